What follows belongs to an exercise in optimizing a design on an open flow for small area; a production flow would make more cautious choices. At most, simulation tests tie the RTL to the original design; equivalence was not proved. The runs stand in the order in which they began. Some may have run side by side, so a run need not build on the results above it, and the first need not be the original design. Not every run is shown, and edits may drop behaviour that the tests do not exercise. No functional check of the RTL was part of runs 4 to 10, 17 and 18. In runs 14 to 20 the design's own scripts or RTL, not TritonCTS, make the clock network. The clock port is modelled as an ideal driver, which makes a skipped or thinned clock tree look cheaper than it is; a real chip needs a root buffer or a tree. No activity file was given, so power comes from the tool's default toggle rates.

==> design.v <==
`timescale 10ns/1ns
module servo( input clk, input rst, output reg PWM, input [1:0]boton_cambiar_grados );
integer contador;
integer frecuencia;
integer auxContador;
reg C;
always@(posedge clk) begin
if (rst) begin
	PWM<=0;
	contador<=0;
end else begin
PWM<=~boton_cambiar_grados;
	auxContador=auxContador+1;
	if(boton_cambiar_grados==1)
		begin
				contador<= contador +1;                      
				if (contador< 75_000) 
				begin
					PWM <= 1;
				end
				else
				if (contador < 1_900_000)  
				begin
				PWM <= 0;
				end
	end			
	else if(boton_cambiar_grados==2)
		begin
				contador<= contador +1;                      
				if (contador<150_000)  
				begin
					PWM <= 1;
				end
				else
				if (contador < 1_850_000)  
				begin
				PWM <= 0;
				end
	end	
	else if(boton_cambiar_grados==3)
		begin
				contador<= contador +1;                      
				if (contador<240_000)	 
				begin
					PWM <= 1;
				end
				else
				if (contador < 1_800_000)  
				begin
				PWM <= 0;
				end
	end
	if(contador >=2_100_000)  
	begin
		contador <= 0;
	end			
end
end
 endmodule 
module ultrasonido1(input ultra, input clk, input rst, input echo, output reg done, output reg trigger, output reg [15:0] distance);
	parameter divH = 1000; 
	parameter divL = 2000;
	integer countF;
	integer countEcho;
	always @(posedge clk) begin 
		if (rst | ultra) 
		begin 
			countF <= 0;
			trigger <= 0;
		end 
		else 
		begin
			countF <= countF +1;  
			if (countF < divH+1)
				trigger <= 1;
			else
			if (countF < divL+1)
				trigger <= 0;
			else 
				countF <= 0;
		end
	end
	always @(posedge clk) begin
		if (rst) begin
			countEcho <= 0;
			done <= 0;
			distance <= 0;
		end
		else if (echo == 1) begin
			countEcho <= countEcho +1;
			done <= 0;
		end
		else
		begin
			if (echo == 0 & countEcho != 0)	
				distance <= (~countEcho*340)/2000000;
				countEcho <=0;
				done <= 1; 	
		end
	end
endmodule
`timescale 10ns/1ns
 module radar(  input clk, input rst, input echo, input [1:0] boton_cambiar_grados, output done, output trigger,
 output [15:0] distance, output PWM, input ultra);
 servo   servo( .clk (clk), .rst(rst), .PWM(PWM), .boton_cambiar_grados(boton_cambiar_grados));
 ultrasonido1 ultrasonido2( .ultra(ultra), .clk(clk), .rst(rst),  .echo(echo), .done(done), .trigger(trigger),.distance(distance));
 endmodule
==> run.sh <==
#!/bin/bash
# synth_recipe.tcl (not shown) runs the flow's synth.tcl, then flattens the netlist and writes it again
# the make line also repeats each setting of config.mk as NAME=value (left out here)
make -C /OpenROAD-flow-scripts/flow DESIGN_CONFIG=/design/flow/config.mk WORK_HOME=/design/flow/orfs CLKGATE_MAP_FILE= SYNTH_SCRIPT=/design/flow/synth_recipe.tcl finish
==> config.mk <==
export PLATFORM = sky130hd
export DESIGN_NAME = radar
export DESIGN_NICKNAME = radar
export VERILOG_FILES = /design/flow/design.v
export SDC_FILE = /design/flow/constraint.sdc
export NUM_CORES = 4
export LEC_CHECK = 0
export CAP_MARGIN = 20
export CORE_MARGIN = 2
export CORE_UTILIZATION = 40
export SLEW_MARGIN = 20
==> constraint.sdc <==
create_clock -name core_clock -period 25.0 [get_ports {clk}]
set_input_delay 5.0000 -clock core_clock [delete_from_list [all_inputs] [get_ports {clk}]]
set_output_delay 5.0000 -clock core_clock [all_outputs]
set_load 0.01 [all_outputs]
==> results of run 1 <==
per-stage QoR:
step | hold slack (ps) | setup WS (ps) | cell area [um^2] | std cells | utilization, %
after floorplan | 438 | 7720 | 20300 | 2725 | -
after global placement | 444 | 2850 | 21000 | 3333 | 42.0
after detailed placement | 455 | 2310 | 21100 | 3333 | 42.0
after CTS | 465 | 2260 | 21700 | 3365 | 43.3
after global routing | 481 | 1030 | 21700 | 3365 | 43.3
final | 459 | 2140 | 21700 | 3365 | 43.3
final cells by class:
type / count / area (um^2) / area share, %
Clock inverter: 15 / 185 / 0.854
Inverter: 173 / 649 / 2.99
Sequential cell: 115 / 2300 / 10.6
Clock buffer: 17 / 425 / 1.96
Timing Repair Buffer: 43 / 383 / 1.77
Tap cell: 672 / 841 / 3.88
Multi-Input combinational cell: 2330 / 16900 / 77.9
critical path: cells and delay by family, from the launching register on:
| family | cells | cell delay [ps] |
|---|---|---|
| multiplexers | 4 | 1920 |
| AND/OR/NAND/NOR | 21 | 6730 |
| buffers and inverters | 3 | 290 |
| flip-flops | 1 | 460 |
| XOR/XNOR | 3 | 1190 |
| AO/OA/AOI/OAI | 28 | 9750 |
| adder cells (fa/ha/maj) | 6 | 2310 |
cells by family after synthesis:
logic type / after synthesis / share of synthesized area (%)
AND/OR/NAND/NOR: 1078 / 27.5
AO/OA/AOI/OAI: 787 / 30.3
buffers and inverters: 280 / 5.53
XOR/XNOR: 275 / 12.2
adder cells (fa/ha/maj): 158 / 11.4
flip-flops: 115 / 11.3
multiplexers: 32 / 1.66
Yosys cell counts, types with 18 or more instances:
cell type,n,area [um^2]
a211oi_1,40,300
a21o_1,28,210
a21oi_1,122,611
a31oi_1,48,300
and2_1,42,263
and3_1,44,275
buf_2,27,135
clkbuf_1,65,244
dfxtp_1,115,2300
fa_1,46,921
ha_1,111,1390
inv_1,172,646
mux2i_1,21,210
nand2_1,187,702
nand2b_1,28,175
nand3_1,114,571
nand4_1,51,319
nor2_1,307,1150
nor3_1,82,410
nor4_1,47,294
o211ai_1,30,225
o21a_1,31,233
o21ai_0,93,465
o21ai_1,33,165
o22ai_1,22,138
o31a_1,18,158
or2_2,22,138
or3_1,34,213
xnor2_1,185,1620
xor2_1,82,718
worst min path at each step:
stage	from	to	slack, ps	cells after the start
6_report	ultrasonido2.distance[12]	ultrasonido2.distance[12]	460	2
5_1_grt	ultrasonido2.distance[11]	ultrasonido2.distance[11]	480	1
4_1_cts	ultrasonido2.distance[12]	ultrasonido2.distance[12]	460	2
3_5_place_dp	ultrasonido2.distance[11]	ultrasonido2.distance[11]	450	1
3_3_place_gp	ultrasonido2.distance[15]	ultrasonido2.distance[15]	440	1
2_1_floorplan	ultrasonido2.countF[0]	ultrasonido2.countF[0]	440	1
routing by layer:
metal  vias to the layer above  part of all wire, %
met3                       130                  5.2
met5                         -                    0
li1                      10100                    -
met1                     10200                   45
met2                       734                   48
met4                         0                  2.7
flip-flops by register name, indices dropped and copies added (netlist names):
signal / flops
servo.PWM: 1
ultrasonido2.countEcho: 32
ultrasonido2.countF: 32
ultrasonido2.distance: 16
ultrasonido2.done: 1
ultrasonido2.trigger: 1
servo.contador: 32
placed cells by master, fill, tap and decap left out, types with 47 or more instances in the layout:
cell type,n
inv_1,172
nand3_1,114
o21ai_0,93
dfxtp_1,115
nor4_1,47
nand2_1,187
nor2_1,307
ha_1,111
xor2_1,82
nor3_1,82
xnor2_1,184
nand4_1,51
a21oi_1,122
==> metrics.yaml, run 1 <==
status: "complete, no violations"
num_vias: 21100
finalNetCount: 2843
grtUsageTotal_pct: 24.5
grt_pass1_vias: 20000
cp-start-kind: "flop"
clk_pin_slew_ps: 70
ant_nets: 0
remaining_drc_errors: 0
skew_ps: 14.3
area_growth_syn_to_layout_pct: 6.89
port_buffers: 24
max_freq_mhz: 43.7
hold_viol: 0
grt.overflow.total: 0
drive_above_1_share_pct: 8.17
synthesis.area_um2: 20300
min_path_type: "reg2reg"
avgViaCountPerCell: 6.28
clock_latency_ps: 410
ys.flop_type: "dfxtp_1"
r2r-start: "ultrasonido2.countEcho[18]"
dieArea_um2: 52500
die-height_um: 229
wirelength_mm: 66.6
wire_per_inst_um: 19.8
hpwl_mm: 53.3
r2r_end: "ultrasonido2.distance[8]"
cp_slowest_cell: "o21ai_1"
path_common_cell: "nor2_1"
drtIter0Drc: 1639
die_width_um: 229
clock_sinks: 115
use_met1_pct: 32.0
cp-startpoint: "ultrasonido2.countEcho[18]"
max-slew-margin-rel_pct: 28.8
tightestPinTransition_ps: 1060
reg2regPathDepth: 65
clockBufferDepth: 2
fin_setup_tns_ps: 0
pin_count: 25
core_um2: 50100
cts_resized: 0
root_buffer: "clkbuf_16"
crit_required_ps: 25260
cts_buffers: 17
seq_area_frac_synth_pct: 11.3
syn_inst: 2725
synth_seq_cells: 115
crit_fanout: 46
cp-endpoint: "ultrasonido2.distance[8]"
cts_setup_buffers: 0
crit_type: "reg2reg"
antenna_found_initial: 0
busiest_layer: "met2"
arrival_ps: 23120
num_antenna_cells: 0
drv_slew: 0
drv_cap: 0
rows: 82
start_util_pct: 40.5
ff2ff_setup_slack_ps: 2140
async_flop_share_pct: 0
grt_max_degree: 47
routabilityCongestion: 0.933
ctsHoldBuffers: 0
max_stage_delay_ps: 850
period_share_pct: 91.4
use_met2_pct: 42.5
synth_edf_count: 0
h-tree-depth: 4
syn_area_per_cell_um2: 7.45
rsz0062_at_grt: "false"
grt_pass1_wl_mm: 108
cts_tree: "built"
final.fill_count: 5239
min_period_ps: 22860
finalSetupViolations: 0
dr.pass1.iters: 6
grt_use_met3_pct: 2.45
synth_cell_types: 143
endpoint_kind: "flop"
yosysWarningCount: 2
syn-num-nets: 2888
Power of run 1 is left out: the tool's default activity adds up to more than one toggle a clock period on the data nets, which glitch-free logic cannot reach.
==> run 2: changes to the inputs <==
==> design.v (replaced) <==
module servo(input clk, input rst, output reg PWM, input [1:0] boton_cambiar_grados);
  reg [21:0] contador;
  wire wrap = contador[21] & contador[11] & contador[9] & contador[8] & contador[5];
  always @(posedge clk) begin
    if (rst) begin
      PWM <= 1'b0;
      contador <= 22'd0;
    end else begin
      case (boton_cambiar_grados)
        2'd0: PWM <= 1'b1;
        2'd1: PWM <= contador < 22'd75_000;
        2'd2: PWM <= (contador < 22'd150_000) | (contador >= 22'd1_850_000);
        2'd3: PWM <= contador < 22'd240_000;
      endcase
      if (wrap)
        contador <= 22'd0;
      else
        contador <= contador + {21'd0, |boton_cambiar_grados};
    end
  end
endmodule
module ultrasonido1(input ultra, input clk, input rst, input echo,
                    output reg done, output reg trigger, output [15:0] distance);
  localparam [9:0] TRIG_X = 10'd209;
  reg  [9:0] tsr;
  wire       tx = (tsr == TRIG_X);
  always @(posedge clk) begin
    if (rst | ultra) begin
      tsr <= TRIG_X;
      trigger <= 1'b0;
    end else begin
      tsr <= {tsr[8:0], tsr[9] ^ tsr[6] ^ tx};
      trigger <= trigger ^ tx;
    end
  end
  localparam [12:0] ECHO_A = 13'h13bb;
  reg  [12:0] esr;
  reg  [9:0]  qn;       
  reg         hi;       
  reg  [9:0]  dreg;     
  reg long_gap;
  always @(*) begin
    case (qn)
      10'd0: long_gap = 1'b0;
      default: begin : m17
        reg [9:0] q;
        q = -qn;
        case (q % 17)
          0, 2, 5, 8, 11, 14: long_gap = 1'b1;
          default: long_gap = 1'b0;
        endcase
      end
    endcase
  end
  wire step = (&esr[12:1]) & (esr[0] ^ long_gap);
  always @(posedge clk) begin
    if (rst | ~echo) begin
      esr <= ECHO_A;
      qn <= 10'd0;
    end else if (step) begin
      esr <= ECHO_A;
      qn <= qn - 10'd1;
    end else begin
      esr <= {esr[11:0], esr[12] ^ esr[3] ^ esr[2] ^ esr[0]};
    end
  end
  always @(posedge clk) begin
    if (rst) begin
      hi <= 1'b0;
      done <= 1'b0;
      dreg <= 10'd0;
    end else begin
      hi <= echo;
      done <= ~echo;
      if (~echo & hi)
        dreg <= qn;
    end
  end
  assign distance = {{6{|dreg}}, dreg};
endmodule
module radar(input clk, input rst, input echo, input [1:0] boton_cambiar_grados,
             output done, output trigger, output [15:0] distance, output PWM, input ultra);
  servo servo (.clk(clk), .rst(rst), .PWM(PWM), .boton_cambiar_grados(boton_cambiar_grados));
  ultrasonido1 ultrasonido2 (.ultra(ultra), .clk(clk), .rst(rst), .echo(echo), .done(done),
                             .trigger(trigger), .distance(distance));
endmodule
==> run 2 against run 1 <==
Compared with the run above: die area fell by 73%; critical path type unchanged; worst setup slack improved by 13000 ps; fmax rose by 130%; still clean; critical endpoint is now ultrasonido2.qn[1]; register-to-register slack better by 13000 ps; synthesized area shrank 74%; via count shrank 77%; global-route usage down 6.3 points; flip-flop and latch count decreased by 46.
==> metrics.yaml, run 2 <==
p_leak_uw: 0.00218
cts_tree: "built"
final_cells: 829  # -75%
largest_reg_flops: 22
synthesis.area_um2: 5260  # -74%
routabilityCongestion: 0.899  # -3.6%
root_buffer: "clkbuf_16"
clock_sinks: 69  # -40%
cts_setup_buffers: 0  # unchanged
skew_ps: 5.77  # -8.55 ps
ant_nets: 0  # unchanged
ctsHoldBuffers: 0  # unchanged
grt_max_degree: 24  # -49%
status: "complete, no violations"
rows: 41  # -50%
grtUsageTotal_pct: 18.2  # -6.3 points
syn_inst: 657  # -76%
port_buffers: 24  # unchanged
wire_per_inst_um: 15.5  # -22%
synth_edf_count: 0  # unchanged
yosysWarningCount: 2  # unchanged
cts_resized: 0  # unchanged
min_path_type: "reg2reg"
h-tree-depth: 3  # -1
min_period_ps: 9980  # -12880 ps
crit_type: "reg2reg"
final_cell_mix: "dfxtp_1, nor2_1, nand2_1"
cp_slowest_cell: "mux2i_1"
clock_latency_ps: 330  # -80 ps
synth_seq_cells: 69  # -40%
die-height_um: 119  # -48%
max_freq_mhz: 100  # +130%
drv_slew: 0  # unchanged
yosysMostFrequentCell: "dfxtp_1"
dr.pass1.iters: 7  # +1
antenna_found_initial: 0  # unchanged
hpwl_mm: 9.61  # -82%
remaining_drc_errors: 0  # unchanged
top_regs: "servo.contador (22), ultrasonido2.esr (13)"
synth_top_cells_by_count: "dfxtp_1, nor2_1, nand2_1"
die_width_um: 119  # -48%
wirelength_mm: 12.9  # -81%
cp-start-kind: "flop"
final_common_cell: "dfxtp_1"
pin_count: 25  # unchanged
crit_required_ps: 25250  # about the same
dp.cells: 815  # -76%
final_util_pct: 45.3  # +2.0 points
ir_drop_mv: 0.0525
synth_cell_types: 91  # -36%
num_vias: 4825  # -77%
clockBufferDepth: 2  # unchanged
top_register: "servo.contador"
hold_viol: 0  # unchanged
num_antenna_cells: 0  # unchanged
path_common_cell: "inv_1"
ys.flop_type: "dfxtp_1"
async_flop_share_pct: 0  # unchanged
finalNetCount: 670  # -76%
fin_setup_tns_ps: 0  # unchanged
drtIter0Drc: 435  # -73%
drive_above_1_share_pct: 7.61  # -0.56 points
avgViaCountPerCell: 5.82  # -7.3%
cts_buffers: 9  # -8
grt_pass1_wl_mm: 21.4  # -80%
finalSetupViolations: 0  # unchanged
seq_area_frac_synth_pct: 26.3  # +15 points
syn_area_per_cell_um2: 8.01  # +7.6%
netlist.area_leader.share_pct: 26.3  # +15 points
power-per-cell-area_nw_per_um2: 41.6
max_stage_delay_ps: 870  # +20 ps
grt_pass1_vias: 4369  # -78%
crit_fanout: 14  # -70%
timing.hold.ws_ps: 432  # -26.5 ps
drv_cap: 0  # unchanged
period_share_pct: 39.9  # -52 points
tightestPinTransition_ps: 985  # -75.1 ps
syn-num-nets: 673  # -77%
start_util_pct: 41.4  # +0.83 points
synth_largest_area_cell: "dfxtp_1"
synthTopCellsByArea: "dfxtp_1, mux2i_1, nor2_1"
area_growth_syn_to_layout_pct: 9.56
arrival_ps: 10230  # -12890 ps
rsz0062_at_grt: "false"
p_total_uw: 240
dieArea_um2: 14100  # -73%
core_um2: 12700  # -75%
grt.overflow.total: 0  # unchanged
endpoint_kind: "flop"
max-slew-margin-rel_pct: 34.3  # +5.5 points
clk_pin_slew_ps: 50  # -20 ps
[run 2: through the flow]
stage	instance area (um^2)	worst slack, ps
CTS	5760	15050
floorplan	5260	17220
finish	5760	15020
global route	5760	14170
global placement	5500	15500
detailed placement	5500	15100
[run 2: path summary, 6_finish.rpt]
check                           cells after the start                start             endpoint  slack [ps]
worst min register to register                      1  ultrasonido2.tsr[3]  ultrasonido2.tsr[4]         430
worst max-delay path                               30   ultrasonido2.qn[0]   ultrasonido2.qn[1]       15020
worst max register to register                     30   ultrasonido2.qn[0]   ultrasonido2.qn[1]       15020
worst min-delay path                                1  ultrasonido2.tsr[3]  ultrasonido2.tsr[4]         430
[run 2: area by class of cell]
| class | instances | area (um^2) |
|---|---|---|
| clock inverter | 2 | 10.0 |
| tap | 172 | 215 |
| inverter | 20 | 75.1 |
| multi-input combinational | 529 | 3580 |
| sequential | 69 | 1380 |
| timing repair buffer | 25 | 248 |
| clock buffer | 12 | 256 |
| fill | 1310 | 6960 |
[run 2: kinds of logic after synthesis]
logic type                 Yosys count  synth area share (%)
DFF                                 69                  26.3
xor gates and xnor gates            45                  7.49
AOI/OAI and AO/OA                  147                  21.5
buffers and inverters               59                  5.85
and+or+nand+nor                    294                  29.9
adders and majority gates           10                  2.38
muxes                               33                  6.61
[run 2: layer usage]
| layer | global-route usage, % | vias up | wire [um] |
|---|---|---|---|
| li1 | - | 2417 | - |
| met1 | 25.6 | 2245 | 6200 |
| met2 | 28.0 | 143 | 5880 |
| met3 | 2.94 | 20 | 557 |
| met4 | 6.32 | 0 | 226 |
| met5 | 0 | - | 0 |
[run 2: power by group]
part           total, uW  leakage [uW]  switching [uW]  internal [uW]
registers            114      0.000561            1.79            113
clock network        113      0.000134            41.8           70.9
logic               12.5       0.00148            6.91           5.56
[run 2: critical path, delay by kind of cell (launching register included)]
family,cells,cell delay (ps)
xor gates and xnor gates,2,410
buffers and inverters,5,770
AOI/OAI and AO/OA,11,4560
DFF,1,600
muxes,2,1120
adders and majority gates,4,1220
and+or+nand+nor,6,1210
==> run 3: changes to the inputs <==
--- a/config.mk
+++ b/config.mk
@@ -5,6 +5,7 @@
 export SDC_FILE = /design/flow/constraint.sdc
 export NUM_CORES = 4
 export LEC_CHECK = 0
+export ABC_AREA = 1
 export CAP_MARGIN = 20
 export CORE_MARGIN = 2
 export CORE_UTILIZATION = 40
==> run 3 against run 2 <==
Compared with the run above: flip-flop and latch count stayed put; highest routed layer unchanged; routed wire length shrank 13%; sequential power hardly changed; register-to-register slack better by 2800 ps; sequential share of layout area rose by 1.2 points; worst setup slack gained 2700 ps; final area down 4.7%; hold slack got worse by 4.9 ps; total power up 18%; via count is 2.8% lower; critical path type is now in2reg.
==> metrics.yaml, run 3 <==
grt_pass1_vias: 4491  # +2.8%
netlist.area_leader.share_pct: 28.8  # +2.5 points
ys.flop_type: "dfxtp_1"
ir_drop_mv: 0.0429  # -18%
grt_pass1_wl_mm: 19.9  # -7.3%
finalSetupViolations: 0  # unchanged
top_register: "servo.contador"
period_share_pct: 29.0  # -11 points
r2r-start: "ultrasonido2.qn[0]"
min_path_type: "reg2reg"
die_width_um: 114  # -4.3%
wirelength_mm: 11.1  # -13%
dr.pass1.iters: 5  # -2
status: "complete, no violations"
synth_largest_area_cell: "dfxtp_1"
reg2regPathDepth: 49  # +63%
holdPathEnd: "ultrasonido2.esr[6]"
drv_cap: 0  # unchanged
synth_top_cells_by_count: "nand2_1, inv_1, nor2_1"
synth_seq_cells: 69  # unchanged
tightestPinTransition_ps: 872  # -113 ps
yosysWarningCount: 2  # unchanged
num_antenna_cells: 0  # unchanged
cts_resized: 0  # unchanged
grt.overflow.total: 0  # unchanged
hold_depth: 2  # +1
cts_buffers: 9  # unchanged
clock_latency_ps: 330  # about the same
cp-start-kind: "primary input"
max-slew-margin-rel_pct: 41.1  # +6.8 points
port_buffers: 24  # unchanged
path_common_cell: "nor2_1"
ant_nets: 0  # unchanged
fin_setup_tns_ps: 0  # unchanged
cp.buffers_inverters: 2  # -3
grt_max_degree: 21  # -13%
largest_reg_flops: 22  # unchanged
arrival_ps: 7500  # -2730 ps
area_growth_syn_to_layout_pct: 14.5
drtIter0Drc: 215  # -51%
routabilityCongestion: 0.881  # -2.1%
root_buffer: "clkbuf_16"
crit_type: "in2reg"
synth_cell_types: 46  # -49%
endpoint_kind: "flop"
avgViaCountPerCell: 5.10  # -12%
antenna_found_initial: 0  # unchanged
yosysMostFrequentCell: "nand2_1"
setup_ws_ps: 17740  # +2720 ps
async_flop_share_pct: 0  # unchanged
synthTopCellsByArea: "dfxtp_1, nand2_1, inv_1"
max_stage_delay_ps: 520  # -350 ps
pin_count: 25  # unchanged
grtUsageTotal_pct: 18.2  # about the same
synthesis.area_um2: 4800  # -8.8%
synth_edf_count: 0  # unchanged
seq_area_frac_synth_pct: 28.8  # +2.5 points
r2r_end: "ultrasonido2.esr[7]"
syn_area_per_cell_um2: 6.45  # -19%
drv_slew: 0  # unchanged
clockBufferDepth: 2  # unchanged
skew_ps: 6.25  # +0.480 ps
num_vias: 4690  # -2.8%
drive_above_1_share_pct: 10.9  # +3.3 points
top_regs: "servo.contador (22), ultrasonido2.esr (13)"
remaining_drc_errors: 0  # unchanged
cts_setup_buffers: 0  # unchanged
max_freq_mhz: 138  # +37%
p_leak_uw: 0.00277  # +27%
cp_slowest_cell: "clkdlybuf4s50_1"
wire_per_inst_um: 12.1  # -22%
hold_start: "ultrasonido2.esr[5]"
h-tree-depth: 3  # unchanged
syn_inst: 744  # +13%
core_um2: 11900  # -6.8%
rsz0062_at_grt: "false"
hpwl_mm: 8.58  # -11%
syn-num-nets: 760  # +13%
power-per-cell-area_nw_per_um2: 51.3  # +23%
crit_required_ps: 25240  # about the same
start_util_pct: 40.5  # -0.88 points
final_common_cell: "nand2_1"
dieArea_um2: 12900  # -8.5%
die-height_um: 114  # -4.3%
finalNetCount: 784  # +17%
clock_sinks: 69  # unchanged
ctsHoldBuffers: 0  # unchanged
rows: 40  # -2.4%
clk_pin_slew_ps: 60  # about the same
path_cells: "clkdlybuf4s50_1 -> or2_2 -> ha_1 -> ha_1 -> nand2_1 -> nor2_1 -> nand3_1 -> nor2_1 -> inv_1 -> nor3_1 -> nand2_1 -> nor3_1 -> nor2_1 -> a211oi_1"
cts_tree: "built"
final_cell_mix: "nand2_1, inv_1, nor2_1"
min_period_ps: 7260  # -2720 ps
critPathTopFamily: "simple AND/OR/NAND/NOR gates"
hold_viol: 0  # unchanged
crit_fanout: 4  # -10
post-place-ws_ps: 17410  # +2310 ps
ff2ff_setup_slack_ps: 17820  # +2800 ps
-- run 3: cell types whose count changed after synthesis, moves of 14 or more --
cell | before | now
nor3_1 | 26 | 11
nand2_1 | 60 | 188
nand2_2 | 1 | 21
or3_1 | 17 | 0
nand4_1 | 14 | 34
inv_2 | 0 | 14
mux2i_1 | 27 | 0
inv_1 | 20 | 100
nor2_1 | 62 | 80
nand2b_1 | 14 | 0
xnor2_1 | 23 | 3
nand3_1 | 30 | 59
-- run 3: how the worst max path moves through the flow --
stage                     depth (start not counted)  slack [ps]             endpoint                     from
after floorplan                                  13       18260   servo.contador[20]  boton_cambiar_grados[1]
after global placement                           14       17460   servo.contador[20]  boton_cambiar_grados[1]
after detailed placement                         14       17410   servo.contador[20]  boton_cambiar_grados[0]
after CTS                                        14       17730   servo.contador[20]  boton_cambiar_grados[0]
after global routing                             50       16960  ultrasonido2.esr[8]       ultrasonido2.qn[0]
final                                            14       17740   servo.contador[20]  boton_cambiar_grados[0]
-- run 3: final cells by class --
cell class,count,area [um^2]
repair buffers,24,240
flip-flops and latches,69,1380
fillers,1221,6370
well taps,147,184
clock buffers,9,225
clock inverters,6,111
inverters,115,432
multi-input cells,549,2920
-- run 3: power by group --
group | switching [uW] | internal (uW)
Sequential | 1.76 | 113
Combinational | 12.1 | 10.3
Clock | 47.4 | 97.0
Total | 61.3 | 221
-- run 3: cells by family after synthesis --
logic type | count (synthesis) | share of synthesized area [%]
xor gates and xnor gates | 21 | 3.99
adders and majority gates | 10 | 2.61
AOI/OAI and AO/OA | 80 | 9.75
DFF | 69 | 28.8
and+or+nand+nor | 438 | 44.3
buffers and inverters | 126 | 10.6
-- run 3: worst min-delay path: stages, from the launching register on --
cell     delay (ps)
dfxtp_1         310
inv_1            50
nor2_1           30
-- run 3: routing by layer --
layer	routed length (um)	vias up	GRT usage, %
met5	0	-	0
met4	145	0	6.26
met3	318	16	2.66
met2	5590	73	32.0
met1	5070	2143	22.8
li1	-	2458	-
-- run 3: per-stage QoR --
stage / hold WS, ps / cell area [um^2] / util [%] / std cells / total power (uW)
2_1_floorplan: 408 / 4800 / - / 744 / 133
3_3_place_gp: 413 / 5150 / 43.4 / 904 / 139
3_5_place_dp: 423 / 5150 / 43.4 / 904 / 140
4_1_cts: 432 / 5490 / 46.3 / 919 / 284
5_1_grt: 450 / 5500 / 46.3 / 919 / 292
6_report: 427 / 5500 / 46.3 / 919 / 282
==> run 4: changes to the inputs <==
--- a/design.v
+++ b/design.v
@@ -1,6 +1,25 @@
 module servo(input clk, input rst, output reg PWM, input [1:0] boton_cambiar_grados);
   reg [21:0] contador;
+  function lt_const(input [21:0] x, input [21:0] k);
+    integer i;
+    begin
+      lt_const = 1'b0;
+      for (i = 0; i < 22; i = i + 1)
+        lt_const = k[i] ? (~x[i] | lt_const) : (~x[i] & lt_const);
+    end
+  endfunction
   wire wrap = contador[21] & contador[11] & contador[9] & contador[8] & contador[5];
+  wire run  = |boton_cambiar_grados;
+  reg [21:0] inc;
+  reg        carry;
+  integer    i;
+  always @(*) begin
+    carry = run;
+    for (i = 0; i < 22; i = i + 1) begin
+      inc[i] = contador[i] ^ carry;
+      carry  = contador[i] & carry;
+    end
+  end
   always @(posedge clk) begin
     if (rst) begin
       PWM <= 1'b0;
@@ -8,14 +27,11 @@
     end else begin
       case (boton_cambiar_grados)
         2'd0: PWM <= 1'b1;
-        2'd1: PWM <= contador < 22'd75_000;
-        2'd2: PWM <= (contador < 22'd150_000) | (contador >= 22'd1_850_000);
-        2'd3: PWM <= contador < 22'd240_000;
+        2'd1: PWM <= lt_const(contador, 22'd75_000);
+        2'd2: PWM <= lt_const(contador, 22'd150_000) | ~lt_const(contador, 22'd1_850_000);
+        2'd3: PWM <= lt_const(contador, 22'd240_000);
       endcase
-      if (wrap)
-        contador <= 22'd0;
-      else
-        contador <= contador + {21'd0, |boton_cambiar_grados};
+      contador <= wrap ? 22'd0 : inc;
     end
   end
 endmodule
@@ -40,26 +56,58 @@
   reg  [9:0]  dreg;     
   reg long_gap;
   always @(*) begin
-    case (qn)
-      10'd0: long_gap = 1'b0;
-      default: begin : m17
-        reg [9:0] q;
-        q = -qn;
-        case (q % 17)
-          0, 2, 5, 8, 11, 14: long_gap = 1'b1;
-          default: long_gap = 1'b0;
-        endcase
-      end
-    endcase
+      case (qn)
+        10'd344, 10'd347, 10'd350, 10'd353, 10'd356, 10'd359, 10'd361, 10'd364,
+        10'd367, 10'd370, 10'd373, 10'd376, 10'd378, 10'd381, 10'd384, 10'd387,
+        10'd390, 10'd393, 10'd395, 10'd398, 10'd401, 10'd404, 10'd407, 10'd410,
+        10'd412, 10'd415, 10'd418, 10'd421, 10'd424, 10'd427, 10'd429, 10'd432,
+        10'd435, 10'd438, 10'd441, 10'd444, 10'd446, 10'd449, 10'd452, 10'd455,
+        10'd458, 10'd461, 10'd463, 10'd466, 10'd469, 10'd472, 10'd475, 10'd478,
+        10'd480, 10'd483, 10'd486, 10'd489, 10'd492, 10'd495, 10'd497, 10'd500,
+        10'd503, 10'd506, 10'd509, 10'd512, 10'd514, 10'd517, 10'd520, 10'd523,
+        10'd526, 10'd529, 10'd531, 10'd534, 10'd537, 10'd540, 10'd543, 10'd546,
+        10'd548, 10'd551, 10'd554, 10'd557, 10'd560, 10'd563, 10'd565, 10'd568,
+        10'd571, 10'd574, 10'd577, 10'd580, 10'd582, 10'd585, 10'd588, 10'd591,
+        10'd594, 10'd597, 10'd599, 10'd602, 10'd605, 10'd608, 10'd611, 10'd614,
+        10'd616, 10'd619, 10'd622, 10'd625, 10'd628, 10'd631, 10'd633, 10'd636,
+        10'd639, 10'd642, 10'd645, 10'd648, 10'd650, 10'd653, 10'd656, 10'd659,
+        10'd662, 10'd665, 10'd667, 10'd670, 10'd673, 10'd676, 10'd679, 10'd682,
+        10'd684, 10'd687, 10'd690, 10'd693, 10'd696, 10'd699, 10'd701, 10'd704,
+        10'd707, 10'd710, 10'd713, 10'd716, 10'd718, 10'd721, 10'd724, 10'd727,
+        10'd730, 10'd733, 10'd735, 10'd738, 10'd741, 10'd744, 10'd747, 10'd750,
+        10'd752, 10'd755, 10'd758, 10'd761, 10'd764, 10'd767, 10'd769, 10'd772,
+        10'd775, 10'd778, 10'd781, 10'd784, 10'd786, 10'd789, 10'd792, 10'd795,
+        10'd798, 10'd801, 10'd803, 10'd806, 10'd809, 10'd812, 10'd815, 10'd818,
+        10'd820, 10'd823, 10'd826, 10'd829, 10'd832, 10'd835, 10'd837, 10'd840,
+        10'd843, 10'd846, 10'd849, 10'd852, 10'd854, 10'd857, 10'd860, 10'd863,
+        10'd866, 10'd869, 10'd871, 10'd874, 10'd877, 10'd880, 10'd883, 10'd886,
+        10'd888, 10'd891, 10'd894, 10'd897, 10'd900, 10'd903, 10'd905, 10'd908,
+        10'd911, 10'd914, 10'd917, 10'd920, 10'd922, 10'd925, 10'd928, 10'd931,
+        10'd934, 10'd937, 10'd939, 10'd942, 10'd945, 10'd948, 10'd951, 10'd954,
+        10'd956, 10'd959, 10'd962, 10'd965, 10'd968, 10'd971, 10'd973, 10'd976,
+        10'd979, 10'd982, 10'd985, 10'd988, 10'd990, 10'd993, 10'd996, 10'd999,
+        10'd1002, 10'd1005, 10'd1007, 10'd1010, 10'd1013, 10'd1016, 10'd1019, 10'd1022: long_gap = 1'b1;
+        default: long_gap = 1'b0;
+      endcase
   end
   wire step = (&esr[12:1]) & (esr[0] ^ long_gap);
+  reg [9:0] dec;
+  reg       borrow;
+  integer   i;
+  always @(*) begin
+    borrow = 1'b1;
+    for (i = 0; i < 10; i = i + 1) begin
+      dec[i] = qn[i] ^ borrow;
+      borrow = ~qn[i] & borrow;
+    end
+  end
   always @(posedge clk) begin
     if (rst | ~echo) begin
       esr <= ECHO_A;
       qn <= 10'd0;
     end else if (step) begin
       esr <= ECHO_A;
-      qn <= qn - 10'd1;
+      qn <= dec;
     end else begin
       esr <= {esr[11:0], esr[12] ^ esr[3] ^ esr[2] ^ esr[0]};
     end
==> run 4 against run 3 <==
Compared with the run above: highest routed layer unchanged; first-iteration DRC count down 47%; worst setup slack lost 2200 ps; routed wire length decreased by 33%; synthesized area shrank 20%; critical endpoint is now servo.contador[21]; die area shrank 20%; combinational power down 18%; total power down 21%; cell count is 29% lower; utilization rose by 0.17 points; clock power decreased by 39%; sequential share of layout area increased by 7.3 points.
==> metrics.yaml, run 4 <==
core_um2: 9280  # -22%
num_antenna_cells: 0  # unchanged
h-tree-depth: 3  # unchanged
p_leak_uw: 0.00192  # -31%
ant_nets: 0  # unchanged
synth-compound-area-share_pct: 7.81  # -1.9 points
grt_max_degree: 23  # +9.5%
seq_area_frac_synth_pct: 36.6  # +7.8 points
grt_pass1_vias: 2898  # -35%
avgViaCountPerCell: 4.74  # -7.2%
synth_edf_count: 0  # unchanged
antenna_found_initial: 0  # unchanged
top_regs: "servo.contador (22), ultrasonido2.esr (13)"
min_path_type: "reg2reg"
final_cells: 653  # -29%
ys.flop_type: "dfxtp_1"
grt.overflow.total: 0  # unchanged
hpwl_mm: 5.63  # -34%
clockBufferDepth: 2  # unchanged
post-place-ws_ps: 15160  # -2250 ps
ir_drop_mv: 0.0203  # -53%
drive_above_1_share_pct: 12.4  # +1.5 points
top_register: "servo.contador"
drv_cap: 0  # unchanged
die_width_um: 102  # -10%
synth_cell_types: 36  # -22%
synth-xor-area-share_pct: 1.37  # -2.6 points
wirelength_mm: 7.44  # -33%
drv_slew: 0  # unchanged
skew_ps: 12.0  # +5.76 ps
drtIter0Drc: 113  # -47%
min_period_ps: 9470  # +2210 ps
max_freq_mhz: 106  # -23%
syn-num-nets: 538  # -29%
cts_resized: 0  # unchanged
area_growth_syn_to_layout_pct: 12.7
cp-startpoint: "boton_cambiar_grados[1]"
dieArea_um2: 10400  # -20%
remaining_drc_errors: 0  # unchanged
crit_fanout: 3  # -1
status: "complete, no violations"
largest_reg_flops: 22  # unchanged
place_area_um2: 4130  # -20%
syn_inst: 501  # -33%
rsz0062_at_grt: "false"
max-slew-margin-rel_pct: 49.2  # +8.1 points
cts_setup_buffers: 0  # unchanged
power-per-cell-area_nw_per_um2: 51.5  # +0.45%
port_buffers: 24  # unchanged
synthesis.area_um2: 3830  # -20%
synth_top_family_by_area: "simple AND/OR/NAND/NOR gates"
pin_count: 25  # unchanged
period_share_pct: 37.9  # +8.8 points
dr.pass1.iters: 4  # -1
setup_ws_ps: 15530  # -2210 ps
clock_latency_ps: 340  # about the same
die-height_um: 102  # -10%
clock_sinks: 70  # +1.4%
crit_required_ps: 25230  # about the same
hold_viol: 0  # unchanged
finalSetupViolations: 0  # unchanged
cts_buffers: 9  # unchanged
synthAdderAreaFrac_pct: 10.1  # +7.5 points
grtUsageTotal_pct: 15.7  # -2.5 points
synth-simple-area-share_pct: 33.7  # -11 points
finish.instance_area_um2: 4320  # -21%
cts_tree: "built"
tightestPinTransition_ps: 762  # -110 ps
num_vias: 3094  # -34%
finalNetCount: 557  # -29%
synth_top_cells_by_count: "nand3_1, inv_1, dfxtp_1, nand2_1, nor2_1"
fin_setup_tns_ps: 0  # unchanged
final_common_cell: "nand3_1"
final_cell_mix: "nand3_1, inv_1, nand2_1, dfxtp_1, nor2_1"
dp.cells: 638  # -29%
synth.area.mux_share_pct: 0  # unchanged
ctsHoldBuffers: 0  # unchanged
routabilityCongestion: 0.849  # -3.6%
yosysMostFrequentCell: "nand3_1"
hold_start: "ultrasonido2.esr[10]"
wire_per_inst_um: 11.4  # -5.9%
rows: 35  # -13%
async_flop_share_pct: 0  # unchanged
synthTopCellsByArea: "dfxtp_1, ha_1, nand3_1"
arrival_ps: 9700  # +2200 ps
clk_pin_slew_ps: 80  # +20 ps
start_util_pct: 41.2  # +0.77 points
root_buffer: "clkbuf_8"
r2r-start: "servo.contador[0]"
synth_largest_area_cell: "dfxtp_1"
synth_seq_cells: 70  # +1.4%
yosysWarningCount: 2  # unchanged
crit_type: "in2reg"
endpoint_kind: "flop"
netlist.area_leader.share_pct: 36.6  # +7.8 points
cp-start-kind: "primary input"
syn_area_per_cell_um2: 7.64  # +18%
grt_pass1_wl_mm: 13.0  # -35%
timing.hold.ws_ps: 422  # -5.69 ps
## run 4: path summary, 6_finish.rpt
path / slack [ps] / cells past startpoint / to
worst min register to register: 420 / 2 / ultrasonido2.esr[11]
worst max register to register: 20630 / 23 / servo.contador[21]
worst max-delay path: 15530 / 25 / servo.contador[21]
worst min-delay path: 420 / 2 / ultrasonido2.esr[11]
## run 4: cell families after synthesis
family,after synthesis
XOR/XNOR,6
flip-flops,70
AND/OR/NAND/NOR,251
adder cells (fa/ha/maj),31
buffers and inverters,94
AO/OA/AOI/OAI,49
## run 4: area by class of cell
class,instances,area (um^2)
Clock buffer,9,124
Tap cell,129,161
Sequential cell,70,1400
Inverter,77,289
Multi-Input combinational cell,337,2030
Clock inverter,6,63.8
Timing Repair Buffer,25,248
Fill cell,948,4970
## run 4: per-stage QoR
step                      power (uW)  utilization (%)
final                            222             46.5
after global routing             234             46.5
after CTS                        226             46.5
after detailed placement         138             44.5
after global placement           137             44.5
after floorplan                  131                -
## run 4: power by group
part / internal (uW) / switching (uW) / leakage (uW)
clock network: 45.3 / 42.2 / 0.0000911
registers: 115 / 1.82 / 0.000570
logic: 9.17 / 9.25 / 0.00126
## run 4: metal layers
layer	global-route usage (%)	vias to the layer above	routed length, um
met3	3.28	15	253
met5	0	-	0
met4	6.67	0	163
met2	25.2	56	3330
li1	-	1661	-
met1	20.5	1362	3690
## run 4: critical path, cell delays in order
cell and delay (ps):
clkdlybuf4s50_1 440, or2_2 310, ha_1 190, ha_1 180, ha_1 190, ha_1 180
ha_1 180, ha_1 180, ha_1 180, ha_1 180, ha_1 180, ha_1 180
ha_1 170, ha_1 180, ha_1 170, ha_1 170, ha_1 170, ha_1 180
ha_1 180, ha_1 180, ha_1 180, ha_1 180, ha_1 190, xnor2_1 130
nor2_1 60
==> run 5: changes to the inputs <==
==> design.v (replaced) <==
module servo(input clk, input rst, output reg PWM, input [1:0] boton_cambiar_grados);
  reg [12:0] lo;
  reg [8:0]  hi;
  wire run    = |boton_cambiar_grados;
  wire lo_top = lo[12] & lo[9] & lo[8] & lo[7] & lo[2] & lo[1] & lo[0];
  wire wrap   = hi[8] & hi[7] & hi[5] & hi[2];      
  wire hi_run = run & lo_top;
  function lt_const(input [8:0] x, input [8:0] k);
    integer i;
    begin
      lt_const = 1'b0;
      for (i = 0; i < 9; i = i + 1)
        lt_const = k[i] ? (~x[i] | lt_const) : (~x[i] & lt_const);
    end
  endfunction
  reg [12:0] lo_inc;
  reg [8:0]  hi_inc;
  reg        c;
  integer    i;
  always @(*) begin
    c = 1'b1;
    for (i = 0; i < 13; i = i + 1) begin
      lo_inc[i] = lo[i] ^ c;
      c = lo[i] & c;
    end
    c = 1'b1;
    for (i = 0; i < 9; i = i + 1) begin
      hi_inc[i] = hi[i] ^ c;
      c = hi[i] & c;
    end
  end
  always @(posedge clk) begin
    if (rst) begin
      PWM <= 1'b0;
      lo <= 13'd0;
      hi <= 9'd0;
    end else begin
      case (boton_cambiar_grados)
        2'd0: PWM <= 1'b1;
        2'd1: PWM <= lt_const(hi, 9'd15);                             
        2'd2: PWM <= lt_const(hi, 9'd30) | ~lt_const(hi, 9'd370);     
        2'd3: PWM <= lt_const(hi, 9'd48);                             
      endcase
      if (wrap) begin
        lo <= 13'd0;
        hi <= 9'd0;
      end else if (run) begin
        lo <= lo_top ? 13'd0 : lo_inc;
        if (lo_top)
          hi <= hi_inc;
      end
    end
  end
endmodule
module ultrasonido1(input ultra, input clk, input rst, input echo,
                    output reg done, output reg trigger, output [15:0] distance);
  localparam [9:0] TRIG_X = 10'd209;
  reg  [9:0] tsr;
  wire       tx = (tsr == TRIG_X);
  always @(posedge clk) begin
    if (rst | ultra) begin
      tsr <= TRIG_X;
      trigger <= 1'b0;
    end else begin
      tsr <= {tsr[8:0], tsr[9] ^ tsr[6] ^ tx};
      trigger <= trigger ^ tx;
    end
  end
  localparam [12:0] ECHO_A = 13'h13bb;
  reg  [12:0] esr;
  reg  [9:0]  qn;       
  reg  [4:0]  ph;
  reg         hi;       
  reg  [9:0]  dreg;     
  reg long_gap;
  always @(*) begin
    case (ph)
      5'd2, 5'd5, 5'd8, 5'd11, 5'd14, 5'd17: long_gap = 1'b1;
      default: long_gap = 1'b0;
    endcase
  end
  wire step = (&esr[12:1]) & (esr[0] ^ long_gap);
  reg [9:0] dec;
  reg       borrow;
  reg [4:0] inc;
  reg       carry;
  integer   i;
  always @(*) begin
    borrow = 1'b1;
    for (i = 0; i < 10; i = i + 1) begin
      dec[i] = qn[i] ^ borrow;
      borrow = ~qn[i] & borrow;
    end
    carry = 1'b1;
    for (i = 0; i < 5; i = i + 1) begin
      inc[i] = ph[i] ^ carry;
      carry = ph[i] & carry;
    end
  end
  always @(posedge clk) begin
    if (rst | ~echo) begin
      esr <= ECHO_A;
      qn <= 10'd0;
      ph <= 5'd0;
    end else if (step) begin
      esr <= ECHO_A;
      qn <= dec;
      ph <= (ph[4] & ph[0]) ? 5'd1 : inc;    
    end else begin
      esr <= {esr[11:0], esr[12] ^ esr[3] ^ esr[2] ^ esr[0]};
    end
  end
  always @(posedge clk) begin
    if (rst) begin
      hi <= 1'b0;
      done <= 1'b0;
      dreg <= 10'd0;
    end else begin
      hi <= echo;
      done <= ~echo;
      if (~echo & hi)
        dreg <= qn;
    end
  end
  assign distance = {{6{|dreg}}, dreg};
endmodule
module radar(input clk, input rst, input echo, input [1:0] boton_cambiar_grados,
             output done, output trigger, output [15:0] distance, output PWM, input ultra);
  servo servo (.clk(clk), .rst(rst), .PWM(PWM), .boton_cambiar_grados(boton_cambiar_grados));
  ultrasonido1 ultrasonido2 (.ultra(ultra), .clk(clk), .rst(rst), .echo(echo), .done(done),
                             .trigger(trigger), .distance(distance));
endmodule
==> run 5 against run 4 <==
Compared with the run above: critical path depth fell by 22; sequential share of layout area rose by 6.3 points; hold slack improved by 6.5 ps; utilization rose by 0.54 points; clock power rose by 9.6%; flip-flop and latch count rose by 4; via count fell by 20%; synthesized area fell by 13%; cell count fell by 18%; synthesized cell count fell by 19%.
==> metrics.yaml, run 5 <==
syn-num-nets: 446  # -17%
wire_per_inst_um: 10.5  # -7.5%
antenna_found_initial: 0  # unchanged
final_cell_mix: "dfxtp_1, nand2_1, inv_1"
path_cells: "nor4_1 -> nand3_1 -> clkdlybuf4s50_1"
synthesis.area_um2: 3340  # -13%
final_common_cell: "dfxtp_1"
power-per-cell-area_nw_per_um2: 62.9  # +22%
grt.overflow.total: 0  # unchanged
synth_cell_types: 30  # -17%
cts_setup_buffers: 0  # unchanged
drtIter0Drc: 76  # -33%
crit_required_ps: 20000  # -5230 ps
cts_resized: 0  # unchanged
status: "complete, no violations"
synth_edf_count: 0  # unchanged
rsz0062_at_grt: "false"
die_width_um: 95.3  # -6.4%
synth_seq_cells: 74  # +5.7%
crit_fanout: 6  # +3
crit_type: "reg2out"
period_share_pct: 27.0  # -11 points
syn_area_per_cell_um2: 8.20  # +7.3%
area_growth_syn_to_layout_pct: 14.7
tightestPinTransition_ps: 839  # +77.4 ps
syn_inst: 407  # -19%
synth_largest_area_cell: "dfxtp_1"
die-height_um: 95.3  # -6.4%
cts_tree: "built"
setup_ws_ps: 18240  # +2710 ps
min_path_type: "reg2reg"
drv_slew: 0  # unchanged
async_flop_share_pct: 0  # unchanged
routabilityCongestion: 0.735  # -13%
post-place-ws_ps: 18020  # +2860 ps
yosysMostFrequentCell: "dfxtp_1"
ir_drop_mv: 0.0289  # +43%
grtUsageTotal_pct: 14.0  # -1.6 points
p_leak_uw: 0.00172  # -10%
ctsHoldBuffers: 0  # unchanged
clock_latency_ps: 350  # about the same
endpoint_kind: "output port"
core_um2: 8130  # -12%
clockBufferDepth: 2  # unchanged
fin_setup_tns_ps: 0  # unchanged
hpwl_mm: 4.03  # -28%
ys.flop_type: "dfxtp_1"
num_vias: 2485  # -20%
max_freq_mhz: 148  # +40%
grt_pass1_vias: 2311  # -20%
yosysWarningCount: 2  # unchanged
dr.pass1.iters: 6  # +2
remaining_drc_errors: 0  # unchanged
arrival_ps: 1760  # -7940 ps
root_buffer: "clkbuf_8"
pin_count: 25  # unchanged
avgViaCountPerCell: 4.64  # -2.2%
synthTopCellsByArea: "dfxtp_1, ha_1, nand2_1"
grt_pass1_wl_mm: 9.82  # -24%
wirelength_mm: 5.65  # -24%
max_stage_delay_ps: 530  # +90 ps
drive_above_1_share_pct: 9.05  # -3.4 points
top_regs: "servo.lo (13), ultrasonido2.esr (13)"
clock_sinks: 74  # +5.7%
hold_viol: 0  # unchanged
num_antenna_cells: 0  # unchanged
drv_cap: 0  # unchanged
h-tree-depth: 3  # unchanged
seq_area_frac_synth_pct: 44.4  # +7.8 points
start_util_pct: 41.0  # -0.22 points
finalNetCount: 465  # -17%
port_buffers: 24  # unchanged
ant_nets: 0  # unchanged
dieArea_um2: 9090  # -12%
cp_slowest_cell: "clkdlybuf4s50_1"
netlist.area_leader.share_pct: 44.4  # +7.8 points
min_period_ps: 6760  # -2710 ps
cp-start-kind: "flop"
finalSetupViolations: 0  # unchanged
skew_ps: 9.33  # -2.68 ps
rows: 33  # -5.7%
synth_top_cells_by_count: "dfxtp_1, nand2_1, inv_1"
clk_pin_slew_ps: 80  # about the same
max-slew-margin-rel_pct: 43.8  # -5.4 points
cts_buffers: 9  # unchanged
grt_max_degree: 24  # +4.3%
[run 5: cell types whose count changed in the layout (fill, tap and decap cells not counted), sizes merged, moves of 4 or more]
cell    delta
a21oi     +15
o211ai     -4
a211oi     -4
nand3     -73
nor2       -7
nand4      +4
dfxtp      +4
o21ai     +18
inv       -18
nand2     -20
[run 5: final timing paths]
path | startpoint | end | slack [ps] | cells after the start
min reg2reg | ultrasonido2.tsr[1] | ultrasonido2.tsr[2] | 430 | 2
min | ultrasonido2.tsr[1] | ultrasonido2.tsr[2] | 430 | 2
max reg2reg | servo.lo[0] | servo.lo[12] | 22060 | 14
max | ultrasonido2.dreg[1] | distance[15] | 18240 | 3
[run 5: final cells by class]
class | count | area (um^2)
multi-input cells | 260 | 1550
clock buffers | 10 | 138
flip-flops and latches | 74 | 1480
inverters | 57 | 214
clock inverters | 6 | 72.6
well taps | 105 | 131
fillers | 820 | 4310
repair buffers | 24 | 240
[run 5: kinds of logic after synthesis]
| logic type | synth area share, % |
|---|---|
| xor gates and xnor gates | 1.84 |
| AOI/OAI and AO/OA | 10.5 |
| adders and majority gates | 12.4 |
| DFF | 44.4 |
| and+or+nand+nor | 21.7 |
| buffers and inverters | 9.26 |
[run 5: per-layer routing]
layer	vias up	routed length, um	global-route usage (%)
met4	0	147	8.33
met2	27	2560	23.4
li1	1346	-	-
met3	12	189	3.40
met1	1100	2750	16.3
met5	-	0	0
[run 5: per-stage QoR]
| step | instance area [um^2] | std cells | utilization (%) | hold slack [ps] | power [uW] |
|---|---|---|---|---|---|
| floorplan | 3340 | 407 | - | 408 | 141 |
| global placement | 3610 | 520 | 44.4 | 417 | 147 |
| detailed placement | 3610 | 520 | 44.4 | 418 | 148 |
| CTS | 3820 | 536 | 47.0 | 432 | 245 |
| global route | 3830 | 536 | 47.0 | 446 | 253 |
| finish | 3830 | 536 | 47.0 | 428 | 241 |
[run 5: worst max-delay path: cells and delay by family (launching register included)]
kind,cells,cell delay (ps)
AND/OR/NAND/NOR,2,560
buffers and inverters,1,530
flip-flops,1,330
[run 5: report_power, final]
group	switching, uW	internal, uW	leakage (uW)
logic	10.5	9.98	0.00101
clock network	46.0	49.8	0.000103
registers	2.53	122	0.000604
total	59.1	182	0.00172
==> run 6: changes to the inputs <==
--- a/design.v
+++ b/design.v
@@ -1,54 +1,37 @@
 module servo(input clk, input rst, output reg PWM, input [1:0] boton_cambiar_grados);
-  reg [12:0] lo;
-  reg [8:0]  hi;
-  wire run    = |boton_cambiar_grados;
-  wire lo_top = lo[12] & lo[9] & lo[8] & lo[7] & lo[2] & lo[1] & lo[0];
-  wire wrap   = hi[8] & hi[7] & hi[5] & hi[2];      
-  wire hi_run = run & lo_top;
-  function lt_const(input [8:0] x, input [8:0] k);
+  reg [21:0] contador;
+  function lt_const(input [21:0] x, input [21:0] k);
     integer i;
     begin
       lt_const = 1'b0;
-      for (i = 0; i < 9; i = i + 1)
+      for (i = 0; i < 22; i = i + 1)
         lt_const = k[i] ? (~x[i] | lt_const) : (~x[i] & lt_const);
     end
   endfunction
-  reg [12:0] lo_inc;
-  reg [8:0]  hi_inc;
-  reg        c;
+  wire wrap = contador[21] & contador[11] & contador[9] & contador[8] & contador[5];
+  wire run  = |boton_cambiar_grados;
+  reg [21:0] inc;
+  reg        carry;
   integer    i;
   always @(*) begin
-    c = 1'b1;
-    for (i = 0; i < 13; i = i + 1) begin
-      lo_inc[i] = lo[i] ^ c;
-      c = lo[i] & c;
-    end
-    c = 1'b1;
-    for (i = 0; i < 9; i = i + 1) begin
-      hi_inc[i] = hi[i] ^ c;
-      c = hi[i] & c;
+    carry = run;
+    for (i = 0; i < 22; i = i + 1) begin
+      inc[i] = contador[i] ^ carry;
+      carry  = contador[i] & carry;
     end
   end
   always @(posedge clk) begin
     if (rst) begin
       PWM <= 1'b0;
-      lo <= 13'd0;
-      hi <= 9'd0;
+      contador <= 22'd0;
     end else begin
       case (boton_cambiar_grados)
         2'd0: PWM <= 1'b1;
-        2'd1: PWM <= lt_const(hi, 9'd15);                             
-        2'd2: PWM <= lt_const(hi, 9'd30) | ~lt_const(hi, 9'd370);     
-        2'd3: PWM <= lt_const(hi, 9'd48);                             
+        2'd1: PWM <= lt_const(contador, 22'd75_000);
+        2'd2: PWM <= lt_const(contador, 22'd150_000) | ~lt_const(contador, 22'd1_850_000);
+        2'd3: PWM <= lt_const(contador, 22'd240_000);
       endcase
-      if (wrap) begin
-        lo <= 13'd0;
-        hi <= 9'd0;
-      end else if (run) begin
-        lo <= lo_top ? 13'd0 : lo_inc;
-        if (lo_top)
-          hi <= hi_inc;
-      end
+      contador <= wrap ? 22'd0 : inc;
     end
   end
 endmodule
==> run 6 against run 5 <==
Compared with the run above: die area down 1.9%; critical path depth up 23; via count down 4.8%; synthesized cell count fell by 2.7%; critical path type is now in2reg; highest routed layer unchanged.
==> metrics.yaml, run 6 <==
status: "complete, no violations"
routed.top_layer: "met4"
critPathTopFamily: "adder cells"
grt_max_degree: 20  # -17%
cts_setup_buffers: 0  # unchanged
switching_share_pct: 22.5  # -2.1 points
ys.flop_type: "dfxtp_1"
die-height_um: 94.4  # -0.98%
internal-power_uw: 189  # +3.9%
crit_type: "in2reg"
syn-num-nets: 437  # -2.0%
min_period_ps: 9320  # +2570 ps
grt_pass1_vias: 2176  # -5.8%
fin_setup_tns_ps: 0  # unchanged
setup_ws_ps: 15680  # -2570 ps
wl_met3_um: 153  # -19%
grt.overflow.total: 0  # unchanged
area_growth_syn_to_layout_pct: 15.8
rsz0062_at_grt: "false"
synthTopCellsByArea: "dfxtp_1, ha_1, inv_1"
crit_required_ps: 25210  # +5210 ps
ir_drop_mv: 0.0309  # +6.8%
clock_latency_ps: 340  # about the same
syn_area_per_cell_um2: 8.26  # +0.70%
clock_sinks: 74  # unchanged
h-tree-depth: 3  # unchanged
drive_above_1_share_pct: 8.73  # -0.32 points
cp-start-kind: "primary input"
yosysMostFrequentCell: "dfxtp_1"
die_width_um: 94.4  # -0.98%
pwr-share-seq_pct: 50.3  # -1.4 points
synth_cell_types: 34  # +13%
p_total_uw: 244  # +1.2%
drtIter0Drc: 37  # -51%
skew_ps: 10.6  # +1.31 ps
synth_seq_cells: 74  # unchanged
cp.buffers_inverters: 2  # +1
met2WireLength_mm: 2.56  # about the same
remaining_drc_errors: 0  # unchanged
r2r-start: "servo.contador[0]"
final_util_pct: 48.5  # +1.5 points
wl_met1_mm: 2.61  # -5.2%
max-slew-margin-rel_pct: 60.2  # +16 points
top_register: "servo.contador"
hpwl_mm: 3.93  # -2.4%
final_common_cell: "dfxtp_1"
power-per-cell-area_nw_per_um2: 64.3  # +2.2%
cts_tree: "built"
p_comb_share_pct: 7.2  # -1.3 points
clk_pin_slew_ps: 80  # about the same
seq_area_frac_synth_pct: 45.3  # +0.92 points
ant_nets: 0  # unchanged
switching_power_uw: 54.7  # -7.3%
drv_cap: 0  # unchanged
wirelength_mm: 5.40  # -4.4%
largest_reg_flops: 22
synth_top_cells_by_count: "dfxtp_1, inv_1, nand2_1"
syn_inst: 396  # -2.7%
yosysWarningCount: 2  # unchanged
min_path_type: "reg2reg"
cts_resized: 0  # unchanged
dieArea_um2: 8910  # -1.9%
crit_fanout: 3  # -3
max_stage_delay_ps: 440  # -90 ps
path_common_cell: "ha_1"
cts_buffers: 9  # unchanged
max_freq_mhz: 107  # -28%
grt_pass1_wl_mm: 9.37  # -4.6%
synth_largest_area_cell: "dfxtp_1"
port_buffers: 24  # unchanged
post-place-ws_ps: 15290  # -2730 ps
endpoint_kind: "flop"
top_regs: "servo.contador (22), ultrasonido2.esr (13)"
cp-startpoint: "boton_cambiar_grados[0]"
antenna_found_initial: 0  # unchanged
hold_viol: 0  # unchanged
routabilityCongestion: 0.742  # +0.90%
hold_start: "ultrasonido2.tsr[1]"
clockBufferDepth: 2  # unchanged
synthesis.area_um2: 3270  # -2.0%
tightestPinTransition_ps: 593  # -247 ps
async_flop_share_pct: 0  # unchanged
num_vias: 2366  # -4.8%
pin_count: 25  # unchanged
final_cell_mix: "dfxtp_1, inv_1, nand2_1"
rows: 32  # -3.0%
wire_per_inst_um: 10.3  # -2.6%
finalSetupViolations: 0  # unchanged
dr.pass1.iters: 4  # -2
arrival_ps: 9530  # +7770 ps
core_um2: 7810  # -4.0%
grtUsageTotal_pct: 13.3  # -0.76 points
p_clk_share_pct: 42.5  # +2.7 points
p_leak_uw: 0.00164  # -4.8%
cp_slowest_cell: "clkdlybuf4s50_1"
netlist.area_leader.share_pct: 45.3  # +0.92 points
start_util_pct: 41.9  # +0.85 points
synth_edf_count: 0  # unchanged
drv_slew: 0  # unchanged
avgViaCountPerCell: 4.50  # -3.0%
num_antenna_cells: 0  # unchanged
root_buffer: "clkbuf_8"
ctsHoldBuffers: 0  # unchanged
finalNetCount: 460  # -1.1%
period_share_pct: 37.3  # +10 points
-- run 6: cell count changes in the layout (fill, tap and decap cells not counted), sizes merged, moves of 2 or more --
cell	delta
o21ai	-21
inv	+8
nand2	+7
nand4	-6
nor2	-4
a21oi	-2
ha	+2
nand3	+2
-- run 6: power by group through the flow --
stage / combinational (uW) / sequential [uW] / clock (uW)
CTS: 17.8 / 123 / 107
finish: 17.5 / 123 / 104
global placement: 17.5 / 125 / 0
floorplan: 11.4 / 126 / 0
detailed placement: 17.8 / 125 / 0
global route: 19.9 / 123 / 112
-- run 6: stage by stage --
stage          hold WS [ps]  cells  cell area [um^2]
2_1_floorplan           408    396              3270
5_1_grt                 450    526              3790
3_5_place_dp            418    510              3560
6_report                422    526              3790
4_1_cts                 421    526              3790
3_3_place_gp            414    510              3560
-- run 6: logic make-up after synthesis --
logic type	synth area share [%]
xor gates and xnor gates	1.61
DFF	45.3
adders and majority gates	13.4
buffers and inverters	10.1
and+or+nand+nor	21.8
AOI/OAI and AO/OA	7.73
-- run 6: worst reg2reg max path, delay by kind of cell (launching register included) --
family        cells  cell delay [ps]
xor+xnor          1              130
fa+ha+maj        21             3780
flops             1              310
simple gates      1               60
-- run 6: final cells by class --
| cell class | instances | area [um^2] |
|---|---|---|
| flip-flops and latches | 74 | 1480 |
| well taps | 102 | 128 |
| repair buffers | 25 | 248 |
| multi-input cells | 243 | 1460 |
| inverters | 66 | 248 |
| clock buffers | 10 | 138 |
| fillers | 771 | 4020 |
| clock inverters | 6 | 88.8 |
-- run 6: worst paths after layout --
path,endpoint,cells after the start,slack [ps]
max,servo.contador[21],26,15680
max reg2reg,servo.contador[21],23,20610
min,ultrasonido2.tsr[2],2,420
min reg2reg,ultrasonido2.tsr[2],2,420
-- run 6: metal layers --
layer | GRT usage (%) | vias up
li1 | - | 1286
met1 | 15.9 | 1048
met3 | 3.11 | 8
met4 | 6.88 | 0
met2 | 22.3 | 24
met5 | 0 | -
==> run 7: changes to the inputs <==
--- a/design.v
+++ b/design.v
@@ -1,37 +1,54 @@
 module servo(input clk, input rst, output reg PWM, input [1:0] boton_cambiar_grados);
-  reg [21:0] contador;
-  function lt_const(input [21:0] x, input [21:0] k);
+  reg [12:0] lo;
+  reg [8:0]  hi;
+  wire run    = |boton_cambiar_grados;
+  wire lo_top = lo[12] & lo[9] & lo[8] & lo[7] & lo[2] & lo[1] & lo[0];
+  wire wrap   = hi[8] & hi[7] & hi[5] & hi[2];      
+  wire hi_run = run & lo_top;
+  function lt_const(input [8:0] x, input [8:0] k);
     integer i;
     begin
       lt_const = 1'b0;
-      for (i = 0; i < 22; i = i + 1)
+      for (i = 0; i < 9; i = i + 1)
         lt_const = k[i] ? (~x[i] | lt_const) : (~x[i] & lt_const);
     end
   endfunction
-  wire wrap = contador[21] & contador[11] & contador[9] & contador[8] & contador[5];
-  wire run  = |boton_cambiar_grados;
-  reg [21:0] inc;
-  reg        carry;
+  reg [12:0] lo_inc;
+  reg [8:0]  hi_inc;
+  reg        c;
   integer    i;
   always @(*) begin
-    carry = run;
-    for (i = 0; i < 22; i = i + 1) begin
-      inc[i] = contador[i] ^ carry;
-      carry  = contador[i] & carry;
+    c = 1'b1;
+    for (i = 0; i < 13; i = i + 1) begin
+      lo_inc[i] = lo[i] ^ c;
+      c = lo[i] & c;
+    end
+    c = 1'b1;
+    for (i = 0; i < 9; i = i + 1) begin
+      hi_inc[i] = hi[i] ^ c;
+      c = hi[i] & c;
     end
   end
   always @(posedge clk) begin
     if (rst) begin
       PWM <= 1'b0;
-      contador <= 22'd0;
+      lo <= 13'd0;
+      hi <= 9'd0;
     end else begin
       case (boton_cambiar_grados)
         2'd0: PWM <= 1'b1;
-        2'd1: PWM <= lt_const(contador, 22'd75_000);
-        2'd2: PWM <= lt_const(contador, 22'd150_000) | ~lt_const(contador, 22'd1_850_000);
-        2'd3: PWM <= lt_const(contador, 22'd240_000);
+        2'd1: PWM <= lt_const(hi, 9'd15);                             
+        2'd2: PWM <= lt_const(hi, 9'd30) | ~lt_const(hi, 9'd370);     
+        2'd3: PWM <= lt_const(hi, 9'd48);                             
       endcase
-      contador <= wrap ? 22'd0 : inc;
+      if (wrap) begin
+        lo <= 13'd0;
+        hi <= 9'd0;
+      end else if (run) begin
+        lo <= lo_top ? 13'd0 : lo_inc;
+        if (lo_top)
+          hi <= hi_inc;
+      end
     end
   end
 endmodule
--- a/config.mk
+++ b/config.mk
@@ -9,4 +9,6 @@
 export CAP_MARGIN = 20
 export CORE_MARGIN = 2
 export CORE_UTILIZATION = 40
+export CTS_CLUSTER_DIAMETER = 200
+export CTS_CLUSTER_SIZE = 40
 export SLEW_MARGIN = 20
==> run 7 against run 6 <==
Compared with the run above: critical path depth decreased by 23; die area is 2.0% higher; count of clock-buffer cells in the layout unchanged; sequential power about the same; first-iteration DRC count increased by 110%; utilization is 1.5 points lower; critical path type is now reg2out; critical endpoint is now distance[15].
==> metrics.yaml, run 7 <==
finalNetCount: 465  # +1.1%
final_cell_mix: "dfxtp_1, nand2_1, inv_1"
yosysMostFrequentCell: "dfxtp_1"
synthesis.area_um2: 3340  # +2.1%
status: "complete, no violations"
wire_per_inst_um: 10.5  # +2.6%
start_util_pct: 41.0  # -0.85 points
num_vias: 2485  # +5.0%
hpwl_mm: 4.03  # +2.5%
synth_top_cells_by_count: "dfxtp_1, nand2_1, inv_1"
antenna_found_initial: 0  # unchanged
power-per-cell-area_nw_per_um2: 62.9  # -2.2%
yosysWarningCount: 2  # unchanged
cp-start-kind: "flop"
crit_type: "reg2out"
cts_resized: 0  # unchanged
ant_nets: 0  # unchanged
final_util_pct: 47.0  # -1.5 points
grt_max_degree: 24  # +20%
crit_fanout: 6  # +3
clockBufferDepth: 2  # unchanged
wirelength_mm: 5.65  # +4.6%
synth_largest_area_cell: "dfxtp_1"
async_flop_share_pct: 0  # unchanged
synth_edf_count: 0  # unchanged
routabilityCongestion: 0.735  # -0.89%
area_growth_syn_to_layout_pct: 14.7
drtIter0Drc: 76  # +110%
post-place-ws_ps: 18020  # +2730 ps
tightestPinTransition_ps: 839  # +247 ps
setup_ws_ps: 18240  # +2570 ps
grtUsageTotal_pct: 14.0  # +0.76 points
p_leak_uw: 0.00172  # +5.0%
dr.pass1.iters: 6  # +2
final_common_cell: "dfxtp_1"
reg2regPathDepth: 14  # -39%
ys.flop_type: "dfxtp_1"
finalSetupViolations: 0  # unchanged
drive_above_1_share_pct: 9.05  # +0.32 points
hold_depth: 2  # unchanged
top_regs: "servo.lo (13), ultrasonido2.esr (13)"
fin_setup_tns_ps: 0  # unchanged
drv_cap: 0  # unchanged
dieArea_um2: 9090  # +2.0%
clk_pin_slew_ps: 80  # about the same
crit_required_ps: 20000  # -5210 ps
port_buffers: 24  # unchanged
ctsHoldBuffers: 0  # unchanged
die-height_um: 95.3  # +0.99%
netlist.area_leader.share_pct: 44.4  # -0.92 points
h-tree-depth: 3  # unchanged
max-slew-margin-rel_pct: 43.8  # -16 points
syn-num-nets: 446  # +2.1%
final_cells: 536  # +1.9%
root_buffer: "clkbuf_8"
syn_inst: 407  # +2.8%
clock_latency_ps: 350  # about the same
dp.cells: 520  # +2.0%
ir_drop_mv: 0.0289  # -6.3%
rows: 33  # +3.1%
pin_count: 25  # unchanged
remaining_drc_errors: 0  # unchanged
synth_seq_cells: 74  # unchanged
timing.hold.ws_ps: 428  # +6.46 ps
die_width_um: 95.3  # +0.99%
grt_pass1_vias: 2311  # +6.2%
rsz0062_at_grt: "false"
min_period_ps: 6760  # -2570 ps
endpoint_kind: "output port"
num_antenna_cells: 0  # unchanged
period_share_pct: 27.0  # -10 points
final.fill_count: 820  # +6.4%
skew_ps: 9.33  # -1.31 ps
grt_pass1_wl_mm: 9.82  # +4.8%
core_um2: 8130  # +4.2%
cts_buffers: 9  # unchanged
min_path_type: "reg2reg"
clock_sinks: 74  # unchanged
synth_cell_types: 30  # -12%
synthTopCellsByArea: "dfxtp_1, ha_1, nand2_1"
drv_slew: 0  # unchanged
cts_tree: "built"
seq_area_frac_synth_pct: 44.4  # -0.92 points
avgViaCountPerCell: 4.64  # +3.1%
cts_setup_buffers: 0  # unchanged
grt.overflow.total: 0  # unchanged
max_freq_mhz: 148  # +38%
syn_area_per_cell_um2: 8.20  # -0.69%
hold_viol: 0  # unchanged
arrival_ps: 1760  # -7770 ps
[run 7: cell count changes in the layout (fill, tap and decap cells not counted), sizes merged, moves of 2 or more]
cell   change
nor2       +4
ha         -2
nand4      +6
a21oi      +2
o21ai     +21
nand3      -2
nand2      -7
inv        -8
[run 7: stage by stage]
| stage | cell area, um^2 | power (uW) |
|---|---|---|
| 5_1_grt | 3830 | 253 |
| 6_report | 3830 | 241 |
| 2_1_floorplan | 3340 | 141 |
| 3_5_place_dp | 3610 | 148 |
| 4_1_cts | 3820 | 245 |
| 3_3_place_gp | 3610 | 147 |
[run 7: power breakdown]
group / total, uW / internal [uW] / switching, uW
Sequential: 125 / 122 / 2.53
Clock: 95.9 / 49.8 / 46.0
Combinational: 20.5 / 9.98 / 10.5
Total: 241 / 182 / 59.1
[run 7: logic make-up after synthesis]
kind of cell | Yosys count | synth area share (%)
simple gates | 151 | 21.7
fa+ha+maj | 33 | 12.4
compound gates | 69 | 10.5
xor+xnor | 7 | 1.84
buf+inv | 73 | 9.26
flops | 74 | 44.4
[run 7: final timing paths]
check | start | end | slack (ps)
hold / removal | ultrasonido2.tsr[1] | ultrasonido2.tsr[2] | 430
setup reg to reg | servo.lo[0] | servo.lo[12] | 22060
setup / recovery | ultrasonido2.dreg[1] | distance[15] | 18240
hold reg to reg | ultrasonido2.tsr[1] | ultrasonido2.tsr[2] | 430
[run 7: final cells by class]
class / count / area (um^2) / share of cell area, %
clock buffers: 10 / 138 / 3.60
clock inverters: 6 / 72.6 / 1.90
inverters: 57 / 214 / 5.59
multi-input cells: 260 / 1550 / 40.5
flip-flops and latches: 74 / 1480 / 38.7
well taps: 105 / 131 / 3.43
repair buffers: 24 / 240 / 6.28
[run 7: critical path: stages, from the launching register on]
cell and delay, ps:
dfxtp_1 330, nor4_1 330, nand3_1 230, clkdlybuf4s50_1 530
[run 7: metal layers]
metal  global-route usage, %  routed length [um]  vias up
met2                    23.4                2560       27
met5                       0                   0        -
li1                        -                   -     1346
met3                    3.40                 189       12
met4                    8.33                 147        0
met1                    16.3                2750     1100
==> run 8: changes to the inputs <==
--- a/design.v
+++ b/design.v
@@ -1,54 +1,37 @@
 module servo(input clk, input rst, output reg PWM, input [1:0] boton_cambiar_grados);
-  reg [12:0] lo;
-  reg [8:0]  hi;
-  wire run    = |boton_cambiar_grados;
-  wire lo_top = lo[12] & lo[9] & lo[8] & lo[7] & lo[2] & lo[1] & lo[0];
-  wire wrap   = hi[8] & hi[7] & hi[5] & hi[2];      
-  wire hi_run = run & lo_top;
-  function lt_const(input [8:0] x, input [8:0] k);
+  reg [21:0] contador;
+  function lt_const(input [21:0] x, input [21:0] k);
     integer i;
     begin
       lt_const = 1'b0;
-      for (i = 0; i < 9; i = i + 1)
+      for (i = 0; i < 22; i = i + 1)
         lt_const = k[i] ? (~x[i] | lt_const) : (~x[i] & lt_const);
     end
   endfunction
-  reg [12:0] lo_inc;
-  reg [8:0]  hi_inc;
-  reg        c;
+  wire wrap = contador[21] & contador[11] & contador[9] & contador[8] & contador[5];
+  wire run  = |boton_cambiar_grados;
+  reg [21:0] inc;
+  reg        carry;
   integer    i;
   always @(*) begin
-    c = 1'b1;
-    for (i = 0; i < 13; i = i + 1) begin
-      lo_inc[i] = lo[i] ^ c;
-      c = lo[i] & c;
-    end
-    c = 1'b1;
-    for (i = 0; i < 9; i = i + 1) begin
-      hi_inc[i] = hi[i] ^ c;
-      c = hi[i] & c;
+    carry = run;
+    for (i = 0; i < 22; i = i + 1) begin
+      inc[i] = contador[i] ^ carry;
+      carry  = contador[i] & carry;
     end
   end
   always @(posedge clk) begin
     if (rst) begin
       PWM <= 1'b0;
-      lo <= 13'd0;
-      hi <= 9'd0;
+      contador <= 22'd0;
     end else begin
       case (boton_cambiar_grados)
         2'd0: PWM <= 1'b1;
-        2'd1: PWM <= lt_const(hi, 9'd15);                             
-        2'd2: PWM <= lt_const(hi, 9'd30) | ~lt_const(hi, 9'd370);     
-        2'd3: PWM <= lt_const(hi, 9'd48);                             
+        2'd1: PWM <= lt_const(contador, 22'd75_000);
+        2'd2: PWM <= lt_const(contador, 22'd150_000) | ~lt_const(contador, 22'd1_850_000);
+        2'd3: PWM <= lt_const(contador, 22'd240_000);
       endcase
-      if (wrap) begin
-        lo <= 13'd0;
-        hi <= 9'd0;
-      end else if (run) begin
-        lo <= lo_top ? 13'd0 : lo_inc;
-        if (lo_top)
-          hi <= hi_inc;
-      end
+      contador <= wrap ? 22'd0 : inc;
     end
   end
 endmodule
==> flow/run.sh (new file) <==
#!/bin/bash
# Standard ORFS layout with two changes: the port buffers use the
# smallest buffer cell, and clock tree synthesis inserts no dummy loads.
set -euo pipefail
export BUFFER_PORTS_ARGS="-buffer_cell sky130_fd_sc_hd__buf_1"
export CTS_ARGS="-sink_clustering_enable -repair_clock_nets -dont_use_dummy_load"
bash standard.sh > standard.log 2>&1
==> standard.sh (new file) <==
#!/bin/bash
# synth_recipe.tcl (not shown) runs the flow's synth.tcl, then flattens the netlist and writes it again
# the make line also repeats each setting of config.mk as NAME=value (left out here)
make -C /OpenROAD-flow-scripts/flow DESIGN_CONFIG=/design/flow/config.mk WORK_HOME=/design/flow/orfs CLKGATE_MAP_FILE= SYNTH_SCRIPT=/design/flow/synth_recipe.tcl "${@:-finish}"
--- a/config.mk
+++ b/config.mk
@@ -9,6 +9,4 @@
 export CAP_MARGIN = 20
 export CORE_MARGIN = 2
 export CORE_UTILIZATION = 40
-export CTS_CLUSTER_DIAMETER = 200
-export CTS_CLUSTER_SIZE = 40
 export SLEW_MARGIN = 20
removed: run.sh
==> run 8 against run 7 <==
Compared with the run above: die area shrank 1.9%; final area shrank 7.6%; worst setup slack lost 2200 ps; still clean; via count shrank 4.9%; non-clock buffer count grew 1; clock skew grew 21 ps; register-to-register slack lost 1400 ps; sequential share of layout area grew 3.2 points; synthesized cell count shrank 2.7%; synthesized area shrank 2.0%; largest cell class is now registers; routed wire length shrank 6.3%; critical endpoint is now servo.contador[21].
==> metrics.yaml, run 8 <==
status: "complete, no violations"
die-height_um: 94.4  # -0.98%
top_regs: "servo.contador (22), ultrasonido2.esr (13)"
ir_drop_mv: 0.0228  # -21%
hold_viol: 0  # unchanged
core_um2: 7810  # -4.0%
period_share_pct: 35.9  # +8.9 points
hpwl_mm: 3.84  # -4.7%
syn_inst: 396  # -2.7%
pwr-share-seq_pct: 60.2  # +8.5 points
p_comb_share_pct: 6.5  # -2.0 points
async_flop_share_pct: 0  # unchanged
reg2regPathDepth: 23  # +9
hold_depth: 2  # unchanged
grt_max_degree: 20  # -17%
switching_share_pct: 22.6  # -2.0 points
yosysWarningCount: 2  # unchanged
tightestPinTransition_ps: 569  # -270 ps
syn_area_per_cell_um2: 8.26  # +0.70%
final_cell_mix: "dfxtp_1, inv_1, nand2_1"
synthesis.area_um2: 3270  # -2.0%
power-per-cell-area_nw_per_um2: 57.7  # -8.3%
wirelength_mm: 5.29  # -6.3%
drv_cap: 0  # unchanged
internal-power_uw: 158  # -13%
drtIter0Drc: 65  # -14%
critPathTopFamily: "adder cells"
remaining_drc_errors: 0  # unchanged
place_area_um2: 3410  # -5.6%
min_period_ps: 8980  # +2220 ps
cts_setup_buffers: 0  # unchanged
h-tree-depth: 3  # unchanged
min_path_type: "reg2reg"
synth_edf_count: 0  # unchanged
clockBufferDepth: 2  # unchanged
cp.buffers_inverters: 2  # +1
max-slew-margin-rel_pct: 61.8  # +18 points
synthTopCellsByArea: "dfxtp_1, ha_1, inv_1"
finish.instance_area_um2: 3530  # -7.6%
ys.flop_type: "dfxtp_1"
grt_pass1_wl_mm: 9.29  # -5.4%
clock_sinks: 74  # unchanged
yosysMostFrequentCell: "dfxtp_1"
drive_above_1_share_pct: 7.19  # -1.9 points
timing.hold.ws_ps: 416  # -12.5 ps
final_cells: 519  # -3.2%
ctsHoldBuffers: 0  # unchanged
rows: 32  # -3.0%
port_buffers: 24  # unchanged
final_common_cell: "dfxtp_1"
area_growth_syn_to_layout_pct: 8.11
rsz0062_at_grt: "false"
max_freq_mhz: 111  # -25%
synth_cell_types: 34  # +13%
path_depth: 26  # +23
clock_latency_ps: 340  # about the same
synth_largest_area_cell: "dfxtp_1"
max_stage_delay_ps: 190  # -340 ps
path_common_cell: "ha_1"
switching_power_uw: 46.0  # -22%
cp_slowest_cell: "ha_1"
crit_type: "in2reg"
dr.pass1.iters: 4  # -2
cts_buffers: 9  # unchanged
arrival_ps: 9180  # +7420 ps
antenna_found_initial: 0  # unchanged
skew_ps: 30.8  # +21.5 ps
crit_fanout: 3  # -3
root_buffer: "clkbuf_8"
start_util_pct: 41.9  # +0.85 points
seq_area_frac_synth_pct: 45.3  # +0.92 points
num_vias: 2362  # -4.9%
p_clk_share_pct: 33.3  # -6.5 points
synth_seq_cells: 74  # unchanged
crit_required_ps: 25200  # +5200 ps
synth_top_cells_by_count: "dfxtp_1, inv_1, nand2_1"
cts_tree: "built"
p_leak_uw: 0.00153  # -11%
top_register: "servo.contador"
finalNetCount: 460  # -1.1%
grt_pass1_vias: 2210  # -4.4%
grt.overflow.total: 0  # unchanged
cp-start-kind: "primary input"
die_width_um: 94.4  # -0.98%
drv_slew: 0  # unchanged
fin_setup_tns_ps: 0  # unchanged
syn-num-nets: 437  # -2.0%
clk_pin_slew_ps: 80  # about the same
netlist.area_leader.share_pct: 45.3  # +0.92 points
dieArea_um2: 8910  # -1.9%
wire_per_inst_um: 10.2  # -3.2%
ant_nets: 0  # unchanged
finalSetupViolations: 0  # unchanged
grtUsageTotal_pct: 13.2  # -0.79 points
largest_reg_flops: 22
pin_count: 25  # unchanged
routabilityCongestion: 0.725  # -1.5%
dp.cells: 510  # -1.9%
avgViaCountPerCell: 4.55  # -1.8%
num_antenna_cells: 0  # unchanged
cts_resized: 0  # unchanged
endpoint_kind: "flop"
-- run 8: power groups by stage --
stage	Sequential (uW)	Clock, uW	Combinational [uW]
global route	123	76.1	15.3
floorplan	126	0	11.4
CTS	123	71.2	13.6
global placement	125	0	13.3
detailed placement	125	0	13.5
finish	123	68.0	13.3
-- run 8: layout make-up --
type / count / area [um^2]
Fill cell: 810 / 4270
Clock buffer: 9 / 124
Timing Repair Buffer: 25 / 97.6
Tap cell: 102 / 128
Sequential cell: 74 / 1480
Inverter: 66 / 248
Multi-Input combinational cell: 243 / 1460
-- run 8: worst paths after layout --
check	from	slack, ps	endpoint
setup / recovery	boton_cambiar_grados[0]	16020	servo.contador[21]
hold / removal	ultrasonido2.tsr[1]	420	ultrasonido2.tsr[2]
setup reg to reg	servo.contador[0]	20620	servo.contador[21]
hold reg to reg	ultrasonido2.tsr[1]	420	ultrasonido2.tsr[2]
-- run 8: per-stage QoR --
step           setup WS, ps  total power, uW  util [%]
2_1_floorplan         16000              137         -
3_3_place_gp          15730              139      43.7
3_5_place_dp          15650              139      43.7
4_1_cts               16000              208      45.3
5_1_grt               15760              214      45.3
6_report              16020              204      45.3
-- run 8: cell families (layout without fill, tap and decap cells) --
| kind of cell | Yosys count | after routing | share of synthesized area [%] |
|---|---|---|---|
| AND/OR/NAND/NOR | 155 | 155 | 21.8 |
| buffers and inverters | 79 | 100 | 10.1 |
| flip-flops | 74 | 74 | 45.3 |
| AO/OA/AOI/OAI | 47 | 47 | 7.73 |
| adder cells (fa/ha/maj) | 35 | 35 | 13.4 |
| XOR/XNOR | 6 | 6 | 1.61 |
-- run 8: worst register-to-register path, delay by kind of cell (launching register included) --
kind,cells,cell delay [ps]
XOR/XNOR,1,140
adder cells (fa/ha/maj),21,3790
flip-flops,1,300
AND/OR/NAND/NOR,1,60
-- run 8: metal layers --
layer / global-route usage (%) / part of all wire, % / vias to the layer above / routed length, um
li1: - / - / 1275 / -
met1: 15.7 / 49 / 1059 / 2580
met2: 22.2 / 46 / 19 / 2460
met3: 4.31 / 3.0 / 9 / 158
met4: 5.43 / 1.7 / 0 / 90
met5: 0 / 0 / - / 0
==> run 9: changes to the inputs <==
==> flow/run.sh (replaced) <==
#!/bin/bash
# Standard ORFS layout with two changes: the port buffers use the
# smallest buffer cell, and clock tree synthesis inserts no dummy loads.
set -euo pipefail
export BUFFER_PORTS_ARGS="-buffer_cell sky130_fd_sc_hd__buf_1"
export CTS_ARGS="-sink_clustering_enable -repair_clock_nets -dont_use_dummy_load -sink_clustering_size 40 -sink_clustering_max_diameter 300"
bash standard.sh > standard.log 2>&1
==> run 9 against run 8 <==
Compared with the run above: final area unchanged; routed wire length unchanged; combinational power barely moved; hold slack is the same; total power stayed put; worst setup slack stayed put; cell count unchanged; critical endpoint unchanged; sequential share of layout area unchanged; non-clock buffer count unchanged.
==> metrics.yaml, run 9 <==
status: "complete, no violations"
crit_required_ps: 25200  # about the same
crit_type: "in2reg"
dr.pass1.iters: 4  # unchanged
dieArea_um2: 8910  # unchanged
final_common_cell: "dfxtp_1"
hold_start: "ultrasonido2.tsr[1]"
synth.area.mux_share_pct: 0  # unchanged
synth_top_cells_by_count: "dfxtp_1, inv_1, nand2_1"
clk_pin_slew_ps: 80  # about the same
top_register: "servo.contador"
skew_ps: 30.8  # unchanged
start_util_pct: 41.9  # unchanged
synth_top_family_by_area: "simple AND/OR/NAND/NOR gates"
place_area_um2: 3410  # unchanged
pin_count: 25  # unchanged
synth_cell_types: 34  # unchanged
period_share_pct: 35.9  # unchanged
yosysWarningCount: 2  # unchanged
synth-simple-area-share_pct: 21.8  # unchanged
seq_area_frac_synth_pct: 45.3  # unchanged
synth-compound-area-share_pct: 7.73  # unchanged
avgViaCountPerCell: 4.55  # unchanged
rows: 32  # unchanged
final_cell_mix: "dfxtp_1, inv_1, nand2_1"
synthAdderAreaFrac_pct: 13.4  # unchanged
min_period_ps: 8980  # unchanged
routabilityCongestion: 0.725  # unchanged
hpwl_mm: 3.84  # unchanged
max-slew-margin-rel_pct: 61.8  # unchanged
finalNetCount: 460  # unchanged
synth_seq_cells: 74  # unchanged
ir_drop_mv: 0.0228  # unchanged
antenna_found_initial: 0  # unchanged
cts_resized: 0  # unchanged
ctsHoldBuffers: 0  # unchanged
grtUsageTotal_pct: 13.2  # unchanged
port_buffers: 24  # unchanged
cts_tree: "built"
remaining_drc_errors: 0  # unchanged
synth_edf_count: 0  # unchanged
die_width_um: 94.4  # unchanged
clock_sinks: 74  # unchanged
synth-xor-area-share_pct: 1.61  # unchanged
synth_largest_area_cell: "dfxtp_1"
endpoint_kind: "flop"
grt.overflow.total: 0  # unchanged
wire_per_inst_um: 10.2  # unchanged
synthesis.area_um2: 3270  # unchanged
die-height_um: 94.4  # unchanged
clock_latency_ps: 340  # about the same
async_flop_share_pct: 0  # unchanged
r2r_end: "servo.contador[21]"
cts_setup_buffers: 0  # unchanged
p_leak_uw: 0.00153  # unchanged
fin_setup_tns_ps: 0  # unchanged
yosysMostFrequentCell: "dfxtp_1"
finish.instance_area_um2: 3530  # unchanged
top_regs: "servo.contador (22), ultrasonido2.esr (13)"
drtIter0Drc: 65  # unchanged
syn_area_per_cell_um2: 8.26  # unchanged
rsz0062_at_grt: "false"
hold_depth: 2  # unchanged
syn-num-nets: 437  # unchanged
netlist.area_leader.share_pct: 45.3  # unchanged
drive_above_1_share_pct: 7.19  # unchanged
reg2regPathDepth: 23  # unchanged
core_um2: 7810  # unchanged
ff2ff_setup_slack_ps: 20620  # about the same
ys.flop_type: "dfxtp_1"
num_antenna_cells: 0  # unchanged
finalSetupViolations: 0  # unchanged
r2r-start: "servo.contador[0]"
drv_slew: 0  # unchanged
holdPathEnd: "ultrasonido2.tsr[2]"
tightestPinTransition_ps: 569  # unchanged
grt_pass1_wl_mm: 9.29  # unchanged
h-tree-depth: 3  # unchanged
min_path_type: "reg2reg"
final.fill_count: 810  # unchanged
wirelength_mm: 5.29  # unchanged
syn_inst: 396  # unchanged
ant_nets: 0  # unchanged
hold_viol: 0  # unchanged
num_vias: 2362  # unchanged
arrival_ps: 9180  # about the same
largest_reg_flops: 22  # unchanged
crit_fanout: 3  # unchanged
drv_cap: 0  # unchanged
synthTopCellsByArea: "dfxtp_1, ha_1, inv_1"
clockBufferDepth: 2  # unchanged
area_growth_syn_to_layout_pct: 8.11  # unchanged
max_freq_mhz: 111  # unchanged
root_buffer: "clkbuf_8"
power-per-cell-area_nw_per_um2: 57.7  # unchanged
grt_max_degree: 20  # unchanged
cp-start-kind: "primary input"
grt_pass1_vias: 2210  # unchanged
cts_buffers: 9  # unchanged
-- run 9: cell families (layout without fill, tap and decap cells) --
logic type	Yosys count	count (layout)
AND/OR/NAND/NOR	155	155
buffers and inverters	79	100
flip-flops	74	74
AO/OA/AOI/OAI	47	47
adder cells (fa/ha/maj)	35	35
XOR/XNOR	6	6
-- run 9: worst max-delay path, cell delays in order --
cell and delay, ps:
buf_1 100, inv_1 70, nand2_1 50, ha_1 180, ha_1 180, ha_1 190, ha_1 190, ha_1 180
ha_1 180, ha_1 180, ha_1 180, ha_1 180, ha_1 180, ha_1 180, ha_1 180, ha_1 180
ha_1 180, ha_1 170, ha_1 170, ha_1 180, ha_1 180, ha_1 170, ha_1 180, ha_1 190
xnor2_1 140, nor2_1 60
-- run 9: metrics by stage --
stage | hold slack [ps] | total power [uW] | cells | utilization (%) | setup slack, ps
2_1_floorplan | 408 | 137 | 396 | - | 16000
3_3_place_gp | 418 | 139 | 510 | 43.7 | 15730
3_5_place_dp | 416 | 139 | 510 | 43.7 | 15650
4_1_cts | 419 | 208 | 519 | 45.3 | 16000
5_1_grt | 441 | 214 | 519 | 45.3 | 15760
6_report | 416 | 204 | 519 | 45.3 | 16020
-- run 9: worst max-delay path by stage --
stage | from | endpoint | slack (ps) | cells after the start
floorplan | boton_cambiar_grados[0] | servo.contador[21] | 16000 | 25
global placement | boton_cambiar_grados[0] | servo.contador[21] | 15730 | 26
detailed placement | boton_cambiar_grados[0] | servo.contador[21] | 15650 | 26
CTS | boton_cambiar_grados[0] | servo.contador[21] | 16000 | 26
global route | boton_cambiar_grados[0] | servo.contador[21] | 15760 | 26
finish | boton_cambiar_grados[0] | servo.contador[21] | 16020 | 26
-- run 9: cell type report --
type / instances / area (um^2) / share of cell area (%)
clock buffer: 9 / 124 / 3.50
inverter: 66 / 248 / 7.01
multi-input combinational: 243 / 1460 / 41.2
sequential: 74 / 1480 / 41.9
tap: 102 / 128 / 3.61
timing repair buffer: 25 / 97.6 / 2.76
-- run 9: layer usage --
layer / wire length, um / up-vias / GRT usage, %
met4: 90 / 0 / 5.43
met1: 2580 / 1059 / 15.7
li1: - / 1275 / -
met2: 2460 / 19 / 22.2
met5: 0 / - / 0
met3: 158 / 9 / 4.31
-- run 9: power breakdown --
| part | switching [uW] | internal [uW] | total [uW] |
|---|---|---|---|
| Combinational | 8.49 | 4.77 | 13.3 |
| Clock | 35.9 | 32.1 | 68.0 |
| Sequential | 1.66 | 121 | 123 |
==> run 10: changes to the inputs <==
==> flow/run.sh (replaced) <==
#!/bin/bash
# Standard ORFS layout with two changes: the port buffers use the
# smallest buffer cell, and clock tree synthesis inserts no dummy loads.
set -euo pipefail
export BUFFER_PORTS_ARGS="-buffer_cell sky130_fd_sc_hd__buf_1"
export CTS_ARGS="-sink_clustering_enable -repair_clock_nets -dont_use_dummy_load -buf_list sky130_fd_sc_hd__clkbuf_16 -root_buf sky130_fd_sc_hd__clkbuf_16 -sink_clustering_size 80 -sink_clustering_max_diameter 500"
bash standard.sh > standard.log 2>&1
==> run 10 against run 9 <==
Compared with the run above: still clean on timing, DRC and antenna; register-to-register slack about the same; routed wire length increased by 0.93%; non-clock buffer count unchanged; critical endpoint unchanged; largest cell class unchanged; highest routed layer unchanged.
==> metrics.yaml, run 10 <==
status: "complete, no violations"
finalNetCount: 460  # unchanged
ff2ff_setup_slack_ps: 20620  # about the same
grt_max_degree: 20  # unchanged
synthTopCellsByArea: "dfxtp_1, ha_1, inv_1"
drtIter0Drc: 65  # unchanged
cp-start-kind: "primary input"
period_share_pct: 36.0  # +0.047 points
crit_fanout: 3  # unchanged
p_comb_share_pct: 5.5  # -1.0 points
syn_area_per_cell_um2: 8.26  # unchanged
synthesis.area_um2: 3270  # unchanged
ys.flop_type: "dfxtp_1"
reg2regPathDepth: 23  # unchanged
cts_setup_buffers: 0  # unchanged
dp.cells: 510  # unchanged
post-place-ws_ps: 15650  # unchanged
use_met2_pct: 22.8  # +0.60 points
finalSetupViolations: 0  # unchanged
hpwl_mm: 3.84  # unchanged
grt_pass1_vias: 2236  # +1.2%
dr.pass1.iters: 4  # unchanged
grt_use_met3_pct: 3.35  # -0.96 points
ctsHoldBuffers: 0  # unchanged
synth_cell_types: 34  # unchanged
final_cells: 519  # unchanged
crit_required_ps: 25190  # about the same
final_cell_mix: "dfxtp_1, inv_1, nand2_1"
routabilityCongestion: 0.725  # unchanged
pwr-share-seq_pct: 51.3  # -8.9 points
synth_edf_count: 0  # unchanged
fin_setup_tns_ps: 0  # unchanged
num_antenna_cells: 0  # unchanged
internal-power_uw: 189  # +20%
top_regs: "servo.contador (22), ultrasonido2.esr (13)"
root_buffer: "clkbuf_16"
busiest_layer: "met2"
setup_ws_ps: 16010  # -11.8 ps
h-tree-depth: 3  # unchanged
wirelength_mm: 5.34  # +0.93%
ant_nets: 0  # unchanged
clockBufferDepth: 2  # unchanged
start_util_pct: 41.9  # unchanged
async_flop_share_pct: 0  # unchanged
clk_pin_slew_ps: 60  # -20 ps
largest_reg_flops: 22  # unchanged
cp-startpoint: "boton_cambiar_grados[0]"
ir_drop_mv: 0.0308  # +35%
top_register: "servo.contador"
p_leak_uw: 0.00158  # +3.0%
grt_pass1_wl_mm: 9.49  # +2.2%
power-per-cell-area_nw_per_um2: 65.9  # +14%
clock_sinks: 74  # unchanged
use_met1_pct: 16.0  # +0.35 points
yosysMostFrequentCell: "dfxtp_1"
endpoint_kind: "flop"
area_growth_syn_to_layout_pct: 11.2
grtUsageTotal_pct: 13.7  # +0.44 points
r2r_end: "servo.contador[21]"
hold_viol: 0  # unchanged
avgViaCountPerCell: 4.59  # +0.85%
port_buffers: 24  # unchanged
cts_buffers: 9  # unchanged
min_period_ps: 8990  # +11.8 ps
tightestPinTransition_ps: 564  # -4.93 ps
die_width_um: 94.4  # unchanged
max_freq_mhz: 111  # -0.13%
skew_ps: 19.9  # -10.9 ps
wire_per_inst_um: 10.3  # +0.93%
synth_seq_cells: 74  # unchanged
path_common_cell: "ha_1"
pin_count: 25  # unchanged
crit_type: "in2reg"
antenna_found_initial: 0  # unchanged
r2r-start: "servo.contador[0]"
synth_largest_area_cell: "dfxtp_1"
drv_cap: 0  # unchanged
syn-num-nets: 437  # unchanged
cts_resized: 0  # unchanged
synth_top_cells_by_count: "dfxtp_1, inv_1, nand2_1"
drv_slew: 0  # unchanged
cp-endpoint: "servo.contador[21]"
die-height_um: 94.4  # unchanged
syn_inst: 396  # unchanged
clock_latency_ps: 330  # about the same
netlist.area_leader.share_pct: 45.3  # unchanged
switching_power_uw: 50.6  # +9.9%
rsz0062_at_grt: "false"
seq_area_frac_synth_pct: 45.3  # unchanged
yosysWarningCount: 2  # unchanged
cts_tree: "built"
num_vias: 2382  # +0.85%
p_clk_share_pct: 43.1  # +9.8 points
cp_slowest_cell: "ha_1"
arrival_ps: 9180  # about the same
max_stage_delay_ps: 190  # about the same
drive_above_1_share_pct: 7.19  # unchanged
max-slew-margin-rel_pct: 62.1  # +0.33 points
rows: 32  # unchanged
dieArea_um2: 8910  # unchanged
switching_share_pct: 21.1  # -1.4 points
min_path_type: "reg2reg"
core_um2: 7810  # unchanged
remaining_drc_errors: 0  # unchanged
grt.overflow.total: 0  # unchanged
final_common_cell: "dfxtp_1"
[run 10: logic make-up after synthesis]
logic type	share of synthesized area [%]
fa+ha+maj	13.4
compound gates	7.73
simple gates	21.8
buf+inv	10.1
flops	45.3
xor+xnor	1.61
[run 10: area by class of cell]
class | instances | area (um^2)
Timing Repair Buffer | 25 | 97.6
Inverter | 66 | 248
Fill cell | 794 | 4170
Clock buffer | 9 | 225
Sequential cell | 74 | 1480
Multi-Input combinational cell | 243 | 1460
Tap cell | 102 | 128
[run 10: worst min path at each step]
stage                              startpoint                    to  slack, ps  cells past startpoint
after CTS                 ultrasonido2.tsr[2]   ultrasonido2.tsr[3]        430                      2
after global placement    ultrasonido2.esr[9]  ultrasonido2.esr[10]        420                      2
final                     ultrasonido2.tsr[1]   ultrasonido2.tsr[2]        420                      2
after floorplan           ultrasonido2.tsr[2]   ultrasonido2.tsr[3]        410                      2
after global routing      ultrasonido2.esr[6]   ultrasonido2.esr[7]        440                      1
after detailed placement  ultrasonido2.tsr[2]   ultrasonido2.tsr[3]        420                      2
[run 10: routing by layer]
layer,wire (um),vias to the layer above
met3,120,9
li1,-,1278
met1,2560,1075
met2,2550,20
met4,102,0
met5,0,-
[run 10: power groups by stage]
stage / Combinational (uW) / Sequential (uW) / Clock [uW]
after floorplan: 11.4 / 126 / 0
after global placement: 13.3 / 125 / 0
after detailed placement: 13.5 / 125 / 0
after CTS: 13.6 / 123 / 107
after global routing: 15.2 / 123 / 113
final: 13.3 / 123 / 103
[run 10: metrics by stage]
stage	utilization [%]	power [uW]	cell area, um^2	hold WS (ps)
6_report	46.6	240	3640	422
5_1_grt	46.6	251	3640	442
4_1_cts	46.6	244	3640	425
3_5_place_dp	43.7	139	3410	416
3_3_place_gp	43.7	139	3410	418
2_1_floorplan	-	137	3270	408
[run 10: critical path: cells and delay by family]
kind                       cells  cell delay, ps
xor gates and xnor gates       1             140
buffers and inverters          2             170
and+or+nand+nor                2             110
adders and majority gates     21            3780
==> run 11: changes to the inputs <==
==> design.v (replaced) <==
module servo(input clk, input rst, output reg PWM, input [1:0] boton_cambiar_grados);
  localparam [21:0] CMASK = 22'h0;
  reg  [21:0] cst;                   
  wire [21:0] contador = cst ^ CMASK;
  function lt_const(input [21:0] x, input [21:0] k);
    integer i;
    begin
      lt_const = 1'b0;
      for (i = 0; i < 22; i = i + 1)
        lt_const = k[i] ? (~x[i] | lt_const) : (~x[i] & lt_const);
    end
  endfunction
  wire wrap = contador[21] & contador[11] & contador[9] & contador[8] & contador[5];
  wire run  = |boton_cambiar_grados;
  reg [21:0] nxt;
  reg        c;
  integer    i;
  always @(*) begin
    c = run;
    for (i = 0; i < 22; i = i + 1) begin
      nxt[i] = contador[i] ^ c;
      c = contador[i] & c;
    end
  end
  always @(posedge clk) begin
    if (rst) begin
      PWM <= 1'b0;
      cst <= CMASK;
    end else begin
      case (boton_cambiar_grados)
        2'd0: PWM <= 1'b1;
        2'd1: PWM <= lt_const(contador, 22'd75_000);
        2'd2: PWM <= lt_const(contador, 22'd150_000) | ~lt_const(contador, 22'd1_850_000);
        2'd3: PWM <= lt_const(contador, 22'd240_000);
      endcase
      cst <= (wrap ? 22'd0 : nxt) ^ CMASK;
    end
  end
endmodule
module ultrasonido1(input ultra, input clk, input rst, input echo,
                    output reg done, output reg trigger, output [15:0] distance);
  localparam [9:0] TRIG_X = 10'd209;
  localparam [9:0] TMASK  = 10'h2AA;
  reg  [9:0] tst;                    
  wire [9:0] tsr = tst ^ TMASK;
  wire       tx  = (tsr == TRIG_X);
  always @(posedge clk) begin
    if (rst | ultra) begin
      tst <= TRIG_X ^ TMASK;
      trigger <= 1'b0;
    end else begin
      tst <= {tsr[8:0], tsr[9] ^ tsr[6] ^ tx} ^ TMASK;
      trigger <= trigger ^ tx;
    end
  end
  localparam [12:0] ECHO_A = 13'h13bb;
  localparam [12:0] EMASK  = 13'h0AAA;
  localparam [9:0]  QMASK  = 10'h0;
  localparam [4:0]  PMASK  = 5'h0;
  reg  [12:0] est;                   
  reg  [9:0]  qst;                   
  reg  [4:0]  pst;                   
  wire [12:0] esr = est ^ EMASK;
  wire [9:0]  qn  = qst ^ QMASK;     
  wire [4:0]  ph  = pst ^ PMASK;
  reg         hi;                    
  reg  [9:0]  dreg;                  
  reg long_gap;
  always @(*) begin
    case (ph)
      5'd2, 5'd5, 5'd8, 5'd11, 5'd14, 5'd17: long_gap = 1'b1;
      default: long_gap = 1'b0;
    endcase
  end
  wire step = (&esr[12:1]) & (esr[0] ^ long_gap);
  reg [9:0] dec;
  reg [4:0] inc;
  reg       c;
  integer   i;
  always @(*) begin
    c = 1'b1;
    for (i = 0; i < 10; i = i + 1) begin
      dec[i] = qn[i] ^ c;
      c = ~qn[i] & c;
    end
    c = 1'b1;
    for (i = 0; i < 5; i = i + 1) begin
      inc[i] = ph[i] ^ c;
      c = ph[i] & c;
    end
  end
  always @(posedge clk) begin
    if (rst | ~echo) begin
      est <= ECHO_A ^ EMASK;
      qst <= QMASK;
      pst <= PMASK;
    end else if (step) begin
      est <= ECHO_A ^ EMASK;
      qst <= dec ^ QMASK;
      pst <= ((ph[4] & ph[0]) ? 5'd1 : inc) ^ PMASK;    
    end else begin
      est <= {esr[11:0], esr[12] ^ esr[3] ^ esr[2] ^ esr[0]} ^ EMASK;
    end
  end
  always @(posedge clk) begin
    if (rst) begin
      hi <= 1'b0;
      done <= 1'b0;
      dreg <= 10'd0;
    end else begin
      hi <= echo;
      done <= ~echo;
      if (~echo & hi)
        dreg <= qn;
    end
  end
  assign distance = {{6{|dreg}}, dreg};
endmodule
module radar(input clk, input rst, input echo, input [1:0] boton_cambiar_grados,
             output done, output trigger, output [15:0] distance, output PWM, input ultra);
  servo servo (.clk(clk), .rst(rst), .PWM(PWM), .boton_cambiar_grados(boton_cambiar_grados));
  ultrasonido1 ultrasonido2 (.ultra(ultra), .clk(clk), .rst(rst), .echo(echo), .done(done),
                             .trigger(trigger), .distance(distance));
endmodule
==> flow/run.sh (replaced) <==
#!/bin/bash
# Standard ORFS layout with two changes: the port buffers use the
# smallest buffer cell, and clock tree synthesis inserts no dummy loads.
set -euo pipefail
export BUFFER_PORTS_ARGS="-buffer_cell sky130_fd_sc_hd__buf_1"
export CTS_ARGS="-sink_clustering_enable -repair_clock_nets -dont_use_dummy_load"
bash standard.sh > standard.log 2>&1
==> run 11 against run 10 <==
Compared with the run above: still clean; first-iteration DRC count increased by 66%; total power decreased by 15%; count of clock-buffer cells in the layout unchanged; utilization decreased by 2.3 points; combinational power decreased by 8%; fmax decreased by 1.6%; hold slack got worse by 38 ps; synthesized area decreased by 4.5%; worst setup slack got worse by 140 ps; clock skew decreased by 3.8 ps; cell count decreased by 4.4%; critical endpoint is now servo.cst[21].
==> metrics.yaml, run 11 <==
status: "complete, no violations"
wire_per_inst_um: 10.4  # +1.3%
synthAdderAreaFrac_pct: 14.0  # +0.63 points
synth_cell_types: 26  # -24%
final.fill_count: 784  # -1.3%
pwr-share-seq_pct: 60.2  # +8.9 points
clock_sinks: 74  # unchanged
place_area_um2: 3260  # -4.4%
rsz0062_at_grt: "false"
hpwl_mm: 3.80  # -1.0%
drv_cap: 0  # unchanged
grt_pass1_vias: 2231  # -0.22%
drive_above_1_share_pct: 5.33  # -1.9 points
skew_ps: 16.0  # -3.85 ps
crit_type: "in2reg"
netlist.area_leader.share_pct: 47.5  # +2.1 points
largest_reg_flops: 22  # unchanged
clock_latency_ps: 340  # about the same
dieArea_um2: 8530  # -4.3%
endpoint_kind: "flop"
finalNetCount: 437  # -5.0%
wirelength_mm: 5.17  # -3.2%
num_vias: 2330  # -2.2%
clockBufferDepth: 2  # unchanged
period_share_pct: 36.5  # +0.58 points
switching_power_uw: 46.7  # -7.8%
p_clk_share_pct: 33.8  # -9.3 points
syn-num-nets: 414  # -5.3%
start_util_pct: 40.8  # -1.1 points
p_leak_uw: 0.00155  # -2.1%
arrival_ps: 9370  # +190 ps
min_path_type: "reg2reg"
synth-xor-area-share_pct: 1.96  # +0.36 points
synth-compound-area-share_pct: 7.86  # +0.13 points
root_buffer: "clkbuf_8"
finalSetupViolations: 0  # unchanged
drtIter0Drc: 108  # +66%
seq_area_frac_synth_pct: 47.5  # +2.1 points
num_antenna_cells: 0  # unchanged
crit_required_ps: 25230  # +40 ps
cts_tree: "built"
dr.pass1.iters: 4  # unchanged
multi_input_area_um2: 1370  # -6.3%
routabilityCongestion: 0.740  # +2.1%
cts_resized: 0  # unchanged
synth.area.mux_share_pct: 0  # unchanged
syn_area_per_cell_um2: 8.37  # +1.4%
synthesis.area_um2: 3120  # -4.5%
async_flop_share_pct: 0  # unchanged
synthTopCellsByArea: "dfxtp_1, ha_1, nand2_1"
grt_pass1_wl_mm: 9.58  # +1.0%
hold_viol: 0  # unchanged
final_common_cell: "dfxtp_1"
clk_pin_slew_ps: 80  # +20 ps
area_growth_syn_to_layout_pct: 8.38
cts_buffers: 9  # unchanged
internal-power_uw: 158  # -17%
ctsHoldBuffers: 0  # unchanged
cp-start-kind: "primary input"
regArea_um2: 1480  # unchanged
fin_setup_tns_ps: 0  # unchanged
h-tree-depth: 3  # unchanged
max-slew-margin-rel_pct: 43.0  # -19 points
ir_drop_mv: 0.0222  # -28%
p_comb_share_pct: 6.0  # +0.5 points
final_cell_mix: "dfxtp_1, nand2_1, nor2_1"
grt.overflow.total: 0  # unchanged
max_freq_mhz: 109  # -1.6%
avgViaCountPerCell: 4.70  # +2.4%
top_regs: "servo.cst (22), ultrasonido2.est (13)"
yosysMostFrequentCell: "dfxtp_1"
rows: 32  # unchanged
synth-simple-area-share_pct: 19.9  # -1.9 points
antenna_found_initial: 0  # unchanged
finish.instance_area_um2: 3380  # -7.0%
pin_count: 25  # unchanged
synth_edf_count: 0  # unchanged
grt_max_degree: 20  # unchanged
switching_share_pct: 22.8  # +1.7 points
yosysWarningCount: 2  # unchanged
core_um2: 7650  # -2.1%
grtUsageTotal_pct: 14.0  # +0.35 points
synth_top_family_by_area: "simple AND/OR/NAND/NOR gates"
top_register: "servo.cst"
drv_slew: 0  # unchanged
power-per-cell-area_nw_per_um2: 60.4  # -8.4%
ant_nets: 0  # unchanged
tightestPinTransition_ps: 852  # +288 ps
cts_setup_buffers: 0  # unchanged
synth_largest_area_cell: "dfxtp_1"
die-height_um: 92.3  # -2.2%
remaining_drc_errors: 0  # unchanged
crit_fanout: 4  # +1
die_width_um: 92.3  # -2.2%
port_buffers: 24  # unchanged
synth_top_cells_by_count: "dfxtp_1, nand2_1, nor2_1"
min_period_ps: 9140  # +144 ps
syn_inst: 373  # -5.8%
synth_seq_cells: 74  # unchanged
ys.flop_type: "dfxtp_1"
==> run 11: cell types whose count changed in the layout (fill, tap and decap cells not counted), moves of 4 or more <==
cell	before	now
inv_1	64	47
clkbuf_16	9	0
clkbuf_8	0	9
or2_1	5	0
a21oi_2	4	0
or2_2	5	1
==> run 11: final cells by class <==
type | instances | share of cell area (%)
well taps | 102 | 3.77
repair buffers | 25 | 2.88
inverters | 50 | 5.55
multi-input cells | 236 | 40.3
flip-flops and latches | 74 | 43.8
clock buffers | 9 | 3.66
==> run 11: logic make-up after synthesis <==
kind of cell | Yosys count
flip-flops | 74
buffers and inverters | 63
XOR/XNOR | 7
AO/OA/AOI/OAI | 47
adder cells (fa/ha/maj) | 35
AND/OR/NAND/NOR | 147
==> run 11: metal layers <==
metal	GRT usage, %	vias to the layer above	wire length, um
li1	-	1224	-
met1	17.7	1068	2560
met2	22.4	30	2370
met3	4.64	8	164
met4	5.22	0	83
met5	0	-	0
==> run 11: worst paths after layout <==
path	from	to	slack [ps]	cells past startpoint
max	boton_cambiar_grados[0]	servo.cst[21]	15860	25
min	ultrasonido2.tst[4]	ultrasonido2.tst[5]	380	1
max reg2reg	servo.cst[0]	servo.cst[21]	20620	23
min reg2reg	ultrasonido2.tst[4]	ultrasonido2.tst[5]	380	1
==> run 11: power groups by stage <==
stage	clock network [uW]	logic, uW	registers (uW)
after floorplan	0	10.4	126
after global placement	0	12.3	126
after detailed placement	0	12.5	126
after CTS	72.6	12.5	123
after global routing	76.6	14.5	123
final	69.0	12.3	123
==> run 11: critical path: stages <==
cell     delay, ps
buf_1          100
or2_2          300
ha_1           180
ha_1           180
ha_1           190
ha_1           180
ha_1           190
ha_1           180
ha_1           180
ha_1           180
ha_1           180
ha_1           180
ha_1           180
ha_1           180
ha_1           170
ha_1           180
ha_1           180
ha_1           170
ha_1           170
ha_1           180
ha_1           170
ha_1           180
ha_1           190
xnor2_1        140
nor2_1          60
==> run 11: stage by stage <==
| stage | cells | hold WS [ps] | utilization (%) | total power [uW] | setup WS [ps] |
|---|---|---|---|---|---|
| after floorplan | 373 | 366 | - | 136 | 15810 |
| after global placement | 487 | 370 | 42.6 | 138 | 15530 |
| after detailed placement | 487 | 377 | 42.6 | 138 | 15500 |
| after CTS | 496 | 387 | 44.2 | 208 | 15850 |
| after global routing | 496 | 402 | 44.2 | 214 | 15560 |
| final | 496 | 384 | 44.2 | 204 | 15860 |
==> run 12: changes to the inputs <==
==> flow/run.sh (replaced) <==
#!/bin/bash
# Standard ORFS layout with two changes: the port buffers use the
# smallest buffer cell, and clock tree synthesis inserts no dummy loads.
set -euo pipefail
export BUFFER_PORTS_ARGS="-buffer_cell sky130_fd_sc_hd__buf_1"
export CTS_ARGS="-sink_clustering_enable -repair_clock_nets -dont_use_dummy_load -sink_clustering_size 40 -sink_clustering_max_diameter 1000 -sink_clustering_levels 1"
bash standard.sh > standard.log 2>&1
==> run 12 against run 11 <==
Compared with the run above: synthesized cell count unchanged; still clean; register-to-register slack about the same; clock power about the same; via count unchanged; sequential share of layout area unchanged; flip-flop and latch count unchanged; global-route usage unchanged; critical endpoint unchanged; routed wire length unchanged.
==> metrics.yaml, run 12 <==
top_regs: "servo.cst (22), ultrasonido2.est (13)"
status: "complete, no violations"
root_buffer: "clkbuf_8"
async_flop_share_pct: 0  # unchanged
hold_viol: 0  # unchanged
cts_resized: 0  # unchanged
ff2ff_setup_slack_ps: 20620  # about the same
wirelength_mm: 5.17  # unchanged
power-per-cell-area_nw_per_um2: 60.4  # unchanged
drive_above_1_share_pct: 5.33  # unchanged
synthesis.area_um2: 3120  # unchanged
met2WireLength_mm: 2.37  # unchanged
place_area_um2: 3260  # unchanged
final_common_cell: "dfxtp_1"
port_buffers: 24  # unchanged
arrival_ps: 9370  # about the same
syn_area_per_cell_um2: 8.37  # unchanged
grt.overflow.total: 0  # unchanged
hpwl_mm: 3.80  # unchanged
synth_seq_cells: 74  # unchanged
clk_pin_slew_ps: 80  # about the same
cp-startpoint: "boton_cambiar_grados[0]"
clock_sinks: 74  # unchanged
wl_met3_um: 164  # unchanged
path_common_cell: "ha_1"
r2r_end: "servo.cst[21]"
yosysMostFrequentCell: "dfxtp_1"
rows: 32  # unchanged
num_antenna_cells: 0  # unchanged
skew_ps: 16.0  # unchanged
finish.instance_area_um2: 3380  # unchanged
p_comb_share_pct: 6.0  # about the same
ys.flop_type: "dfxtp_1"
wire_per_inst_um: 10.4  # unchanged
syn_inst: 373  # unchanged
core_um2: 7650  # unchanged
rsz0062_at_grt: "false"
max_stage_delay_ps: 300  # about the same
hold_start: "ultrasonido2.tst[4]"
clockBufferDepth: 2  # unchanged
antenna_found_initial: 0  # unchanged
num_vias: 2330  # unchanged
fin_setup_tns_ps: 0  # unchanged
seq_area_frac_synth_pct: 47.5  # unchanged
crit_required_ps: 25230  # about the same
wl_met1_mm: 2.56  # unchanged
ant_nets: 0  # unchanged
ir_drop_mv: 0.0222  # unchanged
endpoint_kind: "flop"
pwr-share-seq_pct: 60.2  # about the same
p_clk_share_pct: 33.8  # about the same
synth_cell_types: 26  # unchanged
start_util_pct: 40.8  # unchanged
p_leak_uw: 0.00155  # unchanged
routed.top_layer: "met4"
max_freq_mhz: 109  # unchanged
reg2regPathDepth: 23  # unchanged
cp_slowest_cell: "or2_2"
finalSetupViolations: 0  # unchanged
pin_count: 25  # unchanged
top_register: "servo.cst"
avgViaCountPerCell: 4.70  # unchanged
period_share_pct: 36.5  # unchanged
yosysWarningCount: 2  # unchanged
dr.pass1.iters: 4  # unchanged
cts_buffers: 9  # unchanged
holdPathEnd: "ultrasonido2.tst[5]"
switching_share_pct: 22.8  # unchanged
grt_pass1_vias: 2231  # unchanged
die_width_um: 92.3  # unchanged
dieArea_um2: 8530  # unchanged
drv_cap: 0  # unchanged
ctsHoldBuffers: 0  # unchanged
tightestPinTransition_ps: 852  # unchanged
drtIter0Drc: 108  # unchanged
clock_latency_ps: 340  # about the same
remaining_drc_errors: 0  # unchanged
cts_setup_buffers: 0  # unchanged
grt_max_degree: 20  # unchanged
syn-num-nets: 414  # unchanged
crit_fanout: 4  # unchanged
min_path_type: "reg2reg"
synth_largest_area_cell: "dfxtp_1"
synthTopCellsByArea: "dfxtp_1, ha_1, nand2_1"
min_period_ps: 9140  # unchanged
routabilityCongestion: 0.740  # unchanged
r2r-start: "servo.cst[0]"
largest_reg_flops: 22  # unchanged
cts_tree: "built"
finalNetCount: 437  # unchanged
switching_power_uw: 46.7  # unchanged
synth_top_cells_by_count: "dfxtp_1, nand2_1, nor2_1"
internal-power_uw: 158  # unchanged
grtUsageTotal_pct: 14.0  # unchanged
h-tree-depth: 3  # unchanged
final_cell_mix: "dfxtp_1, nand2_1, nor2_1"
drv_slew: 0  # unchanged
cp-start-kind: "primary input"
area_growth_syn_to_layout_pct: 8.38  # unchanged
die-height_um: 92.3  # unchanged
hold_depth: 1  # unchanged
netlist.area_leader.share_pct: 47.5  # unchanged
max-slew-margin-rel_pct: 43.0  # unchanged
grt_pass1_wl_mm: 9.58  # unchanged
crit_type: "in2reg"
synth_edf_count: 0  # unchanged
## run 12: how the worst max path moves through the flow
stage | endpoint | cells past startpoint
final | servo.cst[21] | 25
after global routing | servo.cst[21] | 25
after CTS | servo.cst[21] | 25
after detailed placement | servo.cst[21] | 25
after global placement | servo.cst[21] | 25
after floorplan | servo.cst[21] | 24
## run 12: cell type report
class                      count  area (um^2)
fill                         784         4260
sequential                    74         1480
multi-input combinational    236         1370
inverter                      50          188
tap                          102          128
clock buffer                   9          124
timing repair buffer          25         97.6
## run 12: cell families after synthesis
kind of cell	after synthesis	share of synthesized area, %
compound gates	47	7.86
xor+xnor	7	1.96
fa+ha+maj	35	14.0
buf+inv	63	8.82
flops	74	47.5
simple gates	147	19.9
## run 12: through the flow
step                      total power [uW]  util, %  hold slack [ps]  setup slack (ps)  cells
after floorplan                        136        -              366             15810    373
after global placement                 138     42.6              370             15530    487
after global routing                   214     44.2              402             15560    496
after CTS                              208     44.2              387             15850    496
after detailed placement               138     42.6              377             15500    487
final                                  204     44.2              384             15860    496
## run 12: critical path: cells and delay by family
kind,cells,cell delay (ps)
buf+inv,1,100
xor+xnor,1,140
fa+ha+maj,21,3770
simple gates,2,360
## run 12: per-layer routing
layer | vias up | track usage, %
li1 | 1224 | -
met1 | 1068 | 17.7
met2 | 30 | 22.4
met3 | 8 | 4.64
met4 | 0 | 5.22
met5 | - | 0
## run 12: power groups by stage
stage	logic (uW)	registers, uW	clock network (uW)
after floorplan	10.4	126	0
final	12.3	123	69.0
after global placement	12.3	126	0
after global routing	14.5	123	76.6
after detailed placement	12.5	126	0
after CTS	12.5	123	72.6
==> run 13: changes to the inputs <==
==> flow/run.sh (replaced) <==
#!/bin/bash
# Standard ORFS layout with two changes: the port buffers use the
# smallest buffer cell, and clock tree synthesis inserts no dummy loads.
set -euo pipefail
export BUFFER_PORTS_ARGS="-buffer_cell sky130_fd_sc_hd__buf_1"
export CTS_ARGS="-repair_clock_nets -dont_use_dummy_load -root_buf sky130_fd_sc_hd__clkbuf_16 -buf_list sky130_fd_sc_hd__clkbuf_16 -sink_buffer_max_cap_derate 0.05"
bash standard.sh > standard.log 2>&1
==> run 13 against run 12 <==
Compared with the run above: synthesized area is the same; die area is the same; largest power group unchanged; worst setup slack lost 14 ps; combinational power is essentially flat.
==> metrics.yaml, run 13 <==
p_leak_uw: 0.00159  # +3.0%
min_path_type: "reg2reg"
synth_edf_count: 0  # unchanged
yosysMostFrequentCell: "dfxtp_1"
max_freq_mhz: 109  # -0.15%
dr.pass1.iters: 4  # unchanged
synthTopCellsByArea: "dfxtp_1, ha_1, nand2_1"
wirelength_mm: 5.17  # about the same
clock_sinks: 74  # unchanged
hold_viol: 0  # unchanged
post-place-ws_ps: 15500  # unchanged
cts_tree: "built"
drv_cap: 0  # unchanged
pin_count: 25  # unchanged
wire_per_inst_um: 10.4  # about the same
status: "complete, no violations"
ys.flop_type: "dfxtp_1"
setup_ws_ps: 15850  # -13.6 ps
start_util_pct: 40.8  # unchanged
routabilityCongestion: 0.740  # unchanged
top_register: "servo.cst"
largest_reg_flops: 22  # unchanged
drv_slew: 0  # unchanged
synth_cell_types: 26  # unchanged
avgViaCountPerCell: 4.65  # -0.94%
root_buffer: "clkbuf_16"
finalSetupViolations: 0  # unchanged
synth_top_cells_by_count: "dfxtp_1, nand2_1, nor2_1"
syn-num-nets: 414  # unchanged
final_common_cell: "dfxtp_1"
synthesis.area_um2: 3120  # unchanged
fin_setup_tns_ps: 0  # unchanged
hpwl_mm: 3.80  # unchanged
arrival_ps: 9360  # about the same
final_cells: 496  # unchanged
dieArea_um2: 8530  # unchanged
synth_seq_cells: 74  # unchanged
syn_area_per_cell_um2: 8.37  # unchanged
crit_type: "in2reg"
syn_inst: 373  # unchanged
clk_pin_slew_ps: 60  # -20 ps
period_share_pct: 36.6  # +0.054 points
h-tree-depth: 3  # unchanged
clockBufferDepth: 2  # unchanged
endpoint_kind: "flop"
crit_required_ps: 25210  # -20 ps
power-per-cell-area_nw_per_um2: 68.7  # +14%
min_period_ps: 9150  # +13.6 ps
grt_max_degree: 20  # unchanged
cts_buffers: 9  # unchanged
skew_ps: 12.1  # -3.97 ps
port_buffers: 24  # unchanged
wl_met3_um: 153  # -6.7%
dp.cells: 487  # unchanged
area_growth_syn_to_layout_pct: 11.6
yosysWarningCount: 2  # unchanged
drtIter0Drc: 104  # -3.7%
seq_area_frac_synth_pct: 47.5  # unchanged
die-height_um: 92.3  # unchanged
cts_resized: 0  # unchanged
async_flop_share_pct: 0  # unchanged
grt_pass1_vias: 2242  # +0.49%
rsz0062_at_grt: "false"
die_width_um: 92.3  # unchanged
routed.top_layer: "met4"
met2WireLength_mm: 2.34  # -0.93%
final_cell_mix: "dfxtp_1, nand2_1, nor2_1"
drive_above_1_share_pct: 5.33  # unchanged
netlist.area_leader.share_pct: 47.5  # unchanged
synth_largest_area_cell: "dfxtp_1"
final.fill_count: 764  # -2.6%
rows: 32  # unchanged
max-slew-margin-rel_pct: 46.1  # +3.1 points
wl_met1_mm: 2.60  # +1.5%
top_regs: "servo.cst (22), ultrasonido2.est (13)"
grt_pass1_wl_mm: 9.56  # -0.29%
ir_drop_mv: 0.0319  # +44%
cts_setup_buffers: 0  # unchanged
grtUsageTotal_pct: 13.8  # -0.21 points
tightestPinTransition_ps: 806  # -46.2 ps
grt.overflow.total: 0  # unchanged
crit_fanout: 4  # unchanged
core_um2: 7650  # unchanged
cp-start-kind: "primary input"
antenna_found_initial: 0  # unchanged
clock_latency_ps: 320  # -20 ps
ant_nets: 0  # unchanged
num_vias: 2308  # -0.94%
ctsHoldBuffers: 0  # unchanged
num_antenna_cells: 0  # unchanged
remaining_drc_errors: 0  # unchanged
finalNetCount: 437  # unchanged
run 13: cell count changes in the layout (fill, tap and decap cells not counted):
cell and change:
clkbuf_16 +9, clkbuf_8 -9
run 13: final cells by class:
cell class	instances	area, um^2	share of cell area (%)
flip-flops and latches	74	1480	42.5
multi-input cells	236	1370	39.2
clock buffers	9	225	6.46
well taps	102	128	3.66
repair buffers	25	97.6	2.80
inverters	50	188	5.39
run 13: kinds of logic (layout without fill, tap and decap cells):
logic type	Yosys count	after routing	synth area share [%]
AND/OR/NAND/NOR	147	147	19.9
flip-flops	74	74	47.5
buffers and inverters	63	84	8.82
AO/OA/AOI/OAI	47	47	7.86
adder cells (fa/ha/maj)	35	35	14.0
XOR/XNOR	7	7	1.96
run 13: worst max-delay path: stages:
cell	delay (ps)
buf_1	100
or2_2	300
ha_1	180
ha_1	180
ha_1	190
ha_1	180
ha_1	190
ha_1	180
ha_1	180
ha_1	180
ha_1	180
ha_1	180
ha_1	180
ha_1	180
ha_1	170
ha_1	180
ha_1	180
ha_1	170
ha_1	170
ha_1	180
ha_1	170
ha_1	180
ha_1	190
xnor2_1	140
nor2_1	60
run 13: where the power goes:
part | switching, uW | internal [uW] | total, uW | leakage, uW
combinational | 7.91 | 4.36 | 12.3 | 0.000878
clock | 40.9 | 62.9 | 104 | 0.000111
sequential | 1.89 | 121 | 123 | 0.000603
run 13: final timing paths:
path / endpoint / depth (start not counted) / slack (ps) / startpoint
max: servo.cst[21] / 25 / 15850 / boton_cambiar_grados[0]
min: ultrasonido2.tst[5] / 1 / 380 / ultrasonido2.tst[4]
max reg2reg: servo.cst[21] / 23 / 20630 / servo.cst[0]
min reg2reg: ultrasonido2.tst[5] / 1 / 380 / ultrasonido2.tst[4]
run 13: per-layer routing:
layer  GRT usage (%)  vias up
met3            3.91        9
li1                -     1226
met5               0        -
met4            4.85        0
met2            22.6       24
met1            17.5     1049
run 13: per-stage QoR:
step	util (%)	total power [uW]	cell area (um^2)	hold WS, ps
3_3_place_gp	42.6	138	3260	370
2_1_floorplan	-	136	3120	366
5_1_grt	45.6	249	3480	401
6_report	45.6	239	3480	384
4_1_cts	45.6	243	3480	388
3_5_place_dp	42.6	138	3260	377
==> run 14: changes to the inputs <==
==> flow/run.sh (replaced) <==
#!/bin/bash
# Standard ORFS layout with three changes: the port buffers use the
# smallest buffer cell, and the clock tree is a flat one (flow/cts_pre.tcl):
# the clock port drives CTS_NGROUPS buffers, each driving a group of
# flip-flops.
set -euo pipefail
here=$(cd "$(dirname "$0")" && pwd)
export BUFFER_PORTS_ARGS="-buffer_cell sky130_fd_sc_hd__buf_1"
export PRE_CTS_TCL="$here/cts_pre.tcl"
export CTS_NGROUPS=4
export CTS_BUFCELL=sky130_fd_sc_hd__clkbuf_8
export CTS_CLOCK_NET=clk
bash standard.sh > standard.log 2>&1
==> flow/cts_pre.tcl (new file) <==
# Sourced by ORFS's cts.tcl before clock tree synthesis (PRE_CTS_TCL).
# Replaces TritonCTS's H-tree with a flat clock tree: the clock port drives
# CTS_NGROUPS clock buffers, each placed at the centre of its group of
# flip-flops (the flip-flops split into groups by x position) and driving
# that group directly.
rename clock_tree_synthesis orig_clock_tree_synthesis
proc clock_tree_synthesis { args } {
  set ngroups $::env(CTS_NGROUPS)
  set bufname $::env(CTS_BUFCELL)
  set block [ord::get_db_block]
  set db [ord::get_db]
  set master [$db findMaster $bufname]
  set clknet [$block findNet $::env(CTS_CLOCK_NET)]
  set sinks {}
  foreach it [$clknet getITerms] {
    set inst [$it getInst]
    set loc [$inst getLocation]
    lappend sinks [list [lindex $loc 0] [lindex $loc 1] $it]
  }
  set sinks [lsort -integer -index 0 $sinks]
  set n [llength $sinks]
  puts "flat clock tree: $n sinks in $ngroups groups of $bufname"
  for { set g 0 } { $g < $ngroups } { incr g } {
    set lo [expr { $g * $n / $ngroups }]
    set hi [expr { ($g + 1) * $n / $ngroups - 1 }]
    set group [lrange $sinks $lo $hi]
    set sx 0
    set sy 0
    foreach s $group {
      set sx [expr { $sx + [lindex $s 0] }]
      set sy [expr { $sy + [lindex $s 1] }]
    }
    set cnt [llength $group]
    set bx [expr { $sx / $cnt }]
    set by [expr { $sy / $cnt }]
    set inst [odb::dbInst_create $block $master "clkbuf_flat_$g"]
    set net [odb::dbNet_create $block "clknet_flat_$g"]
    $net setSigType CLOCK
    foreach s $group {
      set it [lindex $s 2]
      $it disconnect
      $it connect $net
    }
    [$inst findITerm A] connect $clknet
    [$inst findITerm X] connect $net
    $inst setLocation $bx $by
    $inst setPlacementStatus PLACED
    puts "  clkbuf_flat_$g: $cnt sinks at ($bx, $by)"
  }
  set_propagated_clock [all_clocks]
}
==> run 14 against run 13 <==
Compared with the run above: via count fell by 0.91%; highest routed layer unchanged; cell count fell by 1.0%; clock skew fell by 2.7 ps; still clean on timing, DRC and antenna.
==> metrics.yaml, run 14 <==
drv_slew: 0  # unchanged
clk_pin_slew_ps: 110  # +50 ps
seq_area_frac_synth_pct: 47.5  # unchanged
ff2ff_setup_slack_ps: 20620  # about the same
drive_above_1_share_pct: 4.11  # -1.2 points
synthesis.area_um2: 3120  # unchanged
skew_ps: 9.37  # -2.68 ps
grtUsageTotal_pct: 12.8  # -1.0 points
fin_setup_tns_ps: 0  # unchanged
synth_edf_count: 0  # unchanged
ir_drop_mv: 0.0411  # +29%
power-per-cell-area_nw_per_um2: 54.4  # -21%
synthTopCellsByArea: "dfxtp_1, ha_1, nand2_1"
grt_max_degree: 20  # unchanged
synth_largest_area_cell: "dfxtp_1"
reg2regPathDepth: 23  # unchanged
synth_seq_cells: 74  # unchanged
finalNetCount: 432  # -1.1%
status: "complete, no violations"
avgViaCountPerCell: 4.66  # about the same
port_buffers: 24  # unchanged
syn-num-nets: 414  # unchanged
p_leak_uw: 0.00151  # -5.2%
final.fill_count: 784  # +2.6%
arrival_ps: 9370  # about the same
syn_area_per_cell_um2: 8.37  # unchanged
crit_type: "in2reg"
syn_inst: 373  # unchanged
crit_fanout: 4  # unchanged
dr.pass1.iters: 4  # unchanged
ctsHoldBuffers: 0  # unchanged
max_freq_mhz: 108  # -1.6%
synth_top_cells_by_count: "dfxtp_1, nand2_1, nor2_1"
yosysMostFrequentCell: "dfxtp_1"
r2r-start: "servo.cst[0]"
num_antenna_cells: 0  # unchanged
synth_cell_types: 26  # unchanged
crit_required_ps: 25070  # -140 ps
cts_resized: 0  # unchanged
dieArea_um2: 8530  # unchanged
hold_depth: 1  # unchanged
largest_reg_flops: 22  # unchanged
remaining_drc_errors: 0  # unchanged
drtIter0Drc: 100  # -3.8%
holdPathEnd: "ultrasonido2.tst[4]"
rsz0062_at_grt: "false"
top_regs: "servo.cst (22), ultrasonido2.est (13)"
netlist.area_leader.share_pct: 47.5  # unchanged
grt.overflow.total: 0  # unchanged
grt_pass1_wl_mm: 9.52  # -0.36%
die-height_um: 92.3  # unchanged
max-slew-margin-rel_pct: 43.3  # -2.8 points
hpwl_mm: 3.80  # unchanged
antenna_found_initial: 0  # unchanged
pin_count: 25  # unchanged
ys.flop_type: "dfxtp_1"
drv_cap: 0  # unchanged
core_um2: 7650  # unchanged
min_period_ps: 9300  # +149 ps
top_register: "servo.cst"
min_path_type: "reg2reg"
hold_viol: 0  # unchanged
cp-start-kind: "primary input"
ant_nets: 0  # unchanged
die_width_um: 92.3  # unchanged
grt_pass1_vias: 2221  # -0.94%
tightestPinTransition_ps: 848  # +41.4 ps
cts_setup_buffers: 0  # unchanged
yosysWarningCount: 2  # unchanged
wirelength_mm: 5.13  # -0.68%
area_growth_syn_to_layout_pct: 6.17
wire_per_inst_um: 10.5  # +0.33%
final_cell_mix: "dfxtp_1, nand2_1, nor2_1"
endpoint_kind: "flop"
routabilityCongestion: 0.740  # unchanged
hold_start: "ultrasonido2.tst[3]"
dp.cells: 487  # unchanged
async_flop_share_pct: 0  # unchanged
period_share_pct: 37.2  # +0.60 points
start_util_pct: 40.8  # unchanged
clock_latency_ps: 170  # -150 ps
final_common_cell: "dfxtp_1"
finalSetupViolations: 0  # unchanged
r2r_end: "servo.cst[21]"
num_vias: 2287  # -0.91%
rows: 32  # unchanged
final_cells: 491  # -1.0%
## run 14: cell counts after synthesis
No cell type changed its count.
## run 14: routing by layer
metal / up-vias / GRT usage [%] / part of all wire, %
met5: - / 0 / 0
met4: 0 / 0.995 / 0.82
met3: 5 / 0.814 / 2.1
met2: 16 / 24.1 / 49
met1: 1053 / 16.7 / 48
li1: 1213 / - / -
## run 14: kinds of logic (layout without fill, tap and decap cells)
| group | after synthesis | count (layout) | share of synthesized area, % |
|---|---|---|---|
| AO/OA/AOI/OAI | 47 | 47 | 7.86 |
| AND/OR/NAND/NOR | 147 | 147 | 19.9 |
| adder cells (fa/ha/maj) | 35 | 35 | 14.0 |
| buffers and inverters | 63 | 79 | 8.82 |
| XOR/XNOR | 7 | 7 | 1.96 |
| flip-flops | 74 | 74 | 47.5 |
## run 14: report_power, final
part | internal, uW | total [uW] | switching, uW
logic | 4.36 | 12.3 | 7.92
clock network | 15.0 | 45.0 | 30.1
registers | 121 | 123 | 1.89
total | 140 | 180 | 39.9
## run 14: how the worst max path moves through the flow
stage                             from             to  slack (ps)  cells after the start
2_1_floorplan  boton_cambiar_grados[0]  servo.cst[21]       15810                     24
3_3_place_gp   boton_cambiar_grados[0]  servo.cst[21]       15530                     25
3_5_place_dp   boton_cambiar_grados[0]  servo.cst[21]       15500                     25
4_1_cts        boton_cambiar_grados[0]  servo.cst[21]       15670                     25
5_1_grt        boton_cambiar_grados[0]  servo.cst[21]       15380                     25
6_report       boton_cambiar_grados[0]  servo.cst[21]       15700                     25
## run 14: layout make-up
cell class,count,area (um^2),area share [%]
multi-input combinational,236,1370,41.2
buffer,4,55.1,1.66
timing repair buffer,25,97.6,2.94
inverter,50,188,5.66
sequential,74,1480,44.7
tap,102,128,3.85
## run 14: through the flow
stage / worst slack (ps) / cell area, um^2 / utilization (%) / hold slack [ps] / power [uW]
2_1_floorplan: 15810 / 3120 / - / 366 / 136
3_3_place_gp: 15530 / 3260 / 42.6 / 370 / 138
3_5_place_dp: 15500 / 3260 / 42.6 / 377 / 138
4_1_cts: 15670 / 3310 / 43.3 / 404 / 183
5_1_grt: 15380 / 3310 / 43.3 / 416 / 189
6_report: 15700 / 3310 / 43.3 / 400 / 180
## run 14: worst max-delay path, cell delays in order
cell and delay (ps):
buf_1 100, or2_2 300, ha_1 180, ha_1 180, ha_1 190, ha_1 180, ha_1 180, ha_1 180
ha_1 180, ha_1 180, ha_1 180, ha_1 180, ha_1 180, ha_1 180, ha_1 170, ha_1 180
ha_1 180, ha_1 170, ha_1 170, ha_1 180, ha_1 170, ha_1 180, ha_1 190, xnor2_1 140
nor2_1 60
==> run 15: changes to the inputs <==
==> flow/run.sh (replaced) <==
#!/bin/bash
# Standard ORFS layout with three changes: the port buffers use the
# smallest buffer cell, and the clock tree is a flat one (flow/cts_pre.tcl):
# the clock port drives CTS_NX * CTS_NY buffers, each driving a group of
# flip-flops.
set -euo pipefail
here=$(cd "$(dirname "$0")" && pwd)
export BUFFER_PORTS_ARGS="-buffer_cell sky130_fd_sc_hd__buf_1"
export PRE_CTS_TCL="$here/cts_pre.tcl"
export CTS_NX=2
export CTS_NY=2
export CTS_BUFCELL=sky130_fd_sc_hd__buf_8
export CTS_CLOCK_NET=clk
bash standard.sh > standard.log 2>&1
==> flow/cts_pre.tcl (replaced) <==
rename clock_tree_synthesis orig_clock_tree_synthesis
proc clock_tree_synthesis { args } {
  set bufname $::env(CTS_BUFCELL)
  set block [ord::get_db_block]
  set db [ord::get_db]
  set master [$db findMaster $bufname]
  set clknet [$block findNet $::env(CTS_CLOCK_NET)]
  set sinks {}
  foreach it [$clknet getITerms] {
    set inst [$it getInst]
    set loc [$inst getLocation]
    lappend sinks [list [lindex $loc 0] [lindex $loc 1] $it]
  }
  # split into CTS_NX columns by x, then each column into CTS_NY rows by y
  set nx $::env(CTS_NX)
  set ny $::env(CTS_NY)
  set sinks [lsort -integer -index 0 $sinks]
  set n [llength $sinks]
  puts "flat clock tree: $n sinks in $nx x $ny groups of $bufname"
  set g 0
  for { set i 0 } { $i < $nx } { incr i } {
    set col [lrange $sinks [expr { $i * $n / $nx }] [expr { ($i + 1) * $n / $nx - 1 }]]
    set col [lsort -integer -index 1 $col]
    set m [llength $col]
    for { set j 0 } { $j < $ny } { incr j } {
      set group [lrange $col [expr { $j * $m / $ny }] [expr { ($j + 1) * $m / $ny - 1 }]]
      set sx 0
      set sy 0
      foreach s $group {
        set sx [expr { $sx + [lindex $s 0] }]
        set sy [expr { $sy + [lindex $s 1] }]
      }
      set cnt [llength $group]
      set bx [expr { $sx / $cnt }]
      set by [expr { $sy / $cnt }]
      set inst [odb::dbInst_create $block $master "clkbuf_flat_$g"]
      set net [odb::dbNet_create $block "clknet_flat_$g"]
      $net setSigType CLOCK
      foreach s $group {
        set it [lindex $s 2]
        $it disconnect
        $it connect $net
      }
      [$inst findITerm A] connect $clknet
      [$inst findITerm X] connect $net
      $inst setLocation $bx $by
      $inst setPlacementStatus PLACED
      puts "  clkbuf_flat_$g: $cnt sinks at ($bx, $by)"
      incr g
    }
  }
  set_propagated_clock [all_clocks]
}
==> run 15 against run 14 <==
Compared with the run above: total power up 1.0%; first-iteration DRC count up 12%; die area unchanged; synthesized cell count unchanged; critical path depth unchanged; sequential share of layout area down 0.067 points; global-route usage about the same; largest cell class unchanged.
==> metrics.yaml, run 15 <==
synth_largest_area_cell: "dfxtp_1"
cp-endpoint: "servo.cst[21]"
min_period_ps: 9330  # +33.0 ps
top_regs: "servo.cst (22), ultrasonido2.est (13)"
largest_reg_flops: 22  # unchanged
yosysWarningCount: 2  # unchanged
drv_slew: 0  # unchanged
clk_pin_slew_ps: 100  # about the same
yosysMostFrequentCell: "dfxtp_1"
r2r_end: "servo.cst[21]"
cts_setup_buffers: 0  # unchanged
num_antenna_cells: 0  # unchanged
num_vias: 2282  # -0.22%
hold_viol: 0  # unchanged
grtUsageTotal_pct: 12.8  # -0.035 points
hold_depth: 1  # unchanged
final_cell_mix: "dfxtp_1, nand2_1, nor2_1"
crit_required_ps: 25030  # -40 ps
cp-start-kind: "primary input"
ys.flop_type: "dfxtp_1"
ir_drop_mv: 0.0254  # -38%
avgViaCountPerCell: 4.65  # -0.22%
top_register: "servo.cst"
drtIter0Drc: 112  # +12%
synth_seq_cells: 74  # unchanged
pin_count: 25  # unchanged
finalSetupViolations: 0  # unchanged
fin_setup_tns_ps: 0  # unchanged
finalNetCount: 432  # unchanged
grt.overflow.total: 0  # unchanged
r2r-start: "servo.cst[0]"
endpoint_kind: "flop"
cts_resized: 0  # unchanged
clock_latency_ps: 130  # -40 ps
syn_area_per_cell_um2: 8.37  # unchanged
async_flop_share_pct: 0  # unchanged
synthesis.area_um2: 3120  # unchanged
cp-startpoint: "boton_cambiar_grados[0]"
tightestPinTransition_ps: 813  # -34.4 ps
port_buffers: 24  # unchanged
drv_cap: 0  # unchanged
rsz0062_at_grt: "false"
remaining_drc_errors: 0  # unchanged
skew_ps: 9.70  # +0.330 ps
synth_top_cells_by_count: "dfxtp_1, nand2_1, nor2_1"
core_um2: 7650  # unchanged
rows: 32  # unchanged
max_freq_mhz: 107  # -0.35%
die_width_um: 92.3  # unchanged
crit_type: "in2reg"
ctsHoldBuffers: 0  # unchanged
min_path_type: "reg2reg"
seq_area_frac_synth_pct: 47.5  # unchanged
ant_nets: 0  # unchanged
arrival_ps: 9370  # about the same
wire_per_inst_um: 10.3  # -1.3%
grt_max_degree: 20  # unchanged
dieArea_um2: 8530  # unchanged
antenna_found_initial: 0  # unchanged
reg2regPathDepth: 23  # unchanged
grt_pass1_wl_mm: 9.46  # -0.66%
period_share_pct: 37.3  # +0.13 points
final_common_cell: "dfxtp_1"
crit_fanout: 4  # unchanged
drive_above_1_share_pct: 4.11  # unchanged
p_leak_uw: 0.00151  # about the same
netlist.area_leader.share_pct: 47.5  # unchanged
hpwl_mm: 3.80  # unchanged
status: "complete, no violations"
grt_pass1_vias: 2200  # -0.95%
start_util_pct: 40.8  # unchanged
synthTopCellsByArea: "dfxtp_1, ha_1, nand2_1"
dr.pass1.iters: 4  # unchanged
synth_edf_count: 0  # unchanged
max-slew-margin-rel_pct: 45.6  # +2.3 points
ff2ff_setup_slack_ps: 20620  # about the same
area_growth_syn_to_layout_pct: 6.33
syn_inst: 373  # unchanged
power-per-cell-area_nw_per_um2: 54.9  # +0.88%
synth_cell_types: 26  # unchanged
die-height_um: 92.3  # unchanged
final_util_pct: 43.4  # +0.065 points
syn-num-nets: 414  # unchanged
routabilityCongestion: 0.740  # unchanged
wirelength_mm: 5.07  # -1.3%
-- run 15: worst min path at each step --
stage                          from                   end  slack (ps)
5_1_grt         ultrasonido2.tst[3]   ultrasonido2.tst[4]         410
6_report        ultrasonido2.tst[3]   ultrasonido2.tst[4]         400
2_1_floorplan  ultrasonido2.est[10]  ultrasonido2.est[11]         370
4_1_cts         ultrasonido2.tst[3]   ultrasonido2.tst[4]         400
3_3_place_gp    ultrasonido2.tst[3]   ultrasonido2.tst[4]         370
3_5_place_dp    ultrasonido2.tst[3]   ultrasonido2.tst[4]         380
-- run 15: routing by layer --
metal	vias up	GRT usage, %	wire length (um)
met4	0	1.87	95
met1	1043	17.4	2530
li1	1214	-	-
met5	-	0	0
met2	20	22.7	2340
met3	5	0.732	100
-- run 15: layout make-up --
class                           count  area [um^2]
Timing Repair Buffer               25         97.6
Tap cell                          102          128
Inverter                           50          188
Buffer                              4         60.1
Multi-Input combinational cell    236         1370
Fill cell                         787         4330
Sequential cell                    74         1480
-- run 15: where the power goes --
group          internal, uW  switching [uW]
combinational          4.36            7.91
clock                  18.4            28.6
sequential              121            1.87
-- run 15: worst max-delay path: stages --
cell and delay, ps:
buf_1 100, or2_2 300, ha_1 180, ha_1 180, ha_1 190, ha_1 180
ha_1 190, ha_1 180, ha_1 180, ha_1 180, ha_1 180, ha_1 180
ha_1 180, ha_1 180, ha_1 170, ha_1 180, ha_1 180, ha_1 170
ha_1 170, ha_1 180, ha_1 170, ha_1 180, ha_1 190, xnor2_1 140
nor2_1 60
-- run 15: cell families after synthesis --
family,Yosys count,synth area share [%]
adder cells (fa/ha/maj),35,14.0
AO/OA/AOI/OAI,47,7.86
XOR/XNOR,7,1.96
AND/OR/NAND/NOR,147,19.9
buffers and inverters,63,8.82
flip-flops,74,47.5
-- run 15: stage by stage --
| step | area, um^2 | power [uW] | setup WS (ps) | hold slack (ps) | instances |
|---|---|---|---|---|---|
| finish | 3320 | 182 | 15670 | 395 | 491 |
| global route | 3320 | 192 | 15350 | 413 | 491 |
| CTS | 3320 | 185 | 15630 | 400 | 491 |
| detailed placement | 3260 | 138 | 15500 | 377 | 487 |
| global placement | 3260 | 138 | 15530 | 370 | 487 |
| floorplan | 3120 | 136 | 15810 | 366 | 373 |
==> run 16: changes to the inputs <==
--- a/flow/run.sh
+++ b/flow/run.sh
@@ -9,6 +9,6 @@
 export PRE_CTS_TCL="$here/cts_pre.tcl"
 export CTS_NX=2
 export CTS_NY=2
-export CTS_BUFCELL=sky130_fd_sc_hd__buf_8
+export CTS_BUFCELL=sky130_fd_sc_hd__clkbuf_8
 export CTS_CLOCK_NET=clk
 bash standard.sh > standard.log 2>&1
==> run 16 against run 15 <==
Compared with the run above: still clean; register-to-register slack about the same; die area unchanged; clock power down 5.5%; global-route usage unchanged; flip-flop and latch count unchanged; via count about the same; largest cell class unchanged; highest routed layer unchanged.
==> metrics.yaml, run 16 <==
synth_seq_cells: 74  # unchanged
synth_cell_types: 26  # unchanged
synth_edf_count: 0  # unchanged
ant_nets: 0  # unchanged
ir_drop_mv: 0.0227  # -11%
syn_area_per_cell_um2: 8.37  # unchanged
busiest_layer: "met2"
max-slew-margin-rel_pct: 45.1  # -0.46 points
max_freq_mhz: 108  # +0.46%
netlist.area_leader.share_pct: 47.5  # unchanged
cp-start-kind: "primary input"
p_leak_uw: 0.00151  # about the same
num_vias: 2280  # -0.088%
post-place-ws_ps: 15500  # unchanged
final_common_cell: "dfxtp_1"
synth_largest_area_cell: "dfxtp_1"
syn_inst: 373  # unchanged
crit_fanout: 4  # unchanged
final.fill_count: 788  # +0.13%
port_buffers: 24  # unchanged
drtIter0Drc: 105  # -6.3%
pin_count: 25  # unchanged
rsz0062_at_grt: "false"
dieArea_um2: 8530  # unchanged
drv_slew: 0  # unchanged
skew_ps: 13.0  # +3.31 ps
timing.hold.ws_ps: 398  # +2.52 ps
remaining_drc_errors: 0  # unchanged
synthesis.area_um2: 3120  # unchanged
grt_use_met3_pct: 0.732  # unchanged
routabilityCongestion: 0.740  # unchanged
min_period_ps: 9290  # -43.0 ps
path_common_cell: "ha_1"
synthTopCellsByArea: "dfxtp_1, ha_1, nand2_1"
wirelength_mm: 5.11  # +0.75%
async_flop_share_pct: 0  # unchanged
clk_pin_slew_ps: 120  # +20 ps
final_util_pct: 43.3  # -0.065 points
fin_setup_tns_ps: 0  # unchanged
avgViaCountPerCell: 4.64  # about the same
grt_pass1_wl_mm: 9.47  # +0.15%
p_total_uw: 180  # -1.4%
ys.flop_type: "dfxtp_1"
dr.pass1.iters: 4  # unchanged
cp_slowest_cell: "or2_2"
area_growth_syn_to_layout_pct: 6.17
drive_above_1_share_pct: 4.11  # unchanged
synth_top_cells_by_count: "dfxtp_1, nand2_1, nor2_1"
grtUsageTotal_pct: 12.8  # unchanged
crit_required_ps: 25080  # +50 ps
start_util_pct: 40.8  # unchanged
final_cell_mix: "dfxtp_1, nand2_1, nor2_1"
syn-num-nets: 414  # unchanged
rows: 32  # unchanged
grt_max_degree: 20  # unchanged
num_antenna_cells: 0  # unchanged
hpwl_mm: 3.80  # unchanged
grt.overflow.total: 0  # unchanged
tightestPinTransition_ps: 820  # +6.86 ps
status: "complete, no violations"
min_path_type: "reg2reg"
finalNetCount: 432  # unchanged
yosysWarningCount: 2  # unchanged
arrival_ps: 9360  # about the same
largest_reg_flops: 22  # unchanged
yosysMostFrequentCell: "dfxtp_1"
wire_per_inst_um: 10.4  # +0.75%
cts_resized: 0  # unchanged
period_share_pct: 37.2  # -0.17 points
seq_area_frac_synth_pct: 47.5  # unchanged
core_um2: 7650  # unchanged
grt_pass1_vias: 2208  # +0.36%
use_met1_pct: 17.5  # +0.10 points
use_met2_pct: 22.6  # -0.12 points
ctsHoldBuffers: 0  # unchanged
hold_viol: 0  # unchanged
crit_type: "in2reg"
drv_cap: 0  # unchanged
clock_latency_ps: 170  # +40 ps
max_stage_delay_ps: 300  # about the same
antenna_found_initial: 0  # unchanged
finalSetupViolations: 0  # unchanged
power-per-cell-area_nw_per_um2: 54.2  # -1.3%
setup_ws_ps: 15710  # +43.0 ps
top_regs: "servo.cst (22), ultrasonido2.est (13)"
top_register: "servo.cst"
cts_setup_buffers: 0  # unchanged
die-height_um: 92.3  # unchanged
endpoint_kind: "flop"
die_width_um: 92.3  # unchanged
## run 16: cell count changes in the layout (fill, tap and decap cells not counted)
cell and delta:
buf_8 -4, clkbuf_8 +4
## run 16: final timing paths
check             slack [ps]  cells past startpoint                  end                     from
setup / recovery       15710                     25        servo.cst[21]  boton_cambiar_grados[0]
hold / removal           400                      1  ultrasonido2.tst[4]      ultrasonido2.tst[3]
setup reg to reg       20620                     23        servo.cst[21]             servo.cst[0]
hold reg to reg          400                      1  ultrasonido2.tst[4]      ultrasonido2.tst[3]
## run 16: through the flow
stage | area, um^2 | instances
final | 3310 | 491
after floorplan | 3120 | 373
after global routing | 3310 | 491
after CTS | 3310 | 491
after detailed placement | 3260 | 487
after global placement | 3260 | 487
## run 16: critical path: cells and delay by family
family	cells	cell delay, ps
and+or+nand+nor	2	360
buffers and inverters	1	100
adders and majority gates	21	3770
xor gates and xnor gates	1	140
## run 16: metal layers
layer | vias up | routed length (um)
met1 | 1045 | 2570
met5 | - | 0
met2 | 17 | 2350
met4 | 0 | 92
met3 | 6 | 98
li1 | 1212 | -
## run 16: final cells by class
| class | instances | area [um^2] | area share [%] |
|---|---|---|---|
| inverter | 50 | 188 | 5.66 |
| timing repair buffer | 25 | 97.6 | 2.94 |
| buffer | 4 | 55.1 | 1.66 |
| tap | 102 | 128 | 3.85 |
| multi-input combinational | 236 | 1370 | 41.2 |
| sequential | 74 | 1480 | 44.7 |
## run 16: kinds of logic after synthesis
kind of cell / count (synthesis) / synth area share, %
adder cells (fa/ha/maj): 35 / 14.0
flip-flops: 74 / 47.5
AND/OR/NAND/NOR: 147 / 19.9
AO/OA/AOI/OAI: 47 / 7.86
buffers and inverters: 63 / 8.82
XOR/XNOR: 7 / 1.96
## run 16: report_power, final
part | switching (uW) | internal [uW]
sequential | 1.88 | 121
clock | 29.3 | 15.0
combinational | 7.92 | 4.36
==> run 17: changes to the inputs <==
--- a/design.v
+++ b/design.v
@@ -55,7 +55,7 @@
   end
   localparam [12:0] ECHO_A = 13'h13bb;
   localparam [12:0] EMASK  = 13'h0AAA;
-  localparam [9:0]  QMASK  = 10'h0;
+  localparam [9:0]  QMASK  = 10'h3FF;
   localparam [4:0]  PMASK  = 5'h0;
   reg  [12:0] est;                   
   reg  [9:0]  qst;                   
==> run 17 against run 16 <==
Compared with the run above: still clean; worst setup slack got worse by 19 ps; critical endpoint unchanged; hold slack worse by 0.95 ps; utilization stayed put; via count decreased by 3.7%; largest cell class unchanged.
==> metrics.yaml, run 17 <==
drive_above_1_share_pct: 4.74  # +0.62 points
hpwl_mm: 3.63  # -4.6%
synth_top_family_by_area: "simple AND/OR/NAND/NOR gates"
fin_setup_tns_ps: 0  # unchanged
port_buffers: 24  # unchanged
max_freq_mhz: 107  # -0.21%
crit_fanout: 4  # unchanged
dr.pass1.iters: 4  # unchanged
critPathTopFamily: "adder cells"
crit_type: "in2reg"
clock_latency_ps: 160  # about the same
remaining_drc_errors: 0  # unchanged
core_um2: 7650  # unchanged
max-slew-margin-rel_pct: 49.1  # +4.0 points
synth-compound-area-share_pct: 7.25  # -0.60 points
largest_reg_flops: 22  # unchanged
syn_inst: 364  # -2.4%
hold_viol: 0  # unchanged
clk_pin_slew_ps: 110  # about the same
ir_drop_mv: 0.0227  # +0.29%
period_share_pct: 37.2  # +0.077 points
synthesis.area_um2: 3120  # about the same
tightestPinTransition_ps: 758  # -61.6 ps
synthTopCellsByArea: "dfxtp_1, ha_1, nand2_1"
endpoint_kind: "flop"
routabilityCongestion: 0.737  # -0.39%
seq_area_frac_synth_pct: 47.4  # about the same
die-height_um: 92.4  # about the same
grt_pass1_wl_mm: 9.13  # -3.6%
skew_ps: 5.43  # -7.57 ps
cts_resized: 0  # unchanged
final_cell_mix: "dfxtp_1, nand2_1, nor2_1"
rsz0062_at_grt: "false"
wirelength_mm: 4.87  # -4.6%
power-per-cell-area_nw_per_um2: 54.2  # +0.13%
drv_cap: 0  # unchanged
yosysMostFrequentCell: "dfxtp_1"
synth_edf_count: 0  # unchanged
yosysWarningCount: 2  # unchanged
ant_nets: 0  # unchanged
ctsHoldBuffers: 0  # unchanged
syn-num-nets: 405  # -2.2%
avgViaCountPerCell: 4.55  # -1.9%
grtUsageTotal_pct: 12.2  # -0.57 points
ys.flop_type: "dfxtp_1"
synthAdderAreaFrac_pct: 14.0  # about the same
status: "complete, no violations"
cp_slowest_cell: "or2_2"
pin_count: 25  # unchanged
num_antenna_cells: 0  # unchanged
area_growth_syn_to_layout_pct: 6.13  # about the same
top_regs: "servo.cst (22), ultrasonido2.est (13)"
start_util_pct: 40.8  # about the same
cp-start-kind: "primary input"
rows: 32  # unchanged
synth_top_cells_by_count: "dfxtp_1, nand2_1, nor2_1"
grt.overflow.total: 0  # unchanged
synth_largest_area_cell: "dfxtp_1"
final_common_cell: "dfxtp_1"
cts_setup_buffers: 0  # unchanged
die_width_um: 92.4  # about the same
netlist.area_leader.share_pct: 47.4  # about the same
antenna_found_initial: 0  # unchanged
timing.hold.ws_ps: 397  # -0.946 ps
async_flop_share_pct: 0  # unchanged
path_common_cell: "ha_1"
num_vias: 2195  # -3.7%
finalNetCount: 423  # -2.1%
min_path_type: "reg2reg"
max_stage_delay_ps: 300  # about the same
synth-xor-area-share_pct: 1.68  # -0.28 points
syn_area_per_cell_um2: 8.58  # +2.5%
synth-simple-area-share_pct: 21.7  # +1.8 points
cp.buffers_inverters: 1  # unchanged
drtIter0Drc: 83  # -21%
synth_cell_types: 30  # +15%
dieArea_um2: 8530  # about the same
grt_max_degree: 21  # +5.0%
drv_slew: 0  # unchanged
top_register: "servo.cst"
arrival_ps: 9350  # about the same
p_leak_uw: 0.00151  # -0.10%
grt_pass1_vias: 2142  # -3.0%
wire_per_inst_um: 10.1  # -2.9%
synth.area.mux_share_pct: 0  # unchanged
crit_required_ps: 25040  # -40 ps
synth_seq_cells: 74  # unchanged
min_period_ps: 9310  # +19.3 ps
finalSetupViolations: 0  # unchanged
==> run 17: cell types whose count changed after synthesis, moves of 3 or more <==
cell,before,now
a21oi_1,26,16
inv_1,47,38
nand2_1,66,61
nand2_2,0,3
nand3_1,15,23
o21ai_1,1,4
==> run 17: final cells by class <==
class | instances | area, um^2
buffer | 4 | 55.1
timing repair buffer | 26 | 105
multi-input combinational | 236 | 1400
fill | 755 | 4330
sequential | 74 | 1480
inverter | 40 | 150
tap | 102 | 128
==> run 17: kinds of logic after synthesis <==
family,count (synthesis)
AND/OR/NAND/NOR,153
AO/OA/AOI/OAI,42
XOR/XNOR,6
buffers and inverters,54
flip-flops,74
adder cells (fa/ha/maj),35
==> run 17: routing by layer <==
metal | up-vias | global-route usage [%] | routed length (um)
met3 | 8 | 0.732 | 97
met4 | 0 | 2.24 | 113
li1 | 1196 | - | -
met1 | 977 | 15.7 | 2470
met2 | 14 | 22.6 | 2190
met5 | - | 0 | 0
==> run 17: where the power goes <==
group | switching, uW | total, uW | internal (uW) | leakage, uW
Clock | 29.2 | 44.2 | 15.0 | 0.0000288
Sequential | 1.88 | 123 | 121 | 0.000603
Combinational | 8.04 | 12.6 | 4.59 | 0.000876
==> run 17: final timing paths <==
kind / startpoint / to / slack, ps / cells past startpoint
max: boton_cambiar_grados[0] / servo.cst[21] / 15690 / 25
min: ultrasonido2.est[7] / ultrasonido2.est[8] / 400 / 1
max reg2reg: servo.cst[0] / servo.cst[21] / 20610 / 23
min reg2reg: ultrasonido2.est[7] / ultrasonido2.est[8] / 400 / 1
==> run 17: stage by stage <==
stage	setup WS (ps)	utilization, %	power [uW]	instances	area, um^2
2_1_floorplan	15810	-	137	364	3120
3_3_place_gp	15500	42.6	138	478	3260
3_5_place_dp	15480	42.6	138	478	3260
4_1_cts	15660	43.3	182	482	3310
5_1_grt	15360	43.3	189	482	3310
6_report	15690	43.3	180	482	3310
==> run 18: changes to the inputs <==
--- a/design.v
+++ b/design.v
@@ -1,39 +1,46 @@
 module servo(input clk, input rst, output reg PWM, input [1:0] boton_cambiar_grados);
-  localparam [21:0] CMASK = 22'h0;
-  reg  [21:0] cst;                   
-  wire [21:0] contador = cst ^ CMASK;
-  function lt_const(input [21:0] x, input [21:0] k);
+  localparam [12:0] LO_TOP  = 13'h05e0;
+  localparam [12:0] LO_BITS = 13'h1f5f;
+  reg [12:0] lo;
+  reg [8:0]  hi;
+  wire run    = |boton_cambiar_grados;
+  wire lo_top = ((lo ^ LO_TOP) & LO_BITS) == 13'd0;
+  wire wrap   = hi[8] & hi[7] & hi[5] & hi[2];
+  function lt_const(input [8:0] x, input [8:0] k);
     integer i;
     begin
       lt_const = 1'b0;
-      for (i = 0; i < 22; i = i + 1)
+      for (i = 0; i < 9; i = i + 1)
         lt_const = k[i] ? (~x[i] | lt_const) : (~x[i] & lt_const);
     end
   endfunction
-  wire wrap = contador[21] & contador[11] & contador[9] & contador[8] & contador[5];
-  wire run  = |boton_cambiar_grados;
-  reg [21:0] nxt;
-  reg        c;
-  integer    i;
+  reg [8:0] hi_inc;
+  reg       c;
+  integer   i;
   always @(*) begin
-    c = run;
-    for (i = 0; i < 22; i = i + 1) begin
-      nxt[i] = contador[i] ^ c;
-      c = contador[i] & c;
+    c = run & lo_top;
+    for (i = 0; i < 9; i = i + 1) begin
+      hi_inc[i] = hi[i] ^ c;
+      c = hi[i] & c;
     end
   end
   always @(posedge clk) begin
     if (rst) begin
       PWM <= 1'b0;
-      cst <= CMASK;
+      lo <= 13'd0;
+      hi <= 9'd0;
     end else begin
       case (boton_cambiar_grados)
         2'd0: PWM <= 1'b1;
-        2'd1: PWM <= lt_const(contador, 22'd75_000);
-        2'd2: PWM <= lt_const(contador, 22'd150_000) | ~lt_const(contador, 22'd1_850_000);
-        2'd3: PWM <= lt_const(contador, 22'd240_000);
+        2'd1: PWM <= lt_const(hi, 9'd15);                             
+        2'd2: PWM <= lt_const(hi, 9'd30) | ~lt_const(hi, 9'd370);     
+        2'd3: PWM <= lt_const(hi, 9'd48);                             
       endcase
-      cst <= (wrap ? 22'd0 : nxt) ^ CMASK;
+      if (wrap | (run & lo_top))
+        lo <= 13'd0;
+      else if (run)
+        lo <= {lo[11:0], ~(lo[12] ^ lo[2])};
+      hi <= wrap ? 9'd0 : hi_inc;
     end
   end
 endmodule
@@ -55,7 +62,7 @@
   end
   localparam [12:0] ECHO_A = 13'h13bb;
   localparam [12:0] EMASK  = 13'h0AAA;
-  localparam [9:0]  QMASK  = 10'h3FF;
+  localparam [9:0]  QMASK  = 10'h0;
   localparam [4:0]  PMASK  = 5'h0;
   reg  [12:0] est;                   
   reg  [9:0]  qst;                   
==> run 18 against run 17 <==
Compared with the run above: still clean; worst setup slack better by 1800 ps; critical path depth is 10 lower; sequential power hardly changed; fmax is 24% higher; via count is 12% higher; routed wire length is 13% higher; critical path type unchanged; highest routed layer unchanged.
==> metrics.yaml, run 18 <==
status: "complete, no violations"
final_cell_mix: "nor2_1, nand2_1, dfxtp_1"
wire_per_inst_um: 10.7  # +5.5%
dieArea_um2: 8590  # +0.69%
cp-startpoint: "boton_cambiar_grados[0]"
place_area_um2: 3290  # +0.88%
switching_share_pct: 22.4  # +0.61 points
reg2regPathDepth: 12  # -48%
p_clk_share_pct: 24.4  # -0.2 points
switching_power_uw: 40.6  # +3.7%
hold_viol: 0  # unchanged
pwr-share-seq_pct: 68.0  # -0.4 points
core_um2: 7690  # +0.52%
synth_cell_types: 29  # -3.3%
r2r-start: "ultrasonido2.qst[0]"
synth_seq_cells: 74  # unchanged
routabilityCongestion: 0.813  # +10%
ys.flop_type: "dfxtp_1"
finalNetCount: 446  # +5.4%
grt.overflow.total: 0  # unchanged
tightestPinTransition_ps: 616  # -142 ps
syn_inst: 401  # +10%
arrival_ps: 7540  # -1810 ps
grt_pass1_vias: 2235  # +4.3%
crit_fanout: 18  # +14
avgViaCountPerCell: 4.73  # +3.9%
hpwl_mm: 4.14  # +14%
grtUsageTotal_pct: 13.3  # +1.1 points
num_antenna_cells: 0  # unchanged
dr.pass1.iters: 4  # unchanged
synth_edf_count: 0  # unchanged
seq_area_frac_synth_pct: 47.1  # -0.34 points
drv_slew: 0  # unchanged
synth_top_cells_by_count: "dfxtp_1, nand2_1, nor2_1"
ant_nets: 0  # unchanged
ff2ff_setup_slack_ps: 22490  # +1880 ps
ctsHoldBuffers: 0  # unchanged
power-per-cell-area_nw_per_um2: 54.2  # about the same
synth_largest_area_cell: "dfxtp_1"
cp-start-kind: "primary input"
cts_resized: 0  # unchanged
fin_setup_tns_ps: 0  # unchanged
ir_drop_mv: 0.0219  # -3.5%
num_vias: 2452  # +12%
crit_type: "in2reg"
remaining_drc_errors: 0  # unchanged
r2r_end: "ultrasonido2.qst[9]"
grt_max_degree: 20  # -4.8%
wirelength_mm: 5.52  # +13%
rsz0062_at_grt: "false"
finalSetupViolations: 0  # unchanged
yosysWarningCount: 2  # unchanged
async_flop_share_pct: 0  # unchanged
skew_ps: 15.3  # +9.91 ps
crit_required_ps: 25060  # +20 ps
grt_pass1_wl_mm: 9.78  # +7.2%
min_path_type: "reg2reg"
internal-power_uw: 141  # about the same
syn-num-nets: 429  # +5.9%
drv_cap: 0  # unchanged
endpoint_kind: "flop"
synthTopCellsByArea: "dfxtp_1, nand2_1, nor2_1"
p_comb_share_pct: 7.6  # +0.6 points
start_util_pct: 40.9  # +0.080 points
die-height_um: 92.7  # +0.35%
antenna_found_initial: 0  # unchanged
max-slew-margin-rel_pct: 58.9  # +9.8 points
max_freq_mhz: 134  # +24%
drive_above_1_share_pct: 3.85  # -0.89 points
clock_latency_ps: 170  # about the same
cp-endpoint: "servo.hi[8]"
rows: 32  # unchanged
synthesis.area_um2: 3150  # +0.72%
top_regs: "servo.lo (13), ultrasonido2.est (13)"
port_buffers: 24  # unchanged
clk_pin_slew_ps: 110  # about the same
min_period_ps: 7480  # -1830 ps
die_width_um: 92.7  # +0.35%
pin_count: 25  # unchanged
cts_setup_buffers: 0  # unchanged
finish.instance_area_um2: 3340  # +0.87%
drtIter0Drc: 85  # +2.4%
syn_area_per_cell_um2: 7.84  # -8.6%
p_leak_uw: 0.00133  # -12%
area_growth_syn_to_layout_pct: 6.28
period_share_pct: 29.9  # -7.3 points
netlist.area_leader.share_pct: 47.1  # -0.34 points
-- run 18: final cells by class --
cell class / count / area [um^2]
Fill cell: 803 / 4340
Inverter: 44 / 165
Buffer: 4 / 55.1
Multi-Input combinational cell: 269 / 1420
Tap cell: 102 / 128
Sequential cell: 74 / 1480
Timing Repair Buffer: 25 / 97.6
-- run 18: worst min path at each step --
| stage | from | to | slack [ps] | cells past startpoint |
|---|---|---|---|---|
| 2_1_floorplan | ultrasonido2.est[10] | ultrasonido2.est[11] | 370 | 1 |
| 3_3_place_gp | ultrasonido2.tst[4] | ultrasonido2.tst[5] | 370 | 1 |
| 3_5_place_dp | ultrasonido2.tst[0] | ultrasonido2.tst[1] | 380 | 1 |
| 4_1_cts | ultrasonido2.tst[8] | ultrasonido2.tst[9] | 410 | 1 |
| 5_1_grt | ultrasonido2.est[10] | ultrasonido2.est[11] | 420 | 1 |
| 6_report | ultrasonido2.tst[8] | ultrasonido2.tst[9] | 400 | 1 |
-- run 18: routing by layer --
layer / routed length [um] / part of all wire [%] / global-route usage [%]
met5: 0 / 0 / 0
met2: 2580 / 47 / 23.7
met1: 2680 / 49 / 18.0
met3: 179 / 3.2 / 1.14
met4: 77 / 1.4 / 1.47
-- run 18: cell families (layout without fill, tap and decap cells) --
kind of cell	Yosys count	in the layout	synth area share (%)
AOI/OAI and AO/OA	48	48	8.07
xor gates and xnor gates	7	7	1.95
adders and majority gates	22	22	8.75
buffers and inverters	58	73	7.88
DFF	74	74	47.1
and+or+nand+nor	192	192	26.3
-- run 18: critical path, cell delays in order --
cell and delay, ps:
buf_1 130, nor2_2 500, nor2_1 120, nand2_1 90, nor2_1 50, ha_1 170, ha_1 180, ha_1 180
ha_1 180, ha_1 180, ha_1 180, ha_1 190, ha_1 200, xnor2_1 150, nor2_1 60
-- run 18: stage by stage --
step	worst slack, ps	hold WS [ps]	utilization, %	total power, uW	instances
CTS	17480	407	43.5	184	518
floorplan	17900	365	-	138	401
finish	17520	400	43.5	181	518
detailed placement	17280	379	42.8	140	514
global route	17330	420	43.5	191	518
global placement	17410	371	42.8	140	514
-- run 18: power by group through the flow --
stage	Clock [uW]	Combinational [uW]	Sequential, uW
after global placement	0	13.9	126
after floorplan	0	11.6	126
final	44.2	13.8	123
after global routing	50.8	16.0	124
after detailed placement	0	14.0	126
after CTS	46.2	14.1	123
==> run 19: changes to the inputs <==
--- a/design.v
+++ b/design.v
@@ -1,46 +1,39 @@
 module servo(input clk, input rst, output reg PWM, input [1:0] boton_cambiar_grados);
-  localparam [12:0] LO_TOP  = 13'h05e0;
-  localparam [12:0] LO_BITS = 13'h1f5f;
-  reg [12:0] lo;
-  reg [8:0]  hi;
-  wire run    = |boton_cambiar_grados;
-  wire lo_top = ((lo ^ LO_TOP) & LO_BITS) == 13'd0;
-  wire wrap   = hi[8] & hi[7] & hi[5] & hi[2];
-  function lt_const(input [8:0] x, input [8:0] k);
+  localparam [21:0] CMASK = 22'h0;
+  reg  [21:0] cst;                   
+  wire [21:0] contador = cst ^ CMASK;
+  function lt_const(input [21:0] x, input [21:0] k);
     integer i;
     begin
       lt_const = 1'b0;
-      for (i = 0; i < 9; i = i + 1)
+      for (i = 0; i < 22; i = i + 1)
         lt_const = k[i] ? (~x[i] | lt_const) : (~x[i] & lt_const);
     end
   endfunction
-  reg [8:0] hi_inc;
-  reg       c;
-  integer   i;
+  wire wrap = contador[21] & contador[11] & contador[9] & contador[8] & contador[5];
+  wire run  = |boton_cambiar_grados;
+  reg [21:0] nxt;
+  reg        c;
+  integer    i;
   always @(*) begin
-    c = run & lo_top;
-    for (i = 0; i < 9; i = i + 1) begin
-      hi_inc[i] = hi[i] ^ c;
-      c = hi[i] & c;
+    c = run;
+    for (i = 0; i < 22; i = i + 1) begin
+      nxt[i] = contador[i] ^ c;
+      c = contador[i] & c;
     end
   end
   always @(posedge clk) begin
     if (rst) begin
       PWM <= 1'b0;
-      lo <= 13'd0;
-      hi <= 9'd0;
+      cst <= CMASK;
     end else begin
       case (boton_cambiar_grados)
         2'd0: PWM <= 1'b1;
-        2'd1: PWM <= lt_const(hi, 9'd15);                             
-        2'd2: PWM <= lt_const(hi, 9'd30) | ~lt_const(hi, 9'd370);     
-        2'd3: PWM <= lt_const(hi, 9'd48);                             
+        2'd1: PWM <= lt_const(contador, 22'd75_000);
+        2'd2: PWM <= lt_const(contador, 22'd150_000) | ~lt_const(contador, 22'd1_850_000);
+        2'd3: PWM <= lt_const(contador, 22'd240_000);
       endcase
-      if (wrap | (run & lo_top))
-        lo <= 13'd0;
-      else if (run)
-        lo <= {lo[11:0], ~(lo[12] ^ lo[2])};
-      hi <= wrap ? 9'd0 : hi_inc;
+      cst <= (wrap ? 22'd0 : nxt) ^ CMASK;
     end
   end
 endmodule
==> flow/run.sh (replaced) <==
#!/bin/bash
# ORFS layout in the standard flow (standard.sh), with these changes:
#  - after the standard synthesis, its combinational logic is mapped again
#    with an area-oriented ABC script (flow/remap.ys, flow/remap.abc); the
#    flip-flops are left exactly as the standard synthesis made them;
#  - the port buffers use the smallest buffer cell;
#  - the clock tree is a flat one (flow/cts_pre.tcl): the clock port drives
#    CTS_NX * CTS_NY clock buffers, each driving a group of flip-flops.
# Each tool's output goes to a log file in the work folder.
set -euo pipefail
here=$(cd "$(dirname "$0")" && pwd)
work=$(pwd)
res=$work/orfs/results/$FLOW_PLATFORM/radar/base
lib=$FLOW_HOME/platforms/$FLOW_PLATFORM/lib/sky130_fd_sc_hd__tt_025C_1v80.lib

bash standard.sh synth > standard_synth.log 2>&1

cp "$res/1_2_yosys.v" "$work/standard_synth_netlist.v"
dontuse=""
for c in $(awk '/^export DONT_USE_CELLS/{f=1} f{print} f&&!/\\$/{f=0}' "$FLOW_HOME/platforms/$FLOW_PLATFORM/config.mk" | grep -o 'sky130_fd_sc_hd__[A-Za-z0-9_]*'); do
  dontuse="$dontuse -dont_use $c"
done
seq=$(grep -o 'sky130_fd_sc_hd__[a-z]*df[a-z0-9]*_[0-9]*' "$work/standard_synth_netlist.v" | sort -u | tr '\n' ' ')
sed -e "s#{LIB}#$lib#g; s#{IN}#$work/standard_synth_netlist.v#; s#{TOP}#$FLOW_TOP#g; s#{SEQ}#$seq#; s#{ABC}#$here/remap.abc#; s#{DONTUSE}#$dontuse#; s#{STAT}#$work/remap_stat.txt#; s#{OUT}#$work/remap_netlist.v#" \
  "$here/remap.ys" > "$work/remap.ys"
ys=$FLOW_HOME/../tools/install/yosys/bin/yosys
[[ -x $ys ]] || ys=yosys
"$ys" -s "$work/remap.ys" > remap_yosys.log 2>&1
cp "$work/remap_netlist.v" "$res/1_2_yosys.v"

export BUFFER_PORTS_ARGS="-buffer_cell sky130_fd_sc_hd__buf_1"
export PRE_CTS_TCL="$here/cts_pre.tcl"
export CTS_NX=2
export CTS_NY=2
export CTS_BUFCELL=sky130_fd_sc_hd__clkbuf_8
export CTS_CLOCK_NET=clk
bash standard.sh > standard.log 2>&1
==> flow/remap.abc (new file) <==
strash
dc2
dch -f
amap -m
==> flow/remap.ys (new file) <==
# Re-maps the combinational logic of the standard synthesis's netlist with
# an area-oriented ABC script (flow/remap.abc). The flip-flops are kept as
# they are (same instances, names and cell types); every other cell is
# read as its Liberty function and mapped again.
read_liberty -ignore_miss_func {LIB}
read_verilog {IN}
hierarchy -top {TOP}
setattr -mod -set keep_hierarchy 1 {SEQ}
flatten
opt_clean -purge
abc -script {ABC} -liberty {LIB} {DONTUSE}
opt_clean -purge
hilomap -singleton -hicell sky130_fd_sc_hd__conb_1 HI -locell sky130_fd_sc_hd__conb_1 LO
insbuf -buf sky130_fd_sc_hd__buf_4 A X
splitnets
opt_clean -purge
tee -o {STAT} stat -liberty {LIB}
select {TOP}
write_verilog -noattr -nohex -nodec -selected {OUT}
==> run 19 against run 18 <==
Compared with the run above: flip-flop and latch count did not move; cell count fell by 14%; critical endpoint is now servo.cst[20]; clock skew fell by 3.4 ps; first-iteration DRC count fell by 22%; clock power fell by 1%; largest power group unchanged; largest cell class unchanged.
==> metrics.yaml, run 19 <==
status: "complete, no violations"
port_buffers: 24  # unchanged
num_vias: 2262  # -7.7%
tightestPinTransition_ps: 742  # +126 ps
area_growth_syn_to_layout_pct: 5.58
hold_viol: 0  # unchanged
grt_pass1_wl_mm: 9.15  # -6.5%
drv_cap: 0  # unchanged
skew_ps: 12.0  # -3.35 ps
top_regs: "servo.cst (22), ultrasonido2.est (13)"
cts_setup_buffers: 0  # unchanged
crit_type: "in2reg"
finalSetupViolations: 0  # unchanged
max-slew-margin-rel_pct: 50.4  # -8.4 points
cp-start-kind: "primary input"
largest_reg_flops: 22
post-place-ws_ps: 17160  # -120 ps
final_cells: 446  # -14%
fin_setup_tns_ps: 0  # unchanged
num_antenna_cells: 0  # unchanged
drtIter0Drc: 66  # -22%
clk_pin_slew_ps: 110  # about the same
syn-num-nets: 342  # -20%
final_cell_mix: "dfxtp_1, nor2_1, clkinv_1, nand2_1, buf_1"
rsz0062_at_grt: "false"
rows: 30  # -6.3%
finish.instance_area_um2: 3030  # -9.4%
syn_area_per_cell_um2: 8.54  # +8.9%
antenna_found_initial: 0  # unchanged
yosysWarningCount: 2  # unchanged
ctsHoldBuffers: 0  # unchanged
top_register: "servo.cst"
routabilityCongestion: 0.804  # -1.1%
cts_resized: 0  # unchanged
dp.cells: 442  # -14%
met2WireLength_mm: 2.26  # -12%
grt_max_degree: 23  # +15%
crit_fanout: 4  # -14
core_um2: 6870  # -11%
wire_per_inst_um: 11.4  # +6.6%
dieArea_um2: 7870  # -8.4%
crit_required_ps: 25100  # +40 ps
routed.top_layer: "met4"
p_leak_uw: 0.00101  # -24%
remaining_drc_errors: 0  # unchanged
start_util_pct: 41.8  # +0.85 points
wl_met3_um: 170  # -5.0%
ant_nets: 0  # unchanged
synthesis.area_um2: 2870  # -8.8%
wirelength_mm: 5.07  # -8.2%
finalNetCount: 358  # -20%
final_util_pct: 44.1  # +0.61 points
dr.pass1.iters: 4  # unchanged
drive_above_1_share_pct: 1.43  # -2.4 points
min_path_type: "reg2reg"
arrival_ps: 7790  # +250 ps
endpoint_kind: "flop"
place_area_um2: 2970  # -9.6%
grtUsageTotal_pct: 13.7  # +0.48 points
avgViaCountPerCell: 5.07  # +7.1%
ir_drop_mv: 0.0252  # +15%
hpwl_mm: 3.85  # -7.1%
grt.overflow.total: 0  # unchanged
syn_inst: 336  # -16%
wl_met1_mm: 2.57  # -4.3%
period_share_pct: 30.8  # +0.84 points
final_common_cell: "dfxtp_1"
drv_slew: 0  # unchanged
max_freq_mhz: 130  # -2.7%
power-per-cell-area_nw_per_um2: 58.6  # +8.1%
die_width_um: 88.7  # -4.3%
setup_ws_ps: 17310  # -211 ps
die-height_um: 88.7  # -4.3%
min_period_ps: 7690  # +211 ps
clock_latency_ps: 170  # about the same
pin_count: 25  # unchanged
grt_pass1_vias: 2080  # -6.9%
run 19: cell count changes in the layout (fill, tap and decap cells not counted), sizes merged, moves of 6 or more:
cell    change
nand2      -45
inv        -43
clkinv     +30
ha         -22
a21oi      -16
nor2       -10
o221a      +10
nor3        +9
nand3       -7
nand4       -7
o21ai       -7
or4         +7
a211oi      +6
run 19: worst paths after layout:
kind,startpoint,endpoint,slack [ps],cells after the start
worst max-delay path,boton_cambiar_grados[0],servo.cst[20],17310,18
worst min-delay path,ultrasonido2.tst[8],ultrasonido2.tst[9],390,1
worst max register to register,ultrasonido2.pst[0],ultrasonido2.qst[6],21560,18
worst min register to register,ultrasonido2.tst[8],ultrasonido2.tst[9],390,1
run 19: critical path, stage by stage:
cell and delay [ps]:
buf_1 140, or2_0 180, and3_1 210, nand2_1 100
nor3_1 220, clkinv_1 150, nor2_1 200, nand2_1 110
nor2_1 180, nand2_1 120, nor2_1 180, nand2_1 110
nor2_1 180, nand2_1 110, nor2_1 190, and3_1 200
nor2_1 40, nor3_1 150
run 19: routing by layer:
layer | track usage, % | up-vias
li1 | - | 1194
met1 | 19.1 | 1022
met2 | 24.2 | 40
met3 | 0.840 | 6
met4 | 1.52 | 0
met5 | 0 | -
run 19: layout make-up:
type	count	area [um^2]
well taps	96	120
plain buffers	4	55.1
repair buffers	25	97.6
fillers	692	3840
multi-input cells	216	1160
flip-flops and latches	74	1480
inverters	31	116
run 19: power breakdown:
part / internal, uW / switching, uW
clock: 14.9 / 28.7
sequential: 121 / 1.92
combinational: 4.02 / 7.21
run 19: metrics by stage:
stage / hold slack (ps) / power (uW)
floorplan: 353 / 136
global placement: 363 / 137
detailed placement: 366 / 137
CTS: 392 / 180
global route: 407 / 187
finish: 391 / 178
==> run 20: changes to the inputs <==
--- a/design.v
+++ b/design.v
@@ -1,39 +1,50 @@
 module servo(input clk, input rst, output reg PWM, input [1:0] boton_cambiar_grados);
-  localparam [21:0] CMASK = 22'h0;
-  reg  [21:0] cst;                   
-  wire [21:0] contador = cst ^ CMASK;
-  function lt_const(input [21:0] x, input [21:0] k);
+  localparam [12:0] LO_TOP  = 13'h05e0;
+  localparam [12:0] LO_BITS = 13'h1f5f;
+  localparam [12:0] LMASK = 13'h0;
+  localparam [8:0]  HMASK = 9'h0;
+  reg  [12:0] lst;
+  reg  [8:0]  hst;
+  wire [12:0] lo = lst ^ LMASK;
+  wire [8:0]  hi = hst ^ HMASK;
+  wire run    = |boton_cambiar_grados;
+  wire lo_top = ((lo ^ LO_TOP) & LO_BITS) == 13'd0;
+  wire wrap   = hi[8] & hi[7] & hi[5] & hi[2];
+  function lt_const(input [8:0] x, input [8:0] k);
     integer i;
     begin
       lt_const = 1'b0;
-      for (i = 0; i < 22; i = i + 1)
+      for (i = 0; i < 9; i = i + 1)
         lt_const = k[i] ? (~x[i] | lt_const) : (~x[i] & lt_const);
     end
   endfunction
-  wire wrap = contador[21] & contador[11] & contador[9] & contador[8] & contador[5];
-  wire run  = |boton_cambiar_grados;
-  reg [21:0] nxt;
-  reg        c;
-  integer    i;
+  reg [8:0] hi_inc;
+  reg       c;
+  integer   i;
   always @(*) begin
-    c = run;
-    for (i = 0; i < 22; i = i + 1) begin
-      nxt[i] = contador[i] ^ c;
-      c = contador[i] & c;
+    c = run & lo_top;
+    for (i = 0; i < 9; i = i + 1) begin
+      hi_inc[i] = hi[i] ^ c;
+      c = hi[i] & c;
     end
   end
   always @(posedge clk) begin
     if (rst) begin
       PWM <= 1'b0;
-      cst <= CMASK;
+      lst <= LMASK;
+      hst <= HMASK;
     end else begin
       case (boton_cambiar_grados)
         2'd0: PWM <= 1'b1;
-        2'd1: PWM <= lt_const(contador, 22'd75_000);
-        2'd2: PWM <= lt_const(contador, 22'd150_000) | ~lt_const(contador, 22'd1_850_000);
-        2'd3: PWM <= lt_const(contador, 22'd240_000);
+        2'd1: PWM <= lt_const(hi, 9'd15);                             
+        2'd2: PWM <= lt_const(hi, 9'd30) | ~lt_const(hi, 9'd370);     
+        2'd3: PWM <= lt_const(hi, 9'd48);                             
       endcase
-      cst <= (wrap ? 22'd0 : nxt) ^ CMASK;
+      if (wrap | (run & lo_top))
+        lst <= LMASK;
+      else if (run)
+        lst <= {lo[11:0], ~(lo[12] ^ lo[2])} ^ LMASK;
+      hst <= (wrap ? 9'd0 : hi_inc) ^ HMASK;
     end
   end
 endmodule
@@ -53,7 +64,7 @@
       trigger <= trigger ^ tx;
     end
   end
-  localparam [12:0] ECHO_A = 13'h13bb;
+  localparam [12:0] ECHO_A = 13'h1c91;
   localparam [12:0] EMASK  = 13'h0AAA;
   localparam [9:0]  QMASK  = 10'h0;
   localparam [4:0]  PMASK  = 5'h0;
@@ -99,7 +110,7 @@
       qst <= dec ^ QMASK;
       pst <= ((ph[4] & ph[0]) ? 5'd1 : inc) ^ PMASK;    
     end else begin
-      est <= {esr[11:0], esr[12] ^ esr[3] ^ esr[2] ^ esr[0]} ^ EMASK;
+      est <= {esr[11:0], esr[12] ^ esr[2]} ^ EMASK;
     end
   end
   always @(posedge clk) begin
--- a/flow/run.sh
+++ b/flow/run.sh
@@ -1,7 +1,8 @@
 #!/bin/bash
 # ORFS layout in the standard flow (standard.sh), with these changes:
 #  - after the standard synthesis, its combinational logic is mapped again
-#    with an area-oriented ABC script (flow/remap.ys, flow/remap.abc); the
+#    with area-oriented ABC scripts (flow/remap.ys, flow/remap_*.abc, keeping
+#    the smallest result); the
 #    flip-flops are left exactly as the standard synthesis made them;
 #  - the port buffers use the smallest buffer cell;
 #  - the clock tree is a flat one (flow/cts_pre.tcl): the clock port drives
@@ -21,11 +22,27 @@
   dontuse="$dontuse -dont_use $c"
 done
 seq=$(grep -o 'sky130_fd_sc_hd__[a-z]*df[a-z0-9]*_[0-9]*' "$work/standard_synth_netlist.v" | sort -u | tr '\n' ' ')
-sed -e "s#{LIB}#$lib#g; s#{IN}#$work/standard_synth_netlist.v#; s#{TOP}#$FLOW_TOP#g; s#{SEQ}#$seq#; s#{ABC}#$here/remap.abc#; s#{DONTUSE}#$dontuse#; s#{STAT}#$work/remap_stat.txt#; s#{OUT}#$work/remap_netlist.v#" \
-  "$here/remap.ys" > "$work/remap.ys"
 ys=$FLOW_HOME/../tools/install/yosys/bin/yosys
 [[ -x $ys ]] || ys=yosys
-"$ys" -s "$work/remap.ys" > remap_yosys.log 2>&1
+# map with each flow/remap_*.abc script and keep the smallest result
+best=""
+best_area=""
+for abc in "$here"/remap_*.abc; do
+  name=$(basename "$abc" .abc)
+  sed -e "s#{LIB}#$lib#g; s#{IN}#$work/standard_synth_netlist.v#; s#{TOP}#$FLOW_TOP#g; s#{SEQ}#$seq#; s#{ABC}#$abc#; s#{DONTUSE}#$dontuse#; s#{STAT}#$work/${name}_stat.txt#; s#{OUT}#$work/${name}_netlist.v#" \
+    "$here/remap.ys" > "$work/$name.ys"
+  if "$ys" -s "$work/$name.ys" > "${name}_yosys.log" 2>&1; then
+    area=$(awk '/Chip area for top module/{print $NF}' "$work/${name}_stat.txt")
+    echo "$name: $area" >> remap_areas.log
+    if [[ -n "$area" ]] && { [[ -z "$best_area" ]] || awk -v a="$area" -v b="$best_area" 'BEGIN{exit !(a < b)}'; }; then
+      best=$name
+      best_area=$area
+    fi
+  fi
+done
+[[ -n "$best" ]]
+echo "chosen: $best ($best_area)" >> remap_areas.log
+cp "$work/${best}_netlist.v" "$work/remap_netlist.v"
 cp "$work/remap_netlist.v" "$res/1_2_yosys.v"
 
 export BUFFER_PORTS_ARGS="-buffer_cell sky130_fd_sc_hd__buf_1"
==> flow/remap_a.abc (new file) <==
strash
&get -n
&dch -f
&nf -R 1000
&put
==> flow/remap_b.abc (new file) <==
strash
dch -f
amap
==> flow/remap_c.abc (new file) <==
strash
&get -n
&st
&dch -f
&nf -R 1000 -F 10 -C 32 -p
&put
==> flow/remap_d.abc (new file) <==
strash
dc2
dch -f
amap -m
removed: flow/remap.abc
==> run 20 against run 19 <==
Compared with the run above: via count down 9.5%; global-route usage is 1.7 points lower; flip-flop and latch count stayed put; worst setup slack improved by 350 ps; die area fell by 5.5%; final area decreased by 6.3%; fmax rose by 4.7%; combinational power grew 4%; synthesized area shrank 5.8%; hold slack worse by 4.7 ps; total power up 0.29%; highest routed layer unchanged.
==> metrics.yaml, run 20 <==
die-height_um: 86.2  # -2.8%
avgViaCountPerCell: 5.11  # +0.70%
wirelength_mm: 4.53  # -11%
rows: 29  # -3.3%
num_vias: 2048  # -9.5%
grt.overflow.total: 0  # unchanged
top_regs: "servo.lst (13), ultrasonido2.est (13)"
setup_ws_ps: 17650  # +347 ps
regArea_um2: 1480  # unchanged
drv_cap: 0  # unchanged
drv_slew: 0  # unchanged
fin_setup_tns_ps: 0  # unchanged
port_buffers: 24  # unchanged
synthesis.area_um2: 2700  # -5.8%
max-slew-margin-rel_pct: 44.6  # -5.9 points
dr.pass1.iters: 4  # unchanged
clk_pin_slew_ps: 100  # about the same
cp-start-kind: "primary input"
area_growth_syn_to_layout_pct: 5.05
die_width_um: 86.2  # -2.8%
ctsHoldBuffers: 0  # unchanged
routabilityCongestion: 0.782  # -2.7%
grt_max_degree: 20  # -13%
p_total_uw: 178  # +0.29%
ir_drop_mv: 0.0272  # +8.0%
syn_inst: 310  # -7.7%
p_leak_uw: 0.00100  # -0.67%
finalSetupViolations: 0  # unchanged
timing.hold.ws_ps: 386  # -4.67 ps
rsz0062_at_grt: "false"
skew_ps: 7.56  # -4.44 ps
syn-num-nets: 316  # -7.6%
max_freq_mhz: 136  # +4.7%
yosysWarningCount: 2  # unchanged
cts_setup_buffers: 0  # unchanged
start_util_pct: 41.8  # +0.077 points
cp-startpoint: "boton_cambiar_grados[0]"
grt_pass1_wl_mm: 7.89  # -14%
grt_pass1_vias: 1811  # -13%
min_period_ps: 7350  # -347 ps
pin_count: 25  # unchanged
crit_type: "in2reg"
cp.buffers_inverters: 1  # -1
tightestPinTransition_ps: 828  # +86.4 ps
finalNetCount: 332  # -7.3%
crit_fanout: 13  # +9
endpoint_kind: "flop"
status: "complete, no violations"
max_stage_delay_ps: 570  # +350 ps
drtIter0Drc: 86  # +30%
power-per-cell-area_nw_per_um2: 62.7  # +7.0%
core_um2: 6460  # -6.0%
final.fill_count: 674  # -2.6%
syn_area_per_cell_um2: 8.72  # +2.1%
min_path_type: "reg2reg"
arrival_ps: 7410  # -380 ps
grtUsageTotal_pct: 12.1  # -1.7 points
ant_nets: 0  # unchanged
num_antenna_cells: 0  # unchanged
drive_above_1_share_pct: 1.54  # +0.11 points
wire_per_inst_um: 11.3  # -0.57%
post-place-ws_ps: 17490  # +327 ps
crit_required_ps: 25070  # -30 ps
dieArea_um2: 7430  # -5.5%
final_common_cell: "dfxtp_1"
path_common_cell: "and3_1"
final_cell_mix: "dfxtp_1, nand2_1, nor2_1"
r2r-start: "ultrasonido2.pst[1]"
hpwl_mm: 3.17  # -18%
path_cells: "buf_1 -> or2_0 -> nand2_1 -> nand4b_1 -> nor2b_1 -> and3_1 -> and3_1 -> and3_1 -> a21oi_1 -> o21a_1"
clock_latency_ps: 170  # about the same
remaining_drc_errors: 0  # unchanged
antenna_found_initial: 0  # unchanged
hold_start: "ultrasonido2.tst[2]"
period_share_pct: 29.4  # -1.4 points
cts_resized: 0  # unchanged
multi_input_area_um2: 1100  # -5.3%
cp_slowest_cell: "or2_0"
critPathTopFamily: "simple AND/OR/NAND/NOR gates"
hold_viol: 0  # unchanged
## run 20: power breakdown
part | internal, uW | switching (uW) | total [uW]
clock network | 14.9 | 29.1 | 44.0
registers | 121 | 1.69 | 122
logic | 3.95 | 7.72 | 11.7
total | 140 | 38.5 | 178
## run 20: cell type report
class	count	area share, %
buffer	4	1.94
inverter	3	0.397
multi-input combinational	218	38.7
sequential	74	52.2
tap	77	3.39
timing repair buffer	25	3.44
## run 20: path summary, 6_finish.rpt
path | endpoint | slack [ps] | cells past startpoint
worst max-delay path | servo.hst[7] | 17650 | 10
worst min-delay path | ultrasonido2.tst[3] | 390 | 1
worst max register to register | ultrasonido2.qst[4] | 22590 | 11
worst min register to register | ultrasonido2.tst[3] | 390 | 1
## run 20: routing by layer
metal  track usage [%]  up-vias  share of wire, %
met2              21.1       25                42
met1              16.6      931                53
li1                  -     1087                 -
met5                 0        -                 0
met4              1.28        0               1.1
met3              1.52        5               3.9
## run 20: through the flow
step	utilization, %	area, um^2	std cells
after floorplan	-	2700	310
after global placement	43.1	2780	397
after detailed placement	43.1	2780	397
after CTS	44.0	2840	401
after global routing	44.0	2840	401
final	44.0	2840	401

==> port drivers added, routing unchanged <==
No port has a modelled driver above. Below, the same layouts with a new extraction and two added sets of constraints.
Step 1, drivers: a clkbuf_16 drives clk and a buf_2 each remaining input, both assumed.
Step 2, shift: input delay + t, output delay - t, t = (earliest + latest rising clock arrival at the registers) / 2. This alone moves slack from input paths to output paths.
Slacks: ideal ports / drivers / drivers and shift; pairs: ideal ports / drivers.
run | t (ns) | setup slack, ns | worst setup path at the end | latest minus earliest clock arrival (ns) | worst data-port slew with drivers (ns)
run 1 | 0.453 | 2.140 / 2.140 / 2.140 | register to register | 0.015 / 0.015 | 0.03
run 2 | 0.356 | 15.020 / 15.020 / 15.020 | register to register | 0.007 / 0.006 | 0.03
run 3 | 0.355 | 17.741 / 17.750 / 17.394 | input to register | 0.007 / 0.007 | 0.03
run 4 | 0.366 | 15.535 / 15.542 / 15.175 | input to register | 0.013 / 0.013 | 0.03
run 5 | 0.378 | 18.244 / 18.213 / 18.074 | input to register | 0.012 / 0.011 | 0.03
run 6 | 0.362 | 15.677 / 15.685 / 15.322 | input to register | 0.011 / 0.011 | 0.03
run 7 | 0.378 | 18.244 / 18.213 / 18.074 | input to register | 0.012 / 0.011 | 0.03
run 8 | 0.354 | 16.019 / 16.030 / 15.677 | input to register | 0.030 / 0.031 | 0.03
run 9 | 0.354 | 16.019 / 16.030 / 15.677 | input to register | 0.030 / 0.031 | 0.03
run 10 | 0.351 | 16.008 / 16.022 / 15.671 | input to register | 0.020 / 0.020 | 0.03
run 11 | 0.360 | 15.864 / 15.869 / 15.509 | input to register | 0.026 / 0.026 | 0.03
run 12 | 0.360 | 15.864 / 15.869 / 15.509 | input to register | 0.026 / 0.026 | 0.03
run 13 | 0.349 | 15.850 / 15.860 / 15.511 | input to register | 0.020 / 0.020 | 0.03
run 14 | 0.218 | 15.701 / 15.732 / 15.514 | input to register | 0.010 / 0.010 | 0.03
run 15 | 0.198 | 15.668 / 15.718 / 15.520 | input to register | 0.010 / 0.010 | 0.03
run 16 | 0.224 | 15.711 / 15.748 / 15.525 | input to register | 0.014 / 0.013 | 0.03
run 17 | 0.223 | 15.692 / 15.731 / 15.508 | input to register | 0.005 / 0.005 | 0.03
run 18 | 0.226 | 17.518 / 17.561 / 17.335 | input to register | 0.016 / 0.017 | 0.03
run 19 | 0.215 | 17.307 / 17.341 / 17.126 | input to register | 0.013 / 0.013 | 0.03
run 20 | 0.223 | 17.654 / 17.692 / 17.469 | input to register | 0.010 / 0.011 | 0.03
After both steps every run listed still meets setup and hold. For run 4, which loses most, drivers alone change the setup slack by +0.007 ns; drivers and shift together by -0.360 ns.
